This is an optimization exercise on Yosys and OpenROAD, whose aim is small area, a short achievable clock period and few clock cycles, not a production implementation.
RTL that was checked went through simulation tests only; none was proved equivalent to the original.
The runs stand in the order in which they began. Some may have run side by side, so a run need not build on the results above it, and the first need not be the original design.
The series may have gaps, and a smaller design here may also do less where the tests do not look.
For runs 2 to 4, only the layout was checked, not whether the RTL still works.

$ cat flow/run.sh
#!/bin/bash
# synth_recipe.tcl (not shown) runs the flow's synth.tcl, then flattens the netlist and writes it again
# the make line also repeats each setting of config.mk as NAME=value (left out here)
make -C /OpenROAD-flow-scripts/flow DESIGN_CONFIG=/design/flow/config.mk WORK_HOME=/design/flow/orfs CLKGATE_MAP_FILE= SYNTH_SCRIPT=/design/flow/synth_recipe.tcl finish
$ cat flow/constraint.sdc
create_clock -name core_clock -period 7.0 [get_ports {clk}]
set_input_delay 1.4000 -clock core_clock [delete_from_list [all_inputs] [get_ports {clk}]]
set_output_delay 1.4000 -clock core_clock [all_outputs]
set_load 0.01 [all_outputs]
$ cat flow/config.mk
export PLATFORM = sky130hd
export DESIGN_NAME = lascon_top
export DESIGN_NICKNAME = lascon_top
export VERILOG_FILES = /design/flow/design.v
export SDC_FILE = /design/flow/constraint.sdc
export NUM_CORES = 4
export LEC_CHECK = 0
export CAP_MARGIN = 20
export CORE_MARGIN = 2
export CORE_UTILIZATION = 40
export SETUP_SLACK_MARGIN = 0.3
export SLEW_MARGIN = 20
$ cat flow/design.v
`timescale 1ns / 1ps
package lascon_pkg;
    localparam int WORD_WIDTH   = 64;    
    localparam int NUM_WORDS    = 5;     
    localparam int STATE_WIDTH  = 320;   
    localparam int TUSER_WIDTH  = 4;     
    typedef logic [WORD_WIDTH-1:0] ascon_word_t;
    typedef logic [STATE_WIDTH-1:0] ascon_state_t;
    typedef logic [3:0] rnd_t;
    typedef enum logic [TUSER_WIDTH-1:0] {
        TUSER_RESERVED = 4'b0000,
        TUSER_KEY      = 4'b0001,  
        TUSER_NONCE    = 4'b0010,  
        TUSER_AD       = 4'b0011,  
        TUSER_PT       = 4'b0100,  
        TUSER_CT       = 4'b0101,  
        TUSER_TAG      = 4'b0110,  
        TUSER_MSG      = 4'b0111,  
        TUSER_Z        = 4'b1000,  
        TUSER_DIGEST   = 4'b1001   
    } axi_tuser_t;
    typedef enum logic [2:0] {
        MODE_AEAD_ENC   = 3'b000,
        MODE_AEAD_DEC   = 3'b001,
        MODE_HASH256    = 3'b010,
        MODE_XOF        = 3'b011,
        MODE_CXOF       = 3'b100
    } lascon_mode_t;
    typedef enum logic [2:0] {
        DATA_IN_AXI_SEL        = 3'b000,
        DATA_IN_AEAD_SEL       = 3'b001,
        DATA_IN_HASH_SEL       = 3'b010,
        DATA_IN_XOR_AXI_SEL    = 3'b011,
        DATA_IN_XOR_AEAD_SEL   = 3'b100,
        DATA_IN_XOR_HASH_SEL   = 3'b101
    } data_sel_t;
    function automatic ascon_word_t swap_bytes(input ascon_word_t data);
        swap_bytes = {data[7:0],   data[15:8],  data[23:16], data[31:24],
                data[39:32], data[47:40], data[55:48], data[63:56]};
    endfunction
endpackage : lascon_pkg
`timescale 1ns / 1ps
import lascon_pkg::*;
module substitution_layer (
    input   lascon_pkg::ascon_state_t   state_array_i,
    output  lascon_pkg::ascon_state_t   state_array_o
);
    genvar j;
    generate
        for (j = 0; j < 64; j++) begin : gen_sbox_loop
            logic x0, x1, x2, x3, x4;
            logic t0, t1, t2, t3, t4;
            logic y0, y1, y2, y3, y4;
            assign x0 = state_array_i[0*64+j] ^ state_array_i[4*64+j];
            assign x1 = state_array_i[1*64+j];
            assign x2 = state_array_i[2*64+j] ^ state_array_i[1*64+j];
            assign x3 = state_array_i[3*64+j];
            assign x4 = state_array_i[4*64+j] ^ state_array_i[3*64+j];
            assign t0 = ~x0;
            assign t1 = ~x1;
            assign t2 = ~x2;
            assign t3 = ~x3;
            assign t4 = ~x4;
            assign y0 = x0 ^ (t1 & x2);
            assign y1 = x1 ^ (t2 & x3);
            assign y2 = x2 ^ (t3 & x4);
            assign y3 = x3 ^ (t4 & x0);
            assign y4 = x4 ^ (t0 & x1);
            assign state_array_o[0*64+j] = y0 ^ y4;
            assign state_array_o[1*64+j] = y1 ^ y0;
            assign state_array_o[2*64+j] = ~y2;
            assign state_array_o[3*64+j] = y3 ^ y2;
            assign state_array_o[4*64+j] = y4;
        end
    endgenerate
endmodule
`timescale 1ns / 1ps
import lascon_pkg::*;
module linear_diffusion_layer(
    input  lascon_pkg::ascon_state_t state_array_i,
    output lascon_pkg::ascon_state_t state_array_o
);
    lascon_pkg::ascon_word_t s0, s1, s2, s3, s4;
    assign s0 = state_array_i[0*64 +: 64];
    assign s1 = state_array_i[1*64 +: 64];
    assign s2 = state_array_i[2*64 +: 64];
    assign s3 = state_array_i[3*64 +: 64];
    assign s4 = state_array_i[4*64 +: 64];
    lascon_pkg::ascon_word_t s0_d, s1_d, s2_d, s3_d, s4_d;
    always_comb begin
        s0_d = s0 ^ ((s0 >> 19) | (s0 << ( 64 - 19))) ^
                    ((s0 >> 28) | (s0 << ( 64 - 28)));
        s1_d = s1 ^ ((s1 >> 61) | (s1 << ( 64 - 61))) ^
                    ((s1 >> 39) | (s1 << ( 64 - 39)));
        s2_d = s2 ^ ((s2 >> 1 ) | (s2 << ( 64 - 1 ))) ^
                    ((s2 >> 6 ) | (s2 << ( 64 - 6 )));
        s3_d = s3 ^ ((s3 >> 10) | (s3 << ( 64 - 10))) ^
                    ((s3 >> 17) | (s3 << ( 64 - 17)));
        s4_d = s4 ^ ((s4 >> 7 ) | (s4 << ( 64 - 7 ))) ^
                    ((s4 >> 41) | (s4 << ( 64 - 41)));
    end
    assign state_array_o[0*64 +: 64] = s0_d;
    assign state_array_o[1*64 +: 64] = s1_d;
    assign state_array_o[2*64 +: 64] = s2_d;
    assign state_array_o[3*64 +: 64] = s3_d;
    assign state_array_o[4*64 +: 64] = s4_d;
endmodule
`timescale 1ns / 1ps
import lascon_pkg::*;
module constant_addition_layer (
    input   lascon_pkg::rnd_t           rnd_i,
    input   lascon_pkg::ascon_state_t   state_array_i,
    output  lascon_pkg::ascon_state_t   state_array_o
);
    (* keep *) logic [7:0] round_const;
    assign round_const = {~rnd_i, rnd_i};
    always_comb begin
        state_array_o = state_array_i;
        state_array_o[2*64 +: 8] = state_array_i[2*64 +: 8] ^ round_const;
    end
endmodule
`timescale 1ns / 1ps
import lascon_pkg::*;
module lascon_core #(
    parameter int LASCON_VARIANT = 0
)(
    input   logic           clk,
    input   logic           rst,
    input   logic           start_perm_i,
    input   logic           round_config_i,
    input   logic [2:0]     word_sel_i,
    input   lascon_pkg::ascon_word_t    data_i,
    input   logic           write_en_i,
    output  lascon_pkg::ascon_word_t    data_o,
    output  logic           ready_o
);
    typedef enum logic [0:0] {
        STATE_IDLE,
        STATE_PERM
    } state_t;
    state_t state, next_state;
    lascon_pkg::rnd_t rnd_cnt;
    lascon_pkg::ascon_state_t state_array;
    lascon_pkg::ascon_state_t addition_state_array_o, substitution_state_array_o, diffusion_state_array_o;
    constant_addition_layer const_add(
        .rnd_i(rnd_cnt),
        .state_array_i(state_array),
        .state_array_o(addition_state_array_o)
    );
    substitution_layer substitution(
        .state_array_i(addition_state_array_o),
        .state_array_o(substitution_state_array_o)
    );
    linear_diffusion_layer diffusion(
        .state_array_i(substitution_state_array_o),
        .state_array_o(diffusion_state_array_o)
    );
    always_ff @(posedge clk or posedge rst) begin
        if (rst) begin
            state <= STATE_IDLE;
        end else begin
            state <= next_state;
        end
    end
    always_comb begin
        next_state = state;
        case(state)
            STATE_IDLE: begin
                if (start_perm_i) begin
                    next_state = STATE_PERM;
                end else begin
                    next_state = STATE_IDLE;
                end
            end
            STATE_PERM: begin
                if (rnd_cnt < 4'd11) begin
                    next_state = STATE_PERM;
                end else begin
                    next_state = STATE_IDLE;
                end
            end
            default: begin
                next_state = STATE_IDLE;
            end
        endcase
    end
    assign ready_o = (state == STATE_IDLE);
    always_ff @(posedge clk) begin
        unique case (state)
            STATE_IDLE: begin
                if (start_perm_i) rnd_cnt <= round_config_i ? 4'd0 : 4'd4;
                if (write_en_i) begin
                    case (word_sel_i)
                        3'd0: state_array[0*64 +: 64] <= data_i;
                        3'd1: state_array[1*64 +: 64] <= data_i;
                        3'd2: state_array[2*64 +: 64] <= data_i;
                        3'd3: state_array[3*64 +: 64] <= data_i;
                        3'd4: state_array[4*64 +: 64] <= data_i;
                        default: ;
                    endcase
                end
            end
            STATE_PERM: begin
                state_array <= diffusion_state_array_o;
                if (rnd_cnt < 4'd11) rnd_cnt <= rnd_cnt + 4'd1;
            end
        endcase
    end
    always_comb begin
        case (word_sel_i)
            3'd0: data_o = state_array[0*64 +: 64];
            3'd1: data_o = state_array[1*64 +: 64];
            3'd2: data_o = state_array[2*64 +: 64];
            3'd3: data_o = state_array[3*64 +: 64];
            3'd4: data_o = state_array[4*64 +: 64];
            default: data_o = 64'd0;
        endcase
    end
endmodule
`timescale 1ns / 1ps
import lascon_pkg::*;
module lascon_padder (
    input  logic          clk,
    input  logic          rst,
    input  lascon_pkg::lascon_mode_t  mode_i,
    input  lascon_pkg::ascon_word_t   s_axis_tdata_i,
    input  logic [7:0]    s_axis_tkeep_i,
    input  lascon_pkg::axi_tuser_t    s_axis_tuser_i,
    input  logic          s_axis_tlast_i,
    input  logic          s_axis_tvalid_i,
    output logic          s_axis_tready_o,
    output lascon_pkg::ascon_word_t         padded_tdata_o,
    output logic [7:0]          padded_tkeep_raw_o,  
    output lascon_pkg::axi_tuser_t          padded_tuser_o,
    output logic                padded_tlast_o,
    output logic                padded_tvalid_o,
    output logic                padded_is_padding_o,  
    input  logic                padded_tready_i
);
    typedef enum logic [1:0] {
        STATE_IDLE_PASS = 2'b00,
        STATE_PAD_WORD1 = 2'b01,  
        STATE_PAD_WORD2 = 2'b10   
    } padder_state_t;
    padder_state_t state, next_state;
    logic word_count_reg, word_count_next;
    logic is_padding_group;
    assign is_padding_group = (s_axis_tuser_i == TUSER_AD ||
                               s_axis_tuser_i == TUSER_PT ||
                               s_axis_tuser_i == TUSER_MSG ||
                               s_axis_tuser_i == TUSER_Z);
    logic is_aead_mode;
    assign is_aead_mode = ((mode_i == MODE_AEAD_ENC) || (mode_i == MODE_AEAD_DEC));
    logic pad_word2_is_80_reg, pad_word2_data_next;
    lascon_pkg::ascon_word_t masked_data;
    lascon_pkg::axi_tuser_t held_tuser_next, held_tuser_reg;
    function automatic lascon_pkg::ascon_word_t apply_padding(
        input lascon_pkg::ascon_word_t data,
        input logic [7:0]  keep
    );
        case (keep)
            8'h00:   apply_padding = {8'h80, 56'h00_00_00_00_00_00_00};
            8'h01:   apply_padding = {data[7:0], 8'h80, 48'h00_00_00_00_00_00};
            8'h03:   apply_padding = {data[7:0], data[15:8], 8'h80, 40'h00_00_00_00_00};
            8'h07:   apply_padding = {data[7:0], data[15:8], data[23:16], 8'h80, 32'h00_00_00_00};
            8'h0F:   apply_padding = {data[7:0], data[15:8], data[23:16], data[31:24], 8'h80, 24'h00_00_00};
            8'h1F:   apply_padding = {data[7:0], data[15:8], data[23:16], data[31:24], data[39:32], 8'h80, 16'h00_00};
            8'h3F:   apply_padding = {data[7:0], data[15:8], data[23:16], data[31:24], data[39:32], data[47:40], 8'h80, 8'h00};
            8'h7F:   apply_padding = {data[7:0], data[15:8], data[23:16], data[31:24], data[39:32], data[47:40], data[55:48], 8'h80};
            default: apply_padding = lascon_pkg::swap_bytes(data);
        endcase
    endfunction
    always_comb begin
        masked_data = lascon_pkg::swap_bytes(s_axis_tdata_i);
        if (s_axis_tvalid_i && is_padding_group && s_axis_tlast_i && (s_axis_tkeep_i != 8'hFF)) begin
            masked_data = apply_padding(s_axis_tdata_i, s_axis_tkeep_i);
        end
    end
    always_ff @(posedge clk or posedge rst) begin
        if (rst) begin
            state              <= STATE_IDLE_PASS;
            held_tuser_reg     <= TUSER_RESERVED;
            pad_word2_is_80_reg <= '0;
            word_count_reg     <= 1'b0;
        end else begin
            state              <= next_state;
            held_tuser_reg     <= held_tuser_next;
            pad_word2_is_80_reg <= pad_word2_data_next;
            word_count_reg     <= word_count_next;
        end
    end
    always_comb begin
        next_state          = state;
        word_count_next     = word_count_reg;
        held_tuser_next     = held_tuser_reg;
        pad_word2_data_next = pad_word2_is_80_reg;
        s_axis_tready_o = padded_tready_i;
        padded_tvalid_o = s_axis_tvalid_i;
        padded_tdata_o  = masked_data;
        padded_tkeep_raw_o = s_axis_tkeep_i;  
        padded_tuser_o  = s_axis_tuser_i;
        padded_tlast_o  = s_axis_tlast_i;  
        padded_is_padding_o = 1'b0;
        case (state)
            STATE_IDLE_PASS: begin
                if (is_padding_group) begin
                    if (s_axis_tvalid_i && s_axis_tlast_i) begin
                        if (s_axis_tkeep_i == 8'hFF) begin
                            padded_tlast_o = 1'b0;
                        end else begin
                            if (is_aead_mode && word_count_reg == 1'b0) padded_tlast_o = 1'b0;
                            else padded_tlast_o = 1'b1;
                        end
                    end
                    if (s_axis_tvalid_i && padded_tready_i) begin
                        if (s_axis_tlast_i) begin
                            held_tuser_next = s_axis_tuser_i;
                             word_count_next = 1'b0;
                            if (s_axis_tkeep_i == 8'hFF) begin
                                if (is_aead_mode) begin
                                    if (word_count_reg == 1'b0) begin
                                        pad_word2_data_next = 1'b1;
                                        next_state          = STATE_PAD_WORD2;
                                    end else begin
                                        pad_word2_data_next = 1'b0;
                                        next_state          = STATE_PAD_WORD1;
                                    end
                                end else begin
                                    pad_word2_data_next = 1'b1;
                                    next_state          = STATE_PAD_WORD2;
                                end
                            end else begin
                                if (is_aead_mode && (word_count_reg == 1'b0)) begin
                                    pad_word2_data_next = 1'b0;
                                    next_state          = STATE_PAD_WORD2;
                                end
                            end
                        end else begin
                            word_count_next = is_aead_mode ? ~word_count_reg : 1'b0;
                        end
                    end
                end
            end
            STATE_PAD_WORD1: begin
                s_axis_tready_o = 1'b0;
                padded_tvalid_o = 1'b1;
                padded_tdata_o  = 64'h8000_0000_0000_0000;
                padded_tkeep_raw_o = 8'h00;  
                padded_tuser_o  = held_tuser_reg;
                padded_tlast_o  = 1'b0;
                padded_is_padding_o = 1'b1;
                if (padded_tready_i) begin
                    next_state = STATE_PAD_WORD2;
                end
            end
           STATE_PAD_WORD2: begin
                s_axis_tready_o = 1'b0;
                padded_tvalid_o = 1'b1;
                padded_tdata_o  = {pad_word2_is_80_reg, 63'b0};
                padded_tkeep_raw_o = 8'h00;  
                padded_tuser_o  = held_tuser_reg;
                padded_tlast_o  = 1'b1;
                padded_is_padding_o = 1'b1;
                if (padded_tready_i) begin
                    next_state      = STATE_IDLE_PASS;
                    word_count_next = 1'b0;
                end
            end
            default: next_state = STATE_IDLE_PASS;
        endcase
    end
endmodule
`timescale 1ns / 1ps
import lascon_pkg::*;
module hash_fsm (
    input  logic           clk,
    input  logic           rst,
    input  lascon_pkg::lascon_mode_t   mode_i,
    input  logic [31:0]    xof_len_i,      
    input  logic           start_i,
    input  logic           abort_i,        
    output logic           busy_o,
    output logic           done_o,
    input  logic           lascon_ready_i,
    output logic           start_perm_o,
    output logic           round_config_o,  
    output logic [2:0]     word_sel_o,
    output lascon_pkg::ascon_word_t    data_o,          
    output logic           write_en_o,
    output lascon_pkg::data_sel_t      core_in_data_sel_o,
    input  lascon_pkg::axi_tuser_t     padded_tuser_i,
    input  logic           padded_tlast_i,
    input  logic           padded_tvalid_i,
    output logic           padded_tready_o,
    output logic [7:0]     m_axis_tkeep_o,
    output lascon_pkg::axi_tuser_t     m_axis_tuser_o,
    output logic           m_axis_tlast_o,
    output logic           m_axis_tvalid_o,
    input  logic           m_axis_tready_i
);
    typedef enum logic [2:0] {
        STATE_IDLE,
        STATE_INIT,
        STATE_PERM_START,
        STATE_PERM_WAIT,
        STATE_ABSORB,
        STATE_SQUEEZE,
        STATE_DONE
    } state_t;
    typedef enum logic {
        PHASE_ABSORB  = 1'b0,
        PHASE_SQUEEZE = 1'b1
    } phase_t;
    state_t state, next_state;
    phase_t phase_reg, next_phase;
    logic [2:0]  word_cnt, next_word_cnt;
    logic [31:0] words_remaining_r, next_words_remaining;
    logic        abort_latch;
    logic [31:0] target_squeeze_words;
    assign target_squeeze_words = (mode_i == MODE_HASH256) ? 32'd4 : ((xof_len_i + 32'd7) >> 3);
    localparam lascon_pkg::ascon_word_t ASCON_HASH_IV_WORD0  = 64'h0000080100cc0002;
    localparam lascon_pkg::ascon_word_t ASCON_XOF_IV_WORD0   = 64'h0000080000cc0003;
    localparam lascon_pkg::ascon_word_t ASCON_CXOF_IV_WORD0  = 64'h0000080000cc0004;
    always_ff @(posedge clk or posedge rst) begin
        if (rst) begin
            state     <= STATE_IDLE;
            phase_reg <= PHASE_ABSORB;
            word_cnt  <= 3'd0;
            words_remaining_r <= 32'd0;
        end else begin
            state     <= next_state;
            phase_reg <= next_phase;
            word_cnt  <= next_word_cnt;
            words_remaining_r <= next_words_remaining;
            if (state == STATE_IDLE) begin
                abort_latch <= 1'b0;
            end else begin
                abort_latch <= abort_latch | abort_i;
            end
        end
    end
    always_comb begin
        next_state           = state;
        next_word_cnt        = word_cnt;
        next_words_remaining = words_remaining_r;
        next_phase           = phase_reg;
        unique case (state)
            STATE_IDLE: begin
                if (start_i) begin
                    next_state           = STATE_INIT;
                    next_phase           = PHASE_ABSORB;
                    next_word_cnt        = 3'd0;
                    next_words_remaining = target_squeeze_words;
                end
            end
            STATE_INIT: begin
                if (word_cnt == 3'd4) begin
                    next_word_cnt = 3'd0;
                    next_state    = STATE_PERM_START;  
                end else begin
                    next_word_cnt = word_cnt + 3'd1;
                end
            end
            STATE_PERM_START: begin
                next_state = STATE_PERM_WAIT;
            end
            STATE_PERM_WAIT: begin
                if (lascon_ready_i) begin
                    if (phase_reg == PHASE_ABSORB) begin
                        next_state = STATE_ABSORB;
                    end else begin
                        next_state = STATE_SQUEEZE;
                    end
                end
            end
            STATE_ABSORB: begin
                if (padded_tvalid_i && padded_tready_o) begin
                    next_state = STATE_PERM_START;  
                    if (padded_tlast_i && padded_tuser_i != TUSER_Z) begin
                        next_phase    = PHASE_SQUEEZE;
                    end else begin
                        next_phase    = PHASE_ABSORB;
                    end
                end
            end
            STATE_SQUEEZE: begin
                if (m_axis_tready_i) begin
                    next_words_remaining = words_remaining_r - 32'd1;
                    if (abort_i || abort_latch || ((mode_i == MODE_HASH256 || xof_len_i > 0) && words_remaining_r == 32'd1)) begin
                        next_state = STATE_DONE;
                    end else begin
                        next_state = STATE_PERM_START;  
                        next_phase = PHASE_SQUEEZE;
                    end
                end
            end
            STATE_DONE: begin
                next_state = STATE_IDLE;
            end
        endcase
    end
    always_comb begin
        busy_o             = 1'b1;
        done_o             = 1'b0;
        start_perm_o       = 1'b0;
        round_config_o     = 1'b1;  
        write_en_o         = 1'b0;
        word_sel_o         = word_cnt[2:0];
        core_in_data_sel_o = DATA_IN_HASH_SEL;  
        padded_tready_o    = 1'b0;
        m_axis_tvalid_o    = 1'b0;
        m_axis_tlast_o     = 1'b0;
        m_axis_tkeep_o     = 8'hFF;
        m_axis_tuser_o     = TUSER_DIGEST;
        data_o             = 64'b0;
        unique case (state)
            STATE_IDLE: begin
                busy_o = 1'b0;
            end
            STATE_INIT: begin
                write_en_o = 1'b1;
                if (word_cnt == 3'd0) begin
                    unique case (mode_i)
                        MODE_XOF:     data_o = ASCON_XOF_IV_WORD0;
                        MODE_CXOF:    data_o = ASCON_CXOF_IV_WORD0;
                        MODE_HASH256: data_o = ASCON_HASH_IV_WORD0;
                        MODE_AEAD_ENC,
                        MODE_AEAD_DEC: data_o = 64'b0;
                    endcase
                end else begin
                    data_o = 64'b0;
                end
            end
            STATE_PERM_START: begin
                start_perm_o = 1'b1;  
            end
            STATE_PERM_WAIT: begin
            end
            STATE_ABSORB: begin
                padded_tready_o = 1'b1;
                if (padded_tvalid_i) begin
                    write_en_o         = 1'b1;
                    word_sel_o         = 3'd0;  
                    core_in_data_sel_o = DATA_IN_XOR_AXI_SEL;
                end
            end
            STATE_SQUEEZE: begin
                m_axis_tvalid_o = 1'b1;
                word_sel_o      = 3'd0;  
                m_axis_tlast_o = (abort_i || abort_latch || ((mode_i == MODE_HASH256 || xof_len_i > 0) && (words_remaining_r == 32'd1)));
            end
            STATE_DONE: begin
                done_o = 1'b1;
            end
        endcase
    end
endmodule
`timescale 1ns / 1ps
import lascon_pkg::*;
module aead_fsm(
    input logic                 clk,
    input logic                 rst,
    input lascon_pkg::lascon_mode_t         mode_i,   
    input logic                 start_i,
    output logic                busy_o,
    output logic                done_o,
    output logic                tag_fail_o,  
    input  logic                lascon_ready_i,
    input  lascon_pkg::ascon_word_t         core_data_i,    
    output logic                start_perm_o,
    output logic                round_config_o,
    output logic     [2:0]      word_sel_o,   
    output lascon_pkg::ascon_word_t         data_o,
    output logic                write_en_o,
    output lascon_pkg::data_sel_t           in_data_sel_o,   
    input lascon_pkg::ascon_word_t          padded_tdata_i,   
    input logic [7:0]           padded_tkeep_raw_i,  
    input lascon_pkg::axi_tuser_t           padded_tuser_i,   
    input logic                 padded_tlast_i,   
    input logic                 padded_tvalid_i,  
    input logic                 padded_is_padding_i,  
    output logic                padded_tready_o,
    output lascon_pkg::ascon_word_t         m_axis_tdata_o,
    output logic [7:0]          m_axis_tkeep_o,
    output lascon_pkg::axi_tuser_t          m_axis_tuser_o,
    output logic                m_axis_tlast_o,
    output logic                m_axis_tvalid_o,
    input  logic                m_axis_tready_i
);
    localparam lascon_pkg::ascon_word_t AEAD128_IV = 64'h00001000808c0001;  
    localparam lascon_pkg::ascon_word_t DSEP = 64'h0000000000000001;  
    localparam logic ROUND_PA = 1'b1;   
    localparam logic ROUND_PB = 1'b0;   
    typedef enum logic [3:0] {
        ST_IDLE     = 4'd0,
        ST_INIT     = 4'd1,
        ST_PERM     = 4'd2,
        ST_AD       = 4'd3,
        ST_PT_IN    = 4'd4,
        ST_CT_IN    = 4'd5,
        ST_CT_PAD_0 = 4'd6,  
        ST_TAG_INIT = 4'd7,
        ST_ENC_TAG  = 4'd8,
        ST_DEC_TAG  = 4'd9,
        ST_VERIFY   = 4'd10,
        ST_DONE     = 4'd11
    } state_t;
    typedef enum logic [2:0] {
        CTX_INIT   = 3'd0,  
        CTX_AD     = 3'd1,  
        CTX_DATA   = 3'd2,  
        CTX_CT_PAD = 3'd3,  
        CTX_FINAL  = 3'd4   
    } perm_ctx_t;
    state_t    state_r;
    perm_ctx_t perm_ctx_r;
    logic [2:0] shared_cnt_r;
    logic        perm_started_r;
    logic        post_perm_active_r;
    logic    ad_word_r;
    logic    ad_last_seen_r;
    logic    dat_word_r;
    lascon_pkg::ascon_word_t shared_key_tag_r[2];
    logic tag_ok_r;
    function automatic logic [63:0] tkeep_to_mask(input logic [7:0] tkeep);
        logic [63:0] mask;
        mask[63:56] = tkeep[0] ? 8'hFF : 8'h00;
        mask[55:48] = tkeep[1] ? 8'hFF : 8'h00;
        mask[47:40] = tkeep[2] ? 8'hFF : 8'h00;
        mask[39:32] = tkeep[3] ? 8'hFF : 8'h00;
        mask[31:24] = tkeep[4] ? 8'hFF : 8'h00;
        mask[23:16] = tkeep[5] ? 8'hFF : 8'h00;
        mask[15:8]  = tkeep[6] ? 8'hFF : 8'h00;
        mask[7:0]   = tkeep[7] ? 8'hFF : 8'h00;
        tkeep_to_mask = mask;
    endfunction
    function automatic logic [63:0] get_padding_bit(input logic [7:0] tkeep);
        logic [63:0] pad;
        pad = 64'h0;
        casex (tkeep)
            8'bxxxx_xxx0: pad[63] = 1'b1;
            8'bxxxx_xx01: pad[55] = 1'b1;
            8'bxxxx_x011: pad[47] = 1'b1;
            8'bxxxx_0111: pad[39] = 1'b1;
            8'bxxx0_1111: pad[31] = 1'b1;
            8'bxx01_1111: pad[23] = 1'b1;
            8'bx011_1111: pad[15] = 1'b1;
            8'b0111_1111: pad[7]  = 1'b1;
            default:      pad = 64'h0;
        endcase
        get_padding_bit = pad;
    endfunction
    logic is_enc;
    assign is_enc = (mode_i == MODE_AEAD_ENC);
    logic perm_done;
    assign perm_done = perm_started_r && lascon_ready_i;
    logic phs;
    assign phs = padded_tvalid_i && padded_tready_o;
    logic [1:0] pp_max;
    always_comb begin
        case (perm_ctx_r)
            CTX_INIT:   pp_max = 2'd1;
            CTX_AD:     pp_max = 2'd0;
            CTX_DATA:   pp_max = 2'd0;
            CTX_CT_PAD: pp_max = 2'd0;
            CTX_FINAL:  pp_max = 2'd1;
            default:    pp_max = 2'd0;
        endcase
    end
    logic pp_done;
    assign pp_done = post_perm_active_r && (shared_cnt_r == {1'b0, pp_max});
    logic needs_post_perm;
    assign needs_post_perm =    (perm_ctx_r == CTX_INIT)  ||
                                (perm_ctx_r == CTX_FINAL)  ||
                                (perm_ctx_r == CTX_AD && ad_last_seen_r) ||
                                (perm_ctx_r == CTX_CT_PAD);
    state_t next_state;
    always_ff @(posedge clk or posedge rst) begin
        if(rst) state_r <= ST_IDLE;
        else begin
            state_r <= next_state;
        end
    end
    logic init_ack;
    assign init_ack =   (state_r == ST_INIT) &&
                        ((shared_cnt_r == 3'd0 && lascon_ready_i) ||
                        ((shared_cnt_r <= 3'd2) && padded_tvalid_i && padded_tuser_i == TUSER_KEY && padded_tready_o) ||
                        ((shared_cnt_r >= 3'd3 && shared_cnt_r <= 3'd4) && padded_tvalid_i && padded_tuser_i == TUSER_NONCE && padded_tready_o));
    logic ad_word_valid;
    assign ad_word_valid = (state_r == ST_AD && padded_tvalid_i && padded_tuser_i == TUSER_AD && padded_tready_o);
    logic pt_word_valid;
    assign pt_word_valid = (state_r == ST_PT_IN && padded_tvalid_i && padded_tready_o);
    logic ct_word_valid;
    assign ct_word_valid = (state_r == ST_CT_IN && padded_tvalid_i && padded_tready_o);
    always_comb begin
        next_state = state_r;
        case (state_r)
            ST_IDLE: begin
                if (start_i) next_state = ST_INIT;
            end
            ST_INIT: begin
                if (shared_cnt_r == 3'd4 && init_ack) begin
                    next_state = ST_PERM;
                end else begin
                    next_state = ST_INIT;
                end
            end
            ST_PERM: begin
                if ((perm_done && !needs_post_perm) || (post_perm_active_r && pp_done)) begin
                    case (perm_ctx_r)
                        CTX_INIT : next_state = ST_AD;
                        CTX_AD   : next_state = ad_last_seen_r ? (is_enc ? ST_PT_IN : ST_CT_IN) : ST_AD;
                        CTX_DATA : next_state = is_enc ? ST_PT_IN : ST_CT_IN;
                        CTX_CT_PAD: next_state = ST_TAG_INIT;
                        CTX_FINAL: next_state = is_enc ? ST_ENC_TAG : ST_DEC_TAG;
                        default  : next_state = ST_DONE;
                    endcase
                end else begin
                    next_state = ST_PERM;
                end
            end
            ST_AD: begin
                if (padded_tvalid_i && padded_tuser_i != TUSER_AD) begin
                    next_state = is_enc ? ST_PT_IN : ST_CT_IN;
                end else if (ad_word_valid && (padded_tlast_i || ad_word_r == 1'b1)) begin
                    next_state = ST_PERM;
                end else begin
                    next_state = ST_AD;
                end
            end
            ST_PT_IN: begin
                if (pt_word_valid) begin
                    if (padded_tlast_i) next_state = ST_TAG_INIT;
                    else if (dat_word_r == 1'b1) next_state = ST_PERM;
                    else next_state = ST_PT_IN;
                end else begin
                    next_state = ST_PT_IN;
                end
            end
            ST_CT_IN: begin
                if (ct_word_valid) begin
                    if (padded_tlast_i) begin
                        if (padded_tkeep_raw_i == 8'hFF) begin
                            if (dat_word_r == 1'b1) next_state = ST_PERM;
                            else next_state = ST_CT_PAD_0;
                        end else begin
                            next_state = ST_TAG_INIT;
                        end
                    end
                    else if (dat_word_r == 1'b1) next_state = ST_PERM;
                    else next_state = ST_CT_IN;
                end else begin
                    next_state = ST_CT_IN;
                end
            end
            ST_CT_PAD_0: begin
                next_state = ST_TAG_INIT;
            end
            ST_TAG_INIT: begin
                if (shared_cnt_r == 3'd2) begin
                    next_state = ST_PERM;
                end else begin
                    next_state = ST_TAG_INIT;
                end
            end
            ST_ENC_TAG: begin
                if (m_axis_tvalid_o && m_axis_tready_i && shared_cnt_r == 3'd1) begin
                    next_state = ST_DONE;
                end else begin
                    next_state = ST_ENC_TAG;
                end
            end
            ST_DEC_TAG: begin
                if (shared_cnt_r == 3'd1 && padded_tvalid_i && padded_tready_o && padded_tuser_i == TUSER_TAG) begin
                    next_state = ST_VERIFY;
                end else begin
                    next_state = ST_DEC_TAG;
                end
            end
            ST_VERIFY: begin
                if (shared_cnt_r == 3'd2) next_state = ST_DONE;
                else next_state = ST_VERIFY;
            end
            ST_DONE: begin
                if (!start_i) next_state = ST_IDLE;
                else next_state = ST_DONE;
            end
            default: next_state = ST_IDLE;
        endcase
    end
    logic [63:0] ct_mask;
    logic [63:0] pad_bit;
    assign ct_mask = tkeep_to_mask(padded_tkeep_raw_i);
    assign pad_bit = get_padding_bit(padded_tkeep_raw_i);
    always_comb begin
        busy_o             = 1'b1;
        done_o             = 1'b0;
        tag_fail_o         = 1'b0;
        start_perm_o       = 1'b0;
        round_config_o     = ROUND_PB;
        word_sel_o         = 3'd0;
        data_o             = 64'd0;
        write_en_o         = 1'b0;
        in_data_sel_o      = DATA_IN_AXI_SEL;
        padded_tready_o    = 1'b0;
        m_axis_tdata_o  = 64'd0;
        m_axis_tkeep_o  = 8'd0;
        m_axis_tuser_o  = TUSER_RESERVED;
        m_axis_tlast_o  = 1'b0;
        m_axis_tvalid_o = 1'b0;
        case (state_r)
            ST_IDLE: begin
                busy_o = 1'b0;
            end
            ST_INIT: begin
                if (shared_cnt_r == 3'd0) begin
                    write_en_o     = lascon_ready_i;
                    in_data_sel_o  = DATA_IN_AEAD_SEL;
                    word_sel_o     = 3'd0;
                    data_o         = AEAD128_IV;
                end else if (shared_cnt_r <= 3'd2) begin
                    padded_tready_o = 1'b1;
                    if (padded_tvalid_i && padded_tuser_i == TUSER_KEY) begin
                        write_en_o     = 1'b1;
                        in_data_sel_o  = DATA_IN_AXI_SEL;
                        word_sel_o     = shared_cnt_r[2:0];
                    end
                end else begin
                    padded_tready_o = 1'b1;
                    if (padded_tvalid_i && padded_tuser_i == TUSER_NONCE) begin
                        write_en_o     = 1'b1;
                        in_data_sel_o  = DATA_IN_AXI_SEL;
                        word_sel_o     = shared_cnt_r[2:0];
                    end
                end
            end
            ST_PERM: begin
                if (!perm_started_r && !post_perm_active_r) begin
                    start_perm_o   = 1'b1;
                    round_config_o = (perm_ctx_r == CTX_INIT || perm_ctx_r == CTX_FINAL)
                                        ? ROUND_PA : ROUND_PB;
                end else if (post_perm_active_r) begin
                    write_en_o    = 1'b1;
                    in_data_sel_o = DATA_IN_XOR_AEAD_SEL;
                    case (perm_ctx_r)
                        CTX_INIT, CTX_FINAL: begin
                            word_sel_o = (shared_cnt_r == 3'd0) ? 3'd3 : 3'd4;
                            data_o     = (shared_cnt_r == 3'd0) ? shared_key_tag_r[0] : shared_key_tag_r[1];
                        end
                        CTX_AD: begin
                            word_sel_o = 3'd4;
                            data_o     = DSEP;
                        end
                        CTX_CT_PAD: begin
                            word_sel_o = 3'd0;
                            data_o     = 64'h80000000_00000000;
                        end
                        CTX_DATA: ;  
                        default: ;
                    endcase
                end
            end
            ST_AD: begin
                padded_tready_o = 1'b1;
                if (padded_tvalid_i && padded_tuser_i != TUSER_AD) begin
                    padded_tready_o = 1'b0;
                    write_en_o    = 1'b1;
                    in_data_sel_o = DATA_IN_XOR_AEAD_SEL;
                    word_sel_o    = 3'd4;
                    data_o        = DSEP;
                end else if (padded_tvalid_i && padded_tuser_i == TUSER_AD) begin
                    write_en_o    = 1'b1;
                    in_data_sel_o = DATA_IN_XOR_AXI_SEL;
                    word_sel_o    = {2'b00, ad_word_r};  
                end
            end
            ST_PT_IN: begin
                padded_tready_o = padded_is_padding_i ? 1'b1 : m_axis_tready_i;
                if (padded_tvalid_i && padded_tready_o) begin
                    write_en_o      = 1'b1;
                    in_data_sel_o   = DATA_IN_XOR_AXI_SEL;
                    word_sel_o      = {2'b00, dat_word_r};
                    m_axis_tdata_o  = core_data_i ^ padded_tdata_i;
                    m_axis_tvalid_o = ~padded_is_padding_i;
                    m_axis_tkeep_o  = padded_tkeep_raw_i;  
                    m_axis_tuser_o  = TUSER_CT;
                    m_axis_tlast_o  = padded_tlast_i;
                end
            end
            ST_CT_IN: begin
                padded_tready_o = m_axis_tready_i;
                if (padded_tvalid_i && m_axis_tready_i) begin
                    write_en_o      = 1'b1;
                    in_data_sel_o   = DATA_IN_AEAD_SEL;  
                    word_sel_o      = {2'b00, dat_word_r};
                    data_o          = (padded_tdata_i & ct_mask) | ((core_data_i ^ pad_bit) & ~ct_mask);
                    m_axis_tdata_o  = core_data_i ^ padded_tdata_i;
                    m_axis_tvalid_o = 1'b1;
                    m_axis_tkeep_o  = padded_tkeep_raw_i;
                    m_axis_tuser_o  = TUSER_PT;
                    m_axis_tlast_o  = padded_tlast_i;
                end
            end
            ST_CT_PAD_0: begin
                write_en_o    = 1'b1;
                in_data_sel_o = DATA_IN_XOR_AEAD_SEL;
                word_sel_o    = 3'd1;
                data_o        = 64'h80000000_00000000;
            end
            ST_TAG_INIT: begin
                if (shared_cnt_r < 3'd2) begin
                    write_en_o    = 1'b1;
                    in_data_sel_o = DATA_IN_XOR_AEAD_SEL;
                    word_sel_o    = (shared_cnt_r == 3'd0) ? 3'd3 : 3'd4;
                    data_o        = (shared_cnt_r == 3'd0) ? shared_key_tag_r[0] : shared_key_tag_r[1];
                end
            end
            ST_ENC_TAG: begin
                m_axis_tvalid_o = 1'b1;
                m_axis_tkeep_o  = 8'hFF;
                m_axis_tuser_o  = TUSER_TAG;
                m_axis_tlast_o  = (shared_cnt_r == 3'd1);
                word_sel_o      = (shared_cnt_r == 3'd0) ? 3'd3 : 3'd4;
                m_axis_tdata_o  = core_data_i;
            end
            ST_DEC_TAG: begin
                padded_tready_o = 1'b1;
            end
            ST_VERIFY: begin
                word_sel_o = (shared_cnt_r == 3'd0) ? 3'd3 : 3'd4;
            end
            ST_DONE: begin
                busy_o     = 1'b0;
                done_o     = 1'b1;
                tag_fail_o = (is_enc ? 1'b0 : ~tag_ok_r);
            end
            default: ;
        endcase
    end
    always_ff @(posedge clk or posedge rst) begin
        if (rst) begin
            perm_ctx_r         <= CTX_INIT;
            shared_cnt_r       <= 3'd0;
            perm_started_r     <= 1'b0;
            post_perm_active_r <= 1'b0;
            ad_word_r          <= 1'b0;
            ad_last_seen_r     <= 1'b0;
            dat_word_r         <= 1'b0;
            shared_key_tag_r[0]<= 64'd0;
            shared_key_tag_r[1]<= 64'd0;
            tag_ok_r           <= 1'b1;
        end else begin
            case (state_r)
                ST_IDLE: begin
                    if (start_i) begin
                        shared_cnt_r       <= 3'd0;
                        perm_ctx_r         <= CTX_INIT;
                        ad_word_r          <= 1'b0;
                        ad_last_seen_r     <= 1'b0;
                        dat_word_r         <= 1'b0;
                        tag_ok_r           <= 1'b1;
                        perm_started_r     <= 1'b0;
                        post_perm_active_r <= 1'b0;
                    end
                end
            ST_INIT: begin
                    case (shared_cnt_r)
                        3'd0: begin
                            if (lascon_ready_i) shared_cnt_r <= 3'd1;
                        end
                        3'd1: begin
                            if (phs && padded_tuser_i == TUSER_KEY) begin
                                shared_key_tag_r[0] <= padded_tdata_i;  
                                shared_cnt_r <= 3'd2;
                            end
                        end
                        3'd2: begin
                            if (phs && padded_tuser_i == TUSER_KEY) begin
                                shared_key_tag_r[1] <= padded_tdata_i;  
                                shared_cnt_r <= 3'd3;
                            end
                        end
                        3'd3: begin
                            if (phs && padded_tuser_i == TUSER_NONCE)
                                shared_cnt_r <= 3'd4;
                        end
                        3'd4: begin
                            if (init_ack) shared_cnt_r <= 3'd0;
                        end
                        default: ;
                    endcase
                end
                ST_PERM: begin
                    if (!perm_started_r && !post_perm_active_r)
                        perm_started_r <= 1'b1;
                    if (perm_done) begin
                        perm_started_r <= 1'b0;
                        if (needs_post_perm) begin
                            post_perm_active_r <= 1'b1;
                            shared_cnt_r <= 3'd0;
                        end
                    end
                    if (post_perm_active_r) begin
                        if (pp_done) begin
                            post_perm_active_r <= 1'b0;
                            shared_cnt_r <= 3'd0;
                        end else begin
                            shared_cnt_r <= shared_cnt_r + 3'd1;
                        end
                    end
                end
                ST_AD: begin
                    if (padded_tvalid_i && padded_tuser_i != TUSER_AD) begin
                        ad_last_seen_r <= 1'b1;
                    end else if (phs && padded_tuser_i == TUSER_AD) begin
                        if (padded_tlast_i) begin
                            ad_last_seen_r <= 1'b1;
                            perm_ctx_r     <= CTX_AD;  
                            ad_word_r      <= 1'b0;
                        end else if (ad_word_r == 1'b1) begin
                            perm_ctx_r <= CTX_AD;
                            ad_word_r  <= 1'b0;
                        end else begin
                            ad_word_r <= 1'b1;  
                        end
                    end
                end
                ST_PT_IN: begin
                    if (phs) begin
                        if (padded_tlast_i) begin
                            dat_word_r      <= 1'b0;
                        end else if (dat_word_r == 1'b1) begin
                            perm_ctx_r <= CTX_DATA;
                            dat_word_r <= 1'b0;
                        end else begin
                            dat_word_r <= 1'b1;
                        end
                    end
                end
                ST_CT_IN: begin
                    if (phs) begin
                        if (padded_tlast_i) begin
                            dat_word_r      <= 1'b0;
                            if (padded_tkeep_raw_i == 8'hFF && dat_word_r == 1'b1) begin
                                perm_ctx_r <= CTX_CT_PAD;
                            end
                        end else if (dat_word_r == 1'b1) begin
                            perm_ctx_r <= CTX_DATA;
                            dat_word_r <= 1'b0;
                        end else begin
                            dat_word_r <= 1'b1;
                        end
                    end
                end
                ST_TAG_INIT: begin
                    if (shared_cnt_r < 3'd2)
                        shared_cnt_r <= shared_cnt_r + 3'd1;
                    if (shared_cnt_r == 3'd1)
                        perm_ctx_r <= CTX_FINAL;
                    if (shared_cnt_r == 3'd2)
                        shared_cnt_r <= 3'd0;
                end
                ST_ENC_TAG: begin
                    if (m_axis_tvalid_o && m_axis_tready_i) begin
                        if (shared_cnt_r == 3'd1) shared_cnt_r <= 3'd0;
                        else shared_cnt_r <= shared_cnt_r + 3'd1;
                    end
                end
                ST_DEC_TAG: begin
                    if (phs && padded_tuser_i == TUSER_TAG) begin
                        shared_key_tag_r[shared_cnt_r[0]] <= padded_tdata_i;
                        if (shared_cnt_r == 3'd1) shared_cnt_r <= 3'd0;
                        else shared_cnt_r <= shared_cnt_r + 3'd1;
                    end
                end
                ST_VERIFY: begin
                    case (shared_cnt_r)
                        3'd0: begin
                            if (core_data_i != shared_key_tag_r[0]) tag_ok_r <= 1'b0;
                            shared_cnt_r <= 3'd1;
                        end
                        3'd1: begin
                            if (core_data_i != shared_key_tag_r[1]) tag_ok_r <= 1'b0;
                            shared_cnt_r <= 3'd2;
                        end
                        default: ;  
                    endcase
                end
                ST_CT_PAD_0,
                ST_DONE: begin
                end
                default: ;
            endcase
            end
        end
endmodule
`timescale 1ns / 1ps
import lascon_pkg::*;
module lascon_top #(
    parameter int LASCON_VARIANT = 0
)(
    input  logic                                clk,
    input  logic                                rst,
    input  logic [2:0]                          mode_i,      
    input  logic [31:0]                         xof_len_i,   
    input  logic                                start_i,     
    input  logic                                abort_i,     
    output logic                                busy_o,      
    output logic                                done_o,      
    output logic                                tag_fail_o,  
    input  logic [63:0]                         s_axis_tdata,   
    input  logic [7:0]                          s_axis_tkeep,   
    input  logic [3:0]                          s_axis_tuser,   
    input  logic                                s_axis_tlast,   
    input  logic                                s_axis_tvalid,  
    output logic                                s_axis_tready,  
    output logic [63:0]                         m_axis_tdata,   
    output logic [7:0]                          m_axis_tkeep,   
    output logic [3:0]                          m_axis_tuser,   
    output logic                                m_axis_tlast,   
    output logic                                m_axis_tvalid,  
    input  logic                                m_axis_tready   
);
    logic           is_aead_mode;
    assign is_aead_mode = (mode_i == lascon_pkg::MODE_AEAD_ENC) || (mode_i == lascon_pkg::MODE_AEAD_DEC);
    logic           core_start_perm_i;
    logic           core_round_config_i;
    logic   [2:0]   core_word_sel_i;
    lascon_pkg::ascon_word_t    core_data_i;
    logic           core_write_en_i;
    lascon_pkg::ascon_word_t    core_data_o;
    logic           core_ready_o;
    lascon_pkg::data_sel_t      core_in_data_sel;
    logic           aead_write_en, hash_write_en;
    logic [2:0]     aead_word_sel, hash_word_sel;
    logic           aead_start_perm, hash_start_perm;
    logic           aead_round_config, hash_round_config;
    lascon_pkg::ascon_word_t    aead_data_o, hash_data_o;
    lascon_pkg::data_sel_t      aead_in_data_sel, hash_in_data_sel;
    lascon_pkg::ascon_word_t    padded_tdata;
    lascon_pkg::axi_tuser_t     padded_tuser;
    logic           padded_tlast;
    logic           padded_tvalid;
    logic           padded_is_padding;
    logic [7:0]     padded_tkeep_raw;
    logic           padded_tready;  
    logic           aead_busy, aead_done, aead_tag_fail;
    logic           aead_s_axis_tready;
    logic [63:0]    aead_m_axis_tdata;
    logic [7:0]     aead_m_axis_tkeep;
    lascon_pkg::axi_tuser_t     aead_m_axis_tuser;
    logic           aead_m_axis_tlast;
    logic           aead_m_axis_tvalid;
    logic           hash_busy, hash_done;
    logic           hash_s_axis_tready;
    logic [63:0]    hash_m_axis_tdata;
    logic [7:0]     hash_m_axis_tkeep;
    lascon_pkg::axi_tuser_t     hash_m_axis_tuser;
    logic           hash_m_axis_tlast;
    logic           hash_m_axis_tvalid;
    lascon_padder u_padder (
        .clk            (clk),
        .rst            (rst),
        .mode_i         (lascon_pkg::lascon_mode_t'(mode_i)),
        .s_axis_tdata_i     (s_axis_tdata),
        .s_axis_tkeep_i     (s_axis_tkeep),
        .s_axis_tuser_i     (lascon_pkg::axi_tuser_t'(s_axis_tuser)),
        .s_axis_tlast_i     (s_axis_tlast),
        .s_axis_tvalid_i    (s_axis_tvalid),
        .s_axis_tready_o    (s_axis_tready),  
        .padded_tdata_o     (padded_tdata),
        .padded_tuser_o     (padded_tuser),
        .padded_tlast_o     (padded_tlast),
        .padded_tvalid_o    (padded_tvalid),
        .padded_is_padding_o(padded_is_padding),
        .padded_tkeep_raw_o (padded_tkeep_raw),
        .padded_tready_i    (padded_tready)   
    );
    always_comb begin
        if (mode_i == MODE_AEAD_ENC || mode_i == MODE_AEAD_DEC) begin
            core_start_perm_i   = aead_start_perm;
            core_round_config_i = aead_round_config;
            core_word_sel_i     = aead_word_sel;
            core_write_en_i     = aead_write_en;
            core_in_data_sel    = aead_in_data_sel;
            padded_tready       = aead_s_axis_tready;
            m_axis_tdata        = aead_m_axis_tvalid ? lascon_pkg::swap_bytes(aead_m_axis_tdata) : 64'b0;
            m_axis_tvalid       = aead_m_axis_tvalid;
            m_axis_tlast        = aead_m_axis_tlast;
            m_axis_tuser        = aead_m_axis_tuser;
            m_axis_tkeep        = aead_m_axis_tkeep;
        end else begin
            core_start_perm_i   = hash_start_perm;
            core_round_config_i = hash_round_config;
            core_word_sel_i     = hash_word_sel;
            core_write_en_i     = hash_write_en;
            core_in_data_sel    = hash_in_data_sel;
            padded_tready       = hash_s_axis_tready;
            m_axis_tdata        = hash_m_axis_tvalid ? lascon_pkg::swap_bytes(core_data_o) : 64'b0;
            m_axis_tvalid       = hash_m_axis_tvalid;
            m_axis_tlast        = hash_m_axis_tlast;
            m_axis_tuser        = hash_m_axis_tuser;
            m_axis_tkeep        = hash_m_axis_tkeep;
        end
    end
    aead_fsm u_aead_fsm (
        .clk             (clk),
        .rst             (rst),
        .mode_i          (lascon_pkg::lascon_mode_t'(mode_i)),
        .start_i         (start_i && is_aead_mode),  
        .busy_o          (aead_busy),          
        .done_o          (aead_done),          
        .tag_fail_o      (aead_tag_fail),      
        .lascon_ready_i  (core_ready_o),
        .start_perm_o    (aead_start_perm),
        .round_config_o  (aead_round_config),
        .word_sel_o      (aead_word_sel),
        .data_o          (aead_data_o),
        .write_en_o      (aead_write_en),
        .in_data_sel_o   (aead_in_data_sel),
        .core_data_i     (core_data_o),        
        .padded_tdata_i  (padded_tdata),      
        .padded_tuser_i  (padded_tuser),      
        .padded_tlast_i  (padded_tlast),      
        .padded_tvalid_i (padded_tvalid),     
        .padded_is_padding_i(padded_is_padding),  
        .padded_tkeep_raw_i (padded_tkeep_raw),   
        .padded_tready_o (aead_s_axis_tready),  
        .m_axis_tdata_o  (aead_m_axis_tdata),   
        .m_axis_tkeep_o  (aead_m_axis_tkeep),   
        .m_axis_tuser_o  (aead_m_axis_tuser),   
        .m_axis_tlast_o  (aead_m_axis_tlast),   
        .m_axis_tvalid_o (aead_m_axis_tvalid),  
        .m_axis_tready_i (m_axis_tready)        
    );
    hash_fsm u_hash_fsm (
        .clk                    (clk),
        .rst                    (rst),
        .mode_i                 (lascon_pkg::lascon_mode_t'(mode_i)),
        .xof_len_i              (xof_len_i),          
        .start_i                (start_i && !is_aead_mode),  
        .abort_i                (abort_i),            
        .busy_o                 (hash_busy),          
        .done_o                 (hash_done),          
        .lascon_ready_i         (core_ready_o),
        .start_perm_o           (hash_start_perm),
        .round_config_o         (hash_round_config),
        .word_sel_o             (hash_word_sel),
        .data_o                 (hash_data_o),        
        .write_en_o             (hash_write_en),
        .core_in_data_sel_o     (hash_in_data_sel),
        .padded_tuser_i         (padded_tuser),      
        .padded_tlast_i         (padded_tlast),      
        .padded_tvalid_i        (padded_tvalid),
        .padded_tready_o        (hash_s_axis_tready),
        .m_axis_tkeep_o         (hash_m_axis_tkeep),   
        .m_axis_tuser_o         (hash_m_axis_tuser),   
        .m_axis_tlast_o         (hash_m_axis_tlast),   
        .m_axis_tvalid_o        (hash_m_axis_tvalid),  
        .m_axis_tready_i        (m_axis_tready)        
    );
    lascon_core #(
        .LASCON_VARIANT(LASCON_VARIANT)
    ) u_core (
        .clk            (clk),
        .rst            (rst),
        .start_perm_i   (core_start_perm_i),
        .round_config_i (core_round_config_i),
        .word_sel_i     (core_word_sel_i),
        .data_i         (core_data_i),
        .write_en_i     (core_write_en_i),
        .data_o         (core_data_o),
        .ready_o        (core_ready_o)
    );
    always_comb begin
        case(core_in_data_sel)
            DATA_IN_AEAD_SEL     : core_data_i = aead_data_o;
            DATA_IN_HASH_SEL     : core_data_i = hash_data_o;
            DATA_IN_AXI_SEL      : core_data_i = padded_tdata;
            DATA_IN_XOR_AXI_SEL  : core_data_i = core_data_o ^ padded_tdata;
            DATA_IN_XOR_AEAD_SEL : core_data_i = core_data_o ^ aead_data_o;
            DATA_IN_XOR_HASH_SEL : core_data_i = core_data_o ^ hash_data_o;
            default              : core_data_i = 64'd0;
        endcase
    end
    always_comb begin
        if (mode_i == MODE_AEAD_ENC || mode_i == MODE_AEAD_DEC) begin
            busy_o     = aead_busy;
            done_o     = aead_done;
            tag_fail_o = aead_tag_fail;
        end else begin
            busy_o     = hash_busy;
            done_o     = hash_done;
            tag_fail_o = 1'b0;  
        end
    end
endmodule
==> summary.md, run 1 <==
| Metric | Value |
|---|---|
| Min Tclk post-route | roughly 6.9 ns |
| Die X | ~360 µm |
| Top-Level Pins | 200 |
| Global-route wire length before repair | 427000 µm |
| Worst skew pair latency | approximately 0.71 ns |
| Global route overflow | 0 |
| Crit path kind | in -> out |
| Max-slew violation count | 0 |
| Max_slew headroom | 0.0639 |
| CTS tree | done |
| Synth-to-Final Area Change | 22.6% |
| Layout Nets | about 6800 |
| IO buf count | around 200 |
| Routability cong. | about 1.1 |
| DRT Pass-1 Iters | 7 |
| Via count | 54400 |
| Reg2reg start | u_aead_fsm.state_r[1]$_DFFE_PP0N_ |
| Hold Crit Start | u_hash_fsm.words_remaining_r[31]$_DFFE_PP0P_ |
| Number of global-route vias before repair | slightly below 50000 |
| Clock Skew | approximately 0.032 ns |
| Clock sink count | approximately 520 |
| Fillers | 12100 |
| Max reg flops | 320 |
| Hold Crit Depth | 1 |
| Setup violations, final | 0 |
| R2R depth | 14 |
| Clk slew on worst S/H paths | about 0.06 ns |
| Commonest cells after routing, fill and taps aside | 860 x xnor2_1, 626 x nand2_1, 575 x buf_4 |
| Rows | 130 |
| Worst slew pin tran | 1.39 ns |
| Startpoint Class | input pin |
| GRT Total Usage | 0.489 |
| Max-cap violations | 0 |
| Worst slack, placed | -0.158 ns |
| Largest Register | u_core.state_array |
| Htree depth | 3 |
| Die H | 359 µm |
| Hold Buf Count CTS | 0 |
| Arr. time, crit path | around 5.5 ns |
| Final hold slack | just under 0.5 ns |
| Worst Path Max Fanout | 16 |
| Final setup margin | 0.0906 ns |
| Die area | approximately 0.13 mm² |
| WL per Instance | between 30 and 40 µm |
| RSZ-0062 raised after global routing | true |
| Hold Crit Class | reg -> reg |
| Crit end category | primary output |
| Post-route DRC violation count | 0 |
| Synth Warn # | 8 |
| Hold Vio Cnt, Final | 0 |
| Setup crit start | s_axis_tuser[1] |
| DR vias/cell | 6.63 |
| Post-DP HPWL | 259000 µm |
| Final period utilization | 0.987 |
| Status | finished clean |
| Core Area | 0.125 mm² |
| Achievable Freq | ~140 MHz |
| Avg Cell Area, Syn | approximately 8.5 µm² |
| Clock buffer depth | 3 |
| Most common cell after layout, fill and taps aside | xnor2_1 |
| Regs by FF count | u_core.state_array (320), u_aead_fsm.shared_key_tag_r (128), u_hash_fsm.words_remaining_r (32) |
| Starting Density | 0.402 |
| Routed WL | roughly 320000 µm |
| Capturing point of the worst reg2reg path | u_core.state_array[228]$_DFFE_PP_ |
| Fin Setup TNS | 0 ns |
| Synthesized cell area | a little over 0.05 mm² |
| Iter 0 DRT Violations | approximately 9100 |
| Clock root buffer master | clkbuf_16 |
| Cell count after synthesis | 5940 |
| Total CTS buffers | between 70 and 80 |
| Largest net degree at the start of global routing | 145 |
| WHS Endpoint | u_hash_fsm.words_remaining_r[31]$_DFFE_PP0P_ |
| R2R Setup Slk | 0.99 ns |
| Slowest CP cell | clkdlybuf4s50_1 |
| Initial antenna violation count | 10 |
| CP max stage delay | 0.64 ns |
| CP Cell Sequence | clkdlybuf4s50_1, nor4b_4, buf_4, o21ai_2, a2111o_2, nand3_4, buf_12, buf_6, buf_12, a221o_1, a31oi_4, and2_1, o32a_1, o22ai_1, clkdlybuf4s50_1 |
| Antenna Nets Post-Route | 0 |
| Share of layout cells above drive strength 1 | 0.157 |
| Worst Path Required | approximately 5.6 ns |
-- layer usage --
metal,global-route usage,vias up,routed length (µm)
met2,0.672,4525,126000
met4,0.345,6,29800
met1,0.641,26400,122000
met3,0.162,962,46300
met5,0,-,39
li1,-,22500,-
-- final cells by class --
type	instances	area [µm²]	share of cell area
flip-flops and latches	517	14600	0.236
well taps	1650	2060	0.0335
clock buffers	98	1940	0.0314
repair buffers	831	7470	0.121
inverters	210	796	0.0129
diodes	5	12.5	0.000203
multi-input cells	4860	34500	0.560
clock inverters	33	309	0.00501
-- critical path: cells and delay by family --
family / cells / cell delay (ns)
compound gates: 6 / 1.69
buf+inv: 6 / 1.83
simple gates: 3 / 0.54
-- stage by stage --
stage           util  cells  cell area, µm²
2_1_floorplan      -   5940           50300
3_3_place_gp   0.464   8023           58100
3_5_place_dp   0.465   8024           58200
6_report       0.493   8204           61700
5_1_grt        0.492   8199           61700
4_1_cts        0.486   8177           60900
-- worst max path at each step --
| stage | slack, ns | cells past startpoint | end |
|---|---|---|---|
| after detailed placement | -0.16 | 16 | m_axis_tdata[13] |
| final | 0.09 | 15 | m_axis_tdata[48] |
| after global routing | 0.04 | 16 | m_axis_tdata[5] |
| after CTS | 0.21 | 14 | m_axis_tdata[48] |
| after floorplan | 0.35 | 1 | u_aead_fsm.ad_last_seen_r$_DFFE_PP0P_ |
| after global placement | -0.22 | 16 | m_axis_tdata[13] |
-- repair_timing --
action | CTS | global route
cloned | 1 | 1
endpoints found under the hold margin | 0 | 0
setup buffers | 21 | 20
resized for setup | 75 | 126
pin swaps | 19 | 48
endpoints found under the setup margin | 59 | 60
Testbench counts, summed over its fixed seeds: cycles 53,000.
Power of run 1 is left out: the tool's default activity adds up to more than one toggle a clock period on the data nets, which glitch-free logic cannot reach.
==> run 2: changes to the inputs <==
==> flow/design.v (replaced) <==
`timescale 1ns / 1ps
module lascon_top #(
    parameter int LASCON_VARIANT = 0
)(
    input  logic        clk,
    input  logic        rst,
    input  logic [2:0]  mode_i,
    input  logic [31:0] xof_len_i,
    input  logic        start_i,
    input  logic        abort_i,
    output logic        busy_o,
    output logic        done_o,
    output logic        tag_fail_o,
    input  logic [63:0] s_axis_tdata,
    input  logic [7:0]  s_axis_tkeep,
    input  logic [3:0]  s_axis_tuser,
    input  logic        s_axis_tlast,
    input  logic        s_axis_tvalid,
    output logic        s_axis_tready,
    output logic [63:0] m_axis_tdata,
    output logic [7:0]  m_axis_tkeep,
    output logic [3:0]  m_axis_tuser,
    output logic        m_axis_tlast,
    output logic        m_axis_tvalid,
    input  logic        m_axis_tready
);
    localparam int NR = 1;    
    localparam logic [63:0] AEAD_IV = 64'h00001000808c0001;
    localparam logic [319:0] HIV_HASH = {64'h1a5c464906c5976d, 64'h3c7fd4a4d56a4db3,
        64'hae65396c6b34b81a, 64'h4bc3a01e333751d2, 64'h9b1e5494e934d681};
    localparam logic [319:0] HIV_XOF  = {64'he0547524db6f0bde, 64'h0ee0ea53416b58cc,
        64'he7508fd780085631, 64'hcc7ce6c75f1ef969, 64'hda82ce768d9447eb};
    localparam logic [319:0] HIV_CXOF = {64'h8f3f1d02d432bc46, 64'h2ab14907720780b6,
        64'he9901dec426e81b5, 64'h43d12d7dc0377bbc, 64'h675527c2a0e8de03};
    localparam logic [3:0] U_AD = 4'd3, U_PT = 4'd4, U_CT = 4'd5, U_TAG = 4'd6,
                           U_Z = 4'd8, U_DIG = 4'd9;
    localparam logic [3:0] P_IDLE = 4'd0, P_LOAD = 4'd1, P_AD0 = 4'd2, P_AD1 = 4'd3,
                           P_D0 = 4'd4, P_D1 = 4'd5, P_TOUT = 4'd6, P_TIN = 4'd7,
                           P_HABS = 4'd8, P_SQZ = 4'd9, P_FIN = 4'd10, P_DONE = 4'd11;
    function automatic logic [319:0] ascon_round(input logic [319:0] s, input logic [3:0] r);
        logic [63:0] x0, x1, x2, x3, x4, t0, t1, t2, t3, t4;
        x0 = s[0*64 +: 64]; x1 = s[1*64 +: 64]; x2 = s[2*64 +: 64];
        x3 = s[3*64 +: 64]; x4 = s[4*64 +: 64];
        x2[7:0] = x2[7:0] ^ {~r, r};
        x0 = x0 ^ x4; x4 = x4 ^ x3; x2 = x2 ^ x1;
        t0 = ~x0 & x1; t1 = ~x1 & x2; t2 = ~x2 & x3; t3 = ~x3 & x4; t4 = ~x4 & x0;
        x0 = x0 ^ t1; x1 = x1 ^ t2; x2 = x2 ^ t3; x3 = x3 ^ t4; x4 = x4 ^ t0;
        x1 = x1 ^ x0; x0 = x0 ^ x4; x3 = x3 ^ x2; x2 = ~x2;
        x0 = x0 ^ {x0[18:0], x0[63:19]} ^ {x0[27:0], x0[63:28]};
        x1 = x1 ^ {x1[60:0], x1[63:61]} ^ {x1[38:0], x1[63:39]};
        x2 = x2 ^ {x2[0],    x2[63:1]}  ^ {x2[5:0],  x2[63:6]};
        x3 = x3 ^ {x3[9:0],  x3[63:10]} ^ {x3[16:0], x3[63:17]};
        x4 = x4 ^ {x4[6:0],  x4[63:7]}  ^ {x4[40:0], x4[63:41]};
        ascon_round = {x4, x3, x2, x1, x0};
    endfunction
    function automatic logic [63:0] swap64(input logic [63:0] d);
        swap64 = {d[7:0], d[15:8], d[23:16], d[31:24], d[39:32], d[47:40], d[55:48], d[63:56]};
    endfunction
    logic [63:0] s0, s1, s2, s3, s4;
    logic [63:0] k0, k1;
    logic [3:0]  ph;
    logic        pa;           
    logic [3:0]  rc;           
    logic        post_k, post_d, post_p0, chain;
    logic [1:0]  cnt2;         
    logic [28:0] wcnt;         
    logic        abort_l;
    logic [63:0] obuf;
    logic        o_valid, o_last, o_dig;
    logic [3:0]  o_user;
    logic [7:0]  o_keep;
    logic [63:0] in_sw, bmask, padv, pin;
    always_comb begin
        in_sw = swap64(s_axis_tdata);
        for (int i = 0; i < 8; i++) bmask[63-8*i -: 8] = {8{s_axis_tkeep[i]}};
        padv = 64'd0;
        casez (s_axis_tkeep)
            8'b???????0: padv[63] = 1'b1;
            8'b??????01: padv[55] = 1'b1;
            8'b?????011: padv[47] = 1'b1;
            8'b????0111: padv[39] = 1'b1;
            8'b???01111: padv[31] = 1'b1;
            8'b??011111: padv[23] = 1'b1;
            8'b?0111111: padv[15] = 1'b1;
            8'b01111111: padv[7]  = 1'b1;
            default:     padv = 64'd0;
        endcase
        pin = (in_sw & bmask) | padv;
    end
    logic is_aead, is_enc, is_hash256, in_full, in_z;
    assign is_aead    = (mode_i == 3'd0) || (mode_i == 3'd1);
    assign is_enc     = (mode_i == 3'd0);
    assign is_hash256 = (mode_i == 3'd2);
    assign in_full    = (s_axis_tkeep == 8'hFF);
    assign in_z       = (s_axis_tuser == U_Z);
    logic [319:0] st, rout;
    assign st = {s4, s3, s2, s1, s0};
    always_comb begin
        rout = st;
        for (int i = 0; i < NR; i++) rout = ascon_round(rout, rc + 4'(i));
    end
    logic last;
    assign last = pa && (rc == 4'(12 - NR));
    logic or_free;
    assign or_free = !o_valid || m_axis_tready;
    logic tlast_out;
    assign tlast_out = o_last || (o_dig && (abort_i || abort_l));
    logic [319:0] base;
    logic [63:0] m0, m1, m2, m3, m4;       
    logic        dm0, dm1;                 
    logic        ld_k0, ld_k1;
    logic        o_ld;
    logic [2:0]  o_src;                    
    logic        o_ld_last, o_ld_dig;
    logic [3:0]  o_ld_user;
    logic [7:0]  o_ld_keep;
    logic        rdy;
    logic [3:0]  ph_n;
    logic        pa_n, post_k_n, post_d_n, post_p0_n, chain_n;
    logic [3:0]  rc_n;
    logic [1:0]  cnt2_n;
    logic [28:0] wcnt_n;
    logic        act, sq_last;
    logic        hsel;                     
    logic        asel;                     
    logic        zero0, zero1, zero2, zero3, zero4;
    logic        xk3, xk4;
    logic xr;
    assign xr = !is_hash256 && (xof_len_i[2:0] != 3'd0);
    assign sq_last = (is_hash256 || (xof_len_i != 32'd0)) && (xr ? (wcnt == 29'd0) : (wcnt == 29'd1));
    task automatic start_perm(input logic p12, input logic pk, input logic pd, input logic pp0, input logic ch);
        pa_n = 1'b1;
        rc_n = p12 ? 4'd0 : 4'd4;
        post_k_n = pk; post_d_n = pd; post_p0_n = pp0; chain_n = ch;
    endtask
    always_comb begin
        ph_n = ph; pa_n = pa; rc_n = rc + 4'(NR);
        post_k_n = post_k; post_d_n = post_d; post_p0_n = post_p0; chain_n = chain;
        cnt2_n = cnt2; wcnt_n = wcnt;
        m0 = '0; m1 = '0; m2 = '0; m3 = '0; m4 = '0;
        dm0 = 1'b0; dm1 = 1'b0;
        ld_k0 = 1'b0; ld_k1 = 1'b0;
        o_ld = 1'b0; o_src = 3'd0; o_ld_last = 1'b0; o_ld_dig = 1'b0;
        o_ld_user = U_DIG; o_ld_keep = 8'hFF;
        rdy = 1'b0;
        hsel = 1'b0; asel = 1'b0;
        zero0 = 1'b0; zero1 = 1'b0; zero2 = 1'b0; zero3 = 1'b0; zero4 = 1'b0;
        xk3 = 1'b0; xk4 = 1'b0;
        act = !pa || last;
        if (pa && last) begin
            pa_n = 1'b0;
            if (post_p0) m0[63] = 1'b1;
            if (post_k) begin xk3 = 1'b1; xk4 = 1'b1; end
            if (post_d) m4[0] = 1'b1;
            if (chain) begin
                act = 1'b0;
                if (ph == P_AD0 || ph == P_D0) start_perm(1'b0, 1'b0, 1'b1, 1'b0, 1'b0);    
                else if (ph == P_TOUT || ph == P_TIN) start_perm(1'b1, 1'b1, 1'b0, 1'b0, 1'b0);  
                else start_perm(1'b1, 1'b0, 1'b0, 1'b0, 1'b0);                                 
            end
        end
        if (act) begin
            case (ph)
                P_IDLE: begin
                    rdy = 1'b1;
                    if (start_i) begin
                        cnt2_n = 2'd0;
                        wcnt_n = is_hash256 ? 29'd4 : xof_len_i[31:3];
                        if (is_aead) begin
                            asel = 1'b1;
                            ph_n = P_LOAD;
                            if (s_axis_tvalid) begin
                                zero1 = 1'b1; m1 = pin; ld_k0 = 1'b1; cnt2_n = 2'd1;
                            end
                        end else begin
                            hsel = 1'b1;
                            ph_n = P_HABS;
                            if (s_axis_tvalid) begin
                                m0 = pin;
                                if (s_axis_tlast) begin
                                    start_perm(1'b1, 1'b0, 1'b0, in_full, in_full);
                                    ph_n = in_z ? P_HABS : P_SQZ;
                                end else start_perm(1'b1, 1'b0, 1'b0, 1'b0, 1'b0);
                            end
                        end
                    end
                end
                P_LOAD: begin
                    rdy = 1'b1;
                    if (s_axis_tvalid) begin
                        cnt2_n = cnt2 + 2'd1;
                        case (cnt2)
                            2'd0: begin zero1 = 1'b1; m1 = pin; ld_k0 = 1'b1; end
                            2'd1: begin zero2 = 1'b1; m2 = pin; ld_k1 = 1'b1; end
                            2'd2: begin zero3 = 1'b1; m3 = pin; end
                            default: begin
                                zero4 = 1'b1; m4 = pin;
                                start_perm(1'b1, 1'b1, 1'b0, 1'b0, 1'b0);
                                ph_n = P_AD0;
                            end
                        endcase
                    end
                end
                P_AD1: begin
                    rdy = 1'b1;
                    if (s_axis_tvalid) begin
                        m1 = pin;
                        if (s_axis_tlast) begin
                            if (in_full) start_perm(1'b0, 1'b0, 1'b0, 1'b1, 1'b1);
                            else         start_perm(1'b0, 1'b0, 1'b1, 1'b0, 1'b0);
                            ph_n = P_D0;
                        end else begin
                            start_perm(1'b0, 1'b0, 1'b0, 1'b0, 1'b0);
                            ph_n = P_AD0;
                        end
                    end
                end
                P_AD0, P_D0, P_D1: begin
                    rdy = or_free;
                    if (s_axis_tvalid && or_free) begin
                        if (ph == P_AD0 && s_axis_tuser == U_AD) begin
                            m0 = pin;
                            if (s_axis_tlast) begin
                                if (in_full) m1[63] = 1'b1;
                                start_perm(1'b0, 1'b0, 1'b1, 1'b0, 1'b0);
                                ph_n = P_D0;
                            end else ph_n = P_AD1;
                        end else begin
                            if (ph == P_AD0) m4[0] = ~m4[0];    
                            o_ld = 1'b1;
                            o_ld_user = is_enc ? U_CT : U_PT;
                            o_ld_keep = s_axis_tkeep;
                            if (ph == P_D1) begin
                                m1 = pin; dm1 = !is_enc; o_src = 3'd1;
                                o_ld_last = is_enc ? (s_axis_tlast && !in_full) : s_axis_tlast;
                            end else begin
                                m0 = pin; dm0 = !is_enc; o_src = 3'd0;
                                o_ld_last = is_enc ? 1'b0 : s_axis_tlast;
                            end
                            cnt2_n = 2'd0;
                            if (s_axis_tlast) begin
                                if (ph == P_D1 && in_full) begin
                                    start_perm(1'b0, 1'b1, 1'b0, 1'b1, 1'b1);
                                end else begin
                                    if (ph != P_D1 && in_full) m1[63] = 1'b1;
                                    xk3 = ~xk3; xk4 = ~xk4;
                                    start_perm(1'b1, 1'b1, 1'b0, 1'b0, 1'b0);
                                end
                                ph_n = is_enc ? P_TOUT : P_TIN;
                            end else if (ph == P_D1) begin
                                start_perm(1'b0, 1'b0, 1'b0, 1'b0, 1'b0);
                                ph_n = P_D0;
                            end else ph_n = P_D1;
                        end
                    end
                end
                P_TOUT: begin
                    if (or_free) begin
                        o_ld = 1'b1; o_ld_user = 4'd6; o_ld_keep = 8'hFF;
                        if (cnt2 == 2'd0) begin
                            o_src = 3'd3; cnt2_n = 2'd1;
                        end else begin
                            o_src = 3'd4; o_ld_last = 1'b1; ph_n = P_FIN;
                        end
                    end
                end
                P_TIN: begin
                    rdy = !pa;
                    if (!pa && s_axis_tvalid) begin
                        cnt2_n = cnt2 + 2'd1;
                        if (cnt2 == 2'd0) m3 = pin;
                        else begin m4 = pin; ph_n = P_DONE; end
                    end
                end
                P_HABS: begin
                    rdy = 1'b1;
                    if (s_axis_tvalid) begin
                        m0 = pin;
                        if (s_axis_tlast) begin
                            start_perm(1'b1, 1'b0, 1'b0, in_full, in_full);
                            ph_n = in_z ? P_HABS : P_SQZ;
                        end else start_perm(1'b1, 1'b0, 1'b0, 1'b0, 1'b0);
                    end
                end
                P_SQZ: begin
                    if (or_free) begin
                        o_ld = 1'b1; o_src = 3'd0; o_ld_dig = 1'b1;
                        o_ld_last = sq_last || abort_i || abort_l;
                        wcnt_n = wcnt - 29'd1;
                        if (sq_last || abort_i || abort_l) ph_n = P_FIN;
                        else start_perm(1'b1, 1'b0, 1'b0, 1'b0, 1'b0);
                    end
                end
                P_FIN: begin
                    if (or_free) ph_n = P_DONE;
                end
                P_DONE: begin
                    ph_n = P_IDLE;
                end
                default: ph_n = P_IDLE;
            endcase
        end
        if (o_valid && o_dig && m_axis_tready && tlast_out) begin
            ph_n = P_DONE; pa_n = 1'b0; o_ld = 1'b0;
        end
    end
    logic [319:0] basev;
    logic [63:0] x0, x1, n0, n1, n3, n4;
    always_comb begin
        basev = pa ? rout : st;
        if (hsel) begin
            case (mode_i)
                3'd2:    basev = HIV_HASH;
                3'd3:    basev = HIV_XOF;
                default: basev = HIV_CXOF;
            endcase
        end
        if (asel)  basev[0*64 +: 64] = AEAD_IV;
        if (zero1) basev[1*64 +: 64] = 64'd0;
        if (zero2) basev[2*64 +: 64] = 64'd0;
        if (zero3) basev[3*64 +: 64] = 64'd0;
        if (zero4) basev[4*64 +: 64] = 64'd0;
        x0 = basev[0*64 +: 64] ^ m0;
        x1 = basev[1*64 +: 64] ^ m1;
        n0 = x0;
        n1 = x1;
        for (int b = 0; b < 64; b++) begin
            if (dm0 && bmask[b]) n0[b] = pin[b];
            if (dm1 && bmask[b]) n1[b] = pin[b];
        end
        n3 = basev[3*64 +: 64] ^ m3 ^ (xk3 ? k0 : 64'd0);
        n4 = basev[4*64 +: 64] ^ m4 ^ (xk4 ? k1 : 64'd0);
    end
    always_ff @(posedge clk) begin
        s0 <= n0;
        s1 <= n1;
        s2 <= basev[2*64 +: 64] ^ m2;
        s3 <= n3;
        s4 <= n4;
        if (ld_k0) k0 <= pin;
        if (ld_k1) k1 <= pin;
        rc <= rc_n;
        post_k <= post_k_n; post_d <= post_d_n; post_p0 <= post_p0_n; chain <= chain_n;
        cnt2 <= cnt2_n;
        wcnt <= wcnt_n;
        if (o_ld) begin
            case (o_src)
                3'd0:    obuf <= x0;
                3'd1:    obuf <= x1;
                3'd3:    obuf <= n3;
                default: obuf <= s4;
            endcase
            o_last <= o_ld_last; o_dig <= o_ld_dig; o_user <= o_ld_user; o_keep <= o_ld_keep;
        end
    end
    always_ff @(posedge clk or posedge rst) begin
        if (rst) begin
            ph <= P_IDLE;
            pa <= 1'b0;
            o_valid <= 1'b0;
            abort_l <= 1'b0;
        end else begin
            ph <= ph_n;
            pa <= pa_n;
            o_valid <= o_ld || (o_valid && !m_axis_tready);
            abort_l <= (ph == P_IDLE) ? 1'b0 : (abort_l || abort_i);
        end
    end
    assign s_axis_tready = rdy;
    assign m_axis_tvalid = o_valid;
    assign m_axis_tdata  = o_valid ? swap64(obuf) : 64'd0;
    assign m_axis_tkeep  = o_keep;
    assign m_axis_tuser  = o_user;
    assign m_axis_tlast  = tlast_out;
    assign busy_o        = (ph != P_IDLE) && (ph != P_DONE);
    assign done_o        = (ph == P_DONE);
    assign tag_fail_o    = (ph == P_DONE) && (mode_i == 3'd1) && ((s3 | s4) != 64'd0);
endmodule
==> run 2 against run 1 <==
Compared with the run above: still clean; clock-buffer cell count rose by 7; fmax rose by 16%; final cell count shrank 8.4%; core utilization fell by 2.2 points; non-clock buffer count is 381 lower; critical endpoint is now tag_fail_o; highest routed layer unchanged.
==> summary.md, run 2 <==
| Metric | Value |
|---|---|
| Status | finished clean |
| Final setup margin | 1.03 ns (+0.941 ns) |
| Fin Setup TNS | 0 ns (unchanged) |
| Final period utilization | 0.853 (-0.134) |
| Max_slew headroom | 0.106 (+0.0417) |
| Post-route DRC violation count | 0 (unchanged) |
| Setup violations, final | 0 (unchanged) |
| Arr. time, crit path | 4.57 ns (-0.94 ns) |
| Prevailing post-synth register cell | dfxtp_1 |
| Slowest CP cell | nor4_1 |
| Clock buffer depth | 3 (unchanged) |
| Synth Warn # | 1 (-7) |
| Via count | 48900 (-10%) |
| Min Tclk post-route | 5.97 ns (-0.941 ns) |
| Max-slew violation count | 0 (unchanged) |
| Core Area | 0.121 mm² (-3.2%) |
| Crit end category | primary output |
| Share of layout cells above drive strength 1 | 0.0980 (-0.0589) |
| Commonest cells post-synth | 812 x xnor2_1, 568 x nand2_1, 527 x nor2_1, 390 x xor2_1, 339 x o21ai_0 |
| Clock root buffer master | clkbuf_16 |
| DR vias/cell | 6.50 (-1.9%) |
| Initial antenna violation count | 39 (+29) |
| Hold Crit Depth | 1 (unchanged) |
| Die X | 353 µm (-1.6%) |
| Routed WL | 314000 µm (-3.3%) |
| Hold Crit Start | post_p0$_DFF_P_ |
| Layout Nets | 6120 (-9.3%) |
| CP max stage delay | 0.79 ns (+0.15 ns) |
| Most frequent cell after synthesis | xnor2_1 |
| Worst slew pin tran | 1.33 ns (-0.0611 ns) |
| Hold Vio Cnt, Final | 0 (unchanged) |
| Die area | 0.125 mm² (-3.2%) |
| Worst Path Max Fanout | 4 (-12) |
| Iter 0 DRT Violations | 8667 (-4.7%) |
| Area share of the largest cell type after synthesis | 0.146 |
| Clock Skew | 0.0398 ns (+0.00818 ns) |
| WHS Endpoint | post_p0$_DFF_P_ |
| Clk slew on worst S/H paths | 0.06 ns (about the same) |
| WL per Instance | 41.8 µm (+5.6%) |
| CP Cell Sequence | inv_1, ha_1, nand4_1, nor4_1, nand4_1, and4_1, clkdlybuf4s50_1 |
| Number of global-route vias before repair | 44100 (-9.4%) |
| Achievable Freq | 168 MHz (+16%) |
| Clock sink count | 572 (+11%) |
| EDFF count, synth | roughly 240 |
| Commonest cells after routing, fill and taps aside | 777 x xnor2_1, 561 x nand2_1, 518 x nor2_1 |
| Most common cell after layout, fill and taps aside | xnor2_1 |
| CTS tree | done |
| R2R Setup Slk | 1.23 ns (+0.24 ns) |
| Sequential element share of the synthesized area | 0.284 |
| Avg Cell Area, Syn | 8.76 µm² (+3.4%) |
| RSZ-0062 raised after global routing | false |
| Post-CTS Setup Inserts | 0 (-100%) |
| Inst Count DP | 7344 (-8.5%) |
| Post-DP HPWL | 236000 µm (-8.6%) |
| Worst skew pair latency | 0.71 ns (about the same) |
| Global-route wire length before repair | 410000 µm (-4.1%) |
| Post-synthesis cell type count | 98 |
| Post-Layout Cell Count | 7514 (-8.4%) |
| Capturing point of the worst reg2reg path | obuf[63]$_DFFE_PP_ |
| Worst Path Required | 5.60 ns (about the same) |
| Cell count after synthesis | 5560 (-6.4%) |
| Largest net degree at the start of global routing | 118 (-19%) |
| Hold Buf Count CTS | 0 (unchanged) |
| Post-synth ARST share | 0.0122 |
| Total CTS buffers | 77 (+6.9%) |
| Antenna Nets Post-Route | 0 (unchanged) |
| Hold Crit Class | reg -> reg |
| GRT Total Usage | 0.487 (-0.00213) |
| Rows | 128 (-1.5%) |
| IO buf count | 199 (unchanged) |
| Crit path kind | reg -> out |
| Startpoint Class | flop |
| CP most frequent cell | nand4_1 |
| Starting Density | 0.402 (about the same) |
| Synthesized cell area | 0.0487 mm² (-3.2%) |
| Reg2reg start | rc[0]$_DFF_P_ |
| Max-cap violations | 0 (unchanged) |
| Htree depth | 3 (unchanged) |
| Top-Level Pins | 200 (unchanged) |
| Post_cts resized | 0 (-100%) |
| Global route overflow | 0 (unchanged) |
| CP top delay family | simple AND/OR/NAND/NOR gates |
| Synthesized flop and latch total | 572 |
| Die H | 353 µm (-1.6%) |
| DRT Pass-1 Iters | 9 (+2) |
| R2R depth | 9 (-5) |
| Routability cong. | 1.13 (+1.8%) |
| Largest area contributor in the netlist | edfxtp_1 |
| CP Buf/Inv Count | 2 (-4) |
| Top cells by area, synth | edfxtp_1 15%, xnor2_1 15%, dfxtp_1 13% |
| Synth-to-Final Area Change | 17.2% |
| Worst slack, placed | 1.43 ns (+1.59 ns) |
## run 2: cells by family (layout without fill, tap and decap cells)
| family | after synthesis | count (layout) | synth area share |
|---|---|---|---|
| mux | 105 | 105 | 0.0221 |
| other cells | 0 | 24 | 0 |
| flops | 572 | 572 | 0.284 |
| buf+inv | 556 | 861 | 0.0452 |
| compound gates | 1251 | 1251 | 0.167 |
| simple gates | 1457 | 1457 | 0.130 |
| xor+xnor | 1354 | 1354 | 0.287 |
| fa+ha+maj | 265 | 265 | 0.0648 |
## run 2: routing by layer
metal / track usage / part of all wire / wire [µm] / vias up
met2: 0.675 / 0.40 / 125000 / 4133
met1: 0.616 / 0.37 / 117000 / 23900
met5: 0 / 0.00046 / 143 / -
met3: 0.173 / 0.14 / 43700 / 1040
met4: 0.370 / 0.090 / 28100 / 24
li1: - / - / - / 19800
## run 2: area by class of cell
class / instances / area, µm²
inverters: 268 / 1010
repair buffers: 450 / 4170
flip-flops and latches: 572 / 13900
diodes: 24 / 60.1
multi-input cells: 4432 / 33300
well taps: 1625 / 2030
clock buffers: 105 / 2110
fillers: 11800 / 64200
clock inverters: 38 / 493
## run 2: per-stage QoR
stage,util,cell area [µm²],hold WS [ns]
2_1_floorplan,-,48700,0.492
3_3_place_gp,0.447,54200,0.526
3_5_place_dp,0.448,54300,0.536
4_1_cts,0.470,56900,0.550
5_1_grt,0.470,57000,0.568
6_report,0.471,57100,0.571
## run 2: worst max-delay path by stage
stage / from / to / slack [ns] / depth (start not counted)
after floorplan: m_axis_tready / o_dig$_SDFFCE_PN0P_ / 0.91 / 7
after global placement: mode_i[2] / obuf[36]$_DFFE_PP_ / 1.45 / 8
after detailed placement: mode_i[2] / obuf[40]$_DFFE_PP_ / 1.43 / 10
after CTS: s3[25]$_DFF_P_ / tag_fail_o / 1.34 / 7
after global routing: s3[59]$_DFF_P_ / tag_fail_o / 1.18 / 7
final: s3[59]$_DFF_P_ / tag_fail_o / 1.03 / 7
Power of run 2 is left out for the same reason.
==> run 3: changes to the inputs <==
--- a/flow/design.v
+++ b/flow/design.v
@@ -26,3 +26,3 @@
 );
-    localparam int NR = 1;    
+    localparam int NR = 2;    
     localparam logic [63:0] AEAD_IV = 64'h00001000808c0001;
@@ -67,2 +67,3 @@
     logic        abort_l;
+    logic        tfail;        
     logic [63:0] obuf;
@@ -361,2 +362,3 @@
             abort_l <= 1'b0;
+            tfail   <= 1'b0;
         end else begin
@@ -366,2 +368,3 @@
             abort_l <= (ph == P_IDLE) ? 1'b0 : (abort_l || abort_i);
+            tfail   <= (ph == P_TIN) && (s3 != 64'd0 || n4 != 64'd0);
         end
@@ -376,3 +379,3 @@
     assign done_o        = (ph == P_DONE);
-    assign tag_fail_o    = (ph == P_DONE) && (mode_i == 3'd1) && ((s3 | s4) != 64'd0);
+    assign tag_fail_o    = (ph == P_DONE) && tfail;
 endmodule
--- a/flow/config.mk
+++ b/flow/config.mk
@@ -9,4 +9,4 @@
 export CORE_MARGIN = 2
-export CORE_UTILIZATION = 40
-export SETUP_SLACK_MARGIN = 0.3
+export CORE_UTILIZATION = 55
+export SETUP_SLACK_MARGIN = 3.6
 export SLEW_MARGIN = 20
==> run 3 against run 2 <==
Compared with the run above: the flow now stops in global routing; synthesized cell count rose by 20%; area after synthesis grew 26%.
==> summary.md, run 3 <==
| Metric | Value |
|---|---|
| Status | aborted with a tool error |
| Most frequent cell after synthesis | xnor2_1 |
| Number of global-route vias before repair | 87000 |
| Synthesized flop and latch total | 573 (+0.17%) |
| Commonest cells post-synth | 1440 x xnor2_1, 640 x nor2_1, 598 x nand2_1, 595 x xor2_1, 384 x inv_1 |
| Largest net degree at the start of global routing | around 130 |
| Clock buffer depth | 3 (unchanged) |
| Total CTS buffers | 67 (-13%) |
| Post-synthesis cell type count | 82 (-16%) |
| Error | [ERROR GRT-0116] Global routing finished with congestion. Check the congestion regions in the DRC Viewer. |
| Largest area contributor in the netlist | xnor2_1 |
| Global route overflow | around 3700 |
| Routability cong. | 1.39 (+23%) |
| Rows | 122 (-4.7%) |
| Sequential element share of the synthesized area | 0.226 (-0.0580) |
| Prevailing post-synth register cell | dfxtp_1 |
| Post-synth ARST share | 0.0140 (+0.00172) |
| Avg Cell Area, Syn | 9.19 µm² (+4.9%) |
| Synth Warn # | 1 (unchanged) |
| EDFF count, synth | 237 (unchanged) |
| Largest family of logic cells by synthesized area | XOR/XNOR gates |
| GRT Total Usage | 0.953 |
| Synthesized cell area | 0.0613 mm² (+26%) |
| Compound-Gate Fraction of Synth Area | 0.0953 (-0.0712) |
| Post-Synth Simple-Gate Area | 0.106 (-0.0245) |
| Starting Density | 0.554 (+0.152) |
| Area share of the largest cell type after synthesis | 0.206 (+0.0596) |
| Htree depth | 3 (unchanged) |
| IO buf count | 199 (unchanged) |
| Top cells by area, synth | xnor2_1 21%, edfxtp_1 12%, dfxtp_1 11% |
| Die H | 338 µm (-4.3%) |
| Cell count after synthesis | 6674 (+20%) |
| Post-synthesis mux area share | 0.0329 (+0.0107) |
| Synth Area in Adders | 0.0698 (+0.00502) |
| Top-Level Pins | 200 (unchanged) |
| Post-DP HPWL | 317000 µm (+34%) |
| Die X | 338 µm (-4.3%) |
| Clock root buffer master | clkbuf_16 |
| Post-synthesis xor/xnor area fraction | 0.432 (+0.145) |
| Area post-placement | 0.0703 mm² (+29%) |
| Clock sink count | 573 (+0.17%) |
| Stopped at | global routing |
| Global-route wire length before repair | about 770000 µm |
==> run 3: changes by cell type after synthesis, moves of 88 or more <==
cell / previous run / this run
xnor2_1: 812 / 1440
xor2_1: 390 / 595
inv_1: 264 / 384
nor2_1: 527 / 640
xnor2_2: 0 / 110
xnor3_1: 133 / 221
==> run 3: kinds of logic after synthesis <==
kind of cell / count (synthesis)
compound gates: 958
xor+xnor: 2448
fa+ha+maj: 361
buf+inv: 618
flops: 573
mux: 192
simple gates: 1524
==> run 3: timing repair <==
item | in CTS
pin swaps | 959
gates resized for setup | 2958
setup endpoints to repair | 677
hold buffers | 0
cloned | 18
endpoints found under the hold margin | 0
setup buffers | 1145
==> run 3: stage by stage <==
stage | worst slack [ns] | hold WS, ns | std cells | utilization
after floorplan | 3.06 | 0.452 | 6674 | -
after global placement | 0.0700 | 0.511 | 8497 | 0.634
after detailed placement | -0.00640 | 0.521 | 8499 | 0.635
after CTS | 2.36 | 0.558 | 9784 | 0.916
==> run 3: worst max-delay path by stage <==
| stage | startpoint | end | slack, ns |
|---|---|---|---|
| floorplan | m_axis_tready | obuf[4]$_DFFE_PP_ | 3.06 |
| global placement | s_axis_tkeep[2] | tfail$_DFF_PP0_ | 0.07 |
| detailed placement | s_axis_tkeep[2] | tfail$_DFF_PP0_ | -0.006 |
| CTS | rc[1]$_DFF_P_ | tfail$_DFF_PP0_ | 2.36 |
==> run 3: metal layers <==
metal,track usage,overflow
met3,0.873,307
met4,0.967,878
met5,0.796,34
met2,1.06,2139
met1,0.917,341
==> run 4: changes to the inputs <==
--- a/flow/design.v
+++ b/flow/design.v
@@ -36,5 +36,5 @@
                            U_Z = 4'd8, U_DIG = 4'd9;
-    localparam logic [3:0] P_IDLE = 4'd0, P_LOAD = 4'd1, P_AD0 = 4'd2, P_AD1 = 4'd3,
-                           P_D0 = 4'd4, P_D1 = 4'd5, P_TOUT = 4'd6, P_TIN = 4'd7,
-                           P_HABS = 4'd8, P_SQZ = 4'd9, P_FIN = 4'd10, P_DONE = 4'd11;
+    localparam logic [11:0] P_IDLE = 12'd1, P_LOAD = 12'd2, P_AD0 = 12'd4, P_AD1 = 12'd8,
+                            P_D0 = 12'd16, P_D1 = 12'd32, P_TOUT = 12'd64, P_TIN = 12'd128,
+                            P_HABS = 12'd256, P_SQZ = 12'd512, P_FIN = 12'd1024, P_DONE = 12'd2048;
     function automatic logic [319:0] ascon_round(input logic [319:0] s, input logic [3:0] r);
@@ -60,3 +60,4 @@
     logic [63:0] k0, k1;
-    logic [3:0]  ph;
+    logic [11:0] ph;           
+    logic        lastq;        
     logic        pa;           
@@ -103,3 +104,3 @@
     logic last;
-    assign last = pa && (rc == 4'(12 - NR));
+    assign last = pa && lastq;
     logic or_free;
@@ -118,3 +119,3 @@
     logic        rdy;
-    logic [3:0]  ph_n;
+    logic [11:0] ph_n;
     logic        pa_n, post_k_n, post_d_n, post_p0_n, chain_n;
@@ -125,4 +126,2 @@
     logic        hsel;                     
-    logic        asel;                     
-    logic        zero0, zero1, zero2, zero3, zero4;
     logic        xk3, xk4;
@@ -146,4 +145,3 @@
         rdy = 1'b0;
-        hsel = 1'b0; asel = 1'b0;
-        zero0 = 1'b0; zero1 = 1'b0; zero2 = 1'b0; zero3 = 1'b0; zero4 = 1'b0;
+        hsel = 1'b0;
         xk3 = 1'b0; xk4 = 1'b0;
@@ -157,4 +155,4 @@
                 act = 1'b0;
-                if (ph == P_AD0 || ph == P_D0) start_perm(1'b0, 1'b0, 1'b1, 1'b0, 1'b0);    
-                else if (ph == P_TOUT || ph == P_TIN) start_perm(1'b1, 1'b1, 1'b0, 1'b0, 1'b0);  
+                if (ph[$clog2(P_AD0)] || ph[$clog2(P_D0)]) start_perm(1'b0, 1'b0, 1'b1, 1'b0, 1'b0);    
+                else if (ph[$clog2(P_TOUT)] || ph[$clog2(P_TIN)]) start_perm(1'b1, 1'b1, 1'b0, 1'b0, 1'b0);  
                 else start_perm(1'b1, 1'b0, 1'b0, 1'b0, 1'b0);                                 
@@ -163,4 +161,4 @@
         if (act) begin
-            case (ph)
-                P_IDLE: begin
+            unique case (1'b1)
+                ph[$clog2(P_IDLE)]: begin
                     rdy = 1'b1;
@@ -170,6 +168,6 @@
                         if (is_aead) begin
-                            asel = 1'b1;
+                            hsel = 1'b1;
                             ph_n = P_LOAD;
                             if (s_axis_tvalid) begin
-                                zero1 = 1'b1; m1 = pin; ld_k0 = 1'b1; cnt2_n = 2'd1;
+                                m1 = pin; ld_k0 = 1'b1; cnt2_n = 2'd1;
                             end
@@ -188,3 +186,3 @@
                 end
-                P_LOAD: begin
+                ph[$clog2(P_LOAD)]: begin
                     rdy = 1'b1;
@@ -193,7 +191,7 @@
                         case (cnt2)
-                            2'd0: begin zero1 = 1'b1; m1 = pin; ld_k0 = 1'b1; end
-                            2'd1: begin zero2 = 1'b1; m2 = pin; ld_k1 = 1'b1; end
-                            2'd2: begin zero3 = 1'b1; m3 = pin; end
+                            2'd0: begin m1 = pin; ld_k0 = 1'b1; end
+                            2'd1: begin m2 = pin; ld_k1 = 1'b1; end
+                            2'd2: begin m3 = pin; end
                             default: begin
-                                zero4 = 1'b1; m4 = pin;
+                                m4 = pin;
                                 start_perm(1'b1, 1'b1, 1'b0, 1'b0, 1'b0);
@@ -204,3 +202,3 @@
                 end
-                P_AD1: begin
+                ph[$clog2(P_AD1)]: begin
                     rdy = 1'b1;
@@ -218,6 +216,6 @@
                 end
-                P_AD0, P_D0, P_D1: begin
+                ph[$clog2(P_AD0)], ph[$clog2(P_D0)], ph[$clog2(P_D1)]: begin
                     rdy = or_free;
                     if (s_axis_tvalid && or_free) begin
-                        if (ph == P_AD0 && s_axis_tuser == U_AD) begin
+                        if (ph[$clog2(P_AD0)] && s_axis_tuser == U_AD) begin
                             m0 = pin;
@@ -229,3 +227,3 @@
                         end else begin
-                            if (ph == P_AD0) m4[0] = ~m4[0];    
+                            if (ph[$clog2(P_AD0)]) m4[0] = ~m4[0];    
                             o_ld = 1'b1;
@@ -233,3 +231,3 @@
                             o_ld_keep = s_axis_tkeep;
-                            if (ph == P_D1) begin
+                            if (ph[$clog2(P_D1)]) begin
                                 m1 = pin; dm1 = !is_enc; o_src = 3'd1;
@@ -242,6 +240,6 @@
                             if (s_axis_tlast) begin
-                                if (ph == P_D1 && in_full) begin
+                                if (ph[$clog2(P_D1)] && in_full) begin
                                     start_perm(1'b0, 1'b1, 1'b0, 1'b1, 1'b1);
                                 end else begin
-                                    if (ph != P_D1 && in_full) m1[63] = 1'b1;
+                                    if (!ph[$clog2(P_D1)] && in_full) m1[63] = 1'b1;
                                     xk3 = ~xk3; xk4 = ~xk4;
@@ -250,3 +248,3 @@
                                 ph_n = is_enc ? P_TOUT : P_TIN;
-                            end else if (ph == P_D1) begin
+                            end else if (ph[$clog2(P_D1)]) begin
                                 start_perm(1'b0, 1'b0, 1'b0, 1'b0, 1'b0);
@@ -257,4 +255,4 @@
                 end
-                P_TOUT: begin
-                    if (or_free) begin
+                ph[$clog2(P_TOUT)]: begin
+                    if (or_free && !pa) begin
                         o_ld = 1'b1; o_ld_user = 4'd6; o_ld_keep = 8'hFF;
@@ -267,3 +265,3 @@
                 end
-                P_TIN: begin
+                ph[$clog2(P_TIN)]: begin
                     rdy = !pa;
@@ -275,3 +273,3 @@
                 end
-                P_HABS: begin
+                ph[$clog2(P_HABS)]: begin
                     rdy = 1'b1;
@@ -285,3 +283,3 @@
                 end
-                P_SQZ: begin
+                ph[$clog2(P_SQZ)]: begin
                     if (or_free) begin
@@ -294,9 +292,9 @@
                 end
-                P_FIN: begin
+                ph[$clog2(P_FIN)]: begin
                     if (or_free) ph_n = P_DONE;
                 end
-                P_DONE: begin
+                ph[$clog2(P_DONE)]: begin
                     ph_n = P_IDLE;
                 end
-                default: ph_n = P_IDLE;
+                default: ;
             endcase
@@ -307,28 +305,36 @@
     end
-    logic [319:0] basev;
-    logic [63:0] x0, x1, n0, n1, n3, n4;
+    logic [319:0] cst, hb;
+    logic [63:0] y0, y1, y2, y3, y4, u0, u1, n0, n1, n2, n3, n4;
+    logic [63:0] ro0, yo, on;
     always_comb begin
-        basev = pa ? rout : st;
-        if (hsel) begin
-            case (mode_i)
-                3'd2:    basev = HIV_HASH;
-                3'd3:    basev = HIV_XOF;
-                default: basev = HIV_CXOF;
-            endcase
-        end
-        if (asel)  basev[0*64 +: 64] = AEAD_IV;
-        if (zero1) basev[1*64 +: 64] = 64'd0;
-        if (zero2) basev[2*64 +: 64] = 64'd0;
-        if (zero3) basev[3*64 +: 64] = 64'd0;
-        if (zero4) basev[4*64 +: 64] = 64'd0;
-        x0 = basev[0*64 +: 64] ^ m0;
-        x1 = basev[1*64 +: 64] ^ m1;
-        n0 = x0;
-        n1 = x1;
+        case (mode_i)
+            3'd0, 3'd1: cst = {256'd0, AEAD_IV};
+            3'd2:       cst = HIV_HASH;
+            3'd3:       cst = HIV_XOF;
+            default:    cst = HIV_CXOF;
+        endcase
+        hb = hsel ? cst : ((pa) ? 320'd0 : st);
+        y0 = hb[0*64 +: 64] ^ m0;
+        y1 = hb[1*64 +: 64] ^ m1;
+        y2 = hb[2*64 +: 64] ^ m2;
+        y3 = hb[3*64 +: 64] ^ m3 ^ (xk3 ? k0 : 64'd0);
+        y4 = hb[4*64 +: 64] ^ m4 ^ (xk4 ? k1 : 64'd0);
+        u0 = {64{pa}};
+        u1 = {64{pa}};
         for (int b = 0; b < 64; b++) begin
-            if (dm0 && bmask[b]) n0[b] = pin[b];
-            if (dm1 && bmask[b]) n1[b] = pin[b];
+            if (dm0 && bmask[b]) begin u0[b] = 1'b0; y0[b] = pin[b]; end
+            if (dm1 && bmask[b]) begin u1[b] = 1'b0; y1[b] = pin[b]; end
         end
-        n3 = basev[3*64 +: 64] ^ m3 ^ (xk3 ? k0 : 64'd0);
-        n4 = basev[4*64 +: 64] ^ m4 ^ (xk4 ? k1 : 64'd0);
+        n0 = (rout[0*64 +: 64] & u0) ^ y0;
+        n1 = (rout[1*64 +: 64] & u1) ^ y1;
+        n2 = (rout[2*64 +: 64] & {64{pa}}) ^ y2;
+        n3 = (rout[3*64 +: 64] & {64{pa}}) ^ y3;
+        n4 = (rout[4*64 +: 64] & {64{pa}}) ^ y4;
+        ro0 = rout[0*64 +: 64] & {64{o_ld && o_src == 3'd0 && pa}};
+        if (!o_ld)                yo = obuf;
+        else if (o_src == 3'd0)   yo = hb[0*64 +: 64] ^ m0;
+        else if (o_src == 3'd1)   yo = s1 ^ m1;
+        else if (o_src == 3'd3)   yo = s3;
+        else                      yo = s4;
+        on = ro0 ^ yo;
     end
@@ -337,3 +343,3 @@
         s1 <= n1;
-        s2 <= basev[2*64 +: 64] ^ m2;
+        s2 <= n2;
         s3 <= n3;
@@ -343,2 +349,3 @@
         rc <= rc_n;
+        lastq <= (rc_n == 4'(12 - NR));
         post_k <= post_k_n; post_d <= post_d_n; post_p0 <= post_p0_n; chain <= chain_n;
@@ -346,9 +353,4 @@
         wcnt <= wcnt_n;
+        obuf <= on;
         if (o_ld) begin
-            case (o_src)
-                3'd0:    obuf <= x0;
-                3'd1:    obuf <= x1;
-                3'd3:    obuf <= n3;
-                default: obuf <= s4;
-            endcase
             o_last <= o_ld_last; o_dig <= o_ld_dig; o_user <= o_ld_user; o_keep <= o_ld_keep;
@@ -367,4 +369,4 @@
             o_valid <= o_ld || (o_valid && !m_axis_tready);
-            abort_l <= (ph == P_IDLE) ? 1'b0 : (abort_l || abort_i);
-            tfail   <= (ph == P_TIN) && (s3 != 64'd0 || n4 != 64'd0);
+            abort_l <= (ph[$clog2(P_IDLE)]) ? 1'b0 : (abort_l || abort_i);
+            tfail   <= ph[$clog2(P_TIN)] && ((s3 != 64'd0) || ((s4 ^ pin) != 64'd0));
         end
@@ -377,5 +379,5 @@
     assign m_axis_tlast  = tlast_out;
-    assign busy_o        = (ph != P_IDLE) && (ph != P_DONE);
-    assign done_o        = (ph == P_DONE);
-    assign tag_fail_o    = (ph == P_DONE) && tfail;
+    assign busy_o        = (!ph[$clog2(P_IDLE)]) && (!ph[$clog2(P_DONE)]);
+    assign done_o        = (ph[$clog2(P_DONE)]);
+    assign tag_fail_o    = (ph[$clog2(P_DONE)]) && tfail;
 endmodule
--- a/flow/config.mk
+++ b/flow/config.mk
@@ -7,6 +7,7 @@
 export LEC_CHECK = 0
-export CAP_MARGIN = 20
+export CAP_MARGIN = 30
 export CORE_MARGIN = 2
-export CORE_UTILIZATION = 55
-export SETUP_SLACK_MARGIN = 3.6
+export CORE_UTILIZATION = 40
+export PLACE_DENSITY = 0.5
+export SETUP_SLACK_MARGIN = 2.9
 export SLEW_MARGIN = 20
==> run 4 against run 3 <==
Compared with the run above: now clean on timing, DRC and antenna; area after synthesis up 8.9%; synthesized cell count up 14%.
==> summary.md, run 4 <==
| Metric | Value |
|---|---|
| Status | finished clean |
| Share of layout cells above drive strength 1 | 0.283 |
| Most common cell after layout, fill and taps aside | xnor2_1 |
| Sequential element share of the synthesized area | 0.202 (-0.0248) |
| Largest net degree at the start of global routing | approximately 110 |
| Antenna Nets Post-Route | 0 |
| Commonest cells post-synth | 1764 x xnor2_1, 1033 x nand2_1, 627 x nor2_1, 586 x xor2_1, 421 x a21oi_1 |
| Fillers | between 10000 and 15000 |
| Most frequent cell after synthesis | xnor2_1 |
| Avg Cell Area, Syn | 8.77 µm² (-4.5%) |
| Synthesized cell area | 0.0668 mm² (+8.9%) |
| Top-Level Pins | 200 (unchanged) |
| Final period utilization | 0.620 |
| Arr. time, crit path | 4.98 ns |
| Startpoint Class | flop |
| Inst Count DP | 10200 (+20%) |
| WL per Instance | approximately 45 µm |
| IO buf count | 199 (unchanged) |
| Clock Skew | 0.0802 ns |
| Top cells by area, synth | xnor2_1 23%, dfxtp_1 12%, xnor3_1 12% |
| Hold Vio Cnt, Final | 0 |
| Slowest CP cell | xnor3_2 |
| RSZ-0062 raised after global routing | true |
| Die area | around 0.17 mm² |
| Post-DP HPWL | 387000 µm (+22%) |
| Worst Path Required | approximately 7.6 ns |
| Clock buffer depth | 3 (unchanged) |
| Rows | 149 (+22%) |
| Multi-input gate area | 0.0592 mm² |
| Reg2reg start | rc[2]$_DFF_P_ |
| Total CTS buffers | 80 (+19%) |
| Synth Warn # | 1 (unchanged) |
| Clk slew on worst S/H paths | about 0.070 ns |
| Post-Layout Cell Count | ~11000 |
| Fin Setup TNS | 0 ns |
| Post-synthesis cell type count | 78 (-4.9%) |
| Worst slew pin tran | around 1.4 ns |
| Global route overflow | 0 |
| Post-synth ARST share | 0.0275 (+0.0135) |
| Routed WL | about 490000 µm |
| Hold Crit Start | post_p0$_DFF_P_ |
| EDFF count, synth | 173 (-27%) |
| Commonest cells after routing, fill and taps aside | 1322 x xnor2_1, 1013 x nand2_1, 742 x buf_4 |
| Starting Density | 0.404 (-0.150) |
| Worst skew pair latency | between 0.8 and 0.9 ns |
| Via count | 70200 |
| Synthesized flop and latch total | 582 (+1.6%) |
| CTS tree | done |
| Crit path kind | reg -> reg |
| Crit end category | flop |
| GRT Total Usage | 0.556 |
| Synth-to-Final Area Change | 37.3% |
| DR vias/cell | approximately 6.4 |
| Clock root buffer master | clkbuf_16 |
| Global-route wire length before repair | 614000 µm |
| Prevailing post-synth register cell | dfxtp_1 |
| Hold Crit Class | reg -> reg |
| Layout Nets | between 8000 and 9000 |
| Min Tclk post-route | 4.34 ns |
| Die H | 413 µm (+22%) |
| Worst Path Max Fanout | 3 |
| Cell count after synthesis | 7616 (+14%) |
| Routability cong. | 1.20 (-14%) |
| Number of global-route vias before repair | just over 60000 |
| Achievable Freq | about 230 MHz |
| Largest area contributor in the netlist | xnor2_1 |
| Iter 0 DRT Violations | 13600 |
| DRT Pass-1 Iters | 10 |
| Clock sink count | 582 (+1.6%) |
| Register area | ~0.014 mm² |
| Hold Buf Count CTS | 0 (unchanged) |
| CP Cell Sequence | buf_6, xor2_2, ha_4, xnor2_2, buf_6, buf_4, xor2_1, xnor2_1, ha_1, xnor3_2, buf_4, xnor3_2, o22ai_1, a211oi_2, nor2_1, a311oi_2 |
| Setup crit start | rc[2]$_DFF_P_ |
| Area share of the largest cell type after synthesis | 0.231 (+0.0256) |
| Max_slew headroom | 0.0938 |
| Setup violations, final | 0 |
| Core Area | between 0.15 and 0.2 mm² |
| Htree depth | 3 (unchanged) |
| Initial antenna violation count | 60 |
| Final hold slack | ~0.53 ns |
| Max-cap violations | 0 |
| Die X | 413 µm (+22%) |
| Post-route DRC violation count | 0 |
| Max-slew violation count | 0 |
| CP max stage delay | around 0.56 ns |
[run 4: cell types whose count changed after synthesis, sizes merged, moves of 40 or more]
cell / before / now
dfxtp: 328 / 393
clkbuf: 183 / 257
a222oi: 4 / 56
nand2: 599 / 1035
mux2: 75 / 27
edfxtp: 237 / 173
nand3: 26 / 90
nor2b: 26 / 78
o221ai: 101 / 4
xnor2: 1565 / 1837
a31oi: 52 / 12
a21oi: 277 / 421
xnor3: 224 / 350
[run 4: final cells by class]
class | count | share of cell area
antenna | 50 | 0.00136
clock buffer | 113 | 0.0244
clock inverter | 37 | 0.00454
inverter | 347 | 0.0146
multi-input combinational | 6380 | 0.645
sequential | 582 | 0.150
tap | 2189 | 0.0299
timing repair buffer | 1198 | 0.129
[run 4: final timing paths]
path | endpoint | slack (ns) | depth (start not counted)
max in group asynchronous | ph[0]$_DFFE_PP1P_ | 5.50 | 3
max reg2reg | s1[21]$_DFF_P_ | 2.66 | 16
min | post_p0$_DFF_P_ | 0.53 | 2
min reg2reg | post_p0$_DFF_P_ | 0.53 | 2
min in group asynchronous | tfail$_DFF_PP0_ | 0.94 | 2
max | s1[21]$_DFF_P_ | 2.66 | 16
[run 4: per-layer routing]
layer  part of all wire  vias to the layer above  track usage
li1                   -                    27100            -
met2               0.37                     7029        0.715
met3               0.18                     1840        0.301
met4               0.11                       38        0.452
met5             0.0016                        -       0.0127
met1               0.35                    34200        0.669
[run 4: worst max-delay path: cells and delay by family (launching register included)]
kind | cells | cell delay [ns]
buf+inv | 4 | 0.74
flops | 1 | 0.33
fa+ha+maj | 2 | 0.50
compound gates | 3 | 0.86
simple gates | 1 | 0.09
xor+xnor | 6 | 1.67
[run 4: cell families (layout without fill, tap and decap cells)]
group,count (synthesis),in the layout,synth area share
and+or+nand+nor,2038,2042,0.127
AOI/OAI and AO/OA,1005,1006,0.0886
buffers and inverters,659,1695,0.0371
adders and majority gates,334,334,0.0601
DFF,582,582,0.202
xor gates and xnor gates,2815,2815,0.458
muxes,183,183,0.0279
other,0,50,0
[run 4: what timing repair did]
item | CTS | global route
setup buffers | 239 | 247
cloned | 5 | 2
hold endpoints to repair | 0 | 0
pin swaps | 248 | 262
endpoints found under the setup margin | 397 | 361
resized for setup | 804 | 628
[run 4: stage by stage]
step	cell area (µm²)	util	worst slack [ns]
after floorplan	66800	-	2.93
after global placement	75100	0.454	1.28
after detailed placement	75900	0.459	1.19
after CTS	86100	0.521	2.70
after global routing	91600	0.554	2.72
final	91700	0.555	2.66
Power of run 4 is left out for the same reason.
==> run 5: changes to the inputs <==
--- a/flow/design.v
+++ b/flow/design.v
@@ -39,2 +39,3 @@
                             P_HABS = 12'd256, P_SQZ = 12'd512, P_FIN = 12'd1024, P_DONE = 12'd2048;
+    localparam int I_IDLE = 0, I_LOAD = 1, I_AD0 = 2, I_AD1 = 3, I_D0 = 4, I_D1 = 5, I_TOUT = 6, I_TIN = 7, I_HABS = 8, I_SQZ = 9, I_FIN = 10, I_DONE = 11;
     function automatic logic [319:0] ascon_round(input logic [319:0] s, input logic [3:0] r);
@@ -155,4 +156,4 @@
                 act = 1'b0;
-                if (ph[$clog2(P_AD0)] || ph[$clog2(P_D0)]) start_perm(1'b0, 1'b0, 1'b1, 1'b0, 1'b0);    
-                else if (ph[$clog2(P_TOUT)] || ph[$clog2(P_TIN)]) start_perm(1'b1, 1'b1, 1'b0, 1'b0, 1'b0);  
+                if (ph[I_AD0] || ph[I_D0]) start_perm(1'b0, 1'b0, 1'b1, 1'b0, 1'b0);    
+                else if (ph[I_TOUT] || ph[I_TIN]) start_perm(1'b1, 1'b1, 1'b0, 1'b0, 1'b0);  
                 else start_perm(1'b1, 1'b0, 1'b0, 1'b0, 1'b0);                                 
@@ -161,4 +162,4 @@
         if (act) begin
-            unique case (1'b1)
-                ph[$clog2(P_IDLE)]: begin
+            case (1'b1)
+                ph[I_IDLE]: begin
                     rdy = 1'b1;
@@ -186,3 +187,3 @@
                 end
-                ph[$clog2(P_LOAD)]: begin
+                ph[I_LOAD]: begin
                     rdy = 1'b1;
@@ -202,3 +203,3 @@
                 end
-                ph[$clog2(P_AD1)]: begin
+                ph[I_AD1]: begin
                     rdy = 1'b1;
@@ -216,6 +217,6 @@
                 end
-                ph[$clog2(P_AD0)], ph[$clog2(P_D0)], ph[$clog2(P_D1)]: begin
+                ph[I_AD0], ph[I_D0], ph[I_D1]: begin
                     rdy = or_free;
                     if (s_axis_tvalid && or_free) begin
-                        if (ph[$clog2(P_AD0)] && s_axis_tuser == U_AD) begin
+                        if (ph[I_AD0] && s_axis_tuser == U_AD) begin
                             m0 = pin;
@@ -227,3 +228,3 @@
                         end else begin
-                            if (ph[$clog2(P_AD0)]) m4[0] = ~m4[0];    
+                            if (ph[I_AD0]) m4[0] = ~m4[0];    
                             o_ld = 1'b1;
@@ -231,3 +232,3 @@
                             o_ld_keep = s_axis_tkeep;
-                            if (ph[$clog2(P_D1)]) begin
+                            if (ph[I_D1]) begin
                                 m1 = pin; dm1 = !is_enc; o_src = 3'd1;
@@ -240,6 +241,6 @@
                             if (s_axis_tlast) begin
-                                if (ph[$clog2(P_D1)] && in_full) begin
+                                if (ph[I_D1] && in_full) begin
                                     start_perm(1'b0, 1'b1, 1'b0, 1'b1, 1'b1);
                                 end else begin
-                                    if (!ph[$clog2(P_D1)] && in_full) m1[63] = 1'b1;
+                                    if (!ph[I_D1] && in_full) m1[63] = 1'b1;
                                     xk3 = ~xk3; xk4 = ~xk4;
@@ -248,3 +249,3 @@
                                 ph_n = is_enc ? P_TOUT : P_TIN;
-                            end else if (ph[$clog2(P_D1)]) begin
+                            end else if (ph[I_D1]) begin
                                 start_perm(1'b0, 1'b0, 1'b0, 1'b0, 1'b0);
@@ -255,3 +256,3 @@
                 end
-                ph[$clog2(P_TOUT)]: begin
+                ph[I_TOUT]: begin
                     if (or_free && !pa) begin
@@ -265,3 +266,3 @@
                 end
-                ph[$clog2(P_TIN)]: begin
+                ph[I_TIN]: begin
                     rdy = !pa;
@@ -273,3 +274,3 @@
                 end
-                ph[$clog2(P_HABS)]: begin
+                ph[I_HABS]: begin
                     rdy = 1'b1;
@@ -283,3 +284,3 @@
                 end
-                ph[$clog2(P_SQZ)]: begin
+                ph[I_SQZ]: begin
                     if (or_free) begin
@@ -292,6 +293,6 @@
                 end
-                ph[$clog2(P_FIN)]: begin
+                ph[I_FIN]: begin
                     if (or_free) ph_n = P_DONE;
                 end
-                ph[$clog2(P_DONE)]: begin
+                ph[I_DONE]: begin
                     ph_n = P_IDLE;
@@ -369,4 +370,4 @@
             o_valid <= o_ld || (o_valid && !m_axis_tready);
-            abort_l <= (ph[$clog2(P_IDLE)]) ? 1'b0 : (abort_l || abort_i);
-            tfail   <= ph[$clog2(P_TIN)] && ((s3 != 64'd0) || ((s4 ^ pin) != 64'd0));
+            abort_l <= (ph[I_IDLE]) ? 1'b0 : (abort_l || abort_i);
+            tfail   <= ph[I_TIN] && ((s3 != 64'd0) || ((s4 ^ pin) != 64'd0));
         end
@@ -379,5 +380,5 @@
     assign m_axis_tlast  = tlast_out;
-    assign busy_o        = (!ph[$clog2(P_IDLE)]) && (!ph[$clog2(P_DONE)]);
-    assign done_o        = (ph[$clog2(P_DONE)]);
-    assign tag_fail_o    = (ph[$clog2(P_DONE)]) && tfail;
+    assign busy_o        = (!ph[I_IDLE]) && (!ph[I_DONE]);
+    assign done_o        = (ph[I_DONE]);
+    assign tag_fail_o    = (ph[I_DONE]) && tfail;
 endmodule
==> run 5 against run 4 <==
Compared with the run above: global-route usage shrank 2.0 points; worst hold slack worse by 0.011 ns; via count shrank 1.4%; area after synthesis rose by 1.6%; wire length down 2.1%; final cell count up 0.36%; worst setup slack improved by 0.0015 ns; clock-buffer cell count decreased by 3; largest cell class unchanged.
==> summary.md, run 5 <==
| Metric | Value |
|---|---|
| Startpoint Class | flop |
| Commonest cells post-synth | 1772 x xnor2_1, 1070 x nand2_1, 557 x a21oi_1, 506 x nor2_1, 487 x xor2_1 |
| Final hold slack | 0.521 ns (-0.0111 ns) |
| Min Tclk post-route | 4.34 ns (-0.00149 ns) |
| Die area | 0.173 mm² (+1.6%) |
| WHS Endpoint | obuf[63]$_DFF_P_ |
| Die X | 416 µm (+0.79%) |
| Clock Skew | 0.0593 ns (-0.0209 ns) |
| GRT Total Usage | 0.536 (-0.0196) |
| WL per Instance | 43.9 µm (-2.5%) |
| DR vias/cell | 6.33 (-1.8%) |
| Post-synthesis cell type count | 79 (+1.3%) |
| Prevailing post-synth register cell | dfxtp_1 |
| Post-Layout Cell Count | 10900 (+0.36%) |
| Commonest cells after routing, fill and taps aside | 1335 x xnor2_1, 1044 x nand2_1, 712 x buf_4 |
| CP max stage delay | 0.67 ns (+0.11 ns) |
| Inst Count DP | 10300 (+0.50%) |
| Htree depth | 3 (unchanged) |
| Synth Area in Adders | 0.0591 (-0.000970) |
| Largest area contributor in the netlist | xnor2_1 |
| Slowest CP cell | xnor3_2 |
| Global route overflow | 0 (unchanged) |
| Global-route wire length before repair | 608000 µm (-0.99%) |
| CP top delay family | XOR/XNOR gates |
| Clk slew on worst S/H paths | 0.06 ns (about the same) |
| Clock root buffer master | clkbuf_16 |
| Share of layout cells above drive strength 1 | 0.284 (about the same) |
| Crit end category | flop |
| Clock buffer depth | 3 (unchanged) |
| Synth-to-Final Area Change | 36.3% |
| Post-route DRC violation count | 0 (unchanged) |
| Hold Vio Cnt, Final | 0 (unchanged) |
| Routability cong. | 1.21 (+1.1%) |
| CP Cell Sequence | inv_1, ha_1, xor2_1, buf_4, xnor3_2, xor2_2, xnor3_2, xnor3_2, o221ai_1, o21ai_2, xor2_1, a21oi_1 |
| CP Buf/Inv Count | 2 (-2) |
| R2R Setup Slk | 2.66 ns (about the same) |
| Hold Crit Start | obuf[63]$_DFF_P_ |
| Setup violations, final | 0 (unchanged) |
| Starting Density | 0.402 (-0.00211) |
| Avg Cell Area, Syn | 8.82 µm² (+0.58%) |
| Total CTS buffers | 80 (unchanged) |
| Fin Setup TNS | 0 ns (unchanged) |
| Top-Level Pins | 200 (unchanged) |
| Worst Path Required | 7.55 ns (-0.09 ns) |
| Max_slew headroom | 0.232 (+0.138) |
| Compound-Gate Fraction of Synth Area | 0.0906 (+0.00205) |
| Rows | 151 (+1.3%) |
| Status | finished clean |
| Largest family of logic cells by synthesized area | XOR/XNOR gates |
| Final period utilization | 0.619 (about the same) |
| Die H | 416 µm (+0.79%) |
| Largest net degree at the start of global routing | 75 (-34%) |
| Post-synthesis mux area share | 0.0224 (-0.00549) |
| Max-cap violations | 0 (unchanged) |
| DRT Pass-1 Iters | 9 (-1) |
| Worst slack, placed | 1.16 ns (-0.0311 ns) |
| Iter 0 DRT Violations | 11900 (-12%) |
| Area share of the largest cell type after synthesis | 0.229 (-0.00263) |
| Capturing point of the worst reg2reg path | s1[21]$_DFF_P_ |
| Synthesized flop and latch total | 582 (unchanged) |
| Core Area | 0.169 mm² (+2.1%) |
| Cell count after synthesis | 7694 (+1.0%) |
| Clock sink count | 582 (unchanged) |
| Routed WL | 480000 µm (-2.1%) |
| Setup crit start | s3[60]$_DFF_P_ |
| R2R depth | 12 (-4) |
| Reg2reg start | s3[60]$_DFF_P_ |
| Synthesized cell area | 0.0679 mm² (+1.6%) |
| Hold Crit Depth | 2 (unchanged) |
| IO buf count | 199 (unchanged) |
| Via count | 69200 (-1.4%) |
| RSZ-0062 raised after global routing | true |
| Post-synth ARST share | 0.0275 (unchanged) |
| Arr. time, crit path | 4.89 ns (-0.09 ns) |
| Post-DP HPWL | 384000 µm (-0.66%) |
| Final setup margin | 2.66 ns (+0.00149 ns) |
| Post-Synth Simple-Gate Area | 0.132 (+0.00509) |
| Antenna Nets Post-Route | 0 (unchanged) |
| Worst skew pair latency | 0.77 ns (-0.06 ns) |
| EDFF count, synth | 173 (unchanged) |
| Number of global-route vias before repair | 61500 (-0.77%) |
| Layout Nets | 9004 (+0.36%) |
| CTS tree | done |
| Worst slew pin tran | 1.15 ns (-0.210 ns) |
| Sequential element share of the synthesized area | 0.198 (-0.00319) |
| Post-synthesis xor/xnor area fraction | 0.461 (+0.00375) |
| Achievable Freq | 231 MHz (about the same) |
| Most common cell after layout, fill and taps aside | xnor2_1 |
| Crit path kind | reg -> reg |
| Initial antenna violation count | 46 (-23%) |
| Most frequent cell after synthesis | xnor2_1 |
| Max-slew violation count | 0 (unchanged) |
| CP most frequent cell | xnor3_2 |
| Fillers | 15400 (+5.3%) |
| Hold Crit Class | reg -> reg |
| Top cells by area, synth | xnor2_1 23%, xnor3_1 13%, dfxtp_1 12% |
| Worst Path Max Fanout | 6 (+3) |
| Synth Warn # | 1 (unchanged) |
[run 5: changes by cell type after synthesis, sizes merged, moves of 20 or more]
cell	previous run	this run
a222oi	56	0
xor2	599	517
xnor2	1837	1862
nand2	1035	1071
o221ai	4	42
nor2b	78	128
o22ai	29	79
o21ai	323	261
and3	7	27
xnor3	350	388
a21oi	421	557
nor3	19	65
nor2	628	507
[run 5: cell families (layout without fill, tap and decap cells)]
group,after synthesis,count (layout)
XOR/XNOR,2801,2801
AND/OR/NAND/NOR,2091,2095
AO/OA/AOI/OAI,1088,1089
buffers and inverters,648,1638
flip-flops,582,582
adder cells (fa/ha/maj),334,334
multiplexers,150,150
other,0,28
[run 5: final cells by class]
| cell class | count | area (µm²) | area share |
|---|---|---|---|
| clock inverters | 40 | 428 | 0.00463 |
| flip-flops and latches | 582 | 13800 | 0.149 |
| multi-input cells | 6469 | 60500 | 0.653 |
| well taps | 2218 | 2780 | 0.0300 |
| inverters | 340 | 1330 | 0.0144 |
| repair buffers | 1148 | 11300 | 0.122 |
| clock buffers | 110 | 2300 | 0.0248 |
| diodes | 28 | 70.1 | 0.000757 |
[run 5: timing repair]
item                       in CTS  in global routing
setup endpoints to repair     412                349
buffers inserted              265                231
gates resized for setup       905                652
pin swaps                     263                251
gates cloned                    4                  1
hold buffers                    0                  0
[run 5: worst max path at each step]
| stage | depth (start not counted) | slack, ns | endpoint |
|---|---|---|---|
| floorplan | 7 | 2.92 | k1[0]$_DFFE_PP_ |
| global placement | 12 | 0.90 | s1[20]$_DFF_P_ |
| detailed placement | 10 | 1.16 | s3[44]$_DFF_P_ |
| CTS | 13 | 2.72 | s1[30]$_DFF_P_ |
| global route | 12 | 2.75 | s1[21]$_DFF_P_ |
| finish | 12 | 2.66 | s1[21]$_DFF_P_ |
[run 5: worst register-to-register path: cells and delay by family, from the launching register on]
| family | cells | cell delay, ns |
|---|---|---|
| AO/OA/AOI/OAI | 3 | 0.43 |
| XOR/XNOR | 6 | 2.51 |
| adder cells (fa/ha/maj) | 1 | 0.35 |
| buffers and inverters | 2 | 0.41 |
| flip-flops | 1 | 0.48 |
[run 5: per-layer routing]
layer	vias up	share of wire	track usage
li1	27400	-	-
met1	33900	0.35	0.647
met2	6320	0.37	0.700
met3	1619	0.17	0.281
met4	26	0.11	0.425
met5	-	0.0019	0.0158
[run 5: per-stage QoR]
| step | util | instance area [µm²] |
|---|---|---|
| floorplan | - | 67900 |
| global placement | 0.447 | 75500 |
| detailed placement | 0.450 | 76000 |
| CTS | 0.517 | 87300 |
| global route | 0.547 | 92500 |
| finish | 0.548 | 92500 |
Testbench counts for the RTL of run 5, summed over its fixed seeds: cycles 20,321.
Power of run 5 is left out for the same reason.
==> run 6: changes to the inputs <==
--- a/flow/design.v
+++ b/flow/design.v
@@ -1,2 +1,46 @@
 `timescale 1ns / 1ps
+module state_merge #(
+    parameter int W = 384
+)(
+    input  logic [W-1:0] r_i,
+    input  logic [W-1:0] u_i,
+    input  logic [W-1:0] y_i,
+    output logic [W-1:0] n_o
+);
+    assign n_o = (r_i & u_i) ^ y_i;
+endmodule
+`timescale 1ns / 1ps
+module ascon_rounds #(
+    parameter int NR = 2
+)(
+    input  logic [319:0] st_i,
+    input  logic [3:0]   rc_i,
+    output logic [319:0] st_o
+);
+    function automatic logic [319:0] ascon_round(input logic [319:0] s, input logic [7:0] c);
+        logic [63:0] x0, x1, x2, x3, x4, t0, t1, t2, t3, t4;
+        x0 = s[0*64 +: 64]; x1 = s[1*64 +: 64]; x2 = s[2*64 +: 64];
+        x3 = s[3*64 +: 64]; x4 = s[4*64 +: 64];
+        x2[7:0] = x2[7:0] ^ c;
+        x0 = x0 ^ x4; x4 = x4 ^ x3; x2 = x2 ^ x1;
+        t0 = ~x0 & x1; t1 = ~x1 & x2; t2 = ~x2 & x3; t3 = ~x3 & x4; t4 = ~x4 & x0;
+        x0 = x0 ^ t1; x1 = x1 ^ t2; x2 = x2 ^ t3; x3 = x3 ^ t4; x4 = x4 ^ t0;
+        x1 = x1 ^ x0; x0 = x0 ^ x4; x3 = x3 ^ x2; x2 = ~x2;
+        x0 = x0 ^ {x0[18:0], x0[63:19]} ^ {x0[27:0], x0[63:28]};
+        x1 = x1 ^ {x1[60:0], x1[63:61]} ^ {x1[38:0], x1[63:39]};
+        x2 = x2 ^ {x2[0],    x2[63:1]}  ^ {x2[5:0],  x2[63:6]};
+        x3 = x3 ^ {x3[9:0],  x3[63:10]} ^ {x3[16:0], x3[63:17]};
+        x4 = x4 ^ {x4[6:0],  x4[63:7]}  ^ {x4[40:0], x4[63:41]};
+        ascon_round = {x4, x3, x2, x1, x0};
+    endfunction
+    always_comb begin
+        logic [3:0] r;
+        st_o = st_i;
+        for (int i = 0; i < NR; i++) begin
+            r = rc_i + 4'(i);
+            st_o = ascon_round(st_o, (i == 0) ? 8'd0 : {~r, r});
+        end
+    end
+endmodule
+`timescale 1ns / 1ps
 module lascon_top #(
@@ -40,18 +84,2 @@
     localparam int I_IDLE = 0, I_LOAD = 1, I_AD0 = 2, I_AD1 = 3, I_D0 = 4, I_D1 = 5, I_TOUT = 6, I_TIN = 7, I_HABS = 8, I_SQZ = 9, I_FIN = 10, I_DONE = 11;
-    function automatic logic [319:0] ascon_round(input logic [319:0] s, input logic [3:0] r);
-        logic [63:0] x0, x1, x2, x3, x4, t0, t1, t2, t3, t4;
-        x0 = s[0*64 +: 64]; x1 = s[1*64 +: 64]; x2 = s[2*64 +: 64];
-        x3 = s[3*64 +: 64]; x4 = s[4*64 +: 64];
-        x2[7:0] = x2[7:0] ^ {~r, r};
-        x0 = x0 ^ x4; x4 = x4 ^ x3; x2 = x2 ^ x1;
-        t0 = ~x0 & x1; t1 = ~x1 & x2; t2 = ~x2 & x3; t3 = ~x3 & x4; t4 = ~x4 & x0;
-        x0 = x0 ^ t1; x1 = x1 ^ t2; x2 = x2 ^ t3; x3 = x3 ^ t4; x4 = x4 ^ t0;
-        x1 = x1 ^ x0; x0 = x0 ^ x4; x3 = x3 ^ x2; x2 = ~x2;
-        x0 = x0 ^ {x0[18:0], x0[63:19]} ^ {x0[27:0], x0[63:28]};
-        x1 = x1 ^ {x1[60:0], x1[63:61]} ^ {x1[38:0], x1[63:39]};
-        x2 = x2 ^ {x2[0],    x2[63:1]}  ^ {x2[5:0],  x2[63:6]};
-        x3 = x3 ^ {x3[9:0],  x3[63:10]} ^ {x3[16:0], x3[63:17]};
-        x4 = x4 ^ {x4[6:0],  x4[63:7]}  ^ {x4[40:0], x4[63:41]};
-        ascon_round = {x4, x3, x2, x1, x0};
-    endfunction
     function automatic logic [63:0] swap64(input logic [63:0] d);
@@ -100,6 +128,9 @@
     assign st = {s4, s3, s2, s1, s0};
-    always_comb begin
-        rout = st;
-        for (int i = 0; i < NR; i++) rout = ascon_round(rout, rc + 4'(i));
-    end
+    ascon_rounds #(.NR(NR)) u_rounds (.st_i(st), .rc_i(rc), .st_o(rout));
+    state_merge #(.W(384)) u_merge (
+        .r_i ({rout[0*64 +: 64], rout}),
+        .u_i ({uo, {64{pa}}, {64{pa}}, {64{pa}}, u1, u0}),
+        .y_i ({yo, y4, y3, y2c, y1, y0}),
+        .n_o ({on, n4, n3, n2, n1, n0})
+    );
     logic last;
@@ -307,4 +338,4 @@
     logic [319:0] cst, hb;
-    logic [63:0] y0, y1, y2, y3, y4, u0, u1, n0, n1, n2, n3, n4;
-    logic [63:0] ro0, yo, on;
+    logic [63:0] x0, x1, y0, y1, y2, y3, y4, u0, u1, n0, n1, n2, n3, n4;
+    logic [63:0] uo, yo, y2c, on;
     always_comb begin
@@ -317,4 +348,6 @@
         hb = hsel ? cst : ((pa) ? 320'd0 : st);
-        y0 = hb[0*64 +: 64] ^ m0;
-        y1 = hb[1*64 +: 64] ^ m1;
+        x0 = hb[0*64 +: 64] ^ m0;
+        x1 = hb[1*64 +: 64] ^ m1;
+        y0 = x0;
+        y1 = x1;
         y2 = hb[2*64 +: 64] ^ m2;
@@ -328,14 +361,9 @@
         end
-        n0 = (rout[0*64 +: 64] & u0) ^ y0;
-        n1 = (rout[1*64 +: 64] & u1) ^ y1;
-        n2 = (rout[2*64 +: 64] & {64{pa}}) ^ y2;
-        n3 = (rout[3*64 +: 64] & {64{pa}}) ^ y3;
-        n4 = (rout[4*64 +: 64] & {64{pa}}) ^ y4;
-        ro0 = rout[0*64 +: 64] & {64{o_ld && o_src == 3'd0 && pa}};
+        uo = {64{o_ld && o_src == 3'd0 && pa}};
         if (!o_ld)                yo = obuf;
-        else if (o_src == 3'd0)   yo = hb[0*64 +: 64] ^ m0;
-        else if (o_src == 3'd1)   yo = s1 ^ m1;
+        else if (o_src == 3'd0)   yo = x0;
+        else if (o_src == 3'd1)   yo = x1;
         else if (o_src == 3'd3)   yo = s3;
         else                      yo = s4;
-        on = ro0 ^ yo;
+        y2c = y2 ^ {56'd0, pa_n ? {~rc_n, rc_n} : 8'd0};
     end
@@ -371,3 +399,3 @@
             abort_l <= (ph[I_IDLE]) ? 1'b0 : (abort_l || abort_i);
-            tfail   <= ph[I_TIN] && ((s3 != 64'd0) || ((s4 ^ pin) != 64'd0));
+            tfail   <= ph[I_TIN] && ((s3 != 64'd0) || (y4 != 64'd0));
         end
--- a/flow/config.mk
+++ b/flow/config.mk
@@ -13 +13,2 @@
 export SLEW_MARGIN = 20
+export SYNTH_HIERARCHICAL = 1
==> run 6 against run 5 <==
Compared with the run above: still clean on timing, DRC and antenna; core utilization down 2.7 points; sequential cell count unchanged; clock skew down 0.023 ns; global-route usage down 2.7 points; non-clock buffer count down 275; final cell count down 3.0%; design area down 3.5%; wire length down 4.5%; area after synthesis up 1.6%; clock-buffer cell count down 9; sequential share of layout area up 0.37 points; highest routed layer unchanged.
==> summary.md, run 6 <==
| Metric | Value |
|---|---|
| Largest net degree at the start of global routing | 91 (+21%) |
| Sequential element share of the synthesized area | 0.195 (-0.00314) |
| Routability cong. | 1.21 (-0.27%) |
| Post-synth ARST share | 0.0275 (unchanged) |
| WL per Instance | 43.3 µm (-1.5%) |
| Core Area | 0.171 mm² (+1.5%) |
| Hold Crit Start | obuf[44]$_DFF_P_ |
| Synthesized cell area | 0.0689 mm² (+1.6%) |
| DRT Pass-1 Iters | 6 (-3) |
| Fin Setup TNS | 0 ns (unchanged) |
| Prevailing post-synth register cell | dfxtp_1 |
| Status | finished clean |
| Hold Crit Class | reg -> reg |
| EDFF count, synth | 173 (unchanged) |
| Initial antenna violation count | 29 (-37%) |
| Commonest cells after routing, fill and taps aside | 1327 x xnor2_1, 1046 x nand2_1, 486 x buf_4 |
| Global-route wire length before repair | 582000 µm (-4.3%) |
| GRT Total Usage | 0.509 (-0.0273) |
| Most frequent cell after synthesis | xnor2_1 |
| Antenna Nets Post-Route | 0 (unchanged) |
| Hold Vio Cnt, Final | 0 (unchanged) |
| Hold Crit Depth | 3 (+1) |
| Die H | 419 µm (+0.79%) |
| Post-synthesis cell type count | 94 (+19%) |
| R2R Setup Slk | 2.67 ns (about the same) |
| CP Buf/Inv Count | 2 (unchanged) |
| Hold Buf Count CTS | 0 (unchanged) |
| Crit path kind | in -> reg |
| Util after Layout | 0.521 (-0.0270) |
| Top cells by area, synth | xnor2_1 21%, xnor3_1 14%, dfxtp_1 11% |
| Share of layout cells above drive strength 1 | 0.234 (-0.0495) |
| Via count | 65800 (-4.9%) |
| Worst Path Max Fanout | 5 (-1) |
| Worst Path Required | 7.57 ns (+0.02 ns) |
| Routed WL | 459000 µm (-4.5%) |
| R2R depth | 11 (-1) |
| Largest area contributor in the netlist | xnor2_1 |
| Post-Layout Cell Count | 10600 (-3.0%) |
| Min Tclk post-route | 4.37 ns (+0.0342 ns) |
| Most common cell after layout, fill and taps aside | xnor2_1 |
| IO buf count | 199 (unchanged) |
| Commonest cells post-synth | 1632 x xnor2_1, 1064 x nand2_1, 450 x a21oi_1, 432 x xor2_1, 414 x xnor3_1 |
| Inst Count DP | 10100 (-1.2%) |
| Avg Cell Area, Syn | 9.14 µm² (+3.6%) |
| Clock sink count | 582 (unchanged) |
| Setup violations, final | 0 (unchanged) |
| CP Cell Sequence | clkdlybuf4s50_1, nand2_1, inv_1, nand3_1, xnor2_1, xor2_1, nor4_4, nand4_1, and4b_2, a41oi_2 |
| Total CTS buffers | 77 (-3.8%) |
| Die area | 0.176 mm² (+1.6%) |
| Multi-input gate area | 0.0596 mm² (-1.5%) |
| Crit end category | flop |
| Die X | 419 µm (+0.79%) |
| Iter 0 DRT Violations | 11000 (-8.1%) |
| Arr. time, crit path | 4.94 ns (+0.05 ns) |
| WHS Endpoint | obuf[44]$_DFF_P_ |
| Layout Nets | 8595 (-4.5%) |
| Post-DP HPWL | 378000 µm (-1.5%) |
| Final hold slack | 0.565 ns (+0.0438 ns) |
| Htree depth | 3 (unchanged) |
| CTS tree | done |
| Starting Density | 0.402 (+0.000616) |
| Reg2reg start | s3[47]$_DFF_P_ |
| Post-route DRC violation count | 0 (unchanged) |
| RSZ-0062 raised after global routing | true |
| Rows | 152 (+0.66%) |
| Max-cap violations | 0 (unchanged) |
| Area share of the largest cell type after synthesis | 0.207 (-0.0214) |
| Worst slew pin tran | 1.04 ns (-0.110 ns) |
| Capturing point of the worst reg2reg path | obuf[12]$_DFF_P_ |
| Register area | 0.0137 mm² (-1.2%) |
| DR vias/cell | 6.20 (-2.0%) |
| Fillers | 15800 (+2.5%) |
| Global route overflow | 0 (unchanged) |
| Synth Warn # | 8 (+7) |
| Clock Skew | 0.0359 ns (-0.0233 ns) |
| Number of global-route vias before repair | 58700 (-4.6%) |
| Worst skew pair latency | 0.73 ns (-0.04 ns) |
| Synth-to-Final Area Change | 29.4% |
| Clk slew on worst S/H paths | 0.07 ns (about the same) |
| Clock buffer depth | 3 (unchanged) |
| Cell count after synthesis | 7544 (-1.9%) |
| Startpoint Class | input pin |
| Max-slew violation count | 0 (unchanged) |
| Synthesized flop and latch total | 582 (unchanged) |
| Top-Level Pins | 200 (unchanged) |
| Final period utilization | 0.624 (+0.00489) |
| Achievable Freq | 229 MHz (-0.78%) |
| Slowest CP cell | clkdlybuf4s50_1 |
| CP top delay family | simple AND/OR/NAND/NOR gates |
| Max_slew headroom | 0.302 (+0.0708) |
| Clock root buffer master | clkbuf_16 |
| CP max stage delay | 0.68 ns (about the same) |
run 6: what timing repair did:
| item | in CTS | in global routing |
|---|---|---|
| hold endpoints to repair | 0 | 0 |
| buffers inserted | 200 | 100 |
| gates resized for setup | 730 | 341 |
| cloned | 10 | 2 |
| setup endpoints to repair | 418 | 288 |
| pin swaps | 184 | 141 |
run 6: how the worst max path moves through the flow:
stage                     start               end  cells after the start
2_1_floorplan   s_axis_tuser[3]  obuf[34]$_DFF_P_                      9
3_3_place_gp    s_axis_tuser[3]   tfail$_DFF_PP0_                     11
3_5_place_dp    s_axis_tuser[3]   tfail$_DFF_PP0_                     12
4_1_cts          s3[32]$_DFF_P_  obuf[25]$_DFF_P_                     12
5_1_grt          s3[37]$_DFF_P_    s1[21]$_DFF_P_                     13
6_report       s_axis_tdata[14]   tfail$_DFF_PP0_                     10
run 6: cells by family after synthesis:
logic type               synth area share
AND/OR/NAND/NOR                     0.118
AO/OA/AOI/OAI                      0.0866
buffers and inverters              0.0387
flip-flops                          0.195
XOR/XNOR                            0.464
adder cells (fa/ha/maj)            0.0646
multiplexers                       0.0323
run 6: area by class of cell:
| cell class | count | area share |
|---|---|---|
| inverters | 412 | 0.0175 |
| diodes | 17 | 0.000477 |
| clock buffers | 101 | 0.0240 |
| clock inverters | 42 | 0.00458 |
| multi-input cells | 6266 | 0.667 |
| flip-flops and latches | 582 | 0.153 |
| well taps | 2310 | 0.0324 |
| repair buffers | 873 | 0.101 |
run 6: metrics by stage:
stage                     instance area [µm²]  setup slack (ns)
final                                   89200              2.63
after CTS                               86500              2.77
after global routing                    89200              2.84
after detailed placement                76500             0.949
after global placement                  75900              1.02
after floorplan                         69100              2.68
run 6: routing by layer:
metal,up-vias,wire (µm),track usage,part of all wire
met3,1260,72600,0.232,0.16
li1,26500,-,-,-
met4,24,40800,0.348,0.089
met1,32600,171000,0.648,0.37
met2,5392,174000,0.675,0.38
met5,-,675,0.00639,0.0015
run 6: worst min-delay path: stages (launching register included):
cell	delay [ns]
dfxtp_1	0.32
nand2_1	0.05
o21ai_0	0.09
xnor2_1	0.07
Testbench counts for the RTL of run 6, summed over its fixed seeds: cycles 20,321.
Power of run 6 is left out for the same reason.
==> run 7: changes to the inputs <==
--- a/flow/config.mk
+++ b/flow/config.mk
@@ -9,4 +9,4 @@
 export CORE_MARGIN = 2
-export CORE_UTILIZATION = 40
-export PLACE_DENSITY = 0.5
+export CORE_UTILIZATION = 45
+export PLACE_DENSITY = 0.65
 export SETUP_SLACK_MARGIN = 2.9
==> run 7 against run 6 <==
Compared with the run above: still clean; critical path depth grew 1; clock-buffer cell count grew 9; worst hold slack gained 0.0087 ns; clock skew grew 0.036 ns; die area shrank 11%; via count grew 2.8%; sequential share of layout area is essentially flat; wire length shrank 1.1%; synthesized cell count is the same; critical path type is now reg -> reg; highest routed layer unchanged.
==> summary.md, run 7 <==
| Metric | Value |
|---|---|
| Worst slew pin tran | 1.09 ns (+0.0473 ns) |
| Clock sink count | 582 (unchanged) |
| Setup violations, final | 0 (unchanged) |
| Layout Nets | 8552 (-0.50%) |
| Synthesized cell area | 0.0689 mm² (unchanged) |
| R2R Setup Slk | 2.57 ns (-0.10 ns) |
| Inst Count DP | 9816 (-3.1%) |
| Prevailing post-synth register cell | dfxtp_1 |
| Largest area contributor in the netlist | xnor2_1 |
| Synthesized flop and latch total | 582 (unchanged) |
| R2R depth | 11 (unchanged) |
| Worst Path Required | 7.60 ns (+0.03 ns) |
| Achievable Freq | 226 MHz (-1.3%) |
| Clk slew on worst S/H paths | 0.06 ns (about the same) |
| Commonest cells post-synth | 1632 x xnor2_1, 1064 x nand2_1, 450 x a21oi_1, 432 x xor2_1, 414 x xnor3_1 |
| Hold Crit Depth | 3 (unchanged) |
| EDFF count, synth | 173 (unchanged) |
| Top-Level Pins | 200 (unchanged) |
| Initial antenna violation count | 36 (+24%) |
| IO buf count | 199 (unchanged) |
| Post-synth ARST share | 0.0275 (unchanged) |
| Reg2reg start | s4[50]$_DFF_P_ |
| Post-Layout Cell Count | 10300 (-3.0%) |
| Routability cong. | 1.25 (+3.9%) |
| Share of layout cells above drive strength 1 | 0.225 (-0.00965) |
| Setup crit start | s4[50]$_DFF_P_ |
| Arr. time, crit path | 5.03 ns (+0.09 ns) |
| Synth Warn # | 8 (unchanged) |
| Status | finished clean |
| Max-cap violations | 0 (unchanged) |
| RSZ-0062 raised after global routing | true |
| Cell count after synthesis | 7544 (unchanged) |
| Htree depth | 3 (unchanged) |
| Fin Setup TNS | 0 ns (unchanged) |
| Synth-to-Final Area Change | 29.0% |
| Die area | 0.156 mm² (-11%) |
| Post-route DRC violation count | 0 (unchanged) |
| Min Tclk post-route | 4.43 ns (+0.0593 ns) |
| Most common cell after layout, fill and taps aside | xnor2_1 |
| Number of global-route vias before repair | 61200 (+4.2%) |
| GRT Total Usage | 0.562 (+0.0533) |
| Top cells by area, synth | xnor2_1 21%, xnor3_1 14%, dfxtp_1 11% |
| Largest net degree at the start of global routing | 131 (+44%) |
| Startpoint Class | flop |
| Area share of the largest cell type after synthesis | 0.207 (unchanged) |
| WL per Instance | 44.1 µm (+1.9%) |
| Hold Vio Cnt, Final | 0 (unchanged) |
| WHS Endpoint | obuf[9]$_DFF_P_ |
| Crit end category | flop |
| Global route overflow | 0 (unchanged) |
| Sequential element share of the synthesized area | 0.195 (unchanged) |
| Clock buffer depth | 3 (unchanged) |
| Post-synthesis cell type count | 94 (unchanged) |
| DRT Pass-1 Iters | 9 (+3) |
| Rows | 143 (-5.9%) |
| Hold Crit Start | obuf[9]$_DFF_P_ |
| Core Area | 0.152 mm² (-11%) |
| Clock root buffer master | clkbuf_16 |
| Global-route wire length before repair | 580000 µm (-0.28%) |
| Hold Crit Class | reg -> reg |
| Capturing point of the worst reg2reg path | s1[53]$_DFF_P_ |
| Routed WL | 454000 µm (-1.1%) |
| Iter 0 DRT Violations | 13000 (+19%) |
| Total CTS buffers | 75 (-2.6%) |
| Max-slew violation count | 0 (unchanged) |
| Antenna Nets Post-Route | 0 (unchanged) |
| Die H | 395 µm (-5.7%) |
| Max_slew headroom | 0.273 (-0.0298) |
| DR vias/cell | 6.57 (+5.9%) |
| Clock Skew | 0.0718 ns (+0.0359 ns) |
| Avg Cell Area, Syn | 9.14 µm² (unchanged) |
| Worst Path Max Fanout | 5 (unchanged) |
| Most frequent cell after synthesis | xnor2_1 |
| Commonest cells after routing, fill and taps aside | 1313 x xnor2_1, 1052 x nand2_1, 445 x buf_4 |
| Final period utilization | 0.633 (+0.00847) |
| Post-DP HPWL | 362000 µm (-4.3%) |
| Via count | 67600 (+2.8%) |
| Die X | 395 µm (-5.7%) |
| Worst skew pair latency | 0.75 ns (+0.02 ns) |
| CTS tree | done |
| Starting Density | 0.453 (+0.0510) |
| Fillers | 13100 (-17%) |
| Crit path kind | reg -> reg |
run 7: cell types whose count changed in the layout (fill, tap and decap cells not counted), sizes merged, moves of 2 or more:
cell / delta
buf: -43
clkbuf: +12
inv: +6
clkinvlp: -2
a31oi: +2
diode: +10
or2: -2
dlygate4sd2: +3
bufinv: +3
clkinv: -20
clkdlybuf4s50: -2
run 7: logic make-up after synthesis:
family,Yosys count,share of synthesized area
adders and majority gates,373,0.0646
DFF,582,0.195
buffers and inverters,702,0.0387
and+or+nand+nor,1895,0.118
muxes,213,0.0323
AOI/OAI and AO/OA,1035,0.0866
xor gates and xnor gates,2744,0.464
run 7: cell type report:
class                      instances  area [µm²]  share of cell area
multi-input combinational       6264       59900               0.673
sequential                       582       13600               0.153
timing repair buffer             834        8710              0.0979
antenna                           27        67.6            0.000760
inverter                         412        1560              0.0176
clock inverter                    29         423             0.00475
clock buffer                     110        2150              0.0242
tap                             2030        2540              0.0286
run 7: worst max path at each step:
stage                             endpoint  slack, ns  cells after the start
after floorplan           obuf[34]$_DFF_P_       2.68                      9
after CTS                   s3[56]$_DFF_P_       2.75                     15
after detailed placement   tfail$_DFF_PP0_       0.89                     11
after global placement     tfail$_DFF_PP0_       0.88                     11
final                       s1[53]$_DFF_P_       2.57                     11
after global routing        s1[53]$_DFF_P_       2.70                     11
run 7: stage by stage:
stage	utilization	area (µm²)	worst slack (ns)	hold slack [ns]
after floorplan	-	69100	2.68	0.512
after global placement	0.496	75500	0.879	0.550
after detailed placement	0.500	76000	0.890	0.557
after CTS	0.563	85600	2.75	0.573
after global routing	0.584	88900	2.70	0.592
final	0.585	88900	2.57	0.574
run 7: metal layers:
metal,vias up,part of all wire,GRT usage
li1,26400,-,-
met1,32700,0.34,0.646
met2,6662,0.37,0.734
met3,1813,0.18,0.348
met4,42,0.11,0.440
met5,-,0.0030,0.0296
run 7: critical path, stage by stage, from the launching register on:
cell and delay, ns:
dfxtp_1 0.66, xnor2_1 0.26, xor2_1 0.20, xnor2_1 0.15, buf_4 0.26, xnor3_1 0.60, ha_1 0.31, xnor3_2 0.63
xor2_1 0.18, xnor2_2 0.57, nand2_1 0.26, xnor2_1 0.20
run 7: timing repair:
action / in CTS / in global routing
setup buffers: 157 / 134
hold endpoints to repair: 0 / 0
resized for setup: 719 / 310
setup endpoints to repair: 459 / 303
pin swaps: 144 / 139
gates cloned: 8 / 1
hold buffers: 0 / 0
Power of run 7 is left out for the same reason.
==> run 8: changes to the inputs <==
--- a/flow/design.v
+++ b/flow/design.v
@@ -107,13 +107,4 @@
         padv = 64'd0;
-        casez (s_axis_tkeep)
-            8'b???????0: padv[63] = 1'b1;
-            8'b??????01: padv[55] = 1'b1;
-            8'b?????011: padv[47] = 1'b1;
-            8'b????0111: padv[39] = 1'b1;
-            8'b???01111: padv[31] = 1'b1;
-            8'b??011111: padv[23] = 1'b1;
-            8'b?0111111: padv[15] = 1'b1;
-            8'b01111111: padv[7]  = 1'b1;
-            default:     padv = 64'd0;
-        endcase
+        padv[63] = !s_axis_tkeep[0];
+        for (int i = 1; i < 8; i++) padv[63-8*i] = s_axis_tkeep[i-1] && !s_axis_tkeep[i];
         pin = (in_sw & bmask) | padv;
@@ -147,3 +138,3 @@
     logic [2:0]  o_src;                    
-    logic        o_ld_last, o_ld_dig;
+    logic        o_ld_last, o_ld_dig, o_dat;
     logic [3:0]  o_ld_user;
@@ -174,3 +165,3 @@
         ld_k0 = 1'b0; ld_k1 = 1'b0;
-        o_ld = 1'b0; o_src = 3'd0; o_ld_last = 1'b0; o_ld_dig = 1'b0;
+        o_ld = 1'b0; o_src = 3'd0; o_ld_last = 1'b0; o_ld_dig = 1'b0; o_dat = 1'b0;
         o_ld_user = U_DIG; o_ld_keep = 8'hFF;
@@ -203,3 +194,3 @@
                             if (s_axis_tvalid) begin
-                                m1 = pin; ld_k0 = 1'b1; cnt2_n = 2'd1;
+                                m1 = in_sw; ld_k0 = 1'b1; cnt2_n = 2'd1;
                             end
@@ -223,7 +214,7 @@
                         case (cnt2)
-                            2'd0: begin m1 = pin; ld_k0 = 1'b1; end
-                            2'd1: begin m2 = pin; ld_k1 = 1'b1; end
-                            2'd2: begin m3 = pin; end
+                            2'd0: begin m1 = in_sw; ld_k0 = 1'b1; end
+                            2'd1: begin m2 = in_sw; ld_k1 = 1'b1; end
+                            2'd2: begin m3 = in_sw; end
                             default: begin
-                                m4 = pin;
+                                m4 = in_sw;
                                 start_perm(1'b1, 1'b1, 1'b0, 1'b0, 1'b0);
@@ -260,3 +251,3 @@
                             if (ph[I_AD0]) m4[0] = ~m4[0];    
-                            o_ld = 1'b1;
+                            o_ld = 1'b1; o_dat = 1'b1;
                             o_ld_user = is_enc ? U_CT : U_PT;
@@ -301,4 +292,4 @@
                         cnt2_n = cnt2 + 2'd1;
-                        if (cnt2 == 2'd0) m3 = pin;
-                        else begin m4 = pin; ph_n = P_DONE; end
+                        if (cnt2 == 2'd0) m3 = in_sw;
+                        else begin m4 = in_sw; ph_n = P_DONE; end
                     end
@@ -358,4 +349,4 @@
         for (int b = 0; b < 64; b++) begin
-            if (dm0 && bmask[b]) begin u0[b] = 1'b0; y0[b] = pin[b]; end
-            if (dm1 && bmask[b]) begin u1[b] = 1'b0; y1[b] = pin[b]; end
+            if (dm0 && bmask[b]) begin u0[b] = 1'b0; y0[b] = in_sw[b]; end
+            if (dm1 && bmask[b]) begin u1[b] = 1'b0; y1[b] = in_sw[b]; end
         end
@@ -375,4 +366,4 @@
         s4 <= n4;
-        if (ld_k0) k0 <= pin;
-        if (ld_k1) k1 <= pin;
+        if (ld_k0) k0 <= in_sw;
+        if (ld_k1) k1 <= in_sw;
         rc <= rc_n;
--- a/flow/config.mk
+++ b/flow/config.mk
@@ -9,4 +9,4 @@
 export CORE_MARGIN = 2
-export CORE_UTILIZATION = 45
-export PLACE_DENSITY = 0.65
+export CORE_UTILIZATION = 40
+export PLACE_DENSITY = 0.5
 export SETUP_SLACK_MARGIN = 2.9
==> run 8 against run 7 <==
Compared with the run above: register-to-register slack gained 0.16 ns; die area grew 13%; global-route usage shrank 5.0 points.
==> summary.md, run 8 <==
| Metric | Value |
|---|---|
| Status | finished clean |
| Die area | 0.176 mm² (+13%) |
| Post-synth ARST share | 0.0275 (unchanged) |
| Initial antenna violation count | 36 (unchanged) |
| Die X | 420 µm (+6.2%) |
| Most common cell after layout, fill and taps aside | xnor2_1 |
| Global route overflow | 0 (unchanged) |
| Avg Cell Area, Syn | 9.17 µm² (+0.29%) |
| Clock Skew | 0.0403 ns (-0.0316 ns) |
| Clock root buffer master | clkbuf_16 |
| Setup violations, final | 0 (unchanged) |
| EDFF count, synth | 173 (unchanged) |
| Clock buffer depth | 3 (unchanged) |
| Worst slew pin tran | 1.14 ns (+0.0531 ns) |
| Inst Count DP | 10100 (+2.9%) |
| Synth-to-Final Area Change | 29.5% |
| Routed WL | 465000 µm (+2.4%) |
| Hold Crit Class | reg -> reg |
| Max_slew headroom | 0.241 (-0.0319) |
| Largest net degree at the start of global routing | 102 (-22%) |
| Synthesized cell area | 0.0692 mm² (+0.40%) |
| Clock sink count | 582 (unchanged) |
| Crit path kind | reg -> reg |
| Antenna Nets Post-Route | 0 (unchanged) |
| Largest area contributor in the netlist | xnor2_1 |
| Hold Vio Cnt, Final | 0 (unchanged) |
| Prevailing post-synth register cell | dfxtp_1 |
| Iter 0 DRT Violations | 11000 (-16%) |
| Htree depth | 3 (unchanged) |
| Startpoint Class | flop |
| Register area | 0.0136 mm² (-0.23%) |
| Layout Nets | 8559 (+0.082%) |
| Post-synthesis cell type count | 103 (+9.6%) |
| CTS tree | done |
| Fin Setup TNS | 0 ns (unchanged) |
| Most frequent cell after synthesis | xnor2_1 |
| Share of layout cells above drive strength 1 | 0.235 (+0.0101) |
| Worst Path Required | 7.61 ns (about the same) |
| Rows | 152 (+6.3%) |
| Starting Density | 0.403 (-0.0503) |
| Post-Layout Cell Count | 10600 (+2.8%) |
| DRT Pass-1 Iters | 9 (unchanged) |
| RSZ-0062 raised after global routing | true |
| Fillers | 15500 (+19%) |
| Max-slew violation count | 0 (unchanged) |
| Commonest cells post-synth | 1506 x xnor2_1, 1171 x nand2_1, 567 x xor2_1, 544 x a21oi_1, 404 x xnor3_1 |
| Sequential element share of the synthesized area | 0.195 (-0.000773) |
| Die H | 420 µm (+6.2%) |
| Routability cong. | 1.18 (-6.3%) |
| Achievable Freq | 234 MHz (+3.8%) |
| Worst Path Max Fanout | 5 (unchanged) |
| Top cells by area, synth | xnor2_1 19%, xnor3_1 13%, dfxtp_1 11% |
| Crit end category | flop |
| Commonest cells after routing, fill and taps aside | 1205 x xnor2_1, 1164 x nand2_1, 540 x a21oi_1 |
| Area share of the largest cell type after synthesis | 0.191 (-0.0168) |
| Worst skew pair latency | 0.74 ns (about the same) |
| Hold Buf Count CTS | 0 (unchanged) |
| Max-cap violations | 0 (unchanged) |
| Synthesized flop and latch total | 582 (unchanged) |
| Multi-input gate area | 0.0593 mm² (-0.97%) |
| Post-route DRC violation count | 0 (unchanged) |
| Global-route wire length before repair | 590000 µm (+1.7%) |
| Synth Warn # | 8 (unchanged) |
| Number of global-route vias before repair | 60600 (-0.87%) |
| DR vias/cell | 6.30 (-4.1%) |
| Clk slew on worst S/H paths | 0.06 ns (about the same) |
| Post-DP HPWL | 370000 µm (+2.3%) |
| Core Area | 0.172 mm² (+13%) |
| Final period utilization | 0.609 (-0.0232) |
| Top-Level Pins | 200 (unchanged) |
| IO buf count | 199 (unchanged) |
| Via count | 66600 (-1.4%) |
| R2R Setup Slk | 2.73 ns (+0.16 ns) |
| WL per Instance | 43.9 µm (-0.39%) |
| Arr. time, crit path | 4.88 ns (-0.15 ns) |
| Total CTS buffers | 79 (+5.3%) |
| GRT Total Usage | 0.512 (-0.0497) |
| Cell count after synthesis | 7552 (+0.11%) |
| Min Tclk post-route | 4.27 ns (-0.162 ns) |
## run 8: worst paths after layout
check                               startpoint           endpoint  cells past startpoint
worst max-delay path            s3[37]$_DFF_P_     s1[18]$_DFF_P_                     13
worst min-delay path             rc[1]$_DFF_P_      rc[1]$_DFF_P_                      1
worst max register to register  s3[37]$_DFF_P_     s1[18]$_DFF_P_                     13
worst min register to register   rc[1]$_DFF_P_      rc[1]$_DFF_P_                      1
max in group asynchronous                  rst  ph[0]$_DFFE_PP1P_                      3
min in group asynchronous                  rst  ph[9]$_DFFE_PP0P_                      3
## run 8: logic make-up (layout without fill, tap and decap cells)
logic type      count (synthesis)  in the layout  share of synthesized area
xor+xnor                     2728           2728                      0.458
simple gates                 2026           2027                      0.135
compound gates                946            947                     0.0780
buf+inv                       698           1387                     0.0391
flops                         582            582                      0.195
fa+ha+maj                     376            376                     0.0652
mux                           196            196                     0.0302
other cells                     0             23                          0
## run 8: final cells by class
class                           count  area share
Antenna cell                       23    0.000642
Clock buffer                      117      0.0269
Sequential cell                   582       0.152
Multi-Input combinational cell   6274       0.661
Clock inverter                     31     0.00451
Inverter                          343      0.0144
Timing Repair Buffer              896       0.109
Tap cell                         2310      0.0322
## run 8: critical path, cell delays in order (launching register included)
cell and delay [ns]:
dfxtp_1 0.59, inv_1 0.14, ha_1 0.36, xnor2_1 0.28
xnor2_2 0.14, buf_4 0.19, xnor3_1 0.47, xor2_1 0.34
xnor3_2 0.51, xor2_1 0.20, xnor2_1 0.21, buf_4 0.30
nand2_1 0.12, xnor2_1 0.32
## run 8: timing repair
| action | 4_1_cts | 5_1_grt |
|---|---|---|
| gates resized for setup | 621 | 242 |
| setup endpoints to repair | 500 | 265 |
| pin swaps | 147 | 135 |
| setup buffers | 169 | 126 |
| gates cloned | 7 | 6 |
## run 8: per-stage QoR
step | area [µm²] | util | setup WS [ns] | hold slack [ns]
2_1_floorplan | 69400 | - | 2.90 | 0.478
3_3_place_gp | 76300 | 0.444 | 0.701 | 0.523
3_5_place_dp | 77100 | 0.449 | 0.971 | 0.538
4_1_cts | 86700 | 0.505 | 2.88 | 0.545
5_1_grt | 89600 | 0.522 | 2.79 | 0.578
6_report | 89700 | 0.522 | 2.73 | 0.559
## run 8: routing by layer
layer / share of wire / vias to the layer above / global-route usage
li1: - / 26500 / -
met1: 0.36 / 32900 / 0.629
met2: 0.38 / 5750 / 0.693
met3: 0.16 / 1454 / 0.231
met4: 0.10 / 21 / 0.389
met5: 0.00089 / - / 0
Testbench counts for the RTL of run 8, summed over its fixed seeds: cycles 20,321.
Power of run 8 is left out for the same reason.
==> run 9: changes to the inputs <==
--- a/flow/config.mk
+++ b/flow/config.mk
@@ -11,3 +11,3 @@
 export PLACE_DENSITY = 0.5
-export SETUP_SLACK_MARGIN = 2.9
+export SETUP_SLACK_MARGIN = 2.7
 export SLEW_MARGIN = 20
==> run 9 against run 8 <==
Compared with the run above: still clean on timing, DRC and antenna; die area stayed put; global-route usage is 1.7 points lower; worst setup slack worse by 0.22 ns; register-to-register slack worse by 0.22 ns; worst hold slack better by 0.018 ns; critical endpoint is now s3[4]$_DFF_P_; non-clock buffer count is 196 lower; area after synthesis stayed put; sequential cell count stayed put.
==> summary.md, run 9 <==
| Metric | Value |
|---|---|
| Status | finished clean |
| EDFF count, synth | 173 (unchanged) |
| Sequential element share of the synthesized area | 0.195 (unchanged) |
| Hold Crit Class | reg -> reg |
| Global-route wire length before repair | 572000 µm (-3.0%) |
| Clock Skew | 0.0604 ns (+0.0202 ns) |
| Starting Density | 0.403 (unchanged) |
| Post-DP HPWL | 364000 µm (-1.7%) |
| RSZ-0062 raised after global routing | true |
| Share of layout cells above drive strength 1 | 0.194 (-0.0403) |
| Commonest cells post-synth | 1506 x xnor2_1, 1171 x nand2_1, 567 x xor2_1, 544 x a21oi_1, 404 x xnor3_1 |
| Crit path kind | reg -> reg |
| Startpoint Class | flop |
| Top-Level Pins | 200 (unchanged) |
| GRT Total Usage | 0.496 (-0.0166) |
| Max_slew headroom | 0.174 (-0.0670) |
| CP most frequent cell | xnor2_1 |
| Commonest cells after routing, fill and taps aside | 1250 x xnor2_1, 1162 x nand2_1, 538 x a21oi_1 |
| Die H | 420 µm (unchanged) |
| Arr. time, crit path | 5.10 ns (+0.22 ns) |
| Antenna Nets Post-Route | 0 (unchanged) |
| Most frequent cell after synthesis | xnor2_1 |
| Crit end category | flop |
| Slowest CP cell | dfxtp_1 |
| DRT Pass-1 Iters | 9 (unchanged) |
| Achievable Freq | 223 MHz (-4.8%) |
| CP top delay family | XOR/XNOR gates |
| WL per Instance | 43.3 µm (-1.5%) |
| Total CTS buffers | 79 (unchanged) |
| Clock sink count | 582 (unchanged) |
| Most common cell after layout, fill and taps aside | xnor2_1 |
| CP Cell Sequence | xnor2_1, xnor2_1, xnor2_2, xor3_1, ha_1, xnor2_4, xnor2_4, xnor2_1, xnor2_1, nand2_1, xnor2_1 |
| Worst Path Max Fanout | 5 (unchanged) |
| Routability cong. | 1.15 (-2.1%) |
| Htree depth | 3 (unchanged) |
| Die X | 420 µm (unchanged) |
| Routed WL | 449000 µm (-3.3%) |
| Multi-input gate area | 0.0580 mm² (-2.2%) |
| Rows | 152 (unchanged) |
| Layout Nets | 8365 (-2.3%) |
| Prevailing post-synth register cell | dfxtp_1 |
| Synth Warn # | 8 (unchanged) |
| Global route overflow | 0 (unchanged) |
| Post-synthesis cell type count | 103 (unchanged) |
| CP Buf/Inv Count | 0 (-3) |
| Initial antenna violation count | 42 (+17%) |
| Hold Vio Cnt, Final | 0 (unchanged) |
| Via count | 65200 (-2.1%) |
| Number of global-route vias before repair | 59100 (-2.6%) |
| Synth-to-Final Area Change | 23.7% |
| Max-slew violation count | 0 (unchanged) |
| Worst skew pair latency | 0.76 ns (+0.02 ns) |
| Synthesized flop and latch total | 582 (unchanged) |
| CTS tree | done |
| DR vias/cell | 6.28 (-0.27%) |
| Clock buffer depth | 3 (unchanged) |
| Die area | 0.176 mm² (unchanged) |
| Post-synth ARST share | 0.0275 (unchanged) |
| Largest net degree at the start of global routing | 129 (+26%) |
| Clock root buffer master | clkbuf_16 |
| Hold Buf Count CTS | 0 (unchanged) |
| Worst slew pin tran | 1.23 ns (+0.0891 ns) |
| Avg Cell Area, Syn | 9.17 µm² (unchanged) |
| Final period utilization | 0.640 (+0.0308) |
| IO buf count | 199 (unchanged) |
| Worst Path Required | 7.62 ns (about the same) |
| Core Area | 0.172 mm² (unchanged) |
| Fin Setup TNS | 0 ns (unchanged) |
| CP max stage delay | 0.76 ns (+0.17 ns) |
| Cell count after synthesis | 7552 (unchanged) |
| Register area | 0.0135 mm² (-0.47%) |
| Setup violations, final | 0 (unchanged) |
| Largest area contributor in the netlist | xnor2_1 |
| Post-route DRC violation count | 0 (unchanged) |
| Iter 0 DRT Violations | 11100 (+0.59%) |
| Max-cap violations | 0 (unchanged) |
| Top cells by area, synth | xnor2_1 19%, xnor3_1 13%, dfxtp_1 11% |
| Clk slew on worst S/H paths | 0.07 ns (about the same) |
| Area share of the largest cell type after synthesis | 0.191 (unchanged) |
| Fillers | 16100 (+3.3%) |
| Min Tclk post-route | 4.48 ns (+0.215 ns) |
| Synthesized cell area | 0.0692 mm² (unchanged) |
## run 9: final timing paths
kind / startpoint / end / slack [ns] / cells after the start
setup / recovery: s4[43]$_DFF_P_ / s3[4]$_DFF_P_ / 2.52 / 11
max in group asynchronous: rst / ph[0]$_DFFE_PP1P_ / 5.46 / 3
min in group asynchronous: rst / abort_l$_DFF_PP0_ / 1.00 / 2
setup reg to reg: s4[43]$_DFF_P_ / s3[4]$_DFF_P_ / 2.52 / 11
hold reg to reg: obuf[53]$_DFF_P_ / obuf[53]$_DFF_P_ / 0.58 / 3
hold / removal: obuf[53]$_DFF_P_ / obuf[53]$_DFF_P_ / 0.58 / 3
## run 9: cell families after synthesis
kind of cell	Yosys count	synth area share
AND/OR/NAND/NOR	2026	0.135
adder cells (fa/ha/maj)	376	0.0652
flip-flops	582	0.195
multiplexers	196	0.0302
AO/OA/AOI/OAI	946	0.0780
buffers and inverters	698	0.0391
XOR/XNOR	2728	0.458
## run 9: through the flow
step	setup slack [ns]	hold WS, ns	instance area, µm²	utilization	instances
3_5_place_dp	1.21	0.550	76500	0.446	10100
5_1_grt	2.64	0.613	85500	0.498	10400
6_report	2.52	0.577	85600	0.498	10400
3_3_place_gp	0.577	0.554	75900	0.442	10000
2_1_floorplan	2.44	0.478	69300	-	7552
4_1_cts	2.63	0.565	83700	0.487	10300
## run 9: final cells by class
| class | instances | share of cell area |
|---|---|---|
| flip-flops and latches | 582 | 0.158 |
| well taps | 2310 | 0.0338 |
| multi-input cells | 6276 | 0.677 |
| inverters | 343 | 0.0150 |
| clock inverters | 27 | 0.00436 |
| diodes | 28 | 0.000818 |
| clock buffers | 116 | 0.0272 |
| repair buffers | 700 | 0.0835 |
## run 9: layer usage
metal | track usage | share of wire
met1 | 0.638 | 0.38
met2 | 0.677 | 0.39
met3 | 0.197 | 0.15
met4 | 0.325 | 0.084
met5 | 0.00611 | 0.00067
## run 9: timing repair
action | in CTS | in global routing
pin swaps | 56 | 68
gates cloned | 8 | 4
endpoints found under the setup margin | 356 | 229
buffers inserted | 74 | 62
gates resized for setup | 444 | 174
## run 9: worst min-delay path, cell delays in order, from the launching register on
cell and delay, ns:
dfxtp_1 0.33, nand2_1 0.05, o21ai_0 0.08, xnor2_1 0.07
Power of run 9 is left out for the same reason.
==> run 10: changes to the inputs <==
--- a/flow/config.mk
+++ b/flow/config.mk
@@ -11,3 +11,3 @@
 export PLACE_DENSITY = 0.5
-export SETUP_SLACK_MARGIN = 2.7
+export SETUP_SLACK_MARGIN = 2.5
 export SLEW_MARGIN = 20
==> run 10 against run 9 <==
Compared with the run above: register-to-register slack got worse by 0.26 ns; global-route usage fell by 0.64 points; highest routed layer unchanged; worst hold slack got worse by 0.017 ns; critical path depth unchanged; sequential share of layout area increased by 0.50 points; die area unchanged; design area shrank 3.2%; non-clock buffer count decreased by 76; area after synthesis stayed put; wire length shrank 1.7%; critical endpoint is now obuf[9]$_DFF_P_; clock skew decreased by 0.020 ns.
==> summary.md, run 10 <==
| Metric | Value |
|---|---|
| Worst slew pin tran | 1.21 ns (-0.0143 ns) |
| Die area | 0.176 mm² (unchanged) |
| Fin Setup TNS | 0 ns (unchanged) |
| Cell count after synthesis | 7552 (unchanged) |
| Top cells by area, synth | xnor2_1 19%, xnor3_1 13%, dfxtp_1 11% |
| Crit end category | flop |
| Worst skew pair latency | 0.76 ns (about the same) |
| Post-synthesis cell type count | 103 (unchanged) |
| Synthesized flop and latch total | 582 (unchanged) |
| Routability cong. | 1.15 (-0.13%) |
| Hold Buf Count CTS | 0 (unchanged) |
| Final setup margin | 2.26 ns (-0.261 ns) |
| Antenna Nets Post-Route | 0 (unchanged) |
| Achievable Freq | 211 MHz (-5.5%) |
| Largest net degree at the start of global routing | 72 (-44%) |
| Min Tclk post-route | 4.74 ns (+0.261 ns) |
| Starting Density | 0.403 (unchanged) |
| Max-cap violations | 0 (unchanged) |
| EDFF count, synth | 173 (unchanged) |
| Most common cell after layout, fill and taps aside | xnor2_1 |
| Post-route DRC violation count | 0 (unchanged) |
| Clock Skew | 0.0407 ns (-0.0197 ns) |
| Commonest cells post-synth | 1506 x xnor2_1, 1171 x nand2_1, 567 x xor2_1, 544 x a21oi_1, 404 x xnor3_1 |
| Final period utilization | 0.678 (+0.0373) |
| Clock buffer depth | 3 (unchanged) |
| Die H | 420 µm (unchanged) |
| Synth-to-Final Area Change | 19.7% |
| Number of global-route vias before repair | 58100 (-1.7%) |
| Total CTS buffers | 79 (unchanged) |
| Post-DP HPWL | 364000 µm (about the same) |
| Commonest cells after routing, fill and taps aside | 1316 x xnor2_1, 1166 x nand2_1, 540 x a21oi_1 |
| CTS tree | done |
| CP top delay family | XOR/XNOR gates |
| Final hold slack | 0.560 ns (-0.0171 ns) |
| Rows | 152 (unchanged) |
| Worst slack, placed | 0.964 ns (-0.241 ns) |
| Top-Level Pins | 200 (unchanged) |
| Clock sink count | 582 (unchanged) |
| Startpoint Class | flop |
| WL per Instance | 42.9 µm (-0.89%) |
| IO buf count | 199 (unchanged) |
| Arr. time, crit path | 5.36 ns (+0.26 ns) |
| Synthesized cell area | 0.0692 mm² (unchanged) |
| Htree depth | 3 (unchanged) |
| CP max stage delay | 0.75 ns (about the same) |
| CP Buf/Inv Count | 2 (+2) |
| Initial antenna violation count | 38 (-9.5%) |
| Avg Cell Area, Syn | 9.17 µm² (unchanged) |
| Status | finished clean |
| Via count | 64400 (-1.3%) |
| Die X | 420 µm (unchanged) |
| Share of layout cells above drive strength 1 | 0.170 (-0.0248) |
| Worst Path Required | 7.61 ns (about the same) |
| Layout Nets | 8286 (-0.94%) |
| Synth Warn # | 8 (unchanged) |
| Global route overflow | 0 (unchanged) |
| Clock root buffer master | clkbuf_16 |
| Most frequent cell after synthesis | xnor2_1 |
| Crit path kind | reg -> reg |
| Hold Crit Class | reg -> reg |
| Setup violations, final | 0 (unchanged) |
| DR vias/cell | 6.25 (-0.50%) |
| GRT Total Usage | 0.489 (-0.00637) |
| Global-route wire length before repair | 565000 µm (-1.3%) |
| Core Area | 0.172 mm² (unchanged) |
| Largest area contributor in the netlist | xnor2_1 |
| Slowest CP cell | xnor3_1 |
| Clk slew on worst S/H paths | 0.06 ns (about the same) |
| RSZ-0062 raised after global routing | true |
| Post-synth ARST share | 0.0275 (unchanged) |
| Max_slew headroom | 0.187 (+0.0131) |
| DRT Pass-1 Iters | 9 (unchanged) |
| Routed WL | 442000 µm (-1.7%) |
| Prevailing post-synth register cell | dfxtp_1 |
| Area share of the largest cell type after synthesis | 0.191 (unchanged) |
| Max-slew violation count | 0 (unchanged) |
| Worst Path Max Fanout | 4 (-1) |
| Sequential element share of the synthesized area | 0.195 (unchanged) |
| Iter 0 DRT Violations | 10700 (-3.5%) |
| CP Cell Sequence | buf_4, ha_1, xor2_4, xnor3_1, inv_1, ha_1, xnor2_1, xnor2_2, xnor3_1, nand2_1, xnor2_1 |
| Hold Vio Cnt, Final | 0 (unchanged) |
-- run 10: changes by cell type in the layout (fill, tap and decap cells not counted), moves of 23 or more --
cell     delta
buf_12     -47
xnor2_1    +66
xnor2_2    -23
xnor2_4    -43
xnor3_1    +30
xnor3_2    -27
-- run 10: layer usage --
metal  up-vias  global-route usage  wire length, µm
met5         -             0.00917              128
met4        18               0.302            34600
met3      1078               0.189            62400
met2      5200               0.674           174000
met1     32100               0.636           171000
li1      26000                   -                -
-- run 10: per-stage QoR --
stage / cells / cell area, µm² / util
6_report: 10300 / 82900 / 0.483
5_1_grt: 10300 / 82800 / 0.482
3_5_place_dp: 10100 / 76700 / 0.447
3_3_place_gp: 10000 / 76100 / 0.443
2_1_floorplan: 7552 / 69300 / -
4_1_cts: 10200 / 81600 / 0.475
-- run 10: cell families (layout without fill, tap and decap cells) --
| group | count (synthesis) | count (layout) | synth area share |
|---|---|---|---|
| other | 0 | 24 | 0 |
| buffers and inverters | 698 | 1113 | 0.0391 |
| and+or+nand+nor | 2026 | 2027 | 0.135 |
| muxes | 196 | 196 | 0.0302 |
| DFF | 582 | 582 | 0.195 |
| xor gates and xnor gates | 2728 | 2728 | 0.458 |
| adders and majority gates | 376 | 376 | 0.0652 |
| AOI/OAI and AO/OA | 946 | 946 | 0.0780 |
-- run 10: final timing paths --
check                          startpoint                 to  cells after the start  slack, ns
min                         rc[1]$_DFF_P_      rc[1]$_DFF_P_                      1       0.56
max reg2reg                s4[50]$_DFF_P_    obuf[9]$_DFF_P_                     11       2.26
min in group asynchronous             rst  abort_l$_DFF_PP0_                      2       0.94
max                        s4[50]$_DFF_P_    obuf[9]$_DFF_P_                     11       2.26
min reg2reg                 rc[1]$_DFF_P_      rc[1]$_DFF_P_                      1       0.56
max in group asynchronous             rst       pa$_DFF_PP0_                      3       5.58
-- run 10: area by class of cell --
| cell class | count | area (µm²) |
|---|---|---|
| diodes | 24 | 60.1 |
| clock buffers | 108 | 2290 |
| clock inverters | 38 | 429 |
| fillers | 16300 | 88900 |
| inverters | 343 | 1290 |
| multi-input cells | 6273 | 56600 |
| flip-flops and latches | 582 | 13500 |
| well taps | 2310 | 2890 |
| repair buffers | 624 | 5770 |
-- run 10: repair_timing --
| action | 4_1_cts | 5_1_grt |
|---|---|---|
| setup endpoints to repair | 310 | 185 |
| gates resized for setup | 244 | 118 |
| pin swaps | 12 | 33 |
| cloned | 2 | 0 |
| setup buffers | 12 | 33 |
Power of run 10 is left out for the same reason.
==> run 11: changes to the inputs <==
--- a/flow/config.mk
+++ b/flow/config.mk
@@ -11,4 +11,5 @@
 export PLACE_DENSITY = 0.5
-export SETUP_SLACK_MARGIN = 2.5
+export SETUP_SLACK_MARGIN = 2.9
 export SLEW_MARGIN = 20
 export SYNTH_HIERARCHICAL = 1
+export TNS_END_PERCENT = 30
==> run 11 against run 10 <==
Compared with the run above: clock skew up 0.028 ns; core utilization rose by 3.0 points; register-to-register slack better by 0.35 ns; largest cell class unchanged; highest routed layer unchanged.
==> summary.md, run 11 <==
| Metric | Value |
|---|---|
| Starting Density | 0.403 (unchanged) |
| Die X | 420 µm (unchanged) |
| Via count | 65200 (+1.3%) |
| Arr. time, crit path | 5.01 ns (-0.35 ns) |
| Share of layout cells above drive strength 1 | 0.219 (+0.0493) |
| Max-cap violations | 0 (unchanged) |
| CP most frequent cell | xnor2_1 |
| Hold Buf Count CTS | 0 (unchanged) |
| Post-synthesis cell type count | 103 (unchanged) |
| Synth-to-Final Area Change | 27.3% |
| Clock buffer depth | 3 (unchanged) |
| Clock Skew | 0.0686 ns (+0.0279 ns) |
| Iter 0 DRT Violations | 10400 (-2.3%) |
| RSZ-0062 raised after global routing | true |
| Crit end category | flop |
| Slowest CP cell | dfxtp_1 |
| Initial antenna violation count | 38 (unchanged) |
| Status | finished clean |
| Routed WL | 447000 µm (+1.3%) |
| DR vias/cell | 6.21 (-0.69%) |
| Crit path kind | reg -> reg |
| Hold Vio Cnt, Final | 0 (unchanged) |
| Post-route DRC violation count | 0 (unchanged) |
| Synthesized cell area | 0.0692 mm² (unchanged) |
| Worst Path Max Fanout | 5 (+1) |
| GRT Total Usage | 0.494 (+0.00496) |
| Most common cell after layout, fill and taps aside | xnor2_1 |
| WL per Instance | 42.6 µm (-0.74%) |
| Worst Path Required | 7.62 ns (about the same) |
| EDFF count, synth | 173 (unchanged) |
| Setup violations, final | 0 (unchanged) |
| Post-synth ARST share | 0.0275 (unchanged) |
| CP top delay family | XOR/XNOR gates |
| Synthesized flop and latch total | 582 (unchanged) |
| CP Buf/Inv Count | 1 (-1) |
| Htree depth | 3 (unchanged) |
| Final hold slack | 0.556 ns (-0.00359 ns) |
| Prevailing post-synth register cell | dfxtp_1 |
| Layout Nets | 8501 (+2.6%) |
| Routability cong. | 1.15 (+0.48%) |
| Most frequent cell after synthesis | xnor2_1 |
| Min Tclk post-route | 4.39 ns (-0.350 ns) |
| Number of global-route vias before repair | 59200 (+1.9%) |
| Antenna Nets Post-Route | 0 (unchanged) |
| Largest area contributor in the netlist | xnor2_1 |
| Max-slew violation count | 0 (unchanged) |
| Worst skew pair latency | 0.75 ns (about the same) |
| Die H | 420 µm (unchanged) |
| Clock root buffer master | clkbuf_16 |
| Top-Level Pins | 200 (unchanged) |
| Synth Warn # | 8 (unchanged) |
| Top cells by area, synth | xnor2_1 19%, xnor3_1 13%, dfxtp_1 11% |
| Rows | 152 (unchanged) |
| Largest net degree at the start of global routing | 90 (+25%) |
| CP Cell Sequence | xnor2_2, xnor2_1, xnor2_2, xnor3_1, ha_1, xnor2_1, buf_4, xnor2_4, xnor2_1, xnor2_1, nand2_1, xnor2_1 |
| CP max stage delay | 0.75 ns (about the same) |
| CTS tree | done |
| Core Area | 0.172 mm² (unchanged) |
| Cell count after synthesis | 7552 (unchanged) |
| Global route overflow | 0 (unchanged) |
| Global-route wire length before repair | 572000 µm (+1.2%) |
| Total CTS buffers | 75 (-5.1%) |
| Die area | 0.176 mm² (unchanged) |
| Achievable Freq | 228 MHz (+8.0%) |
| Fin Setup TNS | 0 ns (unchanged) |
| Worst slew pin tran | 1.17 ns (-0.0419 ns) |
| Clock sink count | 582 (unchanged) |
| IO buf count | 199 (unchanged) |
| Post-DP HPWL | 364000 µm (-0.12%) |
| Avg Cell Area, Syn | 9.17 µm² (unchanged) |
| Commonest cells after routing, fill and taps aside | 1230 x xnor2_1, 1163 x nand2_1, 539 x a21oi_1 |
| Clk slew on worst S/H paths | 0.06 ns (about the same) |
| Max_slew headroom | 0.219 (+0.0319) |
| Final period utilization | 0.628 (-0.0499) |
| Hold Crit Class | reg -> reg |
| Startpoint Class | flop |
| Commonest cells post-synth | 1506 x xnor2_1, 1171 x nand2_1, 567 x xor2_1, 544 x a21oi_1, 404 x xnor3_1 |
| Sequential element share of the synthesized area | 0.195 (unchanged) |
| DRT Pass-1 Iters | 7 (-2) |
| Area share of the largest cell type after synthesis | 0.191 (unchanged) |
[run 11: cell types whose count changed in the layout (fill, tap and decap cells not counted), moves of 12 or more]
cell,previous run,this run
xnor3_2,35,91
dfxtp_2,24,58
dfxtp_1,369,331
buf_4,356,461
xnor2_1,1316,1230
xor2_1,529,508
clkdlybuf4s50_1,195,178
xnor2_4,126,221
xnor3_1,380,317
buf_12,26,135
xor2_2,40,52
[run 11: path summary, 6_finish.rpt]
| path | slack, ns | cells after the start | endpoint | from |
|---|---|---|---|---|
| hold / removal | 0.56 | 1 | rc[1]$_DFF_P_ | rc[1]$_DFF_P_ |
| min in group asynchronous | 1.03 | 2 | ph[11]$_DFFE_PP0P_ | rst |
| hold reg to reg | 0.56 | 1 | rc[1]$_DFF_P_ | rc[1]$_DFF_P_ |
| max in group asynchronous | 5.47 | 3 | pa$_DFF_PP0_ | rst |
| setup reg to reg | 2.61 | 12 | s3[47]$_DFF_P_ | s4[47]$_DFF_P_ |
| setup / recovery | 2.61 | 12 | s3[47]$_DFF_P_ | s4[47]$_DFF_P_ |
[run 11: cells by family (layout without fill, tap and decap cells)]
family / count (synthesis) / count (layout) / synth area share
AO/OA/AOI/OAI: 946 / 946 / 0.0780
AND/OR/NAND/NOR: 2026 / 2027 / 0.135
multiplexers: 196 / 196 / 0.0302
adder cells (fa/ha/maj): 376 / 376 / 0.0652
flip-flops: 582 / 582 / 0.195
XOR/XNOR: 2728 / 2728 / 0.458
other: 0 / 21 / 0
buffers and inverters: 698 / 1324 / 0.0391
[run 11: timing repair]
item / 4_1_cts / 5_1_grt
endpoints found under the setup margin: 425 / 317
resized for setup: 576 / 217
setup buffers: 140 / 108
pin swaps: 129 / 97
cloned: 9 / 2
[run 11: metrics by stage]
step                      instance area, µm²  utilization  instances  setup WS, ns
after floorplan                        69400            -       7552          2.89
after global placement                 76100        0.443      10000          1.15
after detailed placement               76800        0.447      10100          1.12
after CTS                              85400        0.497      10400          2.72
after global routing                   88000        0.513      10500          2.74
final                                  88100        0.513      10500          2.61
[run 11: area by class of cell]
cell class,instances,area (µm²)
diodes,21,52.6
clock buffers,116,2230
clock inverters,22,238
fillers,15700,83600
inverters,343,1290
multi-input cells,6273,58900
flip-flops and latches,582,13600
well taps,2310,2890
repair buffers,843,8970
[run 11: layer usage]
metal | share of wire | global-route usage | routed length, µm
met1 | 0.38 | 0.637 | 169000
met2 | 0.39 | 0.684 | 176000
met3 | 0.15 | 0.190 | 65100
met4 | 0.081 | 0.315 | 36500
met5 | 0.00083 | 0.00500 | 373
Power of run 11 is left out for the same reason.
==> run 12: changes to the inputs <==
--- a/flow/config.mk
+++ b/flow/config.mk
@@ -7,3 +7,3 @@
 export LEC_CHECK = 0
-export CAP_MARGIN = 30
+export CAP_MARGIN = 20
 export CORE_MARGIN = 2
@@ -12,4 +12,3 @@
 export SETUP_SLACK_MARGIN = 2.9
-export SLEW_MARGIN = 20
+export SLEW_MARGIN = 10
 export SYNTH_HIERARCHICAL = 1
-export TNS_END_PERCENT = 30
==> run 12 against run 11 <==
Compared with the run above: still clean; non-clock buffer count up 21; final cell count up 0.33%; critical path depth unchanged; clock skew down 0.013 ns; fmax about the same.
==> summary.md, run 12 <==
| Metric | Value |
|---|---|
| Setup violations, final | 0 (unchanged) |
| Routed WL | 463000 µm (+3.4%) |
| Largest family of logic cells by synthesized area | XOR/XNOR gates |
| Share of layout cells above drive strength 1 | 0.232 (+0.0132) |
| Post-synth ARST share | 0.0275 (unchanged) |
| Max-cap violations | 0 (unchanged) |
| Post-synthesis mux area share | 0.0302 (unchanged) |
| Synth-to-Final Area Change | 29.9% |
| Avg Cell Area, Syn | 9.17 µm² (unchanged) |
| Reg2reg start | s4[44]$_DFF_P_ |
| Hold Buf Count CTS | 0 (unchanged) |
| Crit path kind | in -> reg |
| Largest net degree at the start of global routing | 102 (+13%) |
| Die H | 420 µm (unchanged) |
| Max-slew violation count | 0 (unchanged) |
| CTS tree | done |
| Post-synthesis cell type count | 103 (unchanged) |
| Hold Crit Start | ph[10]$_DFFE_PP0P_ |
| Achievable Freq | 228 MHz (about the same) |
| Clk slew on worst S/H paths | 0.06 ns (about the same) |
| CP Cell Sequence | clkdlybuf4s50_1, and4_1, nand3_1, nand4_4, buf_12, xnor2_4, buf_4, nor3b_1, nor4b_1, nand4_1, nor3_1, a41oi_2 |
| Most common cell after layout, fill and taps aside | xnor2_1 |
| Post-DP HPWL | 370000 µm (+1.7%) |
| Inst Count DP | 10100 (-0.36%) |
| Synthesized flop and latch total | 582 (unchanged) |
| Post-Synth Simple-Gate Area | 0.135 (unchanged) |
| R2R Setup Slk | 2.73 ns (+0.12 ns) |
| Area share of the largest cell type after synthesis | 0.191 (unchanged) |
| WHS Endpoint | ph[10]$_DFFE_PP0P_ |
| Hold Crit Depth | 2 (+1) |
| Worst Path Max Fanout | 8 (+3) |
| Clock root buffer master | clkbuf_16 |
| Hold Vio Cnt, Final | 0 (unchanged) |
| Commonest cells after routing, fill and taps aside | 1184 x xnor2_1, 1163 x nand2_1, 539 x a21oi_1 |
| Max_slew headroom | 0.211 (-0.00788) |
| Layout Nets | 8524 (+0.27%) |
| GRT Total Usage | 0.512 (+0.0175) |
| Via count | 66600 (+2.1%) |
| Arr. time, crit path | 4.96 ns (-0.05 ns) |
| CP Buf/Inv Count | 3 (+2) |
| Top cells by area, synth | xnor2_1 19%, xnor3_1 13%, dfxtp_1 11% |
| Post-synthesis xor/xnor area fraction | 0.458 (unchanged) |
| Post-route DRC violation count | 0 (unchanged) |
| WL per Instance | 43.9 µm (+3.0%) |
| Largest area contributor in the netlist | xnor2_1 |
| Die area | 0.176 mm² (unchanged) |
| Cell count after synthesis | 7552 (unchanged) |
| Initial antenna violation count | 44 (+16%) |
| Post-Layout Cell Count | 10500 (+0.33%) |
| Status | finished clean |
| Crit end category | flop |
| Synth Area in Adders | 0.0652 (unchanged) |
| Synthesized cell area | 0.0692 mm² (unchanged) |
| Slowest CP cell | clkdlybuf4s50_1 |
| Final setup margin | 2.61 ns (+0.00151 ns) |
| Die X | 420 µm (unchanged) |
| Global route overflow | 0 (unchanged) |
| Starting Density | 0.403 (unchanged) |
| CP max stage delay | 0.63 ns (-0.12 ns) |
| Sequential element share of the synthesized area | 0.195 (unchanged) |
| Rows | 152 (unchanged) |
| Worst slack, placed | 0.701 ns (-0.417 ns) |
| CP top delay family | simple AND/OR/NAND/NOR gates |
| Worst Path Required | 7.57 ns (-0.05 ns) |
| DR vias/cell | 6.32 (+1.8%) |
| Number of global-route vias before repair | 60200 (+1.8%) |
| Commonest cells post-synth | 1506 x xnor2_1, 1171 x nand2_1, 567 x xor2_1, 544 x a21oi_1, 404 x xnor3_1 |
| Final period utilization | 0.627 (about the same) |
| Routability cong. | 1.18 (+1.8%) |
| Hold Crit Class | reg -> reg |
| R2R depth | 10 (-2) |
| Worst skew pair latency | 0.74 ns (about the same) |
| Global-route wire length before repair | 589000 µm (+3.0%) |
| Antenna Nets Post-Route | 0 (unchanged) |
| Prevailing post-synth register cell | dfxtp_1 |
| Clock Skew | 0.0554 ns (-0.0132 ns) |
| Capturing point of the worst reg2reg path | s1[47]$_DFF_P_ |
| EDFF count, synth | 173 (unchanged) |
| Fillers | 15500 (-1.6%) |
| Most frequent cell after synthesis | xnor2_1 |
| Htree depth | 3 (unchanged) |
| Worst slew pin tran | 1.18 ns (+0.0118 ns) |
| IO buf count | 199 (unchanged) |
| Fin Setup TNS | 0 ns (unchanged) |
| Startpoint Class | input pin |
| Synth Warn # | 8 (unchanged) |
| DRT Pass-1 Iters | 11 (+4) |
| Core Area | 0.172 mm² (unchanged) |
| Top-Level Pins | 200 (unchanged) |
| Compound-Gate Fraction of Synth Area | 0.0780 (unchanged) |
| Total CTS buffers | 76 (+1.3%) |
| Clock sink count | 582 (unchanged) |
| Iter 0 DRT Violations | 11700 (+12%) |
| Min Tclk post-route | 4.39 ns (-0.00151 ns) |
| Clock buffer depth | 3 (unchanged) |
| RSZ-0062 raised after global routing | true |
## run 12: worst max path at each step
stage | slack [ns] | startpoint | depth (start not counted) | end
after floorplan | 2.90 | abort_i | 9 | obuf[0]$_DFF_P_
after global placement | 0.70 | s_axis_tvalid | 12 | tfail$_DFF_PP0_
after detailed placement | 0.70 | s_axis_tlast | 12 | tfail$_DFF_PP0_
after CTS | 2.70 | s_axis_tuser[2] | 13 | tfail$_DFF_PP0_
after global routing | 2.71 | s_axis_tuser[2] | 12 | tfail$_DFF_PP0_
final | 2.61 | s_axis_tkeep[3] | 12 | tfail$_DFF_PP0_
## run 12: cells by family after synthesis
group	count (synthesis)
xor gates and xnor gates	2728
buffers and inverters	698
DFF	582
and+or+nand+nor	2026
AOI/OAI and AO/OA	946
muxes	196
adders and majority gates	376
## run 12: layout make-up
type | count | area [µm²] | area share
multi-input combinational | 6274 | 60100 | 0.668
antenna | 30 | 75.1 | 0.000835
tap | 2310 | 2890 | 0.0321
timing repair buffer | 864 | 9470 | 0.105
clock inverter | 48 | 507 | 0.00563
clock buffer | 94 | 2060 | 0.0229
inverter | 343 | 1290 | 0.0143
sequential | 582 | 13600 | 0.151
## run 12: repair_timing
action	4_1_cts	5_1_grt
endpoints found under the setup margin	483	278
pin swaps	163	143
cloned	7	1
gates resized for setup	684	230
buffers inserted	192	118
## run 12: worst reg2reg max path, stage by stage (launching register included)
cell and delay, ns:
dfxtp_1 0.68, xnor2_1 0.30, nand2_1 0.23, xor2_4 0.42, xnor3_1 0.61, xor2_1 0.33, xnor3_1 0.61, xnor2_1 0.24
xnor2_1 0.46, nand2_1 0.16, xnor2_1 0.16
## run 12: per-layer routing
metal / up-vias / global-route usage / wire length, µm
met3: 1413 / 0.233 / 72700
met1: 32900 / 0.629 / 166000
li1: 26500 / - / -
met5: - / 0 / 302
met2: 5804 / 0.695 / 179000
met4: 26 / 0.376 / 44100
## run 12: through the flow
step | cell area, µm² | utilization | hold slack [ns]
4_1_cts | 86900 | 0.506 | 0.545
5_1_grt | 89900 | 0.523 | 0.572
3_5_place_dp | 76500 | 0.446 | 0.537
3_3_place_gp | 76300 | 0.444 | 0.523
6_report | 90000 | 0.524 | 0.558
2_1_floorplan | 69400 | - | 0.478
Power of run 12 is left out for the same reason.
==> run 13: changes to the inputs <==
--- a/flow/design.v
+++ b/flow/design.v
@@ -344,4 +344,4 @@
         y2 = hb[2*64 +: 64] ^ m2;
-        y3 = hb[3*64 +: 64] ^ m3 ^ (xk3 ? k0 : 64'd0);
-        y4 = hb[4*64 +: 64] ^ m4 ^ (xk4 ? k1 : 64'd0);
+        y3 = hb[3*64 +: 64] ^ (m3 | (xk3 ? k0 : 64'd0));
+        y4 = hb[4*64 +: 64] ^ {m4[63:1] | (xk4 ? k1[63:1] : 63'd0), m4[0] ^ (xk4 && k1[0])};
         u0 = {64{pa}};
--- a/flow/config.mk
+++ b/flow/config.mk
@@ -7,3 +7,3 @@
 export LEC_CHECK = 0
-export CAP_MARGIN = 20
+export CAP_MARGIN = 30
 export CORE_MARGIN = 2
@@ -12,3 +12,3 @@
 export SETUP_SLACK_MARGIN = 2.9
-export SLEW_MARGIN = 10
+export SLEW_MARGIN = 20
 export SYNTH_HIERARCHICAL = 1
==> run 13 against run 12 <==
Compared with the run above: wire length decreased by 6.1%; design area shrank 3.8%; area after synthesis down 2.9%; largest cell class unchanged; worst hold slack gained 0.0012 ns; highest routed layer unchanged; sequential cell count stayed put; critical path depth unchanged; critical endpoint is now s1[7]$_DFF_P_; non-clock buffer count grew 15; clock-buffer cell count increased by 12; synthesized cell count fell by 5.3%; die area decreased by 2.8%; register-to-register slack worse by 0.06 ns.
==> summary.md, run 13 <==
| Metric | Value |
|---|---|
| Status | finished clean |
| Worst skew pair latency | 0.73 ns (about the same) |
| Most common cell after layout, fill and taps aside | xnor2_1 |
| Crit path kind | reg -> reg |
| Via count | 63500 (-4.7%) |
| Worst slew pin tran | 1.18 ns (+0.0000558 ns) |
| Max-slew violation count | 0 (unchanged) |
| Worst Path Max Fanout | 5 (-3) |
| Startpoint Class | flop |
| Clk slew on worst S/H paths | 0.06 ns (about the same) |
| Capturing point of the worst reg2reg path | s1[7]$_DFF_P_ |
| Post-synthesis xor/xnor area fraction | 0.452 (-0.00611) |
| EDFF count, synth | 173 (unchanged) |
| Post-route DRC violation count | 0 (unchanged) |
| Iter 0 DRT Violations | 10500 (-11%) |
| Post-DP HPWL | 358000 µm (-3.3%) |
| Min Tclk post-route | 4.33 ns (-0.0606 ns) |
| Clock Skew | 0.0527 ns (-0.00270 ns) |
| Most frequent cell after synthesis | xnor2_1 |
| Antenna Nets Post-Route | 0 (unchanged) |
| Reg2reg start | s3[32]$_DFF_P_ |
| Routability cong. | 1.14 (-3.0%) |
| Layout Nets | 8178 (-4.1%) |
| CTS tree | done |
| Total CTS buffers | 76 (unchanged) |
| Achievable Freq | 231 MHz (+1.4%) |
| R2R depth | 12 (+2) |
| Hold Buf Count CTS | 0 (unchanged) |
| Area share of the largest cell type after synthesis | 0.176 (-0.0147) |
| Post-Synth Simple-Gate Area | 0.121 (-0.0133) |
| Final period utilization | 0.619 (-0.00866) |
| Clock buffer depth | 3 (unchanged) |
| Routed WL | 434000 µm (-6.1%) |
| Htree depth | 3 (unchanged) |
| Global route overflow | 0 (unchanged) |
| Hold Crit Class | reg -> reg |
| Number of global-route vias before repair | 56700 (-5.9%) |
| Synth-to-Final Area Change | 28.6% |
| Cell count after synthesis | 7155 (-5.3%) |
| Clock sink count | 582 (unchanged) |
| Fillers | 15400 (-0.25%) |
| Setup violations, final | 0 (unchanged) |
| Core Area | 0.167 mm² (-2.7%) |
| Post-synth ARST share | 0.0275 (unchanged) |
| Synth Warn # | 8 (unchanged) |
| Compound-Gate Fraction of Synth Area | 0.0942 (+0.0162) |
| Largest net degree at the start of global routing | 127 (+25%) |
| Sequential element share of the synthesized area | 0.200 (+0.00571) |
| WL per Instance | 43.1 µm (-1.8%) |
| Max-cap violations | 0 (unchanged) |
| Avg Cell Area, Syn | 9.40 µm² (+2.5%) |
| Synthesized cell area | 0.0672 mm² (-2.9%) |
| Rows | 150 (-1.3%) |
| Die X | 414 µm (-1.4%) |
| IO buf count | 199 (unchanged) |
| Top cells by area, synth | xnor2_1 18%, xnor3_1 13%, dfxtp_1 12% |
| Largest area contributor in the netlist | xnor2_1 |
| Largest family of logic cells by synthesized area | XOR/XNOR gates |
| GRT Total Usage | 0.486 (-0.0262) |
| Starting Density | 0.403 (-0.000487) |
| Global-route wire length before repair | 551000 µm (-6.3%) |
| Commonest cells after routing, fill and taps aside | 1068 x xnor2_1, 916 x nand2_1, 530 x buf_4 |
| Synth Area in Adders | 0.0671 (+0.00191) |
| Synthesized flop and latch total | 582 (unchanged) |
| DRT Pass-1 Iters | 6 (-5) |
| R2R Setup Slk | 2.67 ns (-0.06 ns) |
| DR vias/cell | 6.30 (-0.35%) |
| Crit end category | flop |
| Hold Vio Cnt, Final | 0 (unchanged) |
| Top-Level Pins | 200 (unchanged) |
| Initial antenna violation count | 33 (-25%) |
| RSZ-0062 raised after global routing | true |
| Worst Path Required | 7.60 ns (+0.03 ns) |
| Fin Setup TNS | 0 ns (unchanged) |
| Commonest cells post-synth | 1350 x xnor2_1, 920 x nand2_1, 583 x xor2_1, 403 x xnor3_1, 393 x dfxtp_1 |
| End of the critical path | s1[7]$_DFF_P_ |
| Die H | 414 µm (-1.4%) |
| Clock root buffer master | clkbuf_16 |
| Prevailing post-synth register cell | dfxtp_1 |
| Area post-placement | 0.0747 mm² (-2.4%) |
| Max_slew headroom | 0.209 (-0.00180) |
| Die area | 0.171 mm² (-2.8%) |
| Arr. time, crit path | 4.94 ns (-0.02 ns) |
| Share of layout cells above drive strength 1 | 0.229 (-0.00289) |
| Setup crit start | s3[32]$_DFF_P_ |
| Post-synthesis mux area share | 0.0284 (-0.00187) |
| Post-synthesis cell type count | 90 (-13%) |
| Design area | 0.0865 mm² (-3.8%) |
## run 13: cell types whose count changed in the layout (fill, tap and decap cells not counted), moves of 91 or more
cell,change
nor2_1,+147
a21oi_1,-173
xnor2_1,-116
and3_1,+91
nand3_1,-121
nand2_1,-247
## run 13: final cells by class
cell class | instances | area, µm² | area share
clock buffers | 106 | 2170 | 0.0251
inverters | 329 | 1240 | 0.0143
clock inverters | 36 | 340 | 0.00393
well taps | 2204 | 2760 | 0.0319
flip-flops and latches | 582 | 13600 | 0.157
repair buffers | 879 | 8760 | 0.101
multi-input cells | 5927 | 57600 | 0.666
diodes | 17 | 42.5 | 0.000492
## run 13: what timing repair did
item	CTS	global route
setup endpoints to repair	391	292
setup buffers	132	121
endpoints found under the hold margin	0	0
gates resized for setup	618	303
gates cloned	3	7
pin swaps	134	145
## run 13: layer usage
| layer | GRT usage | up-vias | wire length (µm) |
|---|---|---|---|
| met2 | 0.663 | 4783 | 170000 |
| met4 | 0.299 | 16 | 33800 |
| met5 | 0.00667 | - | 269 |
| met3 | 0.185 | 1012 | 63500 |
| met1 | 0.640 | 32000 | 167000 |
| li1 | - | 25600 | - |
## run 13: how the worst min path moves through the flow
stage,from,slack (ns),cells after the start,to
floorplan,chain$_DFF_P_,0.49,2,chain$_DFF_P_
detailed placement,chain$_DFF_P_,0.55,2,chain$_DFF_P_
finish,chain$_DFF_P_,0.56,2,chain$_DFF_P_
global route,obuf[60]$_DFF_P_,0.61,3,obuf[60]$_DFF_P_
CTS,chain$_DFF_P_,0.55,2,chain$_DFF_P_
global placement,chain$_DFF_P_,0.54,2,chain$_DFF_P_
## run 13: cell families after synthesis
kind of cell,Yosys count
XOR/XNOR,2584
AND/OR/NAND/NOR,1805
AO/OA/AOI/OAI,976
buffers and inverters,647
flip-flops,582
adder cells (fa/ha/maj),376
multiplexers,185
## run 13: through the flow
stage,util,instances,setup slack [ns],hold WS [ns]
2_1_floorplan,-,7155,2.83,0.493
3_3_place_gp,0.444,9606,0.962,0.537
3_5_place_dp,0.447,9657,0.762,0.545
4_1_cts,0.499,9934,2.71,0.553
5_1_grt,0.518,10100,2.81,0.608
6_report,0.518,10100,2.67,0.559
## run 13: critical path, stage by stage (launching register included)
cell	delay [ns]
dfxtp_2	0.56
inv_1	0.14
ha_1	0.42
xnor2_1	0.26
xnor2_1	0.19
buf_4	0.23
xnor3_1	0.58
xor2_2	0.28
xnor3_2	0.48
xnor2_1	0.20
xnor2_2	0.44
nand2_2	0.23
xnor2_1	0.18
Testbench counts for the RTL of run 13, summed over its fixed seeds: cycles 20,321.
Power of run 13 is left out for the same reason.
==> run 14: changes to the inputs <==
--- a/flow/design.v
+++ b/flow/design.v
@@ -1,2 +1,55 @@
 `timescale 1ns / 1ps
+module substitution_layer (
+    input  logic [319:0] state_array_i,
+    input  logic [7:0]   const_i,
+    output logic [319:0] state_array_o
+);
+    logic [63:0] x0, x1, x2, x3, x4, t0, t1, t2, t3, t4;
+    always_comb begin
+        x0 = state_array_i[0*64 +: 64]; x1 = state_array_i[1*64 +: 64];
+        x2 = state_array_i[2*64 +: 64]; x3 = state_array_i[3*64 +: 64];
+        x4 = state_array_i[4*64 +: 64];
+        x2[7:0] = x2[7:0] ^ const_i;
+        x0 = x0 ^ x4; x4 = x4 ^ x3; x2 = x2 ^ x1;
+        t0 = ~x0 & x1; t1 = ~x1 & x2; t2 = ~x2 & x3; t3 = ~x3 & x4; t4 = ~x4 & x0;
+        x0 = x0 ^ t1; x1 = x1 ^ t2; x2 = x2 ^ t3; x3 = x3 ^ t4; x4 = x4 ^ t0;
+        x1 = x1 ^ x0; x0 = x0 ^ x4; x3 = x3 ^ x2; x2 = ~x2;
+        state_array_o = {x4, x3, x2, x1, x0};
+    end
+endmodule
+`timescale 1ns / 1ps
+module linear_rot_a (
+    input  logic [319:0] state_array_i,
+    output logic [319:0] state_array_o
+);
+    logic [63:0] x0, x1, x2, x3, x4;
+    assign x0 = state_array_i[0*64 +: 64];
+    assign x1 = state_array_i[1*64 +: 64];
+    assign x2 = state_array_i[2*64 +: 64];
+    assign x3 = state_array_i[3*64 +: 64];
+    assign x4 = state_array_i[4*64 +: 64];
+    assign state_array_o = {x4 ^ {x4[6:0],  x4[63:7]},
+                            x3 ^ {x3[9:0],  x3[63:10]},
+                            x2 ^ {x2[0],    x2[63:1]},
+                            x1 ^ {x1[60:0], x1[63:61]},
+                            x0 ^ {x0[18:0], x0[63:19]}};
+endmodule
+module linear_rot_b (
+    input  logic [319:0] state_array_i,
+    input  logic [319:0] partial_i,
+    output logic [319:0] state_array_o
+);
+    logic [63:0] x0, x1, x2, x3, x4;
+    assign x0 = state_array_i[0*64 +: 64];
+    assign x1 = state_array_i[1*64 +: 64];
+    assign x2 = state_array_i[2*64 +: 64];
+    assign x3 = state_array_i[3*64 +: 64];
+    assign x4 = state_array_i[4*64 +: 64];
+    assign state_array_o = partial_i ^ {{x4[40:0], x4[63:41]},
+                                        {x3[16:0], x3[63:17]},
+                                        {x2[5:0],  x2[63:6]},
+                                        {x1[38:0], x1[63:39]},
+                                        {x0[27:0], x0[63:28]}};
+endmodule
+`timescale 1ns / 1ps
 module state_merge #(
@@ -19,26 +72,20 @@
 );
-    function automatic logic [319:0] ascon_round(input logic [319:0] s, input logic [7:0] c);
-        logic [63:0] x0, x1, x2, x3, x4, t0, t1, t2, t3, t4;
-        x0 = s[0*64 +: 64]; x1 = s[1*64 +: 64]; x2 = s[2*64 +: 64];
-        x3 = s[3*64 +: 64]; x4 = s[4*64 +: 64];
-        x2[7:0] = x2[7:0] ^ c;
-        x0 = x0 ^ x4; x4 = x4 ^ x3; x2 = x2 ^ x1;
-        t0 = ~x0 & x1; t1 = ~x1 & x2; t2 = ~x2 & x3; t3 = ~x3 & x4; t4 = ~x4 & x0;
-        x0 = x0 ^ t1; x1 = x1 ^ t2; x2 = x2 ^ t3; x3 = x3 ^ t4; x4 = x4 ^ t0;
-        x1 = x1 ^ x0; x0 = x0 ^ x4; x3 = x3 ^ x2; x2 = ~x2;
-        x0 = x0 ^ {x0[18:0], x0[63:19]} ^ {x0[27:0], x0[63:28]};
-        x1 = x1 ^ {x1[60:0], x1[63:61]} ^ {x1[38:0], x1[63:39]};
-        x2 = x2 ^ {x2[0],    x2[63:1]}  ^ {x2[5:0],  x2[63:6]};
-        x3 = x3 ^ {x3[9:0],  x3[63:10]} ^ {x3[16:0], x3[63:17]};
-        x4 = x4 ^ {x4[6:0],  x4[63:7]}  ^ {x4[40:0], x4[63:41]};
-        ascon_round = {x4, x3, x2, x1, x0};
-    endfunction
-    always_comb begin
-        logic [3:0] r;
-        st_o = st_i;
-        for (int i = 0; i < NR; i++) begin
-            r = rc_i + 4'(i);
-            st_o = ascon_round(st_o, (i == 0) ? 8'd0 : {~r, r});
+    logic [320*(NR+1)-1:0] s;      
+    assign s[0 +: 320] = st_i;
+    genvar i;
+    generate
+        for (i = 0; i < NR; i++) begin : gen_round
+            logic [3:0]   r;
+            logic [319:0] sb, la;
+            assign r = rc_i + 4'(i);
+            substitution_layer u_sbox (
+                .state_array_i (s[320*i +: 320]),
+                .const_i       ((i == 0) ? 8'd0 : {~r, r}),
+                .state_array_o (sb)
+            );
+            linear_rot_a u_lin_a (.state_array_i(sb), .state_array_o(la));
+            linear_rot_b u_lin_b (.state_array_i(sb), .partial_i(la), .state_array_o(s[320*(i+1) +: 320]));
         end
-    end
+    endgenerate
+    assign st_o = s[320*NR +: 320];
 endmodule
==> run 14 against run 13 <==
Compared with the run above: fmax decreased by 2.0%; largest cell class unchanged; die area decreased by 5.8%; critical path type is now in -> reg; clock skew increased by 0.020 ns.
==> summary.md, run 14 <==
| Metric | Value |
|---|---|
| Number of global-route vias before repair | 61500 (+8.6%) |
| DR vias/cell | 6.19 (-1.7%) |
| Hold Crit Class | reg -> reg |
| Arr. time, crit path | 5.01 ns (+0.07 ns) |
| R2R depth | 9 (-3) |
| Global route overflow | 0 (unchanged) |
| Crit end category | flop |
| Final setup margin | 2.58 ns (-0.0869 ns) |
| Min Tclk post-route | 4.42 ns (+0.0869 ns) |
| Most common cell after layout, fill and taps aside | xor2_1 |
| EDFF count, synth | 173 (unchanged) |
| Inst Count DP | 10300 (+6.3%) |
| Final period utilization | 0.631 (+0.0124) |
| Capturing point of the worst reg2reg path | tfail$_DFF_PP0_ |
| Routability cong. | 1.19 (+4.6%) |
| CP max stage delay | 0.61 ns (+0.03 ns) |
| Rows | 146 (-2.7%) |
| Clock root buffer master | clkbuf_16 |
| GRT Total Usage | 0.523 (+0.0377) |
| Core Area | 0.158 mm² (-5.5%) |
| Prevailing post-synth register cell | dfxtp_1 |
| Achievable Freq | 226 MHz (-2.0%) |
| CP Buf/Inv Count | 4 (+2) |
| Setup violations, final | 0 (unchanged) |
| Die H | 402 µm (-2.9%) |
| Hold Buf Count CTS | 0 (unchanged) |
| CTS tree | done |
| Max-slew violation count | 0 (unchanged) |
| Post-Layout Cell Count | 11000 (+9.2%) |
| DRT Pass-1 Iters | 10 (+4) |
| Hold Crit Depth | 2 (unchanged) |
| Iter 0 DRT Violations | 11800 (+13%) |
| IO buf count | 199 (unchanged) |
| Post-route DRC violation count | 0 (unchanged) |
| Starting Density | 0.401 (-0.00134) |
| Commonest cells post-synth | 1900 x xor2_1, 1106 x xnor2_1, 1046 x nand2_1, 409 x inv_1, 393 x dfxtp_1 |
| Slowest CP cell | o41a_1 |
| Startpoint Class | input pin |
| Fin Setup TNS | 0 ns (unchanged) |
| Synthesized cell area | 0.0633 mm² (-5.8%) |
| Max-cap violations | 0 (unchanged) |
| Commonest cells after routing, fill and taps aside | 1352 x xor2_1, 1042 x nand2_1, 885 x buf_4 |
| WL per Instance | 39.9 µm (-7.3%) |
| Clock Skew | 0.0725 ns (+0.0199 ns) |
| Worst Path Required | 7.59 ns (about the same) |
| Initial antenna violation count | 29 (-12%) |
| Global-route wire length before repair | 565000 µm (+2.4%) |
| Clk slew on worst S/H paths | 0.06 ns (about the same) |
| Largest net degree at the start of global routing | 79 (-38%) |
| Worst slack, placed | 0.867 ns (+0.106 ns) |
| Worst skew pair latency | 0.74 ns (about the same) |
| Hold Crit Start | obuf[6]$_DFF_P_ |
| Area share of the largest cell type after synthesis | 0.263 (+0.0869) |
| Clock sink count | 582 (unchanged) |
| Layout Nets | 9248 (+13%) |
| Sequential element share of the synthesized area | 0.213 (+0.0124) |
| Total CTS buffers | 77 (+1.3%) |
| Post-synth ARST share | 0.0275 (unchanged) |
| Worst Path Max Fanout | 16 (+11) |
| Clock buffer depth | 3 (unchanged) |
| Synth Warn # | 8 (unchanged) |
| RSZ-0062 raised after global routing | true |
| Cell count after synthesis | 7741 (+8.2%) |
| Share of layout cells above drive strength 1 | 0.276 (+0.0466) |
| Max_slew headroom | 0.186 (-0.0229) |
| Routed WL | 439000 µm (+1.2%) |
| Post-synthesis cell type count | 82 (-8.9%) |
| Top cells by area, synth | xor2_1 26%, xnor2_1 15%, dfxtp_1 12% |
| Die area | 0.162 mm² (-5.8%) |
| Largest area contributor in the netlist | xor2_1 |
| CP Cell Sequence | buf_4, buf_4, nand4bb_2, o41ai_4, buf_4, bufbuf_16, a32oi_1, xor2_1, nor4_2, nand4b_1, o41a_1 |
| Top-Level Pins | 200 (unchanged) |
| Util after Layout | 0.577 (+0.0588) |
| Reg2reg start | ph[3]$_DFFE_PP0P_ |
| Synthesized flop and latch total | 582 (unchanged) |
| Antenna Nets Post-Route | 0 (unchanged) |
| Avg Cell Area, Syn | 8.18 µm² (-13%) |
| Status | finished clean |
| Crit path kind | in -> reg |
| Hold Vio Cnt, Final | 0 (unchanged) |
| Htree depth | 3 (unchanged) |
| R2R Setup Slk | 2.68 ns (about the same) |
| CP top delay family | compound AO/OA/AOI/OAI gates |
| CP most frequent cell | buf_4 |
| WHS Endpoint | obuf[6]$_DFF_P_ |
| Most frequent cell after synthesis | xor2_1 |
| Die X | 402 µm (-2.9%) |
| Post-DP HPWL | 357000 µm (-0.29%) |
| Worst slew pin tran | 1.22 ns (+0.0370 ns) |
| Via count | 68200 (+7.4%) |
| Synth-to-Final Area Change | 43.7% |
## run 14: cell count changes after synthesis, sizes merged, moves of 20 or more
cell and change:
xor3 -22, mux2i -73, nand2b -30, xor2 +1313, mux2 -20, o21ai +89
xnor3 -415, xnor2 -437, inv +82, nand2 +126, nor2b -33
## run 14: kinds of logic (layout without fill, tap and decap cells)
kind of cell               after synthesis  count (layout)  share of synthesized area
xor gates and xnor gates              3023            3023                      0.420
adders and majority gates              393             393                     0.0726
other                                    1              20                  0.0000592
DFF                                    582             582                      0.213
muxes                                   92              92                     0.0149
AOI/OAI and AO/OA                     1052            1052                      0.106
buffers and inverters                  729            1906                     0.0437
and+or+nand+nor                       1869            1871                      0.130
## run 14: routing by layer
layer	share of wire	vias up	global-route usage	wire, µm
li1	-	27400	-	-
met1	0.36	33400	0.643	157000
met2	0.38	5840	0.704	167000
met3	0.16	1522	0.233	70400
met4	0.10	22	0.411	45600
met5	0.00041	-	0	181
## run 14: modules after synthesis, one instance, submodules excluded, a selection
module / copies in the design / area (µm²) / flops+latches / cells
linear_rot_b: 2 / 2800 / 0 / 320
substitution_layer: 2 / 8630 / 0 / 1152
linear_rot_a: 2 / 2800 / 0 / 320
lascon_top: 1 / 30000 / 582 / 3380
## run 14: timing repair
| item | CTS | global route |
|---|---|---|
| endpoints found under the setup margin | 389 | 323 |
| cloned | 8 | 0 |
| resized for setup | 910 | 548 |
| pin swaps | 232 | 223 |
| buffers inserted | 345 | 235 |
## run 14: metrics by stage
| stage | instance area, µm² | hold slack, ns |
|---|---|---|
| floorplan | 63400 | 0.493 |
| global placement | 71600 | 0.533 |
| detailed placement | 72300 | 0.537 |
| CTS | 85400 | 0.547 |
| global route | 91000 | 0.594 |
| finish | 91000 | 0.566 |
## run 14: final cells by class
type                    instances  area, µm²
flip-flops and latches        582      13700
clock inverters                30        374
inverters                     411       1550
multi-input cells            6439      57500
repair buffers               1354      13000
well taps                    2072       2590
fillers                     14100      66800
clock buffers                 111       2290
diodes                         12       30.0
## run 14: tightest hold or removal path, stage by stage, from the launching register on
cell	delay [ns]
dfxtp_1	0.32
a21o_1	0.12
xnor2_1	0.07
## run 14: worst max-delay path by stage
stage | start | endpoint | slack, ns | depth (start not counted)
after detailed placement | start_i | tfail$_DFF_PP0_ | 0.87 | 12
after CTS | xof_len_i[4] | s2[4]$_DFF_P_ | 2.75 | 11
after global routing | s_axis_tlast | tfail$_DFF_PP0_ | 2.68 | 13
final | s_axis_tvalid | tfail$_DFF_PP0_ | 2.58 | 11
after floorplan | pa$_DFF_PP0_ | obuf[11]$_DFF_P_ | 2.83 | 10
after global placement | start_i | tfail$_DFF_PP0_ | 0.82 | 12
Testbench counts for the RTL of run 14, summed over its fixed seeds: cycles 20,321.
Power of run 14 is left out for the same reason.
==> run 15: changes to the inputs <==
--- a/flow/config.mk
+++ b/flow/config.mk
@@ -11,3 +11,3 @@
 export PLACE_DENSITY = 0.5
-export SETUP_SLACK_MARGIN = 2.9
+export SETUP_SLACK_MARGIN = 3.1
 export SLEW_MARGIN = 20
==> run 15 against run 14 <==
Compared with the run above: still clean; register-to-register slack better by 0.27 ns; sequential cell count unchanged; via count about the same; core utilization grew 4.4 points; non-clock buffer count is 250 higher; wire length fell by 1.7%; critical path type is now reg -> reg.
==> summary.md, run 15 <==
| Metric | Value |
|---|---|
| Status | finished clean |
| DR vias/cell | 6.05 (-2.2%) |
| Routability cong. | 1.21 (+1.5%) |
| Htree depth | 3 (unchanged) |
| EDFF count, synth | 173 (unchanged) |
| Routed WL | 432000 µm (-1.7%) |
| Prevailing post-synth register cell | dfxtp_1 |
| Worst Path Max Fanout | 24 (+8) |
| R2R Setup Slk | 2.95 ns (+0.27 ns) |
| Antenna Nets Post-Route | 0 (unchanged) |
| Die area | 0.162 mm² (unchanged) |
| Most common cell after layout, fill and taps aside | xor2_1 |
| Top cells by area, synth | xor2_1 26%, xnor2_1 15%, dfxtp_1 12% |
| Crit path kind | reg -> reg |
| Synthesized flop and latch total | 582 (unchanged) |
| Iter 0 DRT Violations | 10400 (-12%) |
| Hold Buf Count CTS | 0 (unchanged) |
| Synthesized cell area | 0.0633 mm² (unchanged) |
| Synth Warn # | 8 (unchanged) |
| Commonest cells after routing, fill and taps aside | 1118 x xor2_1, 1037 x buf_4, 1032 x nand2_1 |
| Setup violations, final | 0 (unchanged) |
| Post-synth ARST share | 0.0275 (unchanged) |
| Layout Nets | 9496 (+2.7%) |
| Reg2reg start | pa$_DFF_PP0_ |
| Final hold slack | 0.550 ns (-0.0162 ns) |
| Global-route wire length before repair | 552000 µm (-2.2%) |
| WL per Instance | 38.3 µm (-3.9%) |
| Arr. time, crit path | 4.67 ns (-0.34 ns) |
| IO buf count | 199 (unchanged) |
| Startpoint Class | flop |
| Clock sink count | 582 (unchanged) |
| Clock root buffer master | clkbuf_16 |
| CP top delay family | simple AND/OR/NAND/NOR gates |
| Worst skew pair latency | 0.74 ns (about the same) |
| Largest area contributor in the netlist | xor2_1 |
| Total CTS buffers | 76 (-1.3%) |
| Commonest cells post-synth | 1900 x xor2_1, 1106 x xnor2_1, 1046 x nand2_1, 409 x inv_1, 393 x dfxtp_1 |
| Max_slew headroom | 0.272 (+0.0859) |
| DRT Pass-1 Iters | 9 (-1) |
| CP max stage delay | 0.64 ns (+0.03 ns) |
| Avg Cell Area, Syn | 8.18 µm² (unchanged) |
| Synth-to-Final Area Change | 54.8% |
| Worst slew pin tran | 1.08 ns (-0.139 ns) |
| Fin Setup TNS | 0 ns (unchanged) |
| Top-Level Pins | 200 (unchanged) |
| Core Area | 0.158 mm² (unchanged) |
| Hold Crit Depth | 2 (unchanged) |
| Slowest CP cell | dfrtp_4 |
| Worst Path Required | 7.61 ns (+0.02 ns) |
| R2R depth | 10 (+1) |
| CP Buf/Inv Count | 3 (-1) |
| Min Tclk post-route | 4.05 ns (-0.364 ns) |
| CP Cell Sequence | inv_2, buf_6, nand3_1, or2_4, nand2_1, buf_4, o32ai_1, a21oi_1, o21ai_0, xnor2_1 |
| Achievable Freq | 247 MHz (+9.0%) |
| Crit end category | flop |
| Hold Crit Class | reg -> reg |
| Post-Layout Cell Count | 11300 (+2.3%) |
| Most frequent cell after synthesis | xor2_1 |
| Largest net degree at the start of global routing | 108 (+37%) |
| Number of global-route vias before repair | 61700 (+0.25%) |
| Via count | 68200 (+0.010%) |
| Clock buffer depth | 3 (unchanged) |
| Fillers | 13500 (-4.4%) |
| Inst Count DP | 10200 (-0.67%) |
| Initial antenna violation count | 35 (+21%) |
| Capturing point of the worst reg2reg path | obuf[30]$_DFF_P_ |
| Post-DP HPWL | 345000 µm (-3.2%) |
| Cell count after synthesis | 7741 (unchanged) |
| Die X | 402 µm (unchanged) |
| Share of layout cells above drive strength 1 | 0.345 (+0.0694) |
| Post-synthesis cell type count | 82 (unchanged) |
| RSZ-0062 raised after global routing | true |
| Final period utilization | 0.579 (-0.0520) |
| Max-cap violations | 0 (unchanged) |
| WHS Endpoint | obuf[6]$_DFF_P_ |
| Clock Skew | 0.0864 ns (+0.0139 ns) |
| Die H | 402 µm (unchanged) |
| Post-route DRC violation count | 0 (unchanged) |
| Global route overflow | 0 (unchanged) |
| Starting Density | 0.401 (unchanged) |
| Area share of the largest cell type after synthesis | 0.263 (unchanged) |
| Hold Vio Cnt, Final | 0 (unchanged) |
| Max-slew violation count | 0 (unchanged) |
| Sequential element share of the synthesized area | 0.213 (unchanged) |
| Hold Crit Start | obuf[6]$_DFF_P_ |
| GRT Total Usage | 0.510 (-0.0127) |
| CTS tree | done |
| Clk slew on worst S/H paths | 0.07 ns (about the same) |
| Rows | 146 (unchanged) |
## run 15: cell counts after synthesis
No cell type changed its count.
## run 15: worst register-to-register path, stage by stage, from the launching register on
cell and delay (ns):
dfrtp_4 0.64, inv_2 0.24, buf_6 0.47, nand3_1 0.34, or2_4 0.37, nand2_1 0.55
buf_4 0.50, o32ai_1 0.23, a21oi_1 0.23, o21ai_0 0.13, xnor2_1 0.22
## run 15: cell type report
class	count	area, µm²	share of cell area
inverter	411	1550	0.0158
sequential	582	13800	0.141
tap	2072	2590	0.0264
timing repair buffer	1604	15600	0.159
clock inverter	45	594	0.00606
multi-input combinational	6438	61800	0.630
antenna	15	37.5	0.000383
clock buffer	97	2080	0.0213
## run 15: metrics by stage
stage	cell area, µm²	util	setup slack (ns)
2_1_floorplan	63500	-	2.94
3_3_place_gp	71000	0.450	0.705
3_5_place_dp	71700	0.454	0.517
4_1_cts	89300	0.566	2.89
5_1_grt	98000	0.621	2.98
6_report	98000	0.621	2.95
## run 15: per-module statistics from Yosys (local to each module, per instance), excerpt
module,copies in the design,cells inside,flops+latches
lascon_top,1,3380,582
substitution_layer,2,1152,0
linear_rot_a,2,320,0
linear_rot_b,2,320,0
## run 15: cells by family after synthesis
kind of cell | count (synthesis) | synth area share
xor+xnor | 3023 | 0.420
simple gates | 1869 | 0.130
compound gates | 1052 | 0.106
buf+inv | 729 | 0.0437
flops | 582 | 0.213
fa+ha+maj | 393 | 0.0726
mux | 92 | 0.0149
other cells | 1 | 0.0000592
## run 15: how the worst max path moves through the flow
| stage | cells past startpoint | start | slack, ns | to |
|---|---|---|---|---|
| floorplan | 9 | abort_i | 2.94 | obuf[11]$_DFF_P_ |
| global placement | 11 | s_axis_tkeep[1] | 0.71 | tfail$_DFF_PP0_ |
| detailed placement | 11 | s_axis_tkeep[1] | 0.52 | tfail$_DFF_PP0_ |
| CTS | 14 | s_axis_tkeep[7] | 2.89 | tfail$_DFF_PP0_ |
| global route | 17 | s2[6]$_DFF_P_ | 2.98 | s1[9]$_DFF_P_ |
| finish | 10 | pa$_DFF_PP0_ | 2.95 | obuf[30]$_DFF_P_ |
## run 15: metal layers
layer  GRT usage  vias up  share of wire
met5     0.00684        -        0.00084
met4       0.379       28          0.098
met3       0.208     1323           0.16
met2       0.686     5375           0.38
met1       0.648    33700           0.36
li1            -    27700              -
## run 15: repair_timing
| action | in CTS | in global routing |
|---|---|---|
| endpoints found under the setup margin | 465 | 351 |
| setup buffers | 526 | 375 |
| resized for setup | 1341 | 871 |
| endpoints found under the hold margin | 0 | 0 |
| cloned | 5 | 2 |
| pin swaps | 387 | 438 |
Power of run 15 is left out for the same reason.
==> run 16: changes to the inputs <==
==> flow/design.v: back to that of run 13 <==
--- a/flow/config.mk
+++ b/flow/config.mk
@@ -11,3 +11,3 @@
 export PLACE_DENSITY = 0.5
-export SETUP_SLACK_MARGIN = 3.1
+export SETUP_SLACK_MARGIN = 3.0
 export SLEW_MARGIN = 20
==> run 16 against run 15 <==
Compared with the run above: sequential share of layout area up 1.2 points; critical path type is now in -> reg; largest cell class unchanged; synthesized cell count is 7.6% lower; via count shrank 6.0%; still clean.
==> summary.md, run 16 <==
| Metric | Value |
|---|---|
| Layout Nets | 8249 (-13%) |
| Max_slew headroom | 0.204 (-0.0682) |
| Die H | 414 µm (+3.0%) |
| Total CTS buffers | 79 (+3.9%) |
| Global-route wire length before repair | 556000 µm (+0.68%) |
| Die area | 0.171 mm² (+6.1%) |
| Share of layout cells above drive strength 1 | 0.257 (-0.0887) |
| RSZ-0062 raised after global routing | true |
| Final period utilization | 0.597 (+0.0177) |
| Top cells by area, synth | xnor2_1 18%, xnor3_1 13%, dfxtp_1 12% |
| Cell count after synthesis | 7155 (-7.6%) |
| Antenna Nets Post-Route | 0 (unchanged) |
| Worst slew pin tran | 1.19 ns (+0.105 ns) |
| Arr. time, crit path | 4.74 ns (+0.07 ns) |
| Post-synth ARST share | 0.0275 (unchanged) |
| Final hold slack | 0.571 ns (+0.0208 ns) |
| Routability cong. | 1.14 (-5.8%) |
| IO buf count | 199 (unchanged) |
| CP Cell Sequence | clkdlybuf4s15_1, buf_4, nand2_1, a211oi_1, o21ai_0, a21oi_1, xor2_1, o21ai_0, xnor2_1 |
| Hold Buf Count CTS | 0 (unchanged) |
| Area share of the largest cell type after synthesis | 0.176 (-0.0869) |
| Most common cell after layout, fill and taps aside | xnor2_1 |
| Synthesized flop and latch total | 582 (unchanged) |
| Via count | 64100 (-6.0%) |
| Startpoint Class | input pin |
| WL per Instance | 43.0 µm (+12%) |
| Die X | 414 µm (+3.0%) |
| Final setup margin | 2.82 ns (-0.124 ns) |
| Sequential element share of the synthesized area | 0.200 (-0.0124) |
| Worst skew pair latency | 0.74 ns (about the same) |
| Avg Cell Area, Syn | 9.40 µm² (+15%) |
| End of the critical path | s1[31]$_DFF_P_ |
| Setup violations, final | 0 (unchanged) |
| Prevailing post-synth register cell | dfxtp_1 |
| Clock buffer depth | 3 (unchanged) |
| CTS tree | done |
| Commonest cells post-synth | 1350 x xnor2_1, 920 x nand2_1, 583 x xor2_1, 403 x xnor3_1, 393 x dfxtp_1 |
| R2R depth | 10 (unchanged) |
| Fillers | 15100 (+12%) |
| Hold Crit Class | reg -> reg |
| Htree depth | 3 (unchanged) |
| Post-synthesis cell type count | 90 (+9.8%) |
| Initial antenna violation count | 39 (+11%) |
| Synth Warn # | 8 (unchanged) |
| Status | finished clean |
| DR vias/cell | 6.31 (+4.2%) |
| Post-DP HPWL | 356000 µm (+3.2%) |
| Commonest cells after routing, fill and taps aside | 982 x xnor2_1, 916 x nand2_1, 535 x buf_4 |
| Hold Vio Cnt, Final | 0 (unchanged) |
| Worst slack, placed | 1.25 ns (+0.734 ns) |
| Clock root buffer master | clkbuf_16 |
| Post-route DRC violation count | 0 (unchanged) |
| Synth-to-Final Area Change | 32.6% |
| GRT Total Usage | 0.490 (-0.0205) |
| Crit end category | flop |
| Max-slew violation count | 0 (unchanged) |
| Synthesized cell area | 0.0672 mm² (+6.2%) |
| Global route overflow | 0 (unchanged) |
| Most frequent cell after synthesis | xnor2_1 |
| Achievable Freq | 239 MHz (-3.0%) |
| Worst Path Max Fanout | 11 (-54%) |
| Routed WL | 437000 µm (+1.3%) |
| Rows | 150 (+2.7%) |
| Top-Level Pins | 200 (unchanged) |
| Largest net degree at the start of global routing | 93 (-14%) |
| Slowest CP cell | a211oi_1 |
| Clock sink count | 582 (unchanged) |
| Max-cap violations | 0 (unchanged) |
| Clk slew on worst S/H paths | 0.06 ns (about the same) |
| Fin Setup TNS | 0 ns (unchanged) |
| CP max stage delay | 0.97 ns (+0.33 ns) |
| Iter 0 DRT Violations | 10200 (-1.5%) |
| Clock Skew | 0.0421 ns (-0.0443 ns) |
| Post-Layout Cell Count | 10200 (-9.8%) |
| Worst Path Required | 7.56 ns (-0.05 ns) |
| Inst Count DP | 9616 (-5.7%) |
| Reg2reg start | s3[23]$_DFF_P_ |
| Setup crit start | s_axis_tkeep[4] |
| Starting Density | 0.403 (+0.00134) |
| CP most frequent cell | o21ai_0 |
| DRT Pass-1 Iters | 7 (-2) |
| Core Area | 0.167 mm² (+5.8%) |
| Capturing point of the worst reg2reg path | s1[41]$_DFF_P_ |
| EDFF count, synth | 173 (unchanged) |
| Largest area contributor in the netlist | xnor2_1 |
| Number of global-route vias before repair | 57100 (-7.4%) |
| R2R Setup Slk | 2.85 ns (-0.10 ns) |
| Min Tclk post-route | 4.18 ns (+0.124 ns) |
| Crit path kind | in -> reg |
## run 16: changes by cell type after synthesis, sizes merged, moves of 20 or more
cell | before | now
nor2b | 15 | 48
xnor3 | 0 | 415
xor3 | 0 | 22
mux2i | 73 | 146
o21ai | 278 | 189
nand2b | 8 | 38
nand2 | 1046 | 920
inv | 410 | 328
mux2 | 19 | 39
xnor2 | 1107 | 1544
xor2 | 1916 | 603
## run 16: how the worst min path moves through the flow
stage / startpoint / endpoint / slack, ns / depth (start not counted)
detailed placement: obuf[42]$_DFF_P_ / obuf[42]$_DFF_P_ / 0.56 / 3
floorplan: chain$_DFF_P_ / chain$_DFF_P_ / 0.49 / 2
CTS: obuf[42]$_DFF_P_ / obuf[42]$_DFF_P_ / 0.57 / 3
global route: obuf[42]$_DFF_P_ / obuf[42]$_DFF_P_ / 0.59 / 3
global placement: chain$_DFF_P_ / chain$_DFF_P_ / 0.55 / 2
finish: obuf[63]$_DFF_P_ / obuf[63]$_DFF_P_ / 0.57 / 2
## run 16: cell families after synthesis
family,count (synthesis),synth area share
AOI/OAI and AO/OA,976,0.0942
xor gates and xnor gates,2584,0.452
adders and majority gates,376,0.0671
buffers and inverters,647,0.0366
DFF,582,0.200
muxes,185,0.0284
and+or+nand+nor,1805,0.121
## run 16: cell type report
cell class | instances | area (µm²) | area share
multi-input cells | 5928 | 58900 | 0.661
well taps | 2204 | 2760 | 0.0309
diodes | 24 | 60.1 | 0.000674
clock buffers | 117 | 2240 | 0.0252
repair buffers | 946 | 9910 | 0.111
inverters | 329 | 1240 | 0.0139
clock inverters | 30 | 369 | 0.00414
flip-flops and latches | 582 | 13600 | 0.153
## run 16: worst max-delay path, delay by kind of cell
kind / cells / cell delay (ns)
simple gates: 1 / 0.09
buf+inv: 2 / 0.67
compound gates: 4 / 2.28
xor+xnor: 2 / 0.28
## run 16: metrics by stage
step,util,cell area [µm²]
2_1_floorplan,-,67300
3_3_place_gp,0.443,74000
3_5_place_dp,0.447,74700
4_1_cts,0.512,85600
5_1_grt,0.533,89100
6_report,0.534,89200
## run 16: routing by layer
layer	vias to the layer above	global-route usage	share of wire
met1	32100	0.636	0.38
met2	5055	0.675	0.39
met5	-	0	0.00033
met3	1127	0.191	0.15
li1	25800	-	-
met4	16	0.310	0.081
## run 16: timing repair
action	in CTS	in global routing
pin swaps	199	192
setup endpoints to repair	408	301
gates resized for setup	794	338
gates cloned	8	4
setup buffers	204	155
Testbench counts for the RTL of run 16, summed over its fixed seeds: cycles 20,321.
Power of run 16 is left out for the same reason.
==> run 17: changes to the inputs <==
--- a/flow/config.mk
+++ b/flow/config.mk
@@ -10,4 +10,5 @@
 export CORE_UTILIZATION = 40
+export GPL_TIMING_DRIVEN = 0
 export PLACE_DENSITY = 0.5
-export SETUP_SLACK_MARGIN = 3.0
+export SETUP_SLACK_MARGIN = 2.9
 export SLEW_MARGIN = 20
==> run 17 against run 16 <==
Compared with the run above: wire length increased by 12%; non-clock buffer count increased by 132; die area unchanged; worst hold slack got worse by 0.014 ns; design area increased by 2.0%; area after synthesis unchanged; critical path depth unchanged; synthesized cell count unchanged; sequential share of layout area decreased by 0.31 points; first-iteration DRC count increased by 22%.
==> summary.md, run 17 <==
| Metric | Value |
|---|---|
| Prevailing post-synth register cell | dfxtp_1 |
| Share of layout cells above drive strength 1 | 0.259 (+0.00254) |
| Via count | 67200 (+4.9%) |
| R2R Setup Slk | 2.38 ns (-0.47 ns) |
| R2R depth | 9 (-1) |
| Number of global-route vias before repair | 60000 (+5.0%) |
| Worst skew pair latency | 0.77 ns (+0.03 ns) |
| Routability cong. | 1.21 (+6.4%) |
| Worst slack, placed | 0.0141 ns (-1.24 ns) |
| Min Tclk post-route | 4.62 ns (+0.439 ns) |
| Synthesized flop and latch total | 582 (unchanged) |
| Post-DP HPWL | 406000 µm (+14%) |
| Die area | 0.171 mm² (unchanged) |
| CTS tree | done |
| Core Area | 0.167 mm² (unchanged) |
| Largest net degree at the start of global routing | 64 (-31%) |
| RSZ-0062 raised after global routing | true |
| DRT Pass-1 Iters | 10 (+3) |
| Area share of the largest cell type after synthesis | 0.176 (unchanged) |
| Fillers | 14900 (-1.2%) |
| Htree depth | 3 (unchanged) |
| Hold Crit Depth | 2 (unchanged) |
| Clock sink count | 582 (unchanged) |
| Antenna Nets Post-Route | 0 (unchanged) |
| Die H | 414 µm (unchanged) |
| Most frequent cell after synthesis | xnor2_1 |
| Worst slew pin tran | 1.17 ns (-0.0155 ns) |
| Routed WL | 489000 µm (+12%) |
| Reg2reg start | pa$_DFF_PP0_ |
| Cell count after synthesis | 7155 (unchanged) |
| Synth-to-Final Area Change | 35.2% |
| Post-route DRC violation count | 0 (unchanged) |
| Total CTS buffers | 75 (-5.1%) |
| Max-cap violations | 0 (unchanged) |
| Hold Crit Start | obuf[36]$_DFF_P_ |
| Die X | 414 µm (unchanged) |
| Startpoint Class | input pin |
| Global-route wire length before repair | 612000 µm (+10%) |
| EDFF count, synth | 173 (unchanged) |
| Hold Crit Class | reg -> reg |
| Post-synth ARST share | 0.0275 (unchanged) |
| Top-Level Pins | 200 (unchanged) |
| Largest area contributor in the netlist | xnor2_1 |
| Clock buffer depth | 3 (unchanged) |
| Commonest cells after routing, fill and taps aside | 936 x xnor2_1, 917 x nand2_1, 483 x xor2_1 |
| Final setup margin | 2.38 ns (-0.439 ns) |
| Status | finished clean |
| WHS Endpoint | obuf[36]$_DFF_P_ |
| Util after Layout | 0.544 (+0.0105) |
| Initial antenna violation count | 43 (+10%) |
| Arr. time, crit path | 5.17 ns (+0.43 ns) |
| Synthesized cell area | 0.0672 mm² (unchanged) |
| Iter 0 DRT Violations | 12400 (+22%) |
| Most common cell after layout, fill and taps aside | xnor2_1 |
| Capturing point of the worst reg2reg path | tfail$_DFF_PP0_ |
| Max_slew headroom | 0.219 (+0.0151) |
| Achievable Freq | 217 MHz (-9.5%) |
| Clk slew on worst S/H paths | 0.06 ns (about the same) |
| Global route overflow | 0 (unchanged) |
| Max-slew violation count | 0 (unchanged) |
| GRT Total Usage | 0.551 (+0.0609) |
| Worst Path Required | 7.55 ns (about the same) |
| Starting Density | 0.403 (unchanged) |
| Post-synthesis cell type count | 90 (unchanged) |
| WL per Instance | 47.4 µm (+10%) |
| Synth Warn # | 8 (unchanged) |
| Commonest cells post-synth | 1350 x xnor2_1, 920 x nand2_1, 583 x xor2_1, 403 x xnor3_1, 393 x dfxtp_1 |
| Hold Buf Count CTS | 0 (unchanged) |
| Setup violations, final | 0 (unchanged) |
| DR vias/cell | 6.53 (+3.5%) |
| Top cells by area, synth | xnor2_1 18%, xnor3_1 13%, dfxtp_1 12% |
| Worst Path Max Fanout | 10 (-1) |
| Final period utilization | 0.660 (+0.0628) |
| Hold Vio Cnt, Final | 0 (unchanged) |
| Layout Nets | 8376 (+1.5%) |
| Clock Skew | 0.0758 ns (+0.0337 ns) |
| Crit path kind | in -> reg |
| IO buf count | 196 (-1.5%) |
| Avg Cell Area, Syn | 9.40 µm² (unchanged) |
| Sequential element share of the synthesized area | 0.200 (unchanged) |
| Crit end category | flop |
| Rows | 150 (unchanged) |
| Clock root buffer master | clkbuf_16 |
==> run 17: cell count changes in the layout (fill, tap and decap cells not counted), moves of 33 or more <==
cell	change
xnor2_1	-46
clkbuf_1	+125
buf_6	+59
xnor2_4	+33
clkbuf_2	+75
buf_4	-236
buf_8	+40
==> run 17: cell type report <==
class | instances | area [µm²] | area share
clock inverter | 42 | 450 | 0.00495
timing repair buffer | 760 | 8680 | 0.0955
inverter | 329 | 1240 | 0.0137
tap | 2204 | 2760 | 0.0303
antenna | 41 | 103 | 0.00113
sequential | 582 | 13600 | 0.150
clock buffer | 97 | 2100 | 0.0231
buffer | 318 | 1940 | 0.0214
multi-input combinational | 5927 | 60000 | 0.660
==> run 17: worst max-delay path by stage <==
stage | start | to | slack (ns) | depth (start not counted)
after CTS | s_axis_tkeep[5] | tfail$_DFF_PP0_ | 2.75 | 12
final | s_axis_tdata[32] | tfail$_DFF_PP0_ | 2.38 | 9
after global routing | s_axis_tuser[3] | tfail$_DFF_PP0_ | 2.56 | 15
after floorplan | pa$_DFF_PP0_ | obuf[11]$_DFF_P_ | 2.83 | 10
after global placement | pa$_DFF_PP0_ | s3[56]$_DFF_P_ | -2.44 | 11
after detailed placement | s_axis_tkeep[2] | tfail$_DFF_PP0_ | 0.01 | 11
==> run 17: logic make-up after synthesis <==
family,Yosys count,share of synthesized area
AO/OA/AOI/OAI,976,0.0942
adder cells (fa/ha/maj),376,0.0671
multiplexers,185,0.0284
flip-flops,582,0.200
buffers and inverters,647,0.0366
AND/OR/NAND/NOR,1805,0.121
XOR/XNOR,2584,0.452
==> run 17: worst max-delay path, stage by stage <==
cell and delay, ns:
clkdlybuf4s50_1 0.60, clkbuf_1 0.72, and3_1 0.28, a31o_2 0.11, a21oi_2 0.05, xor2_1 0.20, nor4_2 0.30, nand4b_1 0.71
o41a_1 0.78
==> run 17: through the flow <==
step                      instances  TNS [ns]  instance area [µm²]  hold slack (ns)
after floorplan                7155         0                67300            0.493
after global placement         9555   -304.29                72000            0.541
after detailed placement       9761         0                75900            0.548
after CTS                     10100         0                87300            0.560
after global routing          10300         0                90800            0.593
final                         10300         0                90900            0.557
==> run 17: routing by layer <==
metal,share of wire,vias to the layer above,GRT usage
met5,0.0023,-,0.0408
met4,0.12,30,0.505
met3,0.16,1814,0.287
met2,0.37,6381,0.715
met1,0.35,32900,0.643
li1,-,26100,-
==> run 17: what timing repair did <==
item	CTS	global route
gates resized for setup	1028	373
endpoints found under the setup margin	569	347
setup buffers	191	159
hold endpoints to repair	0	0
pin swaps	170	133
cloned	2	0
Power of run 17 is left out for the same reason.
==> run 18: changes to the inputs <==
--- a/flow/config.mk
+++ b/flow/config.mk
@@ -10,5 +10,4 @@
 export CORE_UTILIZATION = 40
-export GPL_TIMING_DRIVEN = 0
 export PLACE_DENSITY = 0.5
-export SETUP_SLACK_MARGIN = 2.9
+export SETUP_SLACK_MARGIN = 3.2
 export SLEW_MARGIN = 20
==> run 18 against run 17 <==
Compared with the run above: global-route usage down 6.1 points; non-clock buffer count up 189; fmax up 16%.
==> summary.md, run 18 <==
| Metric | Value |
|---|---|
| Status | finished clean |
| Htree depth | 3 (unchanged) |
| CP Cell Sequence | buf_12, nand4_1, buf_6, nor3_4, buf_6, nor4_4, buf_4, xnor2_4, buf_12, buf_12, a32oi_4, xor2_2, nor4_2, nand4_1, o41a_1 |
| Via count | 65400 (-2.7%) |
| Crit end category | flop |
| Clock sink count | 582 (unchanged) |
| Global-route wire length before repair | 557000 µm (-8.9%) |
| Achievable Freq | 251 MHz (+16%) |
| Commonest cells after routing, fill and taps aside | 893 x nand2_1, 881 x xnor2_1, 749 x buf_4 |
| Die H | 414 µm (unchanged) |
| Number of global-route vias before repair | 58800 (-2.0%) |
| Global route overflow | 0 (unchanged) |
| DR vias/cell | 6.25 (-4.3%) |
| CP Buf/Inv Count | 6 (+4) |
| DRT Pass-1 Iters | 9 (-1) |
| WL per Instance | 41.8 µm (-12%) |
| Routability cong. | 1.16 (-4.3%) |
| Iter 0 DRT Violations | 9590 (-23%) |
| Rows | 150 (unchanged) |
| Crit path kind | in -> reg |
| Top-Level Pins | 200 (unchanged) |
| Clk slew on worst S/H paths | 0.06 ns (about the same) |
| Hold Crit Class | reg -> reg |
| GRT Total Usage | 0.489 (-0.0614) |
| Top cells by area, synth | xnor2_1 18%, xnor3_1 13%, dfxtp_1 12% |
| Total CTS buffers | 78 (+4.0%) |
| Layout Nets | 8570 (+2.3%) |
| Fin Setup TNS | 0 ns (unchanged) |
| Share of layout cells above drive strength 1 | 0.342 (+0.0824) |
| Max-cap violations | 0 (unchanged) |
| IO buf count | 199 (+1.5%) |
| Core Area | 0.167 mm² (unchanged) |
| Most frequent cell after synthesis | xnor2_1 |
| Routed WL | 438000 µm (-10%) |
| Clock root buffer master | clkbuf_16 |
| Post-synthesis cell type count | 90 (unchanged) |
| Clock Skew | 0.0483 ns (-0.0275 ns) |
| Worst Path Required | 7.57 ns (+0.02 ns) |
| Synth-to-Final Area Change | 41.6% |
| Largest area contributor in the netlist | xnor2_1 |
| CP max stage delay | 0.50 ns (-0.28 ns) |
| Synthesized cell area | 0.0672 mm² (unchanged) |
| Max-slew violation count | 0 (unchanged) |
| CP most frequent cell | buf_12 |
| Max_slew headroom | 0.240 (+0.0211) |
| Worst skew pair latency | 0.72 ns (-0.05 ns) |
| CP top delay family | simple AND/OR/NAND/NOR gates |
| Fillers | 14700 (-1.5%) |
| EDFF count, synth | 173 (unchanged) |
| Antenna Nets Post-Route | 0 (unchanged) |
| Setup violations, final | 0 (unchanged) |
| Sequential element share of the synthesized area | 0.200 (unchanged) |
| Synth Warn # | 8 (unchanged) |
| Worst slew pin tran | 1.14 ns (-0.0316 ns) |
| Hold Vio Cnt, Final | 0 (unchanged) |
| Largest net degree at the start of global routing | 90 (+41%) |
| Slowest CP cell | o41a_1 |
| Worst Path Max Fanout | 8 (-2) |
| Startpoint Class | input pin |
| Min Tclk post-route | 3.99 ns (-0.628 ns) |
| Area share of the largest cell type after synthesis | 0.176 (unchanged) |
| Arr. time, crit path | 4.56 ns (-0.61 ns) |
| Avg Cell Area, Syn | 9.40 µm² (unchanged) |
| Die X | 414 µm (unchanged) |
| Final period utilization | 0.570 (-0.0897) |
| Clock buffer depth | 3 (unchanged) |
| Die area | 0.171 mm² (unchanged) |
| Post-route DRC violation count | 0 (unchanged) |
| CTS tree | done |
| Starting Density | 0.403 (unchanged) |
| Most common cell after layout, fill and taps aside | nand2_1 |
| Commonest cells post-synth | 1350 x xnor2_1, 920 x nand2_1, 583 x xor2_1, 403 x xnor3_1, 393 x dfxtp_1 |
| Cell count after synthesis | 7155 (unchanged) |
| RSZ-0062 raised after global routing | true |
| Post-synth ARST share | 0.0275 (unchanged) |
| Initial antenna violation count | 32 (-26%) |
| Hold Buf Count CTS | 0 (unchanged) |
| Synthesized flop and latch total | 582 (unchanged) |
| Prevailing post-synth register cell | dfxtp_1 |
| Post-DP HPWL | 352000 µm (-13%) |
-- run 18: changes by cell type in the layout (fill, tap and decap cells not counted), sizes merged, moves of 3 or more --
cell and change:
clkinv -14, bufbuf +3, dlymetal6s2s +5, diode -22, buf +449, clkdlybuf4s50 -6
clkbuf -247
-- run 18: final timing paths --
| check | start | endpoint | slack, ns | cells past startpoint |
|---|---|---|---|---|
| hold / removal | obuf[40]$_DFF_P_ | obuf[40]$_DFF_P_ | 0.57 | 3 |
| setup reg to reg | ph[2]$_DFFE_PP0P_ | tfail$_DFF_PP0_ | 3.07 | 14 |
| setup / recovery | s_axis_tkeep[0] | tfail$_DFF_PP0_ | 3.01 | 15 |
| max in group asynchronous | rst | ph[4]$_DFFE_PP0P_ | 5.49 | 3 |
| min in group asynchronous | rst | abort_l$_DFF_PP0_ | 1.03 | 2 |
| hold reg to reg | obuf[40]$_DFF_P_ | obuf[40]$_DFF_P_ | 0.57 | 3 |
-- run 18: logic make-up after synthesis --
kind of cell | share of synthesized area
AO/OA/AOI/OAI | 0.0942
multiplexers | 0.0284
XOR/XNOR | 0.452
adder cells (fa/ha/maj) | 0.0671
AND/OR/NAND/NOR | 0.121
flip-flops | 0.200
buffers and inverters | 0.0366
-- run 18: through the flow --
step            util  std cells  hold slack, ns  area (µm²)  setup slack, ns
2_1_floorplan      -       7155           0.493       67400             2.94
3_3_place_gp   0.443       9579           0.545       74100            0.804
3_5_place_dp   0.448       9644           0.558       74800            0.958
4_1_cts        0.538      10200           0.573       89800             3.04
5_1_grt        0.570      10500           0.601       95200             3.08
6_report       0.570      10500           0.568       95200             3.01
-- run 18: area by class of cell --
type	instances	area [µm²]	area share
multi-input combinational	5929	61500	0.646
timing repair buffer	1267	13200	0.138
tap	2204	2760	0.0290
clock inverter	29	335	0.00352
antenna	19	47.5	0.000499
sequential	582	13900	0.146
inverter	329	1250	0.0131
clock buffer	115	2250	0.0237
-- run 18: layer usage --
layer,vias to the layer above,share of wire,track usage,routed length [µm]
met5,-,0.00089,0,390
met1,32700,0.37,0.631,162000
met4,28,0.084,0.318,36900
li1,26400,-,-,-
met3,1122,0.16,0.205,69200
met2,5184,0.39,0.664,169000
-- run 18: worst min-delay path: cells and delay by family, from the launching register on --
kind	cells	cell delay, ns
flip-flops	1	0.32
AO/OA/AOI/OAI	1	0.09
XOR/XNOR	1	0.08
AND/OR/NAND/NOR	1	0.04
-- run 18: repair_timing --
item	in CTS	in global routing
pin swaps	417	371
resized for setup	1197	654
endpoints found under the setup margin	421	328
buffers inserted	423	229
gates cloned	9	3
Power of run 18 is left out for the same reason.
==> run 19: changes to the inputs <==
--- a/flow/config.mk
+++ b/flow/config.mk
@@ -11,3 +11,3 @@
 export PLACE_DENSITY = 0.5
-export SETUP_SLACK_MARGIN = 3.2
+export SETUP_SLACK_MARGIN = 3.1
 export SLEW_MARGIN = 20
==> run 19 against run 18 <==
Compared with the run above: first-iteration DRC count grew 18%; sequential cell count unchanged; highest routed layer unchanged; die area unchanged; via count down 0.15%; critical path type is now reg -> reg; design area decreased by 3.3%.
==> summary.md, run 19 <==
| Metric | Value |
|---|---|
| Status | finished clean |
| Prevailing post-synth register cell | dfxtp_1 |
| Most frequent cell after synthesis | xnor2_1 |
| Util after Layout | 0.551 (-0.0188) |
| Largest family of logic cells by synthesized area | XOR/XNOR gates |
| Final period utilization | 0.578 (+0.00784) |
| Crit end category | flop |
| GRT Total Usage | 0.501 (+0.0114) |
| Max_slew headroom | 0.211 (-0.0286) |
| Top cells by area, synth | xnor2_1 18%, xnor3_1 13%, dfxtp_1 12% |
| Largest net degree at the start of global routing | 125 (+39%) |
| IO buf count | 199 (unchanged) |
| EDFF count, synth | 173 (unchanged) |
| Clock sink count | 582 (unchanged) |
| Routed WL | 447000 µm (+2.1%) |
| Arr. time, crit path | 4.66 ns (+0.10 ns) |
| Post-Layout Cell Count | 10300 (-1.7%) |
| Clk slew on worst S/H paths | 0.06 ns (about the same) |
| Synth-to-Final Area Change | 36.9% |
| Startpoint Class | flop |
| Routability cong. | 1.14 (-1.9%) |
| Global route overflow | 0 (unchanged) |
| Initial antenna violation count | 42 (+31%) |
| Starting Density | 0.403 (unchanged) |
| Crit path kind | reg -> reg |
| Worst Path Max Fanout | 5 (-3) |
| Fin Setup TNS | 0 ns (unchanged) |
| DRT Pass-1 Iters | 6 (-3) |
| Hold Crit Class | reg -> reg |
| Min Tclk post-route | 4.04 ns (+0.0549 ns) |
| Sequential element share of the synthesized area | 0.200 (unchanged) |
| DR vias/cell | 6.34 (+1.5%) |
| Share of layout cells above drive strength 1 | 0.294 (-0.0476) |
| Synth Area in Adders | 0.0671 (unchanged) |
| Multi-input gate area | 0.0601 mm² (-2.3%) |
| Setup violations, final | 0 (unchanged) |
| Post-synthesis xor/xnor area fraction | 0.452 (unchanged) |
| Commonest cells post-synth | 1350 x xnor2_1, 920 x nand2_1, 583 x xor2_1, 403 x xnor3_1, 393 x dfxtp_1 |
| Max-slew violation count | 0 (unchanged) |
| Worst skew pair latency | 0.77 ns (+0.05 ns) |
| Synth Warn # | 8 (unchanged) |
| Achievable Freq | 247 MHz (-1.4%) |
| Global-route wire length before repair | 568000 µm (+1.9%) |
| Largest area contributor in the netlist | xnor2_1 |
| Die H | 414 µm (unchanged) |
| Post-DP HPWL | 360000 µm (+2.2%) |
| Cell count after synthesis | 7155 (unchanged) |
| Final hold slack | 0.568 ns (+0.0000460 ns) |
| Area share of the largest cell type after synthesis | 0.176 (unchanged) |
| Htree depth | 3 (unchanged) |
| Avg Cell Area, Syn | 9.40 µm² (unchanged) |
| Synthesized cell area | 0.0672 mm² (unchanged) |
| Post-route DRC violation count | 0 (unchanged) |
| Antenna Nets Post-Route | 0 (unchanged) |
| Compound-Gate Fraction of Synth Area | 0.0942 (unchanged) |
| Hold Crit Start | obuf[45]$_DFF_P_ |
| Setup crit start | s3[37]$_DFF_P_ |
| WL per Instance | 43.4 µm (+3.8%) |
| CTS tree | done |
| Die area | 0.171 mm² (unchanged) |
| Layout Nets | 8391 (-2.1%) |
| Worst Path Required | 7.61 ns (+0.04 ns) |
| Inst Count DP | 9621 (-0.24%) |
| Total CTS buffers | 76 (-2.6%) |
| Post-Synth Simple-Gate Area | 0.121 (unchanged) |
| Worst slew pin tran | 1.18 ns (+0.0409 ns) |
| Top-Level Pins | 200 (unchanged) |
| Clock root buffer master | clkbuf_16 |
| Via count | 65300 (-0.15%) |
| Clock Skew | 0.0554 ns (+0.00716 ns) |
| Most common cell after layout, fill and taps aside | xnor2_1 |
| Synthesized flop and latch total | 582 (unchanged) |
| Rows | 150 (unchanged) |
| Fillers | 14700 (-0.027%) |
| Hold Vio Cnt, Final | 0 (unchanged) |
| Number of global-route vias before repair | 58600 (-0.24%) |
| Commonest cells after routing, fill and taps aside | 957 x xnor2_1, 913 x nand2_1, 601 x buf_4 |
| Clock buffer depth | 3 (unchanged) |
| Core Area | 0.167 mm² (unchanged) |
| Register area | 0.0137 mm² (-1.0%) |
| Reg2reg start | s3[37]$_DFF_P_ |
| Iter 0 DRT Violations | 11300 (+18%) |
| Post-synthesis mux area share | 0.0284 (unchanged) |
| Post-synthesis cell type count | 90 (unchanged) |
| RSZ-0062 raised after global routing | true |
| Post-synth ARST share | 0.0275 (unchanged) |
| Max-cap violations | 0 (unchanged) |
| Die X | 414 µm (unchanged) |
-- run 19: cell counts after synthesis --
Identical to the previous run, type by type.
-- run 19: cells by family after synthesis --
group | Yosys count
buf+inv | 647
mux | 185
simple gates | 1805
flops | 582
compound gates | 976
fa+ha+maj | 376
xor+xnor | 2584
-- run 19: path summary, 6_finish.rpt --
check,to,slack (ns),cells after the start
max in group asynchronous,pa$_DFF_PP0_,5.60,3
worst min-delay path,obuf[45]$_DFF_P_,0.57,3
worst min register to register,obuf[45]$_DFF_P_,0.57,3
min in group asynchronous,ph[11]$_DFFE_PP0P_,0.94,2
worst max register to register,s1[55]$_DFF_P_,2.96,12
worst max-delay path,s1[55]$_DFF_P_,2.96,12
-- run 19: area by class of cell --
class	count	share of cell area
multi-input combinational	5930	0.653
sequential	582	0.149
timing repair buffer	1089	0.127
tap	2204	0.0300
clock buffer	106	0.0233
inverter	329	0.0134
clock inverter	34	0.00310
antenna	27	0.000734
-- run 19: worst max-delay path: stages (launching register included) --
cell and delay (ns):
dfxtp_1 0.31, buf_4 0.23, inv_1 0.12, ha_1 0.35, xor2_1 0.17, buf_4 0.27
xnor3_2 0.58, xor2_2 0.28, xnor3_2 0.51, xor2_1 0.21, xnor2_2 0.57, nand2_1 0.15
xnor2_1 0.15
-- run 19: metrics by stage --
| stage | setup WS [ns] | instance area [µm²] |
|---|---|---|
| 2_1_floorplan | 2.94 | 67400 |
| 3_3_place_gp | 0.175 | 74200 |
| 3_5_place_dp | 0.857 | 74900 |
| 4_1_cts | 2.98 | 88100 |
| 5_1_grt | 3.01 | 92000 |
| 6_report | 2.96 | 92100 |
-- run 19: repair_timing --
| item | 4_1_cts | 5_1_grt |
|---|---|---|
| setup buffers | 319 | 175 |
| hold buffers | 0 | 0 |
| endpoints found under the setup margin | 422 | 323 |
| pin swaps | 310 | 257 |
| gates cloned | 13 | 3 |
| resized for setup | 979 | 445 |
-- run 19: metal layers --
metal  track usage  part of all wire  vias to the layer above
met5      0.000834           0.00071                        -
met1         0.637              0.37                    32400
met3         0.210              0.16                     1348
met2         0.683              0.38                     5522
li1              -                 -                    26100
met4         0.342             0.091                       27
Power of run 19 is left out for the same reason.
==> run 20: changes to the inputs <==
--- a/flow/config.mk
+++ b/flow/config.mk
@@ -11,4 +11,4 @@
 export PLACE_DENSITY = 0.5
-export SETUP_SLACK_MARGIN = 3.1
-export SLEW_MARGIN = 20
+export SETUP_SLACK_MARGIN = 3.0
+export SLEW_MARGIN = 65
 export SYNTH_HIERARCHICAL = 1
==> run 20 against run 19 <==
Compared with the run above: still clean; critical path type unchanged; area after synthesis unchanged; core utilization is 1.2 points lower; worst hold slack gained 0.0012 ns; non-clock buffer count decreased by 72; synthesized cell count unchanged; global-route usage down 1.2 points; largest cell class unchanged.
==> summary.md, run 20 <==
| Metric | Value |
|---|---|
| Status | finished clean |
| Post-Layout Cell Count | 10200 (-0.82%) |
| Fillers | 15200 (+3.2%) |
| Routed WL | 437000 µm (-2.3%) |
| Total CTS buffers | 78 (+2.6%) |
| Hold Crit Depth | 2 (-1) |
| EDFF count, synth | 173 (unchanged) |
| Clock Skew | 0.0312 ns (-0.0243 ns) |
| Htree depth | 3 (unchanged) |
| Core Area | 0.167 mm² (unchanged) |
| CP top delay family | XOR/XNOR gates |
| Inst Count DP | 9784 (+1.7%) |
| Rows | 150 (unchanged) |
| Met1 wire length | 166000 µm (+1.5%) |
| GRT Total Usage | 0.489 (-0.0116) |
| Clock sink count | 582 (unchanged) |
| Worst Path Max Fanout | 5 (unchanged) |
| CTS tree | done |
| Largest area contributor in the netlist | xnor2_1 |
| CP Buf/Inv Count | 2 (-1) |
| CP most frequent cell | xnor2_1 |
| CP max stage delay | 0.64 ns (+0.06 ns) |
| Area share of the largest cell type after synthesis | 0.176 (unchanged) |
| Post-route DRC violation count | 0 (unchanged) |
| Synth-to-Final Area Change | 33.8% |
| CP Cell Sequence | inv_1, ha_1, xnor2_1, xnor2_1, buf_4, xnor3_1, xor2_2, xnor3_2, xor2_1, xnor2_2, nand2_1, xnor2_1 |
| Avg Cell Area, Syn | 9.40 µm² (unchanged) |
| Synthesized flop and latch total | 582 (unchanged) |
| R2R depth | 12 (unchanged) |
| Routability cong. | 1.14 (+0.26%) |
| Arr. time, crit path | 4.78 ns (+0.12 ns) |
| Crit end category | flop |
| Hold Crit Start | obuf[63]$_DFF_P_ |
| Area post-placement | 0.0807 mm² (+7.8%) |
| Final setup margin | 2.84 ns (-0.115 ns) |
| Commonest cells after routing, fill and taps aside | 949 x xnor2_1, 906 x nand2_1, 560 x buf_4 |
| Hold Vio Cnt, Final | 0 (unchanged) |
| Cell count after synthesis | 7155 (unchanged) |
| Hold Buf Count CTS | 0 (unchanged) |
| Top-Level Pins | 200 (unchanged) |
| Capturing point of the worst reg2reg path | s1[60]$_DFF_P_ |
| Synth Warn # | 8 (unchanged) |
| DRT Pass-1 Iters | 8 (+2) |
| Max-slew violation count | 0 (unchanged) |
| Most frequent cell after synthesis | xnor2_1 |
| Die H | 414 µm (unchanged) |
| Slowest CP cell | xnor3_1 |
| Prevailing post-synth register cell | dfxtp_1 |
| Crit path kind | reg -> reg |
| Clock root buffer master | clkbuf_16 |
| Via count | 64500 (-1.4%) |
| Fin Setup TNS | 0 ns (unchanged) |
| Worst skew pair latency | 0.74 ns (-0.03 ns) |
| Startpoint Class | flop |
| Reg2reg start | s3[15]$_DFF_P_ |
| Highest Signal Layer | met5 |
| Global-route wire length before repair | 556000 µm (-2.1%) |
| Top cells by area, synth | xnor2_1 18%, xnor3_1 13%, dfxtp_1 12% |
| Worst slew pin tran | 0.609 ns (-0.572 ns) |
| Post-synthesis cell type count | 90 (unchanged) |
| Design area | 0.0900 mm² (-2.3%) |
| Final period utilization | 0.594 (+0.0165) |
| Max_slew headroom | 0.593 (+0.381) |
| Met3 wire length | 65000 µm (-8.2%) |
| Clk slew on worst S/H paths | 0.06 ns (about the same) |
| Most common cell after layout, fill and taps aside | xnor2_1 |
| Worst slack, placed | 1.40 ns (+0.541 ns) |
| Starting Density | 0.403 (unchanged) |
| Die X | 414 µm (unchanged) |
| Global route overflow | 0 (unchanged) |
| Achievable Freq | 240 MHz (-2.8%) |
| Share of layout cells above drive strength 1 | 0.290 (-0.00439) |
| Number of global-route vias before repair | 57500 (-1.8%) |
| Iter 0 DRT Violations | 10200 (-9.6%) |
| DR vias/cell | 6.31 (-0.55%) |
| Post-DP HPWL | 361000 µm (about the same) |
| Antenna Nets Post-Route | 0 (unchanged) |
| Post-synth ARST share | 0.0275 (unchanged) |
| DR WL met2 | 171000 µm (-0.86%) |
| R2R Setup Slk | 2.84 ns (-0.12 ns) |
| Die area | 0.171 mm² (unchanged) |
| Layout Nets | 8318 (-0.87%) |
| Clock buffer depth | 3 (unchanged) |
| WHS Endpoint | obuf[63]$_DFF_P_ |
| Multi-input gate area | 0.0600 mm² (-0.26%) |
| RSZ-0062 raised after global routing | true |
| WL per Instance | 42.8 µm (-1.5%) |
| Max-cap violations | 0 (unchanged) |
| Worst Path Required | 7.62 ns (about the same) |
| Hold Crit Class | reg -> reg |
| Initial antenna violation count | 29 (-31%) |
| IO buf count | 199 (unchanged) |
| Sequential element share of the synthesized area | 0.200 (unchanged) |
| Largest net degree at the start of global routing | 93 (-26%) |
| Register area | 0.0137 mm² (-0.41%) |
| Min Tclk post-route | 4.16 ns (+0.115 ns) |
| Synthesized cell area | 0.0672 mm² (unchanged) |
| Setup violations, final | 0 (unchanged) |
| Commonest cells post-synth | 1350 x xnor2_1, 920 x nand2_1, 583 x xor2_1, 403 x xnor3_1, 393 x dfxtp_1 |
## run 20: worst max-delay path by stage
stage | start | to | slack [ns] | depth (start not counted)
3_5_place_dp | m_axis_tready | tfail$_DFF_PP0_ | 1.40 | 12
2_1_floorplan | abort_i | obuf[11]$_DFF_P_ | 2.94 | 9
4_1_cts | s_axis_tuser[2] | tfail$_DFF_PP0_ | 2.85 | 13
5_1_grt | s_axis_tkeep[0] | tfail$_DFF_PP0_ | 2.85 | 17
6_report | s3[15]$_DFF_P_ | s1[60]$_DFF_P_ | 2.84 | 12
3_3_place_gp | s_axis_tkeep[1] | tfail$_DFF_PP0_ | 1.23 | 13
## run 20: what timing repair did
action                                 CTS  global route
pin swaps                              132           217
endpoints found under the hold margin    0             0
resized for setup                      368           333
gates cloned                             6             6
setup endpoints to repair              298           262
buffers inserted                       107           144
## run 20: cells by family (layout without fill, tap and decap cells)
group,Yosys count,after routing,share of synthesized area
flip-flops,582,582,0.200
adder cells (fa/ha/maj),376,376,0.0671
multiplexers,185,185,0.0284
other,0,14,0
XOR/XNOR,2584,2584,0.452
AND/OR/NAND/NOR,1805,1806,0.121
buffers and inverters,647,1490,0.0366
AO/OA/AOI/OAI,976,976,0.0942
## run 20: routing by layer
layer | vias up | global-route usage
li1 | 25900 | -
met1 | 32200 | 0.646
met2 | 5179 | 0.667
met3 | 1100 | 0.181
met4 | 14 | 0.313
met5 | - | 0
## run 20: area by class of cell
type / instances / area share
diodes: 14 / 0.000389
clock buffers: 99 / 0.0239
clock inverters: 45 / 0.00569
inverters: 329 / 0.0138
multi-input cells: 5927 / 0.667
flip-flops and latches: 582 / 0.152
well taps: 2204 / 0.0306
repair buffers: 1017 / 0.107
## run 20: stage by stage
step,util,hold WS [ns]
2_1_floorplan,-,0.493
3_3_place_gp,0.443,0.553
3_5_place_dp,0.483,0.558
4_1_cts,0.517,0.571
5_1_grt,0.538,0.592
6_report,0.539,0.569
## run 20: tightest hold or removal path, stage by stage, from the launching register on
cell and delay, ns:
dfxtp_1 0.33, o21a_1 0.13, xnor2_1 0.06
Power of run 20 is left out for the same reason.
==> run 21: changes to the inputs <==
--- a/flow/config.mk
+++ b/flow/config.mk
@@ -12,3 +12,3 @@
 export SETUP_SLACK_MARGIN = 3.0
-export SLEW_MARGIN = 65
+export SLEW_MARGIN = 50
 export SYNTH_HIERARCHICAL = 1
==> run 21 against run 20 <==
Compared with the run above: sequential share of layout area about the same; critical endpoint is now s1[47]$_DFF_P_; via count fell by 1.1%; wire length shrank 0.20%; still clean on timing, DRC and antenna; worst setup slack improved by 0.0054 ns.
==> summary.md, run 21 <==
| Metric | Value |
|---|---|
| Status | finished clean |
| Prevailing post-synth register cell | dfxtp_1 |
| Clock sink count | 582 (unchanged) |
| Clock Skew | 0.0335 ns (+0.00231 ns) |
| Post-synthesis cell type count | 90 (unchanged) |
| Core Area | 0.167 mm² (unchanged) |
| Sequential element share of the synthesized area | 0.200 (unchanged) |
| R2R depth | 11 (-1) |
| Setup violations, final | 0 (unchanged) |
| Post-synth ARST share | 0.0275 (unchanged) |
| Register area | 0.0136 mm² (-0.29%) |
| Routability cong. | 1.14 (unchanged) |
| Hold Crit Class | reg -> reg |
| Share of layout cells above drive strength 1 | 0.262 (-0.0280) |
| Largest net degree at the start of global routing | 93 (unchanged) |
| Synthesized cell area | 0.0672 mm² (unchanged) |
| Die X | 414 µm (unchanged) |
| Worst Path Max Fanout | 4 (-1) |
| Met3 usage | 0.191 (+0.0104) |
| Iter 0 DRT Violations | 10100 (-0.97%) |
| Startpoint Class | flop |
| Htree depth | 3 (unchanged) |
| Total CTS buffers | 76 (-2.6%) |
| Worst Path Required | 7.60 ns (-0.02 ns) |
| Starting Density | 0.403 (unchanged) |
| CP top delay family | XOR/XNOR gates |
| Top-Level Pins | 200 (unchanged) |
| Max-cap violations | 0 (unchanged) |
| Post-DP HPWL | 358000 µm (-0.81%) |
| Global route overflow | 0 (unchanged) |
| Synth Warn # | 8 (unchanged) |
| Most common cell after layout, fill and taps aside | xnor2_1 |
| Post-route DRC violation count | 0 (unchanged) |
| R2R Setup Slk | 2.85 ns (about the same) |
| Top cells by area, synth | xnor2_1 18%, xnor3_1 13%, dfxtp_1 12% |
| Min Tclk post-route | 4.15 ns (-0.00536 ns) |
| Most frequent cell after synthesis | xnor2_1 |
| Die H | 414 µm (unchanged) |
| CP max stage delay | 0.52 ns (-0.12 ns) |
| Die area | 0.171 mm² (unchanged) |
| Cell count after synthesis | 7155 (unchanged) |
| DR vias/cell | 6.29 (-0.34%) |
| Crit end category | flop |
| Largest area contributor in the netlist | xnor2_1 |
| Fin Setup TNS | 0 ns (unchanged) |
| Hold Crit Depth | 2 (unchanged) |
| Worst slew pin tran | 0.791 ns (+0.182 ns) |
| Max_slew headroom | 0.471 (-0.121) |
| Area share of the largest cell type after synthesis | 0.176 (unchanged) |
| Number of global-route vias before repair | 57000 (-0.96%) |
| CP Cell Sequence | inv_1, ha_1, xnor2_4, xnor2_4, xnor3_1, mux2i_1, xnor3_2, xnor2_1, xnor2_2, nand2_1, xnor2_1 |
| Achievable Freq | 241 MHz (+0.13%) |
| Clock buffer depth | 3 (unchanged) |
| Crit path kind | reg -> reg |
| Met2 usage | 0.674 (+0.00663) |
| Clk slew on worst S/H paths | 0.06 ns (about the same) |
| WHS Endpoint | obuf[6]$_DFF_P_ |
| Final period utilization | 0.593 (-0.000766) |
| Worst skew pair latency | 0.72 ns (-0.02 ns) |
| IO buf count | 199 (unchanged) |
| Avg Cell Area, Syn | 9.40 µm² (unchanged) |
| Capturing point of the worst reg2reg path | s1[47]$_DFF_P_ |
| Via count | 63700 (-1.1%) |
| Hold Crit Start | obuf[6]$_DFF_P_ |
| Antenna Nets Post-Route | 0 (unchanged) |
| Commonest cells after routing, fill and taps aside | 964 x xnor2_1, 914 x nand2_1, 504 x buf_4 |
| Met1 Use GR | 0.639 (-0.00689) |
| Rows | 150 (unchanged) |
| Routed WL | 436000 µm (-0.20%) |
| CP Buf/Inv Count | 1 (-1) |
| Fillers | 15100 (-0.34%) |
| Clock root buffer master | clkbuf_16 |
| Initial antenna violation count | 26 (-10%) |
| Multi-input gate area | 0.0596 mm² (-0.60%) |
| Commonest cells post-synth | 1350 x xnor2_1, 920 x nand2_1, 583 x xor2_1, 403 x xnor3_1, 393 x dfxtp_1 |
| Synth-to-Final Area Change | 33.4% |
| WL per Instance | 43.0 µm (+0.59%) |
| Synthesized flop and latch total | 582 (unchanged) |
| CTS tree | done |
| Hold Vio Cnt, Final | 0 (unchanged) |
| Slowest CP cell | xnor3_1 |
| DRT Pass-1 Iters | 6 (-2) |
| EDFF count, synth | 173 (unchanged) |
| RSZ-0062 raised after global routing | true |
| Reg2reg start | s1[54]$_DFF_P_ |
| Most used routing layer | met2 |
| GRT Total Usage | 0.491 (+0.00170) |
| Global-route wire length before repair | 556000 µm (about the same) |
| Hold Buf Count CTS | 0 (unchanged) |
| Arr. time, crit path | 4.76 ns (-0.02 ns) |
| Max-slew violation count | 0 (unchanged) |
| Layout Nets | 8228 (-1.1%) |
-- run 21: cell counts after synthesis --
Identical to the previous run, type by type.
-- run 21: worst max path at each step --
stage / to / cells after the start / slack (ns) / startpoint
2_1_floorplan: obuf[11]$_DFF_P_ / 9 / 2.94 / abort_i
3_5_place_dp: tfail$_DFF_PP0_ / 13 / 1.25 / s_axis_tkeep[1]
3_3_place_gp: tfail$_DFF_PP0_ / 13 / 1.23 / s_axis_tkeep[1]
4_1_cts: s0[54]$_DFF_P_ / 12 / 2.87 / s3[37]$_DFF_P_
6_report: s1[47]$_DFF_P_ / 11 / 2.85 / s1[54]$_DFF_P_
5_1_grt: s1[48]$_DFF_P_ / 12 / 2.91 / s3[9]$_DFF_P_
-- run 21: cell type report --
type | instances | share of cell area
Inverter | 329 | 0.0139
Sequential cell | 582 | 0.152
Timing Repair Buffer | 929 | 0.111
Clock inverter | 33 | 0.00296
Multi-Input combinational cell | 5927 | 0.665
Tap cell | 2204 | 0.0307
Clock buffer | 107 | 0.0236
Antenna cell | 26 | 0.000725
-- run 21: cells by family after synthesis --
| logic type | share of synthesized area |
|---|---|
| buffers and inverters | 0.0366 |
| multiplexers | 0.0284 |
| XOR/XNOR | 0.452 |
| AND/OR/NAND/NOR | 0.121 |
| AO/OA/AOI/OAI | 0.0942 |
| adder cells (fa/ha/maj) | 0.0671 |
| flip-flops | 0.200 |
-- run 21: worst register-to-register path: stages (launching register included) --
cell and delay [ns]:
dfxtp_1 0.41, inv_1 0.11, ha_1 0.37, xnor2_4 0.23, xnor2_4 0.48, xnor3_1 0.53, mux2i_1 0.24, xnor3_2 0.50
xnor2_1 0.21, xnor2_2 0.52, nand2_1 0.25, xnor2_1 0.18
-- run 21: layer usage --
layer | wire [µm] | share of wire | up-vias
met1 | 166000 | 0.38 | 32000
met3 | 65000 | 0.15 | 1067
met2 | 170000 | 0.39 | 4953
met5 | 50 | 0.00011 | -
met4 | 35300 | 0.081 | 8
li1 | - | - | 25800
-- run 21: per-stage QoR --
step	utilization	setup slack, ns	cell area [µm²]	cells	hold WS (ns)
5_1_grt	0.537	2.91	89600	10100	0.597
4_1_cts	0.518	2.87	86500	9974	0.570
2_1_floorplan	-	2.94	67300	7155	0.493
6_report	0.537	2.85	89700	10100	0.564
3_5_place_dp	0.460	1.25	76800	9576	0.558
3_3_place_gp	0.443	1.23	74000	9561	0.553
-- run 21: what timing repair did --
action | in CTS | in global routing
cloned | 9 | 1
setup endpoints to repair | 364 | 287
resized for setup | 615 | 294
buffers inserted | 249 | 132
pin swaps | 215 | 174
Power of run 21 is left out for the same reason.
==> run 22: changes to the inputs <==
--- a/flow/config.mk
+++ b/flow/config.mk
@@ -9,6 +9,6 @@
 export CORE_MARGIN = 2
-export CORE_UTILIZATION = 40
+export CORE_UTILIZATION = 35
 export PLACE_DENSITY = 0.5
 export SETUP_SLACK_MARGIN = 3.0
-export SLEW_MARGIN = 50
+export SLEW_MARGIN = 20
 export SYNTH_HIERARCHICAL = 1
==> run 22 against run 21 <==
Compared with the run above: synthesized cell count is the same; core utilization shrank 6.5 points; largest cell class unchanged; clock-buffer cell count grew 11; global-route usage shrank 4.9 points; worst setup slack gained 0.047 ns; die area grew 14%; via count grew 0.14%; clock skew shrank 0.012 ns; critical path depth grew 1; highest routed layer unchanged; area after synthesis is the same.
==> summary.md, run 22 <==
| Metric | Value |
|---|---|
| Status | finished clean |
| Synthesized flop and latch total | 582 (unchanged) |
| Sequential element share of the synthesized area | 0.200 (unchanged) |
| Setup violations, final | 0 (unchanged) |
| RSZ-0062 raised after global routing | true |
| Hold Crit Class | reg -> reg |
| Max-slew violation count | 0 (unchanged) |
| Clk slew on worst S/H paths | 0.06 ns (about the same) |
| Worst slew pin tran | 1.28 ns (+0.494 ns) |
| Synth Warn # | 8 (unchanged) |
| GRT Total Usage | 0.442 (-0.0491) |
| Worst Path Max Fanout | 5 (+1) |
| Htree depth | 3 (unchanged) |
| Synth-to-Final Area Change | 33.8% |
| WL per Instance | 42.6 µm (-1.0%) |
| Worst Path Required | 7.60 ns (about the same) |
| Antenna Nets Post-Route | 0 (unchanged) |
| CP Buf/Inv Count | 3 (+2) |
| Starting Density | 0.353 (-0.0497) |
| Avg Cell Area, Syn | 9.40 µm² (unchanged) |
| Crit path kind | reg -> reg |
| Post-DP HPWL | 369000 µm (+3.1%) |
| EDFF count, synth | 173 (unchanged) |
| Post-route DRC violation count | 0 (unchanged) |
| Arr. time, crit path | 4.70 ns (-0.06 ns) |
| DR WL met2 | 177000 µm (+4.1%) |
| Clock Skew | 0.0216 ns (-0.0119 ns) |
| Commonest cells post-synth | 1350 x xnor2_1, 920 x nand2_1, 583 x xor2_1, 403 x xnor3_1, 393 x dfxtp_1 |
| Global-route wire length before repair | 570000 µm (+2.5%) |
| Met3 wire length | 61100 µm (-6.0%) |
| Total CTS buffers | 78 (+2.6%) |
| Number of global-route vias before repair | 57300 (+0.54%) |
| Commonest cells after routing, fill and taps aside | 993 x xnor2_1, 917 x nand2_1, 627 x buf_4 |
| Final hold slack | 0.550 ns (-0.0141 ns) |
| Slowest CP cell | xnor3_2 |
| Clock sink count | 582 (unchanged) |
| Area post-placement | 0.0755 mm² (-1.7%) |
| Layout Nets | 8347 (+1.4%) |
| Die H | 442 µm (+6.8%) |
| Highest Signal Layer | met5 |
| Design area | 0.0900 mm² (+0.31%) |
| Hold Vio Cnt, Final | 0 (unchanged) |
| Routability cong. | 1.13 (-0.61%) |
| Largest net degree at the start of global routing | 127 (+37%) |
| Clock root buffer master | clkbuf_16 |
| Top cells by area, synth | xnor2_1 18%, xnor3_1 13%, dfxtp_1 12% |
| Min Tclk post-route | 4.11 ns (-0.0470 ns) |
| Initial antenna violation count | 37 (+42%) |
| CTS tree | done |
| Core Area | 0.191 mm² (+14%) |
| Most frequent cell after synthesis | xnor2_1 |
| Synthesized cell area | 0.0672 mm² (unchanged) |
| Die area | 0.196 mm² (+14%) |
| Prevailing post-synth register cell | dfxtp_1 |
| Startpoint Class | flop |
| Fin Setup TNS | 0 ns (unchanged) |
| Met1 wire length | 178000 µm (+7.3%) |
| Rows | 160 (+6.7%) |
| Share of layout cells above drive strength 1 | 0.270 (+0.00817) |
| IO buf count | 199 (unchanged) |
| Clock buffer depth | 3 (unchanged) |
| CP top delay family | XOR/XNOR gates |
| Worst skew pair latency | 0.72 ns (about the same) |
| Achievable Freq | 243 MHz (+1.1%) |
| Post-synth ARST share | 0.0275 (unchanged) |
| DR vias/cell | 6.05 (-3.8%) |
| Most common cell after layout, fill and taps aside | xnor2_1 |
| Cell count after synthesis | 7155 (unchanged) |
| Max_slew headroom | 0.136 (-0.336) |
| Largest area contributor in the netlist | xnor2_1 |
| Die X | 442 µm (+6.8%) |
| Util after Layout | 0.472 (-0.0649) |
| Routed WL | 449000 µm (+3.1%) |
| CP max stage delay | 0.56 ns (+0.04 ns) |
| Top-Level Pins | 200 (unchanged) |
| Max-cap violations | 0 (unchanged) |
| Post-synthesis cell type count | 90 (unchanged) |
| Global route overflow | 0 (unchanged) |
| DRT Pass-1 Iters | 6 (unchanged) |
| Final period utilization | 0.587 (-0.00672) |
| Crit end category | flop |
| Via count | 63800 (+0.14%) |
| Iter 0 DRT Violations | 9277 (-8.4%) |
| Hold Buf Count CTS | 0 (unchanged) |
| Area share of the largest cell type after synthesis | 0.176 (unchanged) |
| CP Cell Sequence | buf_4, inv_1, ha_1, xor2_1, buf_4, xnor3_1, xor2_1, xnor3_2, xnor2_2, xnor2_4, nand2_2, xnor2_1 |
## run 22: cell counts after synthesis
No cell type changed its count.
## run 22: cell type report
cell class,instances,area [µm²]
tap,2511,3140
multi-input combinational,5928,58600
timing repair buffer,1045,10700
inverter,329,1240
antenna,14,35.0
fill,18100,101000
clock inverter,25,289
clock buffer,118,2300
sequential,582,13700
## run 22: worst paths after layout
kind	start	to	slack, ns	cells past startpoint
max	s3[41]$_DFF_P_	s1[44]$_DFF_P_	2.89	12
min	obuf[36]$_DFF_P_	obuf[36]$_DFF_P_	0.55	2
max reg2reg	s3[41]$_DFF_P_	s1[44]$_DFF_P_	2.89	12
min reg2reg	obuf[36]$_DFF_P_	obuf[36]$_DFF_P_	0.55	2
max in group asynchronous	rst	ph[2]$_DFFE_PP0P_	5.51	3
min in group asynchronous	rst	abort_l$_DFF_PP0_	1.02	2
## run 22: routing by layer
layer | vias up | global-route usage
met2 | 4669 | 0.611
met1 | 32200 | 0.592
met5 | - | 0
li1 | 26000 | -
met3 | 925 | 0.144
met4 | 24 | 0.267
## run 22: logic make-up (layout without fill, tap and decap cells)
group | count (synthesis) | count (layout) | share of synthesized area
buffers and inverters | 647 | 1517 | 0.0366
other | 0 | 14 | 0
AND/OR/NAND/NOR | 1805 | 1806 | 0.121
flip-flops | 582 | 582 | 0.200
multiplexers | 185 | 185 | 0.0284
adder cells (fa/ha/maj) | 376 | 376 | 0.0671
XOR/XNOR | 2584 | 2584 | 0.452
AO/OA/AOI/OAI | 976 | 977 | 0.0942
## run 22: per-stage QoR
step           setup WS [ns]  std cells
2_1_floorplan           2.94       7155
3_3_place_gp           0.908       9904
3_5_place_dp            1.06       9970
4_1_cts                 2.89      10400
5_1_grt                 2.90      10500
6_report                2.89      10600
## run 22: worst register-to-register path, stage by stage (launching register included)
cell and delay (ns):
dfxtp_1 0.30, buf_4 0.23, inv_1 0.13, ha_1 0.35, xor2_1 0.26, buf_4 0.25
xnor3_1 0.55, xor2_1 0.32, xnor3_2 0.56, xnor2_2 0.24, xnor2_4 0.48, nand2_2 0.16
xnor2_1 0.16
## run 22: what timing repair did
| item | 4_1_cts | 5_1_grt |
|---|---|---|
| resized for setup | 803 | 345 |
| setup endpoints to repair | 406 | 302 |
| pin swaps | 218 | 197 |
| gates cloned | 9 | 2 |
| setup buffers | 240 | 171 |
Power of run 22 is left out for the same reason.
==> run 23: changes to the inputs <==
--- a/flow/config.mk
+++ b/flow/config.mk
@@ -9,3 +9,3 @@
 export CORE_MARGIN = 2
-export CORE_UTILIZATION = 35
+export CORE_UTILIZATION = 45
 export PLACE_DENSITY = 0.5
==> run 23 against run 22 <==
Compared with the run above: sequential share of layout area rose by 0.34 points; sequential cell count did not move; fmax fell by 2.3%; still clean.
==> summary.md, run 23 <==
| Metric | Value |
|---|---|
| Status | finished clean |
| DRT Pass-1 Iters | 9 (+3) |
| CP Buf/Inv Count | 7 (+4) |
| Arr. time, crit path | 4.78 ns (+0.08 ns) |
| IO buf count | 199 (unchanged) |
| Initial antenna violation count | 25 (-32%) |
| DR vias/cell | 6.58 (+8.7%) |
| Worst Path Required | 7.58 ns (-0.02 ns) |
| Post-Synth Simple-Gate Area | 0.121 (unchanged) |
| Hold Vio Cnt, Final | 0 (unchanged) |
| Post-synth ARST share | 0.0275 (unchanged) |
| Fin Setup TNS | 0 ns (unchanged) |
| Post-synthesis mux area share | 0.0284 (unchanged) |
| Worst slack, placed | 0.961 ns (-0.103 ns) |
| Sequential element share of the synthesized area | 0.200 (unchanged) |
| Prevailing post-synth register cell | dfxtp_1 |
| Largest family of logic cells by synthesized area | XOR/XNOR gates |
| Compound-Gate Fraction of Synth Area | 0.0942 (unchanged) |
| Area share of the largest cell type after synthesis | 0.176 (unchanged) |
| Via count | 64700 (+1.4%) |
| Most common cell after layout, fill and taps aside | xnor2_1 |
| RSZ-0062 raised after global routing | true |
| WL per Instance | 42.8 µm (+0.45%) |
| Startpoint Class | input pin |
| Post-synthesis xor/xnor area fraction | 0.452 (unchanged) |
| R2R depth | 12 (unchanged) |
| Cell count after synthesis | 7155 (unchanged) |
| Crit path depth | 16 (+4) |
| Routed WL | 421000 µm (-6.3%) |
| Achievable Freq | 238 MHz (-2.3%) |
| Global route overflow | 0 (unchanged) |
| Largest net degree at the start of global routing | 148 (+17%) |
| Clock root buffer master | clkbuf_16 |
| Hold Crit Depth | 3 (+1) |
| Hold Buf Count CTS | 0 (unchanged) |
| Layout Nets | 8218 (-1.5%) |
| Synth Area in Adders | 0.0671 (unchanged) |
| GRT Total Usage | 0.535 (+0.0935) |
| Total CTS buffers | 75 (-3.8%) |
| Area post-placement | 0.0739 mm² (-2.2%) |
| Hold Crit Class | reg -> reg |
| Die area | 0.153 mm² (-22%) |
| Share of layout cells above drive strength 1 | 0.249 (-0.0210) |
| Synth-to-Final Area Change | 30.6% |
| Setup crit start | s_axis_tkeep[7] |
| Synthesized flop and latch total | 582 (unchanged) |
| Capturing point of the worst reg2reg path | s1[47]$_DFF_P_ |
| Clock sink count | 582 (unchanged) |
| End of the critical path | tfail$_DFF_PP0_ |
| Global-route wire length before repair | 541000 µm (-5.0%) |
| Worst Path Max Fanout | 3 (-2) |
| Reg2reg start | s4[39]$_DFF_P_ |
| Post-synthesis cell type count | 90 (unchanged) |
| Clock buffer depth | 3 (unchanged) |
| Slowest CP cell | o41a_1 |
| Post-route DRC violation count | 0 (unchanged) |
| Avg Cell Area, Syn | 9.40 µm² (unchanged) |
| Max-slew violation count | 0 (unchanged) |
| Clock Skew | 0.0548 ns (+0.0333 ns) |
| R2R Setup Slk | 2.83 ns (-0.06 ns) |
| Final setup margin | 2.80 ns (-0.0964 ns) |
| Die X | 391 µm (-12%) |
| Clk slew on worst S/H paths | 0.06 ns (about the same) |
| Antenna Nets Post-Route | 0 (unchanged) |
| Largest area contributor in the netlist | xnor2_1 |
| Max-cap violations | 0 (unchanged) |
| Max_slew headroom | 0.139 (+0.00275) |
| Most frequent cell after synthesis | xnor2_1 |
| Crit end category | flop |
| Htree depth | 3 (unchanged) |
| CTS tree | done |
| Post-DP HPWL | 340000 µm (-7.8%) |
| CP max stage delay | 0.60 ns (+0.04 ns) |
| Routability cong. | 1.17 (+3.3%) |
| CP most frequent cell | buf_6 |
| Crit path kind | in -> reg |
| Commonest cells post-synth | 1350 x xnor2_1, 920 x nand2_1, 583 x xor2_1, 403 x xnor3_1, 393 x dfxtp_1 |
| Final period utilization | 0.601 (+0.0138) |
| Min Tclk post-route | 4.20 ns (+0.0964 ns) |
| Fillers | 12600 (-31%) |
| Worst slew pin tran | 1.29 ns (+0.00772 ns) |
| Core Area | 0.148 mm² (-22%) |
| Synthesized cell area | 0.0672 mm² (unchanged) |
| Worst skew pair latency | 0.73 ns (about the same) |
| Synth Warn # | 8 (unchanged) |
| Die H | 391 µm (-12%) |
| Starting Density | 0.454 (+0.101) |
| Top-Level Pins | 200 (unchanged) |
| Number of global-route vias before repair | 58700 (+2.4%) |
| Iter 0 DRT Violations | 11400 (+23%) |
| CP top delay family | simple AND/OR/NAND/NOR gates |
| Setup violations, final | 0 (unchanged) |
| Rows | 141 (-12%) |
| Commonest cells after routing, fill and taps aside | 1014 x xnor2_1, 916 x nand2_1, 527 x buf_4 |
| CP Cell Sequence | buf_6, buf_6, nand4_1, buf_6, nor3_4, buf_6, nor4_4, buf_4, xnor2_4, buf_6, buf_6, a32oi_4, xor2_4, nor4_4, nand4b_1, o41a_1 |
| Design area | 0.0878 mm² (-2.4%) |
| Top cells by area, synth | xnor2_1 18%, xnor3_1 13%, dfxtp_1 12% |
| EDFF count, synth | 173 (unchanged) |
run 23: cell counts after synthesis:
Identical to the previous run, type by type.
run 23: cell families after synthesis:
family	count (synthesis)
fa+ha+maj	376
simple gates	1805
mux	185
xor+xnor	2584
buf+inv	647
compound gates	976
flops	582
run 23: final cells by class:
| type | count | area, µm² | area share |
|---|---|---|---|
| inverter | 329 | 1240 | 0.0142 |
| multi-input combinational | 5928 | 58500 | 0.666 |
| clock buffer | 105 | 2090 | 0.0238 |
| antenna | 12 | 30.0 | 0.000342 |
| timing repair buffer | 919 | 9430 | 0.107 |
| sequential | 582 | 13600 | 0.155 |
| clock inverter | 33 | 464 | 0.00529 |
| tap | 1930 | 2410 | 0.0275 |
run 23: metal layers:
metal | share of wire | track usage | wire (µm) | up-vias
met5 | 0.00085 | 0.00542 | 357 | -
met4 | 0.094 | 0.385 | 39800 | 16
met3 | 0.17 | 0.253 | 70700 | 1376
met2 | 0.38 | 0.711 | 160000 | 5724
met1 | 0.36 | 0.671 | 151000 | 31900
li1 | - | - | - | 25700
run 23: through the flow:
step	instances	util	hold slack, ns
finish	9838	0.593	0.583
global route	9827	0.593	0.612
CTS	9664	0.571	0.583
detailed placement	9315	0.499	0.563
global placement	9246	0.495	0.550
floorplan	7155	-	0.493
run 23: worst min-delay path by stage:
| stage | from | slack (ns) | end |
|---|---|---|---|
| finish | obuf[53]$_DFF_P_ | 0.58 | obuf[53]$_DFF_P_ |
| global route | obuf[53]$_DFF_P_ | 0.61 | obuf[53]$_DFF_P_ |
| CTS | obuf[47]$_DFF_P_ | 0.58 | obuf[47]$_DFF_P_ |
| detailed placement | chain$_DFF_P_ | 0.56 | chain$_DFF_P_ |
| global placement | chain$_DFF_P_ | 0.55 | chain$_DFF_P_ |
| floorplan | chain$_DFF_P_ | 0.49 | chain$_DFF_P_ |
run 23: tightest hold or removal path, cell delays in order, from the launching register on:
cell and delay (ns):
dfxtp_1 0.33, nand2_1 0.05, o21ai_0 0.08, xnor2_1 0.08
run 23: repair_timing:
item                                    4_1_cts  5_1_grt
setup buffers                               200      159
pin swaps                                   197      178
endpoints found under the setup margin      465      302
gates resized for setup                     780      342
endpoints found under the hold margin         0        0
gates cloned                                 11        1
Power of run 23 is left out for the same reason.

-- re-timing with driven ports --
In the flow no input, the clock included, has a driving cell. The finished layouts below were timed again as built, in two steps.
Step 1 sets driving cells, clkbuf_16 on the clock port and buf_2 on the other inputs (assumed; they add their load-dependent delay and slew).
Step 2 adds t to the input delays and takes it off the output delays; t is the mean of the earliest and latest rising clock arrival at the registers after step 1. Input paths then give back, and output paths get back, about the clock's delay inside the block.
Slacks: ideal ports / drivers / drivers and shift; pairs: ideal ports / drivers.
| run | t, ns | setup slack, ns | worst hold slack (ns) |
|---|---|---|---|
| run 1 | 0.782 | 0.091 / 0.059 / 0.059 | 0.491 / 0.491 / 0.491 |
| run 2 | 0.765 | 1.031 / 0.957 / 1.135 | 0.571 / 0.571 / 0.571 |
| run 4 | 0.885 | 2.663 / 2.663 / 1.918 | 0.532 / 0.532 / 0.532 |
| run 5 | 0.836 | 2.665 / 2.665 / 1.974 | 0.521 / 0.521 / 0.521 |
| run 6 | 0.807 | 2.631 / 2.674 / 1.883 | 0.565 / 0.565 / 0.565 |
| run 7 | 0.799 | 2.571 / 2.571 / 2.057 | 0.574 / 0.574 / 0.574 |
| run 8 | 0.820 | 2.734 / 2.734 / 2.132 | 0.559 / 0.559 / 0.559 |
| run 9 | 0.821 | 2.518 / 2.518 / 1.930 | 0.577 / 0.577 / 0.577 |
| run 10 | 0.835 | 2.257 / 2.257 / 1.750 | 0.560 / 0.560 / 0.560 |
| run 11 | 0.806 | 2.607 / 2.607 / 2.056 | 0.556 / 0.556 / 0.556 |
| run 12 | 0.797 | 2.608 / 2.657 / 1.859 | 0.558 / 0.558 / 0.558 |
| run 13 | 0.803 | 2.669 / 2.669 / 2.189 | 0.559 / 0.559 / 0.559 |
| run 14 | 0.793 | 2.582 / 2.642 / 1.849 | 0.566 / 0.566 / 0.566 |
| run 15 | 0.783 | 2.946 / 2.946 / 2.231 | 0.550 / 0.550 / 0.550 |
| run 16 | 0.809 | 2.822 / 2.846 / 2.071 | 0.571 / 0.571 / 0.571 |
| run 17 | 0.824 | 2.383 / 2.385 / 1.614 | 0.557 / 0.557 / 0.557 |
| run 18 | 0.788 | 3.010 / 3.044 / 2.256 | 0.568 / 0.568 / 0.568 |
| run 19 | 0.824 | 2.956 / 2.956 / 2.252 | 0.568 / 0.568 / 0.568 |
| run 20 | 0.808 | 2.840 / 2.840 / 2.170 | 0.569 / 0.569 / 0.569 |
| run 21 | 0.802 | 2.846 / 2.846 / 2.248 | 0.564 / 0.564 / 0.564 |
| run 22 | 0.801 | 2.893 / 2.893 / 2.227 | 0.550 / 0.550 / 0.550 |
| run 23 | 0.782 | 2.796 / 2.825 / 2.043 | 0.583 / 0.583 / 0.583 |
After both steps every run listed still meets setup and hold. For run 17, which loses most, drivers alone change the setup slack by +0.002 ns; drivers and shift together by -0.769 ns.
